Source: an optimization exercise on an open RTL-to-GDS flow (aim: small area, a short achievable clock period and few clock cycles). Production flows keep margins and buffers that such runs may drop.
The RTL was checked by simulation tests, not by an equivalence proof against the original design.
Runs are listed by start time; runs that overlapped did not see each other's results, and the first one shown may already differ from the original design.
The series may have gaps, and a smaller design here may also do less where the tests do not look.
No activity file was given, so power comes from the tool's default toggle rates.

==> design/flow/design.v <==
`timescale 1ns / 1ps
module pawd_crack(
    input clk,
    input reset_n,
    input [0:127]password_hash,
    input [4:0]blocknum,
    input btn_pressed,
    output reg find,
    output reg [7:0] out0,
    output reg [7:0] out1,
    output reg [7:0] out2,
    output reg [7:0] out3,
    output reg [7:0] out4,
    output reg [7:0] out5,
    output reg [7:0] out6,
    output reg [7:0] out7
    );
    localparam [3:0] INIT = 0,Pre = 1, For1 = 2, For2part1 = 3, Store = 4, Cmp = 5, Show = 6,Wait = 7,Sprintf = 8,For2part2 = 9, For2part3 = 10,For2part4 = 11,Sprintf2 = 12,Initialidx = 13;
    reg [3:0] P,P_next;
    reg pre_done,for1_done,store_done;
    wire for2_done;
    reg [6:0] for2_counter;
    reg sprintf_done;
    reg [7:0] msg[0:119];
    reg [7:0] hash[0:15];
    reg [3:0] idx[0:8];
    reg [3:0] idx2[0:8];
    reg [3:0] idx3[0:8];
    reg [3:0] idx4[0:8];
    reg [31:0] h0,h1,h2,h3;
    reg [31:0] w[0:15];
    reg [31:0] a,b,c,d,f,g,rotatepart1,rotatepart2,temp;
    function [31:0] r;
        input [6:0] i;
        begin
            case (i[5:0])
                6'd0: r = 32'd7;
                6'd1: r = 32'd12;
                6'd2: r = 32'd17;
                6'd3: r = 32'd22;
                6'd4: r = 32'd7;
                6'd5: r = 32'd12;
                6'd6: r = 32'd17;
                6'd7: r = 32'd22;
                6'd8: r = 32'd7;
                6'd9: r = 32'd12;
                6'd10: r = 32'd17;
                6'd11: r = 32'd22;
                6'd12: r = 32'd7;
                6'd13: r = 32'd12;
                6'd14: r = 32'd17;
                6'd15: r = 32'd22;
                6'd16: r = 32'd5;
                6'd17: r = 32'd9;
                6'd18: r = 32'd14;
                6'd19: r = 32'd20;
                6'd20: r = 32'd5;
                6'd21: r = 32'd9;
                6'd22: r = 32'd14;
                6'd23: r = 32'd20;
                6'd24: r = 32'd5;
                6'd25: r = 32'd9;
                6'd26: r = 32'd14;
                6'd27: r = 32'd20;
                6'd28: r = 32'd5;
                6'd29: r = 32'd9;
                6'd30: r = 32'd14;
                6'd31: r = 32'd20;
                6'd32: r = 32'd4;
                6'd33: r = 32'd11;
                6'd34: r = 32'd16;
                6'd35: r = 32'd23;
                6'd36: r = 32'd4;
                6'd37: r = 32'd11;
                6'd38: r = 32'd16;
                6'd39: r = 32'd23;
                6'd40: r = 32'd4;
                6'd41: r = 32'd11;
                6'd42: r = 32'd16;
                6'd43: r = 32'd23;
                6'd44: r = 32'd4;
                6'd45: r = 32'd11;
                6'd46: r = 32'd16;
                6'd47: r = 32'd23;
                6'd48: r = 32'd6;
                6'd49: r = 32'd10;
                6'd50: r = 32'd15;
                6'd51: r = 32'd21;
                6'd52: r = 32'd6;
                6'd53: r = 32'd10;
                6'd54: r = 32'd15;
                6'd55: r = 32'd21;
                6'd56: r = 32'd6;
                6'd57: r = 32'd10;
                6'd58: r = 32'd15;
                6'd59: r = 32'd21;
                6'd60: r = 32'd6;
                6'd61: r = 32'd10;
                6'd62: r = 32'd15;
                6'd63: r = 32'd21;
                default: r = 32'd0;
            endcase
        end
    endfunction
    function [31:0] k;
        input [6:0] i;
        begin
            case (i[5:0])
                6'd0: k = 32'hd76aa478;
                6'd1: k = 32'he8c7b756;
                6'd2: k = 32'h242070db;
                6'd3: k = 32'hc1bdceee;
                6'd4: k = 32'hf57c0faf;
                6'd5: k = 32'h4787c62a;
                6'd6: k = 32'ha8304613;
                6'd7: k = 32'hfd469501;
                6'd8: k = 32'h698098d8;
                6'd9: k = 32'h8b44f7af;
                6'd10: k = 32'hffff5bb1;
                6'd11: k = 32'h895cd7be;
                6'd12: k = 32'h6b901122;
                6'd13: k = 32'hfd987193;
                6'd14: k = 32'ha679438e;
                6'd15: k = 32'h49b40821;
                6'd16: k = 32'hf61e2562;
                6'd17: k = 32'hc040b340;
                6'd18: k = 32'h265e5a51;
                6'd19: k = 32'he9b6c7aa;
                6'd20: k = 32'hd62f105d;
                6'd21: k = 32'h02441453;
                6'd22: k = 32'hd8a1e681;
                6'd23: k = 32'he7d3fbc8;
                6'd24: k = 32'h21e1cde6;
                6'd25: k = 32'hc33707d6;
                6'd26: k = 32'hf4d50d87;
                6'd27: k = 32'h455a14ed;
                6'd28: k = 32'ha9e3e905;
                6'd29: k = 32'hfcefa3f8;
                6'd30: k = 32'h676f02d9;
                6'd31: k = 32'h8d2a4c8a;
                6'd32: k = 32'hfffa3942;
                6'd33: k = 32'h8771f681;
                6'd34: k = 32'h6d9d6122;
                6'd35: k = 32'hfde5380c;
                6'd36: k = 32'ha4beea44;
                6'd37: k = 32'h4bdecfa9;
                6'd38: k = 32'hf6bb4b60;
                6'd39: k = 32'hbebfbc70;
                6'd40: k = 32'h289b7ec6;
                6'd41: k = 32'heaa127fa;
                6'd42: k = 32'hd4ef3085;
                6'd43: k = 32'h04881d05;
                6'd44: k = 32'hd9d4d039;
                6'd45: k = 32'he6db99e5;
                6'd46: k = 32'h1fa27cf8;
                6'd47: k = 32'hc4ac5665;
                6'd48: k = 32'hf4292244;
                6'd49: k = 32'h432aff97;
                6'd50: k = 32'hab9423a7;
                6'd51: k = 32'hfc93a039;
                6'd52: k = 32'h655b59c3;
                6'd53: k = 32'h8f0ccc92;
                6'd54: k = 32'hffeff47d;
                6'd55: k = 32'h85845dd1;
                6'd56: k = 32'h6fa87e4f;
                6'd57: k = 32'hfe2ce6e0;
                6'd58: k = 32'ha3014314;
                6'd59: k = 32'h4e0811a1;
                6'd60: k = 32'hf7537e82;
                6'd61: k = 32'hbd3af235;
                6'd62: k = 32'h2ad7d2bb;
                6'd63: k = 32'heb86d391;
                default: k = 32'h0;
            endcase
        end
    endfunction
    always @(posedge clk) begin
      if (~reset_n) P <= Wait;
      else P <= P_next;
    end
    always @(*) begin
        case(P)
            INIT:
                P_next = Wait;
            Wait:
                if(btn_pressed)  P_next = Initialidx;
                else P_next = Wait;
            Initialidx:
                P_next = Sprintf;
            Sprintf:
                if(sprintf_done) P_next = Sprintf2;
                else P_next = Sprintf;
            Sprintf2:
                P_next = Pre;
            Pre:
                if(pre_done) P_next = For1;
                else P_next = Pre;
            For1:
                if(for1_done) P_next = For2part1;
                else P_next = For1;
            For2part1:
                P_next = For2part2;
            For2part2:
                P_next = For2part3;
            For2part3:
                P_next = For2part4;
            For2part4:
                if (for2_done) P_next = Store;
                else P_next = For2part1;
            Store:
                if(store_done) P_next = Cmp;
                else P_next = Store;
            Cmp:
                if(find) P_next = Show;
                else P_next = Sprintf;
            Show:
                P_next = Show;
            default:
                P_next = Wait;
        endcase
    end
    always @(posedge clk)begin
        if(P == Initialidx) begin
            if(blocknum == 0) begin
                {idx[0],idx[1],idx[2],idx[3],idx[4],idx[5],idx[6],idx[7],idx[8]} <=
                {4'd0,4'd0,4'd0,4'd0,4'd0,4'd0,4'd0,4'd0,4'd0};
            end
            else if(blocknum == 1) begin
                {idx[0],idx[1],idx[2],idx[3],idx[4],idx[5],idx[6],idx[7],idx[8]} <=
                {4'd0,4'd0,4'd5,4'd0,4'd0,4'd0,4'd0,4'd0,4'd0};
            end
            else if(blocknum == 2) begin
                {idx[0],idx[1],idx[2],idx[3],idx[4],idx[5],idx[6],idx[7],idx[8]} <=
                {4'd0,4'd1,4'd0,4'd0,4'd0,4'd0,4'd0,4'd0,4'd0};
            end
            else if(blocknum == 3) begin
                {idx[0],idx[1],idx[2],idx[3],idx[4],idx[5],idx[6],idx[7],idx[8]} <=
                {4'd0,4'd1,4'd5,4'd0,4'd0,4'd0,4'd0,4'd0,4'd0};
            end
            else if(blocknum == 4) begin
                {idx[0],idx[1],idx[2],idx[3],idx[4],idx[5],idx[6],idx[7],idx[8]} <=
                 {4'd0,4'd2,4'd0,4'd0,4'd0,4'd0,4'd0,4'd0,4'd0};
            end
            else if(blocknum == 5) begin
                {idx[0],idx[1],idx[2],idx[3],idx[4],idx[5],idx[6],idx[7],idx[8]} <=
                {4'd0,4'd2,4'd5,4'd0,4'd0,4'd0,4'd0,4'd0,4'd0};
            end
            else if(blocknum == 6) begin
                {idx[0],idx[1],idx[2],idx[3],idx[4],idx[5],idx[6],idx[7],idx[8]} <=
                {4'd0,4'd3,4'd0,4'd0,4'd0,4'd0,4'd0,4'd0,4'd0};
            end
            else if(blocknum == 7) begin
                {idx[0],idx[1],idx[2],idx[3],idx[4],idx[5],idx[6],idx[7],idx[8]} <=
                {4'd0,4'd3,4'd5,4'd0,4'd0,4'd0,4'd0,4'd0,4'd0};
            end
            else if(blocknum == 8) begin
                {idx[0],idx[1],idx[2],idx[3],idx[4],idx[5],idx[6],idx[7],idx[8]} <=
                {4'd0,4'd4,4'd0,4'd0,4'd0,4'd0,4'd0,4'd0,4'd0};
            end
            else if(blocknum == 9) begin
                {idx[0],idx[1],idx[2],idx[3],idx[4],idx[5],idx[6],idx[7],idx[8]} <=
                {4'd0,4'd4,4'd5,4'd0,4'd0,4'd0,4'd0,4'd0,4'd0};
            end
            else if(blocknum == 10) begin
                {idx[0],idx[1],idx[2],idx[3],idx[4],idx[5],idx[6],idx[7],idx[8]} <=
                {4'd0,4'd5,4'd0,4'd0,4'd0,4'd0,4'd0,4'd0,4'd0};
            end
            else if(blocknum == 11) begin
                {idx[0],idx[1],idx[2],idx[3],idx[4],idx[5],idx[6],idx[7],idx[8]} <=
                {4'd0,4'd5,4'd5,4'd0,4'd0,4'd0,4'd0,4'd0,4'd0};
            end
            else if(blocknum == 12) begin
                {idx[0],idx[1],idx[2],idx[3],idx[4],idx[5],idx[6],idx[7],idx[8]} <=
                {4'd0,4'd6,4'd0,4'd0,4'd0,4'd0,4'd0,4'd0,4'd0};
            end
            else if(blocknum == 13) begin
                {idx[0],idx[1],idx[2],idx[3],idx[4],idx[5],idx[6],idx[7],idx[8]} <=
                {4'd0,4'd6,4'd5,4'd0,4'd0,4'd0,4'd0,4'd0,4'd0};
            end
            else if(blocknum == 14) begin
                {idx[0],idx[1],idx[2],idx[3],idx[4],idx[5],idx[6],idx[7],idx[8]} <=
                {4'd0,4'd7,4'd0,4'd0,4'd0,4'd0,4'd0,4'd0,4'd0};
            end
            else if(blocknum == 15) begin
                {idx[0],idx[1],idx[2],idx[3],idx[4],idx[5],idx[6],idx[7],idx[8]} <=
                 {4'd0,4'd7,4'd5,4'd0,4'd0,4'd0,4'd0,4'd0,4'd0};
            end
            else if(blocknum == 16) begin
                {idx[0],idx[1],idx[2],idx[3],idx[4],idx[5],idx[6],idx[7],idx[8]} <=
                {4'd0,4'd8,4'd0,4'd0,4'd0,4'd0,4'd0,4'd0,4'd0};
            end
            else if(blocknum == 17) begin
                {idx[0],idx[1],idx[2],idx[3],idx[4],idx[5],idx[6],idx[7],idx[8]} <=
                {4'd0,4'd8,4'd5,4'd0,4'd0,4'd0,4'd0,4'd0,4'd0};
            end
            else if(blocknum == 18) begin
                {idx[0],idx[1],idx[2],idx[3],idx[4],idx[5],idx[6],idx[7],idx[8]} <=
                {4'd0,4'd9,4'd0,4'd0,4'd0,4'd0,4'd0,4'd0,4'd0};
            end
            else if(blocknum == 19) begin
                {idx[0],idx[1],idx[2],idx[3],idx[4],idx[5],idx[6],idx[7],idx[8]} <=
                {4'd0,4'd9,4'd5,4'd0,4'd0,4'd0,4'd0,4'd0,4'd0};
            end
            else  begin
                {idx[0],idx[1],idx[2],idx[3],idx[4],idx[5],idx[6],idx[7],idx[8]} <=
                {4'd0,4'd0,4'd0,4'd0,4'd0,4'd0,4'd0,4'd0,4'd0};
            end
        end
        else if(P == Sprintf2 && idx[8] < 9) 
        begin
            idx[8] <= idx[8] + 1;
        end
        else if(P == Sprintf2 && idx[8] == 9 && idx[7] < 9) begin
            idx[7] <= idx[7] + 1;
            idx[8] <= 0;
        end
        else if(P == Sprintf2 && idx[8] == 9 && idx[7] == 9 && idx[6] < 9)begin
            idx[6] <= idx[6] + 1;
            idx[7] <= 0;
            idx[8] <= 0;
        end
        else if(P == Sprintf2 && idx[8] == 9 && idx[7] == 9 && idx[6] == 9 && idx[5] < 9)begin
            idx[5] <= idx[5] + 1;
            idx[6] <= 0;
            idx[7] <= 0;
            idx[8] <= 0;
        end
        else if(P == Sprintf2 && idx[8] == 9 && idx[7] == 9 && idx[6] == 9 && idx[5] == 9 && idx[4] < 9)begin
            idx[4] <= idx[4] + 1;
            idx[5] <= 0;
            idx[6] <= 0;
            idx[7] <= 0;
            idx[8] <= 0;
        end
        else if(P == Sprintf2 && idx[8] == 9 && idx[7] == 9 && idx[6] == 9 && idx[5] == 9 && idx[4] == 9 && idx[3] < 9)begin
           idx[3] <= idx[3] + 1;
           idx[4] <= 0;
           idx[5] <= 0;
           idx[6] <= 0;
           idx[7] <= 0;
           idx[8] <= 0;
        end
        else if(P == Sprintf2 && idx[8] == 9 && idx[7] == 9 && idx[6] == 9 && idx[5] == 9 && idx[4] == 9 && idx[3] == 9 && idx[2] < 9)begin
          idx[2] <= idx[2] + 1;
          idx[3] <= 0;
          idx[4] <= 0;
          idx[5] <= 0;
          idx[6] <= 0;
          idx[7] <= 0;
          idx[8] <= 0;
        end
        else if(P == Sprintf2 && idx[8] == 9 && idx[7] == 9 && idx[6] == 9 && idx[5] == 9 && idx[4] == 9 && idx[3] == 9 && idx[2] == 9 && idx[1] < 9)begin
            idx[1] <= idx[1] + 1;
            idx[2] <= 0;
            idx[3] <= 0;
            idx[4] <= 0;
            idx[5] <= 0;
            idx[6] <= 0;
            idx[7] <= 0;
            idx[8] <= 0;
        end
        else if(P == Sprintf2 && idx[8] == 9 && idx[7] == 9 && idx[6] == 9 && idx[5] == 9 && idx[4] == 9 && idx[3] == 9 && idx[2] == 9 && idx[1] == 9)begin
            idx[0] <= 0;
            idx[1] <= 0;
            idx[2] <= 0;
            idx[3] <= 0;
            idx[4] <= 0;
            idx[5] <= 0;
            idx[6] <= 0;
            idx[7] <= 0;
            idx[8] <= 0;
        end
        else idx[0] <= idx[0];
    end
    always @(posedge clk)begin
        if(~reset_n) sprintf_done <= 0;
        else if(P == Store) sprintf_done <= 0;
        else if(P == Sprintf) begin
            out0 <= "0" +idx[1];
            out1 <= "0" +idx[2];
            out2 <= "0" +idx[3];
            out3 <= "0" +idx[4];
            out4 <= "0" +idx[5];
            out5 <= "0" +idx[6];
            out6 <= "0" +idx[7];
            out7 <= "0" +idx[8];
            sprintf_done <= 1;
        end
        else out0 <= out0;
    end
    always @(posedge clk)begin
        if(P == Pre)begin
            h0 <= 32'h67452301;
            h1 <= 32'hefcdab89;
            h2 <= 32'h98badcfe;
            h3 <= 32'h10325476;
        end
        else if(P == For2part4 && for2_counter > 63)begin
            h0 <= h0 + a;
            h1 <= h1 + b;
            h2 <= h2 + c;
            h3 <= h3 + d;
        end
        else begin
            h0 <= h0;
            h1 <= h1;
            h2 <= h2;
            h3 <= h3;
        end
    end
    always @(posedge clk)begin
        if(~reset_n) pre_done <= 0;
        else if(P == Sprintf) pre_done <= 0;
        else if(P == Pre) begin
            { msg[9  ],
            msg[10 ],msg[11 ],msg[12 ],msg[13 ],msg[14 ],msg[15 ],msg[16 ],msg[17 ],msg[18 ],msg[19 ],
            msg[20 ],msg[21 ],msg[22 ],msg[23 ],msg[24 ],msg[25 ],msg[26 ],msg[27 ],msg[28 ],msg[29 ],
            msg[30 ],msg[31 ],msg[32 ],msg[33 ],msg[34 ],msg[35 ],msg[36 ],msg[37 ],msg[38 ],msg[39 ],
            msg[40 ],msg[41 ],msg[42 ],msg[43 ],msg[44 ],msg[45 ],msg[46 ],msg[47 ],msg[48 ],msg[49 ],
            msg[50 ],msg[51 ],msg[52 ],msg[53 ],msg[54 ],msg[55 ] ,msg[57 ],msg[58 ],msg[59 ],
            msg[60 ],msg[61 ],msg[62 ],msg[63 ],msg[64 ],msg[65 ],msg[66 ],msg[67 ],msg[68 ],msg[69 ],
            msg[70 ],msg[71 ],msg[72 ],msg[73 ],msg[74 ],msg[75 ],msg[76 ],msg[77 ],msg[78 ],msg[79 ],
            msg[80 ],msg[81 ],msg[82 ],msg[83 ],msg[84 ],msg[85 ],msg[86 ],msg[87 ],msg[88 ],msg[89 ],
            msg[90 ],msg[91 ],msg[92 ],msg[93 ],msg[94 ],msg[95 ],msg[96 ],msg[97 ],msg[98 ],msg[99 ],
            msg[100],msg[101],msg[102],msg[103],msg[104],msg[105],msg[106],msg[107],msg[108],msg[109],
            msg[110],msg[111],msg[112],msg[113],msg[114],msg[115],msg[116],msg[117],msg[118],msg[119]} <=
            { 8'd0,
            8'd0,8'd0,8'd0,8'd0,8'd0,8'd0,8'd0,8'd0,8'd0,8'd0,
            8'd0,8'd0,8'd0,8'd0,8'd0,8'd0,8'd0,8'd0,8'd0,8'd0,
            8'd0,8'd0,8'd0,8'd0,8'd0,8'd0,8'd0,8'd0,8'd0,8'd0,
            8'd0,8'd0,8'd0,8'd0,8'd0,8'd0,8'd0,8'd0,8'd0,8'd0,
            8'd0,8'd0,8'd0,8'd0,8'd0,8'd0,8'd0,8'd0,8'd0,8'd0,
            8'd0,8'd0,8'd0,8'd0,8'd0,8'd0,8'd0,8'd0,8'd0,8'd0,
            8'd0,8'd0,8'd0,8'd0,8'd0,8'd0,8'd0,8'd0,8'd0,8'd0,
            8'd0,8'd0,8'd0,8'd0,8'd0,8'd0,8'd0,8'd0,8'd0,8'd0,
            8'd0,8'd0,8'd0,8'd0,8'd0,8'd0,8'd0,8'd0,8'd0,8'd0,
            8'd0,8'd0,8'd0,8'd0,8'd0,8'd0,8'd0,8'd0,8'd0,8'd0,
            8'd0,8'd0,8'd0,8'd0,8'd0,8'd0,8'd0,8'd0,8'd0 };
            msg[0] <= out0;
            msg[1] <= out1;
            msg[2] <= out2;
            msg[3] <= out3;
            msg[4] <= out4;
            msg[5] <= out5;
            msg[6] <= out6;
            msg[7] <= out7; 
            msg[8] <= 8'd128;
            msg[56] <= 8'd64;
            pre_done <= 1;
        end
        else msg[0] <= msg[0];
    end
    always @(posedge clk) begin
        if(~reset_n) for1_done <= 0;
        else if(P == Cmp) for1_done <= 0;
        else if(P == For1) begin
            w[0 ] <= {msg[3 ],msg[2 ],msg[1 ],msg[0 ]};
            w[1 ] <= {msg[7 ],msg[6 ],msg[5 ],msg[4 ]};
            w[2 ] <= {msg[11],msg[10],msg[9 ],msg[8 ]};
            w[3 ] <= {msg[15],msg[14],msg[13],msg[12]};
            w[4 ] <= {msg[19],msg[18],msg[17],msg[16]};
            w[5 ] <= {msg[23],msg[22],msg[21],msg[20]};
            w[6 ] <= {msg[27],msg[26],msg[25],msg[24]};
            w[7 ] <= {msg[31],msg[30],msg[29],msg[28]};
            w[8 ] <= {msg[35],msg[34],msg[33],msg[32]};
            w[9 ] <= {msg[39],msg[38],msg[37],msg[36]};
            w[10] <= {msg[43],msg[42],msg[41],msg[40]};
            w[11] <= {msg[47],msg[46],msg[45],msg[44]};
            w[12] <= {msg[51],msg[50],msg[49],msg[48]};
            w[13] <= {msg[55],msg[54],msg[53],msg[52]};
            w[14] <= {msg[59],msg[58],msg[57],msg[56]};
            w[15] <= {msg[63],msg[62],msg[61],msg[60]};
            for1_done <= 1;
        end
    end
    always @(posedge clk)begin
        if(~reset_n) for2_counter <= 0;
        else if(P == For2part4 && for2_counter < 127 && P_next == For2part1) for2_counter <= for2_counter + 1;
        else if(P == Cmp) for2_counter <= 0;
        else for2_counter <= for2_counter; 
    end
    always @(posedge clk)begin
        if(P == For2part1 && for2_counter < 16) begin
            f <= (b & c) | ( (~b) & d);
            g <= for2_counter;
        end
        else if(P == For2part1 && for2_counter < 32) begin
            f <= (d & b) | ((~d) & c);
            g <= (5*for2_counter+1)%16;
        end
        else if(P == For2part1 && for2_counter < 48) begin
            f <= b ^ c ^ d;
            g <= (3*for2_counter+5)%16;
        end
        else if(P == For2part1 && for2_counter < 64) begin
            f <= c ^ (b | (~d));
            g <= (7*for2_counter)%16;
        end
        else if(P == Store)begin
            f <= 0;g <= 0;
        end
        else begin
            f <= f;
        end
    end
    always @(posedge clk)begin
        if(P == For1) begin
            c <= h2;
            d <= h3;
        end
        else if(P == For2part2 && for2_counter < 16) begin
            d <= c;
            c <= b;
            rotatepart1 <= a + f + k(for2_counter) + w[g];
            temp <= d;
        end
        else if(P == For2part2 && for2_counter < 32) begin
            d <= c;
            c <= b;
            rotatepart1 <= a + f + k(for2_counter) + w[g];
            temp <= d;
        end
        else if(P == For2part2 && for2_counter < 48) begin
            d <= c;
            c <= b;
            rotatepart1 <= a + f + k(for2_counter) + w[g];
            temp <= d;
        end
        else if(P == For2part2 && for2_counter < 64) begin
            d <= c;
            c <= b;
            rotatepart1 <= a + f + k(for2_counter) + w[g];
            temp <= d;
        end
        else if(P == Store)begin
           rotatepart1 <= 0;
        end
        else rotatepart1 <= rotatepart1;
    end
    always @ (posedge clk) begin
        if(P == For2part3 && for2_counter < 16) begin
            rotatepart2 <= (((rotatepart1) << (r(for2_counter))) | ((rotatepart1) >> (32 - (r(for2_counter)))));
        end
        else if(P == For2part3 && for2_counter < 32) begin  
            rotatepart2 <= (((rotatepart1) << (r(for2_counter))) | ((rotatepart1) >> (32 - (r(for2_counter)))));
        end
        else if(P == For2part3 && for2_counter < 48) begin
            rotatepart2 <= (((rotatepart1) << (r(for2_counter))) | ((rotatepart1) >> (32 - (r(for2_counter)))));
        end
        else if(P == For2part3 && for2_counter < 64) begin
            rotatepart2 <= (((rotatepart1) << (r(for2_counter))) | ((rotatepart1) >> (32 - (r(for2_counter)))));
        end
        else if(P == Store)begin
           rotatepart2 <= 0;
        end
        else rotatepart2 <= rotatepart2;
    end
    always @(posedge clk) begin
        if(P == For1) begin
            a <= h0;
            b <= h1;
        end
        else if(P == For2part4 && for2_counter < 16) begin
            b <= b + rotatepart2;
            a <= temp;
        end
        else if(P == For2part4 && for2_counter < 32) begin
            b <= b + rotatepart2;
            a <= temp;
        end
        else if(P == For2part4 && for2_counter < 48) begin
            b <= b + rotatepart2;
            a <= temp;
        end
        else if(P == For2part4 && for2_counter < 65) begin
            b <= b + rotatepart2;
            a <= temp;
        end
        else a <= a;
    end
    assign for2_done = (for2_counter > 63);
    always @(posedge clk) begin
        if(~reset_n) store_done <= 0;
        else if(P == Sprintf) store_done <= 0;
        else if(P == Store) begin
            hash[0 ] <= h0[7:0];
            hash[1 ] <= h0[15:8];
            hash[2 ] <= h0[23:16];
            hash[3 ] <= h0[31:24];
            hash[4 ] <= h1[7:0];
            hash[5 ] <= h1[15:8];
            hash[6 ] <= h1[23:16];
            hash[7 ] <= h1[31:24];
            hash[8 ] <= h2[7:0];
            hash[9 ] <= h2[15:8];
            hash[10] <= h2[23:16];
            hash[11] <= h2[31:24];
            hash[12] <= h3[7:0];
            hash[13] <= h3[15:8];
            hash[14] <= h3[23:16];
            hash[15] <= h3[31:24];
            store_done <= 1;
        end
        else hash[0 ] <= hash[0 ];
    end
    always @(posedge clk)begin
        if(~reset_n) find <= 0;
        else if(P == Store && store_done &&
        hash[0 ] == password_hash[0:7] && hash[1] == password_hash[8:15] && hash[2] == password_hash[16:23] && hash[3] == password_hash[24:31]&& 
        hash[4 ] == password_hash[32:39] && hash[5] == password_hash[40:47] && hash[6] == password_hash[48:55] && hash[7] == password_hash[56:63]&&
        hash[8 ] == password_hash[64:71] && hash[9] == password_hash[72:79] && hash[10] == password_hash[80:87] && hash[11] == password_hash[88:95]&&
        hash[12] == password_hash[96:103] && hash[13] == password_hash[104:111] && hash[14] == password_hash[112:119] && hash[15] == password_hash[120:127])
        find <= 1;
        else find <= find;
    end
endmodule               
==> design/flow/run.sh <==
#!/bin/bash
# synth_recipe.tcl (not shown) runs the flow's synth.tcl, then flattens the netlist and writes it again
# the make line also repeats each setting of config.mk as NAME=value (left out here)
make -C /OpenROAD-flow-scripts/flow DESIGN_CONFIG=/design/flow/config.mk WORK_HOME=/design/flow/orfs CLKGATE_MAP_FILE= SYNTH_SCRIPT=/design/flow/synth_recipe.tcl finish
==> design/flow/config.mk <==
export PLATFORM = sky130hd
export DESIGN_NAME = pawd_crack
export DESIGN_NICKNAME = pawd_crack
export VERILOG_FILES = /design/flow/design.v
export SDC_FILE = /design/flow/constraint.sdc
export NUM_CORES = 4
export LEC_CHECK = 0
export CAP_MARGIN = 20
export CORE_MARGIN = 2
export CORE_UTILIZATION = 40
export PLACE_DENSITY = 0.6
export SLEW_MARGIN = 20
==> design/flow/constraint.sdc <==
create_clock -name core_clock -period 10.0 [get_ports {clk}]
set_input_delay 2.0000 -clock core_clock [delete_from_list [all_inputs] [get_ports {clk}]]
set_output_delay 2.0000 -clock core_clock [all_outputs]
set_load 0.01 [all_outputs]
==> results of run 1 <==
==> kinds of logic after synthesis <==
group,share of synthesized area
xor+xnor,0.0682
simple gates,0.156
buf+inv,0.0407
flops,0.413
fa+ha+maj,0.0896
other cells,0.000164
mux,0.0298
compound gates,0.202
==> state kept, by name (all words and copies together), names as in the netlist, 7 cells and up, named ones only <==
name and cells:
a 32, b 32, c 32, d 32, f 32, for2_counter 7
h0 32, h1 32, h2 32, h3 32, hash 128, idx 32
msg 32, rotatepart1 32, rotatepart2 32, temp 32, w 32
==> per-layer routing <==
layer	share of wire	global-route usage
met1	0.44	0.368
met2	0.44	0.408
met3	0.076	0.0408
met4	0.039	0.0979
met5	0.000083	0
==> path summary, 6_finish.rpt <==
check	cells past startpoint	to	slack [ps]
max	16	rotatepart1[31]	3880
max reg2reg	16	rotatepart1[31]	3880
min reg2reg	0	w[1][26]	420
min	0	w[1][26]	420
==> stage by stage <==
stage | hold slack [ps] | cell area (µm²) | instances
floorplan | 400 | 45800 | 5027
global placement | 400 | 48800 | 6494
detailed placement | 405 | 48800 | 6494
CTS | 417 | 51500 | 6645
global route | 422 | 51500 | 6645
finish | 418 | 51500 | 6646
==> power by group through the flow <==
stage	clock [mW]	sequential [mW]	combinational (mW)
after global placement	0	4.06	4.29
after global routing	3.23	4.04	4.88
after detailed placement	0	4.06	4.32
final	3.09	4.01	4.41
after CTS	3.13	4.00	4.35
after floorplan	0	3.79	3.31
==> cells in the final DEF, fill, tap and decap left out, types with 35 or more instances in the layout <==
| cell type | count |
|---|---|
| edfxtp_1 | 492 |
| nand2b_1 | 57 |
| inv_1 | 167 |
| nand2_1 | 719 |
| o211ai_1 | 78 |
| o21a_1 | 42 |
| buf_4 | 64 |
| a311oi_1 | 38 |
| a21oi_1 | 435 |
| o21ai_0 | 393 |
| nand3_1 | 84 |
| nor3_1 | 82 |
| fa_1 | 35 |
| ha_1 | 271 |
| xor2_1 | 144 |
| a21o_1 | 104 |
| xnor2_1 | 208 |
| dfxtp_1 | 201 |
| or2_2 | 38 |
| a211oi_1 | 81 |
| a31oi_1 | 46 |
| clkbuf_16 | 86 |
| o21bai_1 | 37 |
| mux2i_1 | 92 |
| nand4_1 | 41 |
| nor2_1 | 391 |
| clkdlybuf4s50_1 | 168 |
==> area by class of cell <==
class | instances | area [µm²] | area share
clock buffers | 102 | 2240 | 0.0436
diodes | 1 | 2.50 | 0.0000486
inverters | 175 | 657 | 0.0128
flip-flops and latches | 697 | 18900 | 0.367
clock inverters | 49 | 482 | 0.00936
repair buffers | 233 | 2180 | 0.0424
well taps | 1500 | 1880 | 0.0365
multi-input cells | 3889 | 25200 | 0.489
==> worst register-to-register path, stage by stage, from the launching register on <==
cell       delay, ps
edfxtp_1         400
nor3_1           830
clkinv_1         880
nor2_1           320
fa_1             440
ha_1             220
fa_1             480
a211oi_1         230
nor2_1           110
o41a_1           380
a211oi_2         300
a2111oi_0        210
or3_1            440
a31o_1           230
a21oi_1          170
xnor3_1          230
nor2_1            90
==> summary.txt, run 1 <==
Synthesis
  • Post-synth top area cell: edfxtp_1
  • Primary FF master, synth: edfxtp_1
  • Yosys warning count: 5
  • Syn Std Cell Area: approximately 0.046 mm²
  • Unique masters post-synth: 110
  • Post-synth EDFFs: 492
  • Mapped Cells: 4997
  • Sequential element share of the synthesized area: 0.413
  • Yosys top cell area share: 0.323
  • Top-count cell post-synth: nand2_1
  • Top cells by area, synth: edfxtp_1 (32%), dfxtp_1 (9.0%), ha_1 (7.4%)
  • Post-synth top cells: nand2_1 (721), edfxtp_1 (492), a21oi_1 (435)
  • FF+latch count, synth: 697
  • Synth async-reset ratio: 0
  • Syn_area_per_cell: 9.14 µm²

Die
  • Die extent in x: 342 µm
  • Row cnt: 123
  • Initial core utilization: 0.405
  • Die Area: 0.117 mm²
  • I/O Pins: 201
  • Die Y: 342 µm
  • Total core area: around 0.11 mm²

Timing
  • Final setup margin: 3880 ps
  • Unrepaired setup endpoints after global routing: no
  • Final Hold Vio Count: 0
  • Tmin final: 6120 ps
  • Final Max Tran Viols: 0
  • Fmax: between 150 and 200 MHz
  • Tcrit/Tclk final: 0.612
  • Worst rel slew slack: 0.234
  • Final setup vio count: 0
  • Clock skew: about 30 ps
  • Slew at the pin closest to its max-slew limit: around 1100 ps
  • Total negative slack: 0 ps

CTS
  • Clock slew seen by the registers of the worst setup and hold paths: ~70 ps
  • Worst-Skew Late Latency: 660 ps
  • TritonCTS clock tree: built
  • CTS Buf Count: 82
  • Number of setup buffers added after CTS: 0
  • Root Buffer: clkbuf_16
  • H-tree levels: 3
  • Sink Count: 697
  • Resize count post-CTS: 0
  • CTS max path bufs: 3
  • Hold-fix buffers, CTS: 0

Worst setup path
  • Worst-path cell chain: nor3_1, clkinv_1, nor2_1, fa_1, ha_1, fa_1, a211oi_1, nor2_1, o41a_1, a211oi_2, a2111oi_0, or3_1, a31o_1, a21oi_1, xnor3_1, nor2_1
  • CP max stage delay: about 880 ps
  • Worst setup startpoint: g[3]
  • Worst-path maximum fanout: 15
  • Critical Path Source Type: register
  • Crit-path leading delay family: simple AND/OR/NAND/NOR gates
  • Crit-path slowest cell: clkinv_1
  • Crit path arrival time: 6620 ps
  • Most common cell on crit path: nor2_1
  • WP buf/inv: 1
  • CP Data Required Time: 10500 ps
  • Crit path kind: reg -> reg
  • RR Startpoint: g[3]
  • Critical path capture point type: register

Drt
  • Drt via density: 5.85
  • Total Wirelength: 158000 µm
  • Routed via count: 38900
  • DR iter-0 viols: 4255
  • Antenna Violating Nets Remaining: 0
  • Drt first pass iters: 6
  • Avg WL per Cell: 23.7 µm
  • # DRC: 0

Min path
  • Worst Hold Launch: msg[7][2]
  • Hold Crit Class: reg -> reg

Global routing
  • Vias in the first global route: 36200
  • Largest net degree at the start of global routing: 129
  • Antenna violations before repair: 1
  • Global-route wire length before repair: around 230000 µm
  • Total Routing Usage GR: 0.262
  • Total gr overflow: 0

Pwr
  • VDD IR max: about 0.13 mV
  • Leak: 20.1 nW
  • Int Power: roughly 7.1 mW
  • Clock power frac: 0.268
  • Sw power: around 4.4 mW
  • PwrDens: 223 mW/mm²
  • Combinational share of power: 0.383
  • Sequential power share: 0.348
  • Net Sw Frac: 0.383
  • Final Power: 11.5 mW

Layout
  • Synth-to-Final Area Change: 12.7%
  • Final Net Count: 5520
  • FILL cells: 10800
  • Fraction of layout cells with a size suffix above 1: 0.0634
  • Util after Layout: 0.456

Place
  • Setup WS pre-CTS: 3920 ps
  • Port Buffer Count: 168
  • HPWL Detailed: about 120000 µm
  • GP Congestion: approximately 0.96

Job
  • Max-cap violations: 0

Status
  • Status: finished clean
Testbench counts, summed over its fixed seeds: cycles 900,848.
==> run 2, diff against run 1 <==
==> design/flow/design.v (replaced) <==
`timescale 1ns / 1ps
module pawd_crack(
    input clk,
    input reset_n,
    input [0:127] password_hash,
    input [4:0] blocknum,
    input btn_pressed,
    output reg find,
    output [7:0] out0,
    output [7:0] out1,
    output [7:0] out2,
    output [7:0] out3,
    output [7:0] out4,
    output [7:0] out5,
    output [7:0] out6,
    output [7:0] out7
    );
    localparam [31:0] IVA = 32'h67452301, IVB = 32'hefcdab89,
                      IVC = 32'h98badcfe, IVD = 32'h10325476;
    localparam [31:0] S0C = 32'h6edff7a9;  
    localparam [1:0] IDLE = 2'd0, LOAD = 2'd1, RUN = 2'd2, DONE = 2'd3;
    function [31:0] kpn; input [5:0] r; begin
        kpn =
            ({32{r == 6'd0}} & 32'h18f7e786) |
            ({32{r == 6'd1}} & 32'h2420715b) |
            ({32{r == 6'd2}} & 32'hc1bdceee) |
            ({32{r == 6'd3}} & 32'hf57c0faf) |
            ({32{r == 6'd4}} & 32'h4787c62a) |
            ({32{r == 6'd5}} & 32'ha8304613) |
            ({32{r == 6'd6}} & 32'hfd469501) |
            ({32{r == 6'd7}} & 32'h698098d8) |
            ({32{r == 6'd8}} & 32'h8b44f7af) |
            ({32{r == 6'd9}} & 32'hffff5bb1) |
            ({32{r == 6'd10}} & 32'h895cd7be) |
            ({32{r == 6'd11}} & 32'h6b901122) |
            ({32{r == 6'd12}} & 32'hfd987193) |
            ({32{r == 6'd13}} & 32'ha67943ce) |
            ({32{r == 6'd14}} & 32'h49b40821) |
            ({32{r == 6'd15}} & 32'h264e5592) |
            ({32{r == 6'd16}} & 32'hc040b340) |
            ({32{r == 6'd17}} & 32'h265e5a51) |
            ({32{r == 6'd18}} & 32'h19e6f7da) |
            ({32{r == 6'd19}} & 32'hd62f105d) |
            ({32{r == 6'd20}} & 32'h02441453) |
            ({32{r == 6'd21}} & 32'hd8a1e681) |
            ({32{r == 6'd22}} & 32'he7d3fbc8) |
            ({32{r == 6'd23}} & 32'h21e1cde6) |
            ({32{r == 6'd24}} & 32'hc3370816) |
            ({32{r == 6'd25}} & 32'hf4d50d87) |
            ({32{r == 6'd26}} & 32'h455a14ed) |
            ({32{r == 6'd27}} & 32'ha9e3e905) |
            ({32{r == 6'd28}} & 32'hfcefa478) |
            ({32{r == 6'd29}} & 32'h676f02d9) |
            ({32{r == 6'd30}} & 32'h8d2a4c8a) |
            ({32{r == 6'd31}} & 32'hfffa3942) |
            ({32{r == 6'd32}} & 32'h8771f681) |
            ({32{r == 6'd33}} & 32'h6d9d6122) |
            ({32{r == 6'd34}} & 32'hfde5384c) |
            ({32{r == 6'd35}} & 32'hd4ef1a74) |
            ({32{r == 6'd36}} & 32'h4bdecfa9) |
            ({32{r == 6'd37}} & 32'hf6bb4b60) |
            ({32{r == 6'd38}} & 32'hbebfbc70) |
            ({32{r == 6'd39}} & 32'h289b7ec6) |
            ({32{r == 6'd40}} & 32'h1ad1582a) |
            ({32{r == 6'd41}} & 32'hd4ef3085) |
            ({32{r == 6'd42}} & 32'h04881d05) |
            ({32{r == 6'd43}} & 32'hd9d4d039) |
            ({32{r == 6'd44}} & 32'he6db99e5) |
            ({32{r == 6'd45}} & 32'h1fa27cf8) |
            ({32{r == 6'd46}} & 32'hc4ac56e5) |
            ({32{r == 6'd47}} & 32'h24595274) |
            ({32{r == 6'd48}} & 32'h432aff97) |
            ({32{r == 6'd49}} & 32'hab9423e7) |
            ({32{r == 6'd50}} & 32'hfc93a039) |
            ({32{r == 6'd51}} & 32'h655b59c3) |
            ({32{r == 6'd52}} & 32'h8f0ccc92) |
            ({32{r == 6'd53}} & 32'hffeff47d) |
            ({32{r == 6'd54}} & 32'hb5b48e01) |
            ({32{r == 6'd55}} & 32'h6fa87e4f) |
            ({32{r == 6'd56}} & 32'hfe2ce6e0) |
            ({32{r == 6'd57}} & 32'ha3014314) |
            ({32{r == 6'd58}} & 32'h4e0811a1) |
            ({32{r == 6'd59}} & 32'hf7537e82) |
            ({32{r == 6'd60}} & 32'hbd3af235) |
            ({32{r == 6'd61}} & 32'h2ad7d33b) |
            ({32{r == 6'd62}} & 32'heb86d391) |
            ({32{r == 6'd63}} & 32'h079ad4a8);
    end endfunction
    function [1:0] xseln; input [5:0] r; begin case (r)
        6'd0: xseln = 2'd2;
        6'd15: xseln = 2'd2;
        6'd18: xseln = 2'd1;
        6'd35: xseln = 2'd2;
        6'd40: xseln = 2'd1;
        6'd47: xseln = 2'd1;
        6'd54: xseln = 2'd2;
        6'd63: xseln = 2'd1;
        default: xseln = 2'd0;
    endcase end endfunction
    function [4:0] rotamt; input [5:0] r; begin
        case ({r[5:4], r[1:0]})
            4'd0: rotamt = 5'd7;   4'd1: rotamt = 5'd12; 4'd2: rotamt = 5'd17; 4'd3: rotamt = 5'd22;
            4'd4: rotamt = 5'd5;   4'd5: rotamt = 5'd9;  4'd6: rotamt = 5'd14; 4'd7: rotamt = 5'd20;
            4'd8: rotamt = 5'd4;   4'd9: rotamt = 5'd11; 4'd10: rotamt = 5'd16; 4'd11: rotamt = 5'd23;
            4'd12: rotamt = 5'd6;  4'd13: rotamt = 5'd10; 4'd14: rotamt = 5'd15; default: rotamt = 5'd21;
        endcase
    end endfunction
    function [31:0] xw0; input [31:0] d; begin
        xw0 = {4'h0, d[19:16], 4'h0, d[23:20], 4'h0, d[27:24], 4'h0, d[31:28]};
    end endfunction
    function [31:0] xw1; input [31:0] d; begin
        xw1 = {4'h0, d[3:0], 4'h0, d[7:4], 4'h0, d[11:8], 4'h0, d[15:12]};
    end endfunction
    reg [1:0] st;
    reg ph;               
    reg [6:0] rnd;        
    reg [31:0] G;         
    reg a0, a1, h0;       
    reg ld1;              
    reg [31:0] S, B, C, D;         
    reg [31:0] T1, Sn, B1, C1;     
    reg [4:0] sh1;
    reg [31:0] Hc;        
    assign out0 = {4'h3, G[31:28]};
    assign out1 = {4'h3, G[27:24]};
    assign out2 = {4'h3, G[23:20]};
    assign out3 = {4'h3, G[19:16]};
    assign out4 = {4'h3, G[15:12]};
    assign out5 = {4'h3, G[11:8]};
    assign out6 = {4'h3, G[7:4]};
    assign out7 = {4'h3, G[3:0]};
    reg [31:0] G2;
    reg cy;
    integer j;
    always @(*) begin
        if (G[3:0] == 4'd8) begin G2[3:0] = 4'd0; cy = 1'b1; end
        else begin G2[3:0] = G[3:0] + 4'd2; cy = 1'b0; end
        for (j = 1; j < 8; j = j + 1) begin
            if (cy) begin
                if (G[4*j +: 4] == 4'd9) G2[4*j +: 4] = 4'd0;
                else begin G2[4*j +: 4] = G[4*j +: 4] + 4'd1; cy = 1'b0; end
            end else G2[4*j +: 4] = G[4*j +: 4];
        end
    end
    reg [31:0] F;
    always @(*) begin
        case (rnd[5:4])
            2'd0: F = (B & C) | (~B & D);
            2'd1: F = (D & B) | (~D & C);
            2'd2: F = B ^ C ^ D;
            default: F = C ^ (B | ~D);
        endcase
    end
    wire [1:0] xs = xseln(rnd[5:0]);
    wire [31:0] Gt = {G[31:1], ph};    
    wire [31:0] Xn = (xs == 2'd1) ? xw0(Gt) : (xs == 2'd2) ? xw1(Gt) : 32'd0;
    always @(posedge clk) begin
        T1 <= S + F;
        Sn <= D + kpn(rnd[5:0]) + Xn;
        B1 <= B;
        C1 <= C;
        sh1 <= rotamt(rnd[5:0]);
    end
    wire [63:0] T1d = {T1, T1} << sh1;
    wire [31:0] Bn = B1 + T1d[63:32];
    reg [31:0] Kc;
    always @(*) begin
        case (rnd[1:0])
            2'd1: Kc = IVA;      
            2'd2: Kc = IVD;      
            2'd3: Kc = IVC;      
            default: Kc = IVB;   
        endcase
    end
    wire [31:0] cin = B ^ Kc ^ Hc;
    wire [31:0] cout = (B & Kc) | (B & cin) | (Kc & cin);
    wire hit = ~cin[0] & (cin[31:1] == cout[30:0]);
    always @(posedge clk) begin
        if (ph) case (rnd[1:0])
            2'd0: Hc <= {password_hash[24:31], password_hash[16:23], password_hash[8:15], password_hash[0:7]};
            2'd1: Hc <= {password_hash[120:127], password_hash[112:119], password_hash[104:111], password_hash[96:103]};
            2'd2: Hc <= {password_hash[88:95], password_hash[80:87], password_hash[72:79], password_hash[64:71]};
            default: Hc <= {password_hash[56:63], password_hash[48:55], password_hash[40:47], password_hash[32:39]};
        endcase
    end
    wire chk = (st == RUN) && (rnd >= 7'd61);
    wire n0 = a0 & h0;
    wire n1 = a1 & hit;
    wire endpair = chk && ph;                        
    wire found = endpair && rnd[6] && (n0 | n1);
    wire drop = endpair && !(n0 | n1);
    wire load0 = (st == LOAD) || drop;               
    wire [31:0] S0 = S0C + xw0(drop ? G2 : G);
    always @(posedge clk) begin
        if (!reset_n) begin
            st <= IDLE;
            find <= 1'b0;
        end else begin
            case (st)
                IDLE: if (btn_pressed) st <= LOAD;
                LOAD: st <= RUN;
                RUN: if (found) begin st <= DONE; find <= 1'b1; end
                default: ;
            endcase
        end
    end
    always @(posedge clk) begin
        if (st == IDLE)
            G <= (blocknum < 5'd20) ? {blocknum[4:1], blocknum[0] ? 4'd5 : 4'd0, 24'd0} : 32'd0;
        else if (drop)
            G <= G2;
        else if (found && !n0)
            G <= {G[31:1], 1'b1};
    end
    always @(posedge clk) begin
        if (load0 || ld1) begin
            S <= S0;
            B <= IVB;
            C <= IVC;
            D <= IVD;
        end else begin
            S <= Sn;
            B <= Bn;
            C <= B1;
            D <= C1;
        end
    end
    always @(posedge clk) begin
        ld1 <= load0;
        if (load0) begin
            ph <= 1'b0;
            rnd <= 7'd0;
            a0 <= 1'b1;
            a1 <= 1'b1;
        end else begin
            ph <= ~ph;
            if (ph) rnd <= rnd + 7'd1;
            if (chk && !ph) h0 <= hit;
            if (endpair) begin a0 <= n0; a1 <= n1; end
        end
    end
endmodule
--- a/design/flow/config.mk
+++ b/design/flow/config.mk
@@ -7,2 +7,3 @@
 export LEC_CHECK = 0
+export ABC_AREA = 1
 export CAP_MARGIN = 20
==> summary.txt, run 2 <==
Status
  • Status: finished clean

Drt
  • Uppermost layer routed: met5
  • DR iter-0 viols: 2627
  • # DRC: 0
  • Metal3 WL: 7670 µm
  • Drt via density: 5.47
  • Avg WL per Cell: 22.6 µm
  • Drt first pass iters: 6
  • Total Wirelength: approximately 100000 µm
  • Routed via count: 24700
  • WL met1: about 44000 µm
  • Antenna Violating Nets Remaining: 0
  • Met2 Wirelength: approximately 46000 µm

Job
  • Max-cap violations: 0

Layout
  • Finished Layout Cells: about 4500
  • Synth-to-Final Area Change: 15.0%
  • Commonest cells after routing, fill and taps aside: nand2_1 (670), nor2_1 (477), inv_1 (435)
  • FILL cells: 6323
  • Register area: between 0.007 and 0.008 mm²
  • Final Net Count: ~4000
  • Multi-input logic area: 0.0150 mm²
  • Commonest non-fill, non-tap cell in the layout: nand2_1
  • Fraction of layout cells with a size suffix above 1: 0.0624

CTS
  • TritonCTS clock tree: built
  • CTS max path bufs: 3
  • H-tree levels: 2
  • Sink Count: 340
  • Resize count post-CTS: 0
  • Number of setup buffers added after CTS: 0
  • Clock slew seen by the registers of the worst setup and hold paths: 60 ps
  • Hold-fix buffers, CTS: 0
  • CTS Buf Count: 40
  • Worst-Skew Late Latency: 590 ps
  • Root Buffer: clkbuf_16

Synthesis
  • Yosys warning count: 1
  • Top-count cell post-synth: nand2_1
  • Post-synth top area cell: dfxtp_1
  • Mapped Cells: 3546
  • Yosys top cell area share: 0.223
  • Synth async-reset ratio: 0
  • Post-synthesis compound-gate area fraction: 0.152
  • Post-synth top cells: nand2_1 (670), nor2_1 (477), inv_1 (435)
  • Top cells by area, synth: dfxtp_1 (22%), nand2_1 (10%), edfxtp_1 (7.9%)
  • FF+latch count, synth: 340
  • Primary FF master, synth: dfxtp_1
  • Sequential element share of the synthesized area: 0.302
  • Unique masters post-synth: 71
  • Mux cell area share after synthesis: 0.0113
  • Adder-Cell Fraction of Synth Area: 0.108
  • Main combinational cell family by area after synthesis: simple AND/OR/NAND/NOR gates
  • Syn Std Cell Area: 0.0247 mm²
  • Simple logic cell fraction of the synthesized area: 0.296
  • Synth Area in XOR/XNOR: 0.0340
  • Syn_area_per_cell: about 7 µm²
  • Post-synth EDFFs: 65

Die
  • Row cnt: about 90
  • Total core area: 0.0614 mm²
  • Die Y: 253 µm
  • Die extent in x: 253 µm
  • I/O Pins: 201
  • Die Area: about 0.064 mm²
  • Initial core utilization: 0.403

Place
  • Port Buffer Count: 168
  • GP Congestion: between 1 and 1.5
  • HPWL Detailed: 82400 µm
  • Inst Count DP: 4432

Timing
  • Hold WS: between 300 and 400 ps
  • Unrepaired setup endpoints after global routing: no
  • Final Hold Vio Count: 0
  • Slew at the pin closest to its max-slew limit: between 1000 and 1500 ps
  • Final setup vio count: 0
  • Final Max Tran Viols: 0
  • Tcrit/Tclk final: 0.639
  • Fmax: ~160 MHz
  • Total negative slack: 0 ps
  • Worst rel slew slack: 0.244
  • Clock skew: approximately 36 ps
  • Tmin final: 6390 ps

Worst setup path
  • CP endpoint: Sn[25]
  • Worst setup startpoint: rnd[4]
  • Crit path arrival time: 6920 ps
  • CP max stage delay: between 700 and 800 ps
  • Worst-path maximum fanout: 21
  • Crit-path slowest cell: nor3_1
  • RR Startpoint: rnd[4]
  • Crit path kind: reg -> reg
  • Flop2flop setup slack: 3610 ps
  • Critical path capture point type: register
  • Critical Path Source Type: register
  • Reg2Reg Depth: 26
  • Critical R2R Capture: Sn[25]
  • CP Data Required Time: about 11000 ps

Global routing
  • Largest net degree at the start of global routing: 94
  • Total gr overflow: 0
  • Vias in the first global route: 22500
  • Antenna violations before repair: 3
  • Global-route wire length before repair: 146000 µm
  • Total Routing Usage GR: 0.310

Min path
  • Hold Crit Class: reg -> reg
-- run 2: changes by cell type after synthesis, sizes merged, moves of 75 or more --
cell,previous run,this run
clkbuf,173,52
xnor2,208,29
a21oi,437,291
edfxtp,492,65
a211oi,82,2
ha,271,133
nor2,397,487
inv,171,448
o211ai,79,4
o21ai,403,232
xor2,145,66
a21o,104,7
nand3,85,169
-- run 2: layout make-up --
class                      count  share of cell area
multi-input combinational   2657               0.527
antenna                        1           0.0000880
clock buffer                  57              0.0422
timing repair buffer         197              0.0668
clock inverter                17             0.00709
inverter                     448              0.0593
tap                          790              0.0348
sequential                   340               0.262
-- run 2: worst min-delay path by stage --
stage | from | to | slack, ps | cells past startpoint
final | C[26] | C1[26] | 380 | 0
after global routing | C[14] | C1[14] | 380 | 0
after CTS | C[14] | C1[14] | 370 | 0
after detailed placement | C[25] | C1[25] | 370 | 0
after global placement | C[25] | C1[25] | 370 | 0
after floorplan | C[0] | C1[0] | 360 | 0
-- run 2: layer usage --
metal	track usage	vias to the layer above
met5	0	-
met4	0.108	2
met3	0.0527	229
met2	0.503	1010
met1	0.415	11500
li1	-	12000
-- run 2: cells by family after synthesis --
| group | count (synthesis) |
|---|---|
| other | 2 |
| adders and majority gates | 183 |
| DFF | 340 |
| AOI/OAI and AO/OA | 662 |
| muxes | 28 |
| xor gates and xnor gates | 95 |
| and+or+nand+nor | 1657 |
| buffers and inverters | 579 |
-- run 2: stage by stage --
stage / setup slack [ps] / utilization / instance area [µm²]
after CTS: 3730 / 0.463 / 28400
after global placement: 3750 / 0.440 / 27000
after global routing: 3320 / 0.463 / 28400
after detailed placement: 3710 / 0.440 / 27000
after floorplan: 5370 / - / 24800
final: 3610 / 0.463 / 28400
-- run 2: critical path, delay by kind of cell (launching register included) --
family	cells	cell delay, ps
buf+inv	7	1730
simple gates	9	1490
compound gates	7	1490
fa+ha+maj	3	1040
flops	1	570
Testbench counts for the RTL of run 2, summed over its fixed seeds: cycles 212,072.
Power of run 2 is left out: the tool's default activity adds up to more than one toggle a clock period on the data nets, which glitch-free logic cannot reach.
==> run 3, diff against run 2 <==
--- a/design/flow/config.mk
+++ b/design/flow/config.mk
@@ -12,2 +12,3 @@
 export PLACE_DENSITY = 0.6
+export SETUP_SLACK_MARGIN = 4.5
 export SLEW_MARGIN = 20
==> summary.txt, run 3 <==
Status
  • Status: finished clean

Job
  • Max-cap violations: 0

Drt
  • Avg WL per Cell: about 23 µm
  • DR iter-0 viols: 2617
  • Drt via density: 5.49
  • Total Wirelength: 102000 µm
  • # DRC: 0
  • Routed via count: 24800
  • Drt first pass iters: 9
  • Antenna Violating Nets Remaining: 0

CTS
  • Sink Count: 340
  • TritonCTS clock tree: built
  • Root Buffer: clkbuf_16
  • CTS max path bufs: 3
  • Clock slew seen by the registers of the worst setup and hold paths: about 60 ps
  • H-tree levels: 2
  • Worst-Skew Late Latency: 590 ps
  • CTS Buf Count: 40

Die
  • I/O Pins: about 200
  • Row cnt: 91
  • Die Y: 253 µm
  • Die extent in x: 253 µm
  • Total core area: a little over 0.06 mm²
  • Die Area: 0.0638 mm²
  • Initial core utilization: 0.403

Timing
  • Slew at the pin closest to its max-slew limit: 1000 ps
  • Final Hold Vio Count: 0
  • Fmax: 185 MHz
  • Tmin final: 5390 ps
  • Unrepaired setup endpoints after global routing: no
  • Final setup vio count: 0
  • Total negative slack: 0 ps
  • Final Max Tran Viols: 0
  • Final setup margin: 4610 ps
  • Worst rel slew slack: 0.333
  • Tcrit/Tclk final: 0.539
  • Clock skew: 33.1 ps

Worst setup path
  • Crit-path slowest cell: nor4_1
  • Crit path kind: reg -> reg
  • Worst-path cell chain: nor2_1, inv_2, nor2_1, inv_1, nand2_1, nor4_1, or3b_1, nor3_2, fa_1, inv_1, ha_1, a21oi_1, o21ai_0, a221oi_1, o21ai_0, a21oi_1, xnor2_1
  • CP Data Required Time: 10460 ps
  • Worst-path maximum fanout: 20
  • Crit path arrival time: 5850 ps
  • CP max stage delay: 680 ps
  • Critical path capture point type: register
  • Crit-path leading delay family: simple AND/OR/NAND/NOR gates
  • WP buf/inv: 3
  • Critical Path Source Type: register

Layout
  • Synth-to-Final Area Change: 16.1%
  • Util after Layout: 0.468
  • Final Net Count: 4013
  • Fraction of layout cells with a size suffix above 1: 0.0749
  • Finished Layout Cells: around 4500
  • Commonest non-fill, non-tap cell in the layout: nand2_1
  • Commonest cells after routing, fill and taps aside: nand2_1 (666), nor2_1 (462), inv_1 (432)

Synthesis
  • Top-count cell post-synth: nand2_1
  • Syn Std Cell Area: about 0.025 mm²
  • Top cells by area, synth: dfxtp_1 (22%), nand2_1 (10%), edfxtp_1 (7.9%)
  • Yosys warning count: 1
  • Primary FF master, synth: dfxtp_1
  • Post-synth top area cell: dfxtp_1
  • Syn_area_per_cell: 6.97 µm²
  • Synth async-reset ratio: 0
  • Unique masters post-synth: 71
  • Post-synth EDFFs: 65
  • Mapped Cells: 3546
  • Yosys top cell area share: 0.223
  • Post-synth top cells: nand2_1 (670), nor2_1 (477), inv_1 (435)
  • Sequential element share of the synthesized area: 0.302
  • FF+latch count, synth: 340

Place
  • Setup WS pre-CTS: roughly 3700 ps
  • Port Buffer Count: 168
  • GP Congestion: 1.08
  • Inst Count DP: 4432
  • HPWL Detailed: just over 80000 µm

Global routing
  • Vias in the first global route: approximately 23000
  • Total Routing Usage GR: 0.311
  • Largest net degree at the start of global routing: 94
  • Total gr overflow: 0
  • Global-route wire length before repair: 147000 µm
  • Antenna violations before repair: 3

Min path
  • Hold Crit Class: reg -> reg
[run 3: cell type report]
type / instances / area [µm²]
Fill cell: 6308 / 32700
Sequential cell: 340 / 7460
Antenna cell: 2 / 5.00
Tap cell: 790 / 988
Clock inverter: 17 / 201
Timing Repair Buffer: 206 / 1980
Clock buffer: 57 / 1200
Multi-Input combinational cell: 2658 / 15200
Inverter: 448 / 1700
[run 3: worst register-to-register path: stages, from the launching register on]
cell	delay (ps)
dfxtp_1	570
nor2_1	180
inv_2	370
nor2_1	280
inv_1	300
nand2_1	140
nor4_1	680
or3b_1	450
nor3_2	390
fa_1	490
inv_1	60
ha_1	280
a21oi_1	210
o21ai_0	140
a221oi_1	340
o21ai_0	150
a21oi_1	170
xnor2_1	100
[run 3: kinds of logic after synthesis]
group | Yosys count | synth area share
mux | 28 | 0.0113
fa+ha+maj | 183 | 0.108
flops | 340 | 0.302
compound gates | 662 | 0.152
buf+inv | 579 | 0.0964
xor+xnor | 95 | 0.0340
simple gates | 1657 | 0.296
other cells | 2 | 0.000304
[run 3: what timing repair did]
item / CTS / global route
buffers inserted: 4 / 5
hold buffers: 0 / 0
cloned: 1 / 0
endpoints found under the setup margin: 112 / 67
pin swaps: 2 / 3
resized for setup: 23 / 30
[run 3: metal layers]
metal,up-vias,GRT usage,share of wire
li1,12000,-,-
met1,11500,0.415,0.43
met2,1045,0.504,0.46
met3,234,0.0542,0.080
met4,2,0.108,0.039
met5,-,0,0.00013
[run 3: worst paths after layout]
path,from,endpoint,slack [ps],cells past startpoint
worst max-delay path,rnd[4],Sn[31],4610,17
worst min-delay path,C[21],C1[21],380,0
worst max register to register,rnd[4],Sn[31],4610,17
worst min register to register,C[21],C1[21],380,0
[run 3: through the flow]
step / cell area [µm²] / hold WS (ps)
floorplan: 24800 / 359
global placement: 27000 / 367
detailed placement: 27000 / 368
CTS: 28500 / 375
global route: 28700 / 381
finish: 28700 / 379
Power of run 3 is left out for the same reason.
==> run 4, diff against run 3 <==
==> design/flow/design.v (replaced) <==
`timescale 1ns / 1ps
module pawd_crack(
    input clk,
    input reset_n,
    input [0:127] password_hash,
    input [4:0] blocknum,
    input btn_pressed,
    output reg find,
    output [7:0] out0,
    output [7:0] out1,
    output [7:0] out2,
    output [7:0] out3,
    output [7:0] out4,
    output [7:0] out5,
    output [7:0] out6,
    output [7:0] out7
    );
    localparam [31:0] IVA = 32'h67452301, IVB = 32'hefcdab89,
                      IVC = 32'h98badcfe, IVD = 32'h10325476;
    localparam [1:0] IDLE = 2'd0, LOAD = 2'd1, RUN = 2'd2, DONE = 2'd3;
    function [31:0] kpn2; input [5:0] r; begin
        kpn2 =
            ({32{r == 6'd0}} & 32'h2420715b) |
            ({32{r == 6'd1}} & 32'hc1bdceee) |
            ({32{r == 6'd2}} & 32'hf57c0faf) |
            ({32{r == 6'd3}} & 32'h4787c62a) |
            ({32{r == 6'd4}} & 32'ha8304613) |
            ({32{r == 6'd5}} & 32'hfd469501) |
            ({32{r == 6'd6}} & 32'h698098d8) |
            ({32{r == 6'd7}} & 32'h8b44f7af) |
            ({32{r == 6'd8}} & 32'hffff5bb1) |
            ({32{r == 6'd9}} & 32'h895cd7be) |
            ({32{r == 6'd10}} & 32'h6b901122) |
            ({32{r == 6'd11}} & 32'hfd987193) |
            ({32{r == 6'd12}} & 32'ha67943ce) |
            ({32{r == 6'd13}} & 32'h49b40821) |
            ({32{r == 6'd14}} & 32'h264e5592) |
            ({32{r == 6'd15}} & 32'hc040b340) |
            ({32{r == 6'd16}} & 32'h265e5a51) |
            ({32{r == 6'd17}} & 32'h19e6f7da) |
            ({32{r == 6'd18}} & 32'hd62f105d) |
            ({32{r == 6'd19}} & 32'h02441453) |
            ({32{r == 6'd20}} & 32'hd8a1e681) |
            ({32{r == 6'd21}} & 32'he7d3fbc8) |
            ({32{r == 6'd22}} & 32'h21e1cde6) |
            ({32{r == 6'd23}} & 32'hc3370816) |
            ({32{r == 6'd24}} & 32'hf4d50d87) |
            ({32{r == 6'd25}} & 32'h455a14ed) |
            ({32{r == 6'd26}} & 32'ha9e3e905) |
            ({32{r == 6'd27}} & 32'hfcefa478) |
            ({32{r == 6'd28}} & 32'h676f02d9) |
            ({32{r == 6'd29}} & 32'h8d2a4c8a) |
            ({32{r == 6'd30}} & 32'hfffa3942) |
            ({32{r == 6'd31}} & 32'h8771f681) |
            ({32{r == 6'd32}} & 32'h6d9d6122) |
            ({32{r == 6'd33}} & 32'hfde5384c) |
            ({32{r == 6'd34}} & 32'hd4ef1a74) |
            ({32{r == 6'd35}} & 32'h4bdecfa9) |
            ({32{r == 6'd36}} & 32'hf6bb4b60) |
            ({32{r == 6'd37}} & 32'hbebfbc70) |
            ({32{r == 6'd38}} & 32'h289b7ec6) |
            ({32{r == 6'd39}} & 32'h1ad1582a) |
            ({32{r == 6'd40}} & 32'hd4ef3085) |
            ({32{r == 6'd41}} & 32'h04881d05) |
            ({32{r == 6'd42}} & 32'hd9d4d039) |
            ({32{r == 6'd43}} & 32'he6db99e5) |
            ({32{r == 6'd44}} & 32'h1fa27cf8) |
            ({32{r == 6'd45}} & 32'hc4ac56e5) |
            ({32{r == 6'd46}} & 32'h24595274) |
            ({32{r == 6'd47}} & 32'h432aff97) |
            ({32{r == 6'd48}} & 32'hab9423e7) |
            ({32{r == 6'd49}} & 32'hfc93a039) |
            ({32{r == 6'd50}} & 32'h655b59c3) |
            ({32{r == 6'd51}} & 32'h8f0ccc92) |
            ({32{r == 6'd52}} & 32'hffeff47d) |
            ({32{r == 6'd53}} & 32'hb5b48e01) |
            ({32{r == 6'd54}} & 32'h6fa87e4f) |
            ({32{r == 6'd55}} & 32'hfe2ce6e0) |
            ({32{r == 6'd56}} & 32'ha3014314) |
            ({32{r == 6'd57}} & 32'h4e0811a1) |
            ({32{r == 6'd58}} & 32'hf7537e82) |
            ({32{r == 6'd59}} & 32'hbd3af235) |
            ({32{r == 6'd60}} & 32'h2ad7d33b) |
            ({32{r == 6'd61}} & 32'heb86d391) |
            ({32{r == 6'd62}} & 32'h079ad4a8) |
            ({32{r == 6'd63}} & 32'h18f7e786);
    end endfunction
    function [1:0] xseln2; input [5:0] r; begin
        xseln2 = {r == 6'd14 | r == 6'd34 | r == 6'd53 | r == 6'd63,
                  r == 6'd17 | r == 6'd39 | r == 6'd46 | r == 6'd62};
    end endfunction
    localparam [31:0] KP1 = 32'h18f7e786;  
    localparam [1:0] XS1 = 2'd2;       
    function [4:0] rotamt; input [5:0] r; begin
        case ({r[5:4], r[1:0]})
            4'd0: rotamt = 5'd7;   4'd1: rotamt = 5'd12; 4'd2: rotamt = 5'd17; 4'd3: rotamt = 5'd22;
            4'd4: rotamt = 5'd5;   4'd5: rotamt = 5'd9;  4'd6: rotamt = 5'd14; 4'd7: rotamt = 5'd20;
            4'd8: rotamt = 5'd4;   4'd9: rotamt = 5'd11; 4'd10: rotamt = 5'd16; 4'd11: rotamt = 5'd23;
            4'd12: rotamt = 5'd6;  4'd13: rotamt = 5'd10; 4'd14: rotamt = 5'd15; default: rotamt = 5'd21;
        endcase
    end endfunction
    function [31:0] xw0; input [31:0] d; begin
        xw0 = {4'h0, d[19:16], 4'h0, d[23:20], 4'h0, d[27:24], 4'h0, d[31:28]};
    end endfunction
    function [31:0] xw1; input [31:0] d; begin
        xw1 = {4'h0, d[3:0], 4'h0, d[7:4], 4'h0, d[11:8], 4'h0, d[15:12]};
    end endfunction
    reg [1:0] st;
    reg ph;               
    reg [6:0] rnd;        
    reg [31:0] G;         
    reg a0, a1;           
    reg hl, hf;           
    reg dk;               
    reg ld1;              
    reg [31:0] S, B, C, D;         
    reg [31:0] T1, Sn, B1, C1;     
    reg [4:0] sh1;
    reg [31:0] Kr;        
    reg [1:0] xs;         
    reg [3:0] fg;         
    reg ck;               
    reg [3:0] kc;         
    reg [31:0] Hc;        
    assign out0 = {4'h3, G[31:28]};
    assign out1 = {4'h3, G[27:24]};
    assign out2 = {4'h3, G[23:20]};
    assign out3 = {4'h3, G[19:16]};
    assign out4 = {4'h3, G[15:12]};
    assign out5 = {4'h3, G[11:8]};
    assign out6 = {4'h3, G[7:4]};
    assign out7 = {4'h3, G[3:0]};
    reg [31:0] G2;
    reg cy;
    integer j;
    always @(*) begin
        if (G[3:0] == 4'd8) begin G2[3:0] = 4'd0; cy = 1'b1; end
        else begin G2[3:0] = G[3:0] + 4'd2; cy = 1'b0; end
        for (j = 1; j < 8; j = j + 1) begin
            if (cy) begin
                if (G[4*j +: 4] == 4'd9) G2[4*j +: 4] = 4'd0;
                else begin G2[4*j +: 4] = G[4*j +: 4] + 4'd1; cy = 1'b0; end
            end else G2[4*j +: 4] = G[4*j +: 4];
        end
    end
    wire [31:0] F = ({32{fg[0]}} & ((B & C) | (~B & D)))
                  | ({32{fg[1]}} & ((D & B) | (~D & C)))
                  | ({32{fg[2]}} & (B ^ C ^ D))
                  | ({32{fg[3]}} & (C ^ (B | ~D)));
    wire [31:0] Gt = {G[31:1], ph};    
    wire [31:0] Xn = ({32{xs[0]}} & xw0(Gt)) | ({32{xs[1]}} & xw1(Gt));
    always @(posedge clk) begin
        T1 <= S + F;
        Sn <= D + Kr + Xn;
        B1 <= B;
        C1 <= C;
        sh1 <= rotamt(rnd[5:0]);
    end
    wire [63:0] T1d = {T1, T1} << sh1;
    wire [31:0] Bn = B1 + T1d[63:32];
    wire [31:0] Kc = ({32{kc[0]}} & IVA) | ({32{kc[1]}} & IVD)
                   | ({32{kc[2]}} & IVC) | ({32{kc[3]}} & IVB);
    wire [31:0] cin = B ^ Kc ^ Hc;
    wire [31:0] cout = (B & Kc) | (B & cin) | (Kc & cin);
    wire hit = ~cin[0] & (cin[31:1] == cout[30:0]);
    wire run = (st == RUN);
    wire n0 = a0 & hl;
    wire n1 = a1 & hf;
    wire last = rnd[6] & rnd[0];                     
    wire found = run && dk && last && (n0 | n1);
    wire drop = run && dk && !(n0 | n1);
    wire load0 = (st == LOAD) || drop;               
    wire [31:0] S0 = 32'h6edff7a9 + xw0(drop ? G2 : G);    
    always @(posedge clk) begin
        if (!reset_n) begin
            st <= IDLE;
            find <= 1'b0;
        end else begin
            case (st)
                IDLE: if (btn_pressed) st <= LOAD;
                LOAD: st <= RUN;
                RUN: if (found) begin st <= DONE; find <= 1'b1; end
                default: ;
            endcase
        end
    end
    always @(posedge clk) begin
        if (st == IDLE)
            G <= (blocknum < 5'd20) ? {blocknum[4:1], blocknum[0] ? 4'd5 : 4'd0, 24'd0} : 32'd0;
        else if (drop)
            G <= G2;
        else if (found && !n0)
            G <= {G[31:1], 1'b1};
    end
    always @(posedge clk) begin
        if (load0 || ld1) begin
            S <= S0;
            B <= IVB;
            C <= IVC;
            D <= IVD;
        end else begin
            S <= Sn;
            B <= Bn;
            C <= B1;
            D <= C1;
        end
    end
    wire [6:0] rn = rnd + 7'd1;
    always @(posedge clk) begin
        ld1 <= load0;
        if (ck) begin
            if (ph) hf <= hit;
            else hl <= hit;
        end
        if (load0) begin
            ph <= 1'b0;
            rnd <= 7'd0;
            a0 <= 1'b1;
            a1 <= 1'b1;
            dk <= 1'b0;
            Kr <= KP1;
            xs <= XS1;
            fg <= 4'b0001;
            ck <= 1'b0;
        end else begin
            ph <= ~ph;
            dk <= ph & ck;
            if (dk) begin a0 <= n0; a1 <= n1; end
            if (ph) begin
                rnd <= rn;
                Kr <= kpn2(rnd[5:0]);
                xs <= xseln2(rnd[5:0]);
                fg <= 4'b0001 << rn[5:4];
                ck <= (rn >= 7'd61) && (rn <= 7'd64);
                kc <= 4'b0001 << (rn[1:0] - 2'd1);
                case (rn[1:0])
                    2'd1: Hc <= {password_hash[24:31], password_hash[16:23], password_hash[8:15], password_hash[0:7]};
                    2'd2: Hc <= {password_hash[120:127], password_hash[112:119], password_hash[104:111], password_hash[96:103]};
                    2'd3: Hc <= {password_hash[88:95], password_hash[80:87], password_hash[72:79], password_hash[64:71]};
                    default: Hc <= {password_hash[56:63], password_hash[48:55], password_hash[40:47], password_hash[32:39]};
                endcase
            end
        end
    end
endmodule
--- a/design/flow/config.mk
+++ b/design/flow/config.mk
@@ -12,3 +12,3 @@
 export PLACE_DENSITY = 0.6
-export SETUP_SLACK_MARGIN = 4.5
+export SETUP_SLACK_MARGIN = 5
 export SLEW_MARGIN = 20
==> summary.txt, run 4 <==
Global routing
  • Largest net degree at the start of global routing: 63
  • Total gr overflow: 0
  • Vias in the first global route: 24400
  • Antenna violations before repair: 6
  • Global-route wire length before repair: 153000 µm
  • Total Routing Usage GR: 0.300

Layout
  • Fraction of layout cells with a size suffix above 1: 0.0651
  • FILL cells: roughly 6700
  • Commonest non-fill, non-tap cell in the layout: nand2_1
  • Commonest cells after routing, fill and taps aside: nand2_1 (675), inv_1 (479), nor2_1 (449)
  • Final Net Count: 4147
  • Synth-to-Final Area Change: 15.3%

Worst setup path
  • Crit path arrival time: 4990 ps
  • Crit path kind: reg -> reg
  • Critical Path Source Type: register
  • CP Data Required Time: 10520 ps
  • Worst-path maximum fanout: 38
  • Critical path capture point type: register

Synthesis
  • Top-count cell post-synth: nand2_1
  • Post-synth top cells: nand2_1 (675), inv_1 (480), nor2_1 (449)
  • Post-synth EDFFs: 70
  • Unique masters post-synth: 66
  • Sequential element share of the synthesized area: 0.322
  • Top cells by area, synth: dfxtp_1 (24%), nand2_1 (9.7%), edfxtp_1 (8.1%)
  • Syn Std Cell Area: between 0.02 and 0.03 mm²
  • FF+latch count, synth: 385
  • Syn_area_per_cell: ~7 µm²
  • Yosys top cell area share: 0.242
  • Primary FF master, synth: dfxtp_1
  • Mapped Cells: between 3000 and 4000
  • Yosys warning count: 1
  • Synth async-reset ratio: 0
  • Post-synth top area cell: dfxtp_1

Job
  • Max-cap violations: 0

Die
  • Die Area: 0.0673 mm²
  • Die extent in x: 259 µm
  • Die Y: 259 µm
  • Row cnt: between 90 and 100
  • Initial core utilization: 0.405
  • Total core area: 0.0645 mm²
  • I/O Pins: ~200

Drt
  • # DRC: 0
  • Drt first pass iters: 6
  • Total Wirelength: 103000 µm
  • Avg WL per Cell: 21.8 µm
  • DR iter-0 viols: 2671
  • Antenna Violating Nets Remaining: 0
  • Routed via count: 25900
  • Drt via density: ~5.5

Timing
  • Worst rel slew slack: 0.317
  • Fmax: 223 MHz
  • Unrepaired setup endpoints after global routing: no
  • Slew at the pin closest to its max-slew limit: 1020 ps
  • Final setup vio count: 0
  • Total negative slack: 0 ps
  • Tmin final: approximately 4500 ps
  • Clock skew: just under 20 ps
  • Final Hold Vio Count: 0
  • Final Max Tran Viols: 0
  • Tcrit/Tclk final: 0.448

CTS
  • CTS Buf Count: 47
  • TritonCTS clock tree: built
  • CTS max path bufs: 3
  • Number of setup buffers added after CTS: 0
  • Resize count post-CTS: 0
  • Hold-fix buffers, CTS: 0
  • H-tree levels: 2
  • Sink Count: between 300 and 400
  • Root Buffer: clkbuf_16
  • Worst-Skew Late Latency: roughly 590 ps
  • Clock slew seen by the registers of the worst setup and hold paths: roughly 60 ps

Place
  • Port Buffer Count: roughly 170
  • GP Congestion: around 1.1
  • HPWL Detailed: 82900 µm

Min path
  • Hold Crit Class: reg -> reg

Status
  • Status: finished clean
==> run 4: cell types whose count changed in the layout (fill, tap and decap cells not counted), moves of 14 or more <==
cell	before	now
o21ai_0	199	287
a21oi_1	288	210
inv_1	432	479
dfxtp_1	271	314
a21o_1	7	49
nand3_1	165	124
inv_2	11	51
o211ai_1	4	43
o2111ai_1	1	36
or2_2	73	43
a22o_1	32	3
a31oi_1	20	42
a2111oi_0	17	2
nor3_1	104	90
==> run 4: layout make-up <==
type	instances	area, µm²	share of cell area
flip-flops and latches	385	8410	0.279
inverters	534	2000	0.0666
well taps	855	1070	0.0355
repair buffers	194	1880	0.0624
diodes	1	2.50	0.0000831
multi-input cells	2672	15100	0.503
clock inverters	20	208	0.00690
clock buffers	66	1390	0.0462
==> run 4: through the flow <==
stage | cell area (µm²) | cells | setup slack [ps] | hold slack (ps) | util
final | 30100 | 4727 | 5520 | 395 | 0.467
after global routing | 30100 | 4727 | 5110 | 410 | 0.467
after CTS | 30100 | 4726 | 5620 | 394 | 0.467
after detailed placement | 28500 | 4640 | 5660 | 397 | 0.442
after global placement | 28500 | 4640 | 5690 | 393 | 0.442
after floorplan | 26200 | 3722 | 6590 | 376 | -
==> run 4: critical path, stage by stage, from the launching register on <==
cell	delay, ps
dfxtp_1	380
inv_1	430
buf_4	410
o21ai_0	140
inv_1	80
nor2_1	40
a21oi_1	230
mux2i_1	110
inv_1	90
nand2_1	50
o21ai_0	80
ha_1	190
inv_1	60
fa_1	420
o21ai_0	270
a31oi_1	210
o21ai_0	500
a21oi_1	190
o21ai_0	230
o21ai_0	110
a21oi_1	160
==> run 4: cell families (layout without fill, tap and decap cells) <==
logic type               count (synthesis)  after routing  share of synthesized area
AND/OR/NAND/NOR                       1564           1564                      0.262
AO/OA/AOI/OAI                          792            792                      0.177
buffers and inverters                  665            814                      0.102
flip-flops                             385            385                      0.322
adder cells (fa/ha/maj)                177            177                     0.0992
XOR/XNOR                                81             81                     0.0272
multiplexers                            26             26                     0.0100
other                                    2             33                   0.000288
==> run 4: final timing paths <==
kind / startpoint / to / slack (ps) / cells after the start
setup / recovery: sh1[1] / B[20] / 5520 / 20
hold / removal: C1[15] / D[15] / 390 / 2
setup reg to reg: sh1[1] / B[20] / 5520 / 20
hold reg to reg: C1[15] / D[15] / 390 / 2
==> run 4: metal layers <==
layer | global-route usage | wire (µm)
met1 | 0.397 | 44600
met2 | 0.476 | 45900
met3 | 0.0447 | 6660
met4 | 0.154 | 6000
met5 | 0 | 0
Testbench counts for the RTL of run 4, summed over its fixed seeds: cycles 213,774.
Power of run 4 is not shown: the default activity estimate is doubtful for this run.
==> run 5, diff against run 4 <==
--- a/design/flow/config.mk
+++ b/design/flow/config.mk
@@ -7,3 +7,3 @@
 export LEC_CHECK = 0
-export ABC_AREA = 1
+export ABC_CLOCK_PERIOD_IN_PS = 3500
 export CAP_MARGIN = 20
==> summary.txt, run 5 <==
Drt
  • # DRC: 0
  • Drt first pass iters: 9
  • Drt via density: a little under 6
  • Routed via count: about 25000
  • Total Wirelength: 98700 µm
  • Antenna Violating Nets Remaining: 0
  • DR iter-0 viols: ~3100
  • Avg WL per Cell: 23.5 µm

Synthesis
  • Mapped Cells: roughly 3200
  • Synth async-reset ratio: 0
  • Post-synth EDFFs: 70
  • Primary FF master, synth: dfxtp_1
  • Yosys warning count: 1
  • Syn Std Cell Area: 0.0268 mm²
  • Unique masters post-synth: 93
  • Top cells by area, synth: dfxtp_1 (24%), edfxtp_1 (7.8%), ha_1 (5.9%)
  • Sequential element share of the synthesized area: 0.314
  • Top-count cell post-synth: nand2_1
  • Post-synth top area cell: dfxtp_1
  • Post-synth top cells: nand2_1 (368), dfxtp_1 (315), nor2_1 (263)
  • FF+latch count, synth: 385
  • Syn_area_per_cell: a little over 8 µm²
  • Yosys top cell area share: 0.235

Die
  • Die Y: 263 µm
  • Die Area: slightly below 0.07 mm²
  • Row cnt: 94
  • I/O Pins: about 200
  • Total core area: about 0.066 mm²
  • Initial core utilization: 0.406
  • Die extent in x: around 260 µm

Layout
  • Fraction of layout cells with a size suffix above 1: 0.0721
  • Final Net Count: approximately 3600
  • Commonest non-fill, non-tap cell in the layout: nand2_1
  • FILL cells: 6420
  • Final instance area: 0.0305 mm²
  • Register area: 0.00842 mm²
  • Commonest cells after routing, fill and taps aside: nand2_1 (368), dfxtp_1 (309), nor2_1 (262)
  • Util after Layout: 0.463
  • Synth-to-Final Area Change: 14.0%
  • Multi-input logic area: 0.0169 mm²

Place
  • Port Buffer Count: 168
  • DP Area: 0.0290 mm²
  • HPWL Detailed: 73600 µm
  • Setup WS pre-CTS: 4920 ps
  • GP Congestion: 1.05

Timing
  • Slew at the pin closest to its max-slew limit: between 1000 and 1500 ps
  • Worst rel slew slack: 0.186
  • Final Hold Vio Count: 0
  • Clock skew: between 20 and 25 ps
  • Final setup margin: 5320 ps
  • Total negative slack: 0 ps
  • Final Max Tran Viols: 0
  • Final setup vio count: 0
  • Tmin final: 4680 ps
  • Fmax: 214 MHz
  • Unrepaired setup endpoints after global routing: no
  • Tcrit/Tclk final: 0.468

CTS
  • Clock slew seen by the registers of the worst setup and hold paths: approximately 60 ps
  • CTS max path bufs: 3
  • TritonCTS clock tree: built
  • Root Buffer: clkbuf_16
  • Worst-Skew Late Latency: 590 ps
  • Hold-fix buffers, CTS: 0
  • H-tree levels: 2
  • Sink Count: 385
  • CTS Buf Count: 45

Worst setup path
  • Worst-path maximum fanout: 32
  • CP Data Required Time: 10450 ps
  • Crit path arrival time: 5130 ps
  • Critical path capture point type: register
  • Crit path kind: reg -> reg
  • Reg2Reg Depth: 16
  • Critical Path Source Type: register

Global routing
  • Antenna violations before repair: 0
  • Total Routing Usage GR: 0.277
  • Vias in the first global route: 23400
  • Total gr overflow: 0
  • Largest net degree at the start of global routing: between 80 and 90
  • Global-route wire length before repair: 148000 µm

Job
  • Max-cap violations: 0

Status
  • Status: finished clean

Min path
  • Hold Crit Class: reg -> reg
  • Hold path depth: 0
## run 5: changes by cell type after synthesis, sizes merged, moves of 38 or more
cell    delta
a31oi     +47
and2      +50
clkbuf    +96
inv      -360
mux2i     +70
nand2    -318
nand2b    +38
nand3     -76
nand4     -49
nor2     -216
o21ai     -65
xnor2    +130
## run 5: worst max-delay path, stage by stage, from the launching register on
cell and delay (ps):
dfxtp_1 300, buf_4 230, inv_1 660, o21ai_0 270, mux2i_1 330, ha_1 270
inv_1 80, fa_1 440, nand2b_1 180, a21oi_1 270, o2111ai_1 200, nand2_1 170
o211ai_1 200, o2bb2ai_1 260, o221ai_1 240, nor4b_1 360, a211oi_1 70
## run 5: metrics by stage
stage,instances,hold WS [ps]
finish,4207,394
detailed placement,4123,394
global placement,4123,387
CTS,4205,395
floorplan,3272,329
global route,4206,409
## run 5: kinds of logic (layout without fill, tap and decap cells)
family	count (synthesis)	after routing	share of synthesized area
and+or+nand+nor	1069	1069	0.190
AOI/OAI and AO/OA	870	870	0.202
muxes	147	147	0.0713
other	2	33	0.000280
adders and majority gates	177	177	0.0967
buffers and inverters	390	460	0.0594
DFF	385	385	0.314
xor gates and xnor gates	202	202	0.0661
## run 5: per-layer routing
metal | routed length (µm) | vias to the layer above | global-route usage
li1 | - | 11600 | -
met1 | 42400 | 11700 | 0.379
met4 | 4490 | 0 | 0.113
met3 | 7120 | 241 | 0.0348
met5 | 0 | - | 0
met2 | 44700 | 1144 | 0.442
## run 5: final cells by class
cell class / count / area share
Multi-Input combinational cell: 2497 / 0.554
Sequential cell: 385 / 0.276
Timing Repair Buffer: 207 / 0.0652
Clock buffer: 62 / 0.0423
Tap cell: 864 / 0.0354
Inverter: 171 / 0.0210
Clock inverter: 20 / 0.00582
Antenna cell: 1 / 0.0000820
## run 5: timing repair
action	4_1_cts	5_1_grt
endpoints found under the hold margin	0	0
resized for setup	1	2
setup buffers	0	1
setup endpoints to repair	2	4
pin swaps	0	0
## run 5: path summary, 6_finish.rpt
path                             start    end  slack, ps
worst min register to register    B[3]  B1[3]        390
worst max register to register  sh1[3]  B[30]       5320
worst min-delay path              B[3]  B1[3]        390
worst max-delay path            sh1[3]  B[30]       5320
Power of run 5 is not shown: the default activity estimate is doubtful for this run.
==> run 6, diff against run 5 <==
--- a/design/flow/design.v
+++ b/design/flow/design.v
@@ -20,75 +20,74 @@
     localparam [1:0] IDLE = 2'd0, LOAD = 2'd1, RUN = 2'd2, DONE = 2'd3;
-    function [31:0] kpn2; input [5:0] r; begin
-        kpn2 =
-            ({32{r == 6'd0}} & 32'h2420715b) |
-            ({32{r == 6'd1}} & 32'hc1bdceee) |
-            ({32{r == 6'd2}} & 32'hf57c0faf) |
-            ({32{r == 6'd3}} & 32'h4787c62a) |
-            ({32{r == 6'd4}} & 32'ha8304613) |
-            ({32{r == 6'd5}} & 32'hfd469501) |
-            ({32{r == 6'd6}} & 32'h698098d8) |
-            ({32{r == 6'd7}} & 32'h8b44f7af) |
-            ({32{r == 6'd8}} & 32'hffff5bb1) |
-            ({32{r == 6'd9}} & 32'h895cd7be) |
-            ({32{r == 6'd10}} & 32'h6b901122) |
-            ({32{r == 6'd11}} & 32'hfd987193) |
-            ({32{r == 6'd12}} & 32'ha67943ce) |
-            ({32{r == 6'd13}} & 32'h49b40821) |
-            ({32{r == 6'd14}} & 32'h264e5592) |
-            ({32{r == 6'd15}} & 32'hc040b340) |
-            ({32{r == 6'd16}} & 32'h265e5a51) |
-            ({32{r == 6'd17}} & 32'h19e6f7da) |
-            ({32{r == 6'd18}} & 32'hd62f105d) |
-            ({32{r == 6'd19}} & 32'h02441453) |
-            ({32{r == 6'd20}} & 32'hd8a1e681) |
-            ({32{r == 6'd21}} & 32'he7d3fbc8) |
-            ({32{r == 6'd22}} & 32'h21e1cde6) |
-            ({32{r == 6'd23}} & 32'hc3370816) |
-            ({32{r == 6'd24}} & 32'hf4d50d87) |
-            ({32{r == 6'd25}} & 32'h455a14ed) |
-            ({32{r == 6'd26}} & 32'ha9e3e905) |
-            ({32{r == 6'd27}} & 32'hfcefa478) |
-            ({32{r == 6'd28}} & 32'h676f02d9) |
-            ({32{r == 6'd29}} & 32'h8d2a4c8a) |
-            ({32{r == 6'd30}} & 32'hfffa3942) |
-            ({32{r == 6'd31}} & 32'h8771f681) |
-            ({32{r == 6'd32}} & 32'h6d9d6122) |
-            ({32{r == 6'd33}} & 32'hfde5384c) |
-            ({32{r == 6'd34}} & 32'hd4ef1a74) |
-            ({32{r == 6'd35}} & 32'h4bdecfa9) |
-            ({32{r == 6'd36}} & 32'hf6bb4b60) |
-            ({32{r == 6'd37}} & 32'hbebfbc70) |
-            ({32{r == 6'd38}} & 32'h289b7ec6) |
-            ({32{r == 6'd39}} & 32'h1ad1582a) |
-            ({32{r == 6'd40}} & 32'hd4ef3085) |
-            ({32{r == 6'd41}} & 32'h04881d05) |
-            ({32{r == 6'd42}} & 32'hd9d4d039) |
-            ({32{r == 6'd43}} & 32'he6db99e5) |
-            ({32{r == 6'd44}} & 32'h1fa27cf8) |
-            ({32{r == 6'd45}} & 32'hc4ac56e5) |
-            ({32{r == 6'd46}} & 32'h24595274) |
-            ({32{r == 6'd47}} & 32'h432aff97) |
-            ({32{r == 6'd48}} & 32'hab9423e7) |
-            ({32{r == 6'd49}} & 32'hfc93a039) |
-            ({32{r == 6'd50}} & 32'h655b59c3) |
-            ({32{r == 6'd51}} & 32'h8f0ccc92) |
-            ({32{r == 6'd52}} & 32'hffeff47d) |
-            ({32{r == 6'd53}} & 32'hb5b48e01) |
-            ({32{r == 6'd54}} & 32'h6fa87e4f) |
-            ({32{r == 6'd55}} & 32'hfe2ce6e0) |
-            ({32{r == 6'd56}} & 32'ha3014314) |
-            ({32{r == 6'd57}} & 32'h4e0811a1) |
-            ({32{r == 6'd58}} & 32'hf7537e82) |
-            ({32{r == 6'd59}} & 32'hbd3af235) |
-            ({32{r == 6'd60}} & 32'h2ad7d33b) |
-            ({32{r == 6'd61}} & 32'heb86d391) |
-            ({32{r == 6'd62}} & 32'h079ad4a8) |
-            ({32{r == 6'd63}} & 32'h18f7e786);
-    end endfunction
-    function [1:0] xseln2; input [5:0] r; begin
-        xseln2 = {r == 6'd14 | r == 6'd34 | r == 6'd53 | r == 6'd63,
-                  r == 6'd17 | r == 6'd39 | r == 6'd46 | r == 6'd62};
-    end endfunction
-    localparam [31:0] KP1 = 32'h18f7e786;  
-    localparam [1:0] XS1 = 2'd2;       
+    function [31:0] kpn; input [5:0] r; begin
+        kpn =
+            ({32{r == 6'd0}} & 32'h18f7e786) |
+            ({32{r == 6'd1}} & 32'h2420715b) |
+            ({32{r == 6'd2}} & 32'hc1bdceee) |
+            ({32{r == 6'd3}} & 32'hf57c0faf) |
+            ({32{r == 6'd4}} & 32'h4787c62a) |
+            ({32{r == 6'd5}} & 32'ha8304613) |
+            ({32{r == 6'd6}} & 32'hfd469501) |
+            ({32{r == 6'd7}} & 32'h698098d8) |
+            ({32{r == 6'd8}} & 32'h8b44f7af) |
+            ({32{r == 6'd9}} & 32'hffff5bb1) |
+            ({32{r == 6'd10}} & 32'h895cd7be) |
+            ({32{r == 6'd11}} & 32'h6b901122) |
+            ({32{r == 6'd12}} & 32'hfd987193) |
+            ({32{r == 6'd13}} & 32'ha67943ce) |
+            ({32{r == 6'd14}} & 32'h49b40821) |
+            ({32{r == 6'd15}} & 32'h264e5592) |
+            ({32{r == 6'd16}} & 32'hc040b340) |
+            ({32{r == 6'd17}} & 32'h265e5a51) |
+            ({32{r == 6'd18}} & 32'h19e6f7da) |
+            ({32{r == 6'd19}} & 32'hd62f105d) |
+            ({32{r == 6'd20}} & 32'h02441453) |
+            ({32{r == 6'd21}} & 32'hd8a1e681) |
+            ({32{r == 6'd22}} & 32'he7d3fbc8) |
+            ({32{r == 6'd23}} & 32'h21e1cde6) |
+            ({32{r == 6'd24}} & 32'hc3370816) |
+            ({32{r == 6'd25}} & 32'hf4d50d87) |
+            ({32{r == 6'd26}} & 32'h455a14ed) |
+            ({32{r == 6'd27}} & 32'ha9e3e905) |
+            ({32{r == 6'd28}} & 32'hfcefa478) |
+            ({32{r == 6'd29}} & 32'h676f02d9) |
+            ({32{r == 6'd30}} & 32'h8d2a4c8a) |
+            ({32{r == 6'd31}} & 32'hfffa3942) |
+            ({32{r == 6'd32}} & 32'h8771f681) |
+            ({32{r == 6'd33}} & 32'h6d9d6122) |
+            ({32{r == 6'd34}} & 32'hfde5384c) |
+            ({32{r == 6'd35}} & 32'hd4ef1a74) |
+            ({32{r == 6'd36}} & 32'h4bdecfa9) |
+            ({32{r == 6'd37}} & 32'hf6bb4b60) |
+            ({32{r == 6'd38}} & 32'hbebfbc70) |
+            ({32{r == 6'd39}} & 32'h289b7ec6) |
+            ({32{r == 6'd40}} & 32'h1ad1582a) |
+            ({32{r == 6'd41}} & 32'hd4ef3085) |
+            ({32{r == 6'd42}} & 32'h04881d05) |
+            ({32{r == 6'd43}} & 32'hd9d4d039) |
+            ({32{r == 6'd44}} & 32'he6db99e5) |
+            ({32{r == 6'd45}} & 32'h1fa27cf8) |
+            ({32{r == 6'd46}} & 32'hc4ac56e5) |
+            ({32{r == 6'd47}} & 32'h24595274) |
+            ({32{r == 6'd48}} & 32'h432aff97) |
+            ({32{r == 6'd49}} & 32'hab9423e7) |
+            ({32{r == 6'd50}} & 32'hfc93a039) |
+            ({32{r == 6'd51}} & 32'h655b59c3) |
+            ({32{r == 6'd52}} & 32'h8f0ccc92) |
+            ({32{r == 6'd53}} & 32'hffeff47d) |
+            ({32{r == 6'd54}} & 32'hb5b48e01) |
+            ({32{r == 6'd55}} & 32'h6fa87e4f) |
+            ({32{r == 6'd56}} & 32'hfe2ce6e0) |
+            ({32{r == 6'd57}} & 32'ha3014314) |
+            ({32{r == 6'd58}} & 32'h4e0811a1) |
+            ({32{r == 6'd59}} & 32'hf7537e82) |
+            ({32{r == 6'd60}} & 32'hbd3af235) |
+            ({32{r == 6'd61}} & 32'h2ad7d33b) |
+            ({32{r == 6'd62}} & 32'heb86d391) |
+            ({32{r == 6'd63}} & 32'h079ad4a8);
+    end endfunction
+    function [1:0] xseln; input [5:0] r; begin
+        xseln = {r == 6'd0 | r == 6'd15 | r == 6'd35 | r == 6'd54,
+                 r == 6'd18 | r == 6'd40 | r == 6'd47 | r == 6'd63};
+    end endfunction
+    localparam [31:0] S0C = 32'h6edff7a9;  
     function [4:0] rotamt; input [5:0] r; begin
@@ -116,5 +115,5 @@
     reg [31:0] S, B, C, D;         
-    reg [31:0] T1, Sn, B1, C1;     
+    reg [31:0] T1, D1, B1, C1;     
     reg [4:0] sh1;
-    reg [31:0] Kr;        
+    reg [5:0] rb;         
     reg [1:0] xs;         
@@ -152,4 +151,4 @@
     always @(posedge clk) begin
-        T1 <= S + F;
-        Sn <= D + Kr + Xn;
+        T1 <= S + F + Xn;
+        D1 <= D;
         B1 <= B;
@@ -157,2 +156,3 @@
         sh1 <= rotamt(rnd[5:0]);
+        rb <= rnd[5:0];
     end
@@ -160,2 +160,3 @@
     wire [31:0] Bn = B1 + T1d[63:32];
+    wire [31:0] Sn = D1 + kpn(rb);       
     wire [31:0] Kc = ({32{kc[0]}} & IVA) | ({32{kc[1]}} & IVD)
@@ -172,3 +173,2 @@
     wire load0 = (st == LOAD) || drop;               
-    wire [31:0] S0 = 32'h6edff7a9 + xw0(drop ? G2 : G);    
     always @(posedge clk) begin
@@ -196,3 +196,3 @@
         if (load0 || ld1) begin
-            S <= S0;
+            S <= S0C;
             B <= IVB;
@@ -220,4 +220,3 @@
             dk <= 1'b0;
-            Kr <= KP1;
-            xs <= XS1;
+            xs <= 2'b01;
             fg <= 4'b0001;
@@ -230,4 +229,3 @@
                 rnd <= rn;
-                Kr <= kpn2(rnd[5:0]);
-                xs <= xseln2(rnd[5:0]);
+                xs <= xseln(rnd[5:0]);
                 fg <= 4'b0001 << rn[5:4];
--- a/design/flow/config.mk
+++ b/design/flow/config.mk
@@ -7,3 +7,3 @@
 export LEC_CHECK = 0
-export ABC_CLOCK_PERIOD_IN_PS = 3500
+export ABC_AREA = 1
 export CAP_MARGIN = 20
==> summary.txt, run 6 <==
Status
  • Status: finished clean

Timing
  • Clock skew: roughly 63 ps
  • Tmin final: 4510 ps
  • Slew at the pin closest to its max-slew limit: around 1200 ps
  • Fmax: between 200 and 250 MHz
  • Final Max Tran Viols: 0
  • Unrepaired setup endpoints after global routing: no
  • Total negative slack: 0 ps
  • Hold WS: between 300 and 400 ps
  • Worst rel slew slack: 0.189
  • Final Hold Vio Count: 0
  • Final setup vio count: 0
  • Tcrit/Tclk final: 0.451

Worst setup path
  • Reg2Reg Depth: 18
  • RR Startpoint: rb[2]
  • CP Data Required Time: approximately 11000 ps
  • Worst-path maximum fanout: 6
  • Crit path kind: reg -> reg
  • Critical R2R Capture: S[30]
  • Crit path arrival time: 5060 ps
  • Critical path capture point type: register
  • Flop2flop setup slack: between 5000 and 6000 ps
  • Critical Path Source Type: register

Global routing
  • Largest net degree at the start of global routing: 67
  • Antenna violations before repair: 7
  • Vias in the first global route: 24100
  • Total Routing Usage GR: 0.334
  • Global-route wire length before repair: 158000 µm
  • Total gr overflow: 0

Synthesis
  • Top cells by area, synth: dfxtp_1 (23%), nand2_1 (11%), edfxtp_1 (8.4%)
  • Unique masters post-synth: 54
  • Post-synth top cells: nand2_1 (746), inv_1 (416), nor2_1 (375)
  • Top-count cell post-synth: nand2_1
  • Synth async-reset ratio: 0
  • FF+latch count, synth: 359
  • Post-synth EDFFs: 70
  • Syn Std Cell Area: 0.0249 mm²
  • Post-synth top area cell: dfxtp_1
  • Sequential element share of the synthesized area: 0.316
  • Yosys top cell area share: 0.232
  • Mapped Cells: 3539
  • Primary FF master, synth: dfxtp_1
  • Syn_area_per_cell: 7.05 µm²
  • Yosys warning count: 1

Drt
  • Drt via density: roughly 5.6
  • Routed via count: roughly 26000
  • # DRC: 0
  • Avg WL per Cell: between 20 and 25 µm
  • DR iter-0 viols: 2501
  • Total Wirelength: approximately 110000 µm
  • Antenna Violating Nets Remaining: 0
  • Drt first pass iters: 6

Layout
  • Synth-to-Final Area Change: 16.1%
  • Final Net Count: 4004
  • Commonest cells after routing, fill and taps aside: nand2_1 (746), inv_1 (414), nor2_1 (374)
  • Final instance area: 0.0290 mm²
  • Finished Layout Cells: 4562
  • Commonest non-fill, non-tap cell in the layout: nand2_1
  • Fraction of layout cells with a size suffix above 1: 0.0492

Place
  • HPWL Detailed: 86800 µm
  • Port Buffer Count: 168
  • DP Area: 0.0273 mm²
  • Inst Count DP: approximately 4500
  • GP Congestion: 1.05

CTS
  • CTS Buf Count: 44
  • CTS max path bufs: 3
  • TritonCTS clock tree: built
  • Worst-Skew Late Latency: 620 ps
  • Root Buffer: clkbuf_16
  • Sink Count: around 360
  • Clock slew seen by the registers of the worst setup and hold paths: 70 ps
  • H-tree levels: 2

Min path
  • Worst Hold Launch: D[2]
  • Hold Crit Class: reg -> reg
  • Hold path depth: 0
  • Hold Path Sink: D1[2]

Die
  • Row cnt: 91
  • Die Y: around 250 µm
  • Initial core utilization: 0.404
  • Die extent in x: 254 µm
  • Total core area: 0.0617 mm²
  • I/O Pins: 201
  • Die Area: 0.0644 mm²

Job
  • Max-cap violations: 0
-- run 6: cell count changes after synthesis, moves of 66 or more --
cell,change
nand2_1,+378
inv_1,+248
nand3_1,+168
xnor2_1,-136
nor2_1,+112
clkbuf_1,-100
mux2i_1,-66
-- run 6: cell type report --
type	count	area, µm²
well taps	837	1050
clock inverters	21	310
multi-input cells	2662	15000
clock buffers	61	1300
repair buffers	185	1820
fillers	6436	32700
inverters	432	1630
diodes	5	12.5
flip-flops and latches	359	7890
-- run 6: per-layer routing --
metal	track usage	wire length [µm]
met1	0.445	46000
met2	0.520	47300
met3	0.0617	9010
met4	0.164	6150
met5	0	13
-- run 6: metrics by stage --
stage          worst slack, ps  utilization
3_5_place_dp              4970        0.443
4_1_cts                   5210        0.469
2_1_floorplan             6660            -
3_3_place_gp              4990        0.443
6_report                  5490        0.469
5_1_grt                   5180        0.469
-- run 6: worst max-delay path: stages (launching register included) --
cell and delay [ps]:
dfxtp_1 450, inv_2 80, nand2_1 130, nor2_1 100, nand2_1 390, nand2_1 400
nor2_1 250, nand3_1 90, nor3_1 440, nand4_1 430, ha_1 570, nand2_1 130
nor2_1 130, inv_1 90, nor4_1 350, nand3_1 160, nand2_1 130, a21oi_1 70
o21ai_0 90
-- run 6: logic make-up (layout without fill, tap and decap cells) --
group / Yosys count / count (layout) / share of synthesized area
AOI/OAI and AO/OA: 722 / 722 / 0.170
xor gates and xnor gates: 66 / 66 / 0.0232
adders and majority gates: 184 / 184 / 0.107
buffers and inverters: 548 / 699 / 0.0889
DFF: 359 / 359 / 0.316
muxes: 29 / 29 / 0.0116
other: 2 / 37 / 0.000301
and+or+nand+nor: 1629 / 1629 / 0.283
-- run 6: worst max-delay path by stage --
stage	start	to	slack [ps]	depth (start not counted)
finish	rb[2]	S[30]	5490	18
global route	sh1[1]	B[30]	5180	17
floorplan	st[0]	rnd[0]	6660	9
CTS	sh1[1]	B[30]	5210	17
global placement	sh1[2]	B[30]	4990	15
detailed placement	sh1[2]	B[30]	4970	15
-- run 6: repair_timing --
action                     CTS  global route
setup buffers                0             0
resized for setup            1             3
setup endpoints to repair    3             7
pin swaps                    0             0
hold buffers                 0             0
Testbench counts for the RTL of run 6, summed over its fixed seeds: cycles 213,774.
Power of run 6 is left out: the tool's default activity adds up to more than one toggle a clock period on the data nets, which glitch-free logic cannot reach.
==> run 7, diff against run 6 <==
==> design/flow/flow/run.sh (new file) <==
#!/bin/bash
set -o pipefail
export BUFFER_PORTS_ARGS="-buffer_cell sky130_fd_sc_hd__buf_1"
bash standard.sh > standard.log 2>&1
==> design/flow/standard.sh (new file) <==
#!/bin/bash
# synth_recipe.tcl (not shown) runs the flow's synth.tcl, then flattens the netlist and writes it again
# the make line also repeats each setting of config.mk as NAME=value (left out here)
make -C /OpenROAD-flow-scripts/flow DESIGN_CONFIG=/design/flow/config.mk WORK_HOME=/design/flow/orfs CLKGATE_MAP_FILE= SYNTH_SCRIPT=/design/flow/synth_recipe.tcl "${@:-finish}"
removed: design/flow/run.sh
==> summary.txt, run 7 <==
Global routing
  • Total Routing Usage GR: 0.313
  • Vias in the first global route: 23300
  • Antenna violations before repair: 4
  • Global-route wire length before repair: between 100000 and 150000 µm
  • Largest net degree at the start of global routing: 69
  • Total gr overflow: 0

CTS
  • CTS Buf Count: 42
  • Sink Count: 359
  • Root Buffer: clkbuf_16
  • CTS max path bufs: 3
  • Number of setup buffers added after CTS: 0
  • TritonCTS clock tree: built
  • Worst-Skew Late Latency: 590 ps
  • H-tree levels: 2
  • Clock slew seen by the registers of the worst setup and hold paths: 80 ps

Worst setup path
  • CP Data Required Time: between 10000 and 15000 ps
  • Crit path arrival time: ~5000 ps
  • Worst-path cell chain: nor2_2, nand3_1, nand2_1, nor4_1, nand4_1, ha_1, nand2_1, nor2_1, inv_1, nor3_1, nand2_1, nand3_1, nand3_1, a21oi_1, nor2_1
  • Critical path capture point type: register
  • CP max stage delay: 1020 ps
  • Crit-path slowest cell: nor4_1
  • Crit path kind: reg -> reg
  • Critical Path Source Type: register
  • Worst-path maximum fanout: 17

Layout
  • Fraction of layout cells with a size suffix above 1: 0.0477
  • Final Net Count: 4000
  • Synth-to-Final Area Change: 10.9%
  • Register area: between 0.007 and 0.008 mm²
  • FILL cells: 6530
  • Multi-input logic area: 0.0150 mm²
  • Commonest cells after routing, fill and taps aside: nand2_1 (746), inv_1 (414), nor2_1 (374)
  • Util after Layout: 0.449
  • Commonest non-fill, non-tap cell in the layout: nand2_1

Drt
  • # DRC: 0
  • Drt first pass iters: 6
  • Avg WL per Cell: approximately 22 µm
  • Routed via count: 25500
  • Drt via density: 5.61
  • Total Wirelength: a little over 100000 µm
  • DR iter-0 viols: 2329
  • Antenna Violating Nets Remaining: 0

Min path
  • Hold Crit Class: reg -> reg

Synthesis
  • Top cells by area, synth: dfxtp_1 (23%), nand2_1 (11%), edfxtp_1 (8.4%)
  • Yosys warning count: 1
  • Post-synth top area cell: dfxtp_1
  • Sequential element share of the synthesized area: 0.316
  • Yosys top cell area share: 0.232
  • Post-synth top cells: nand2_1 (746), inv_1 (416), nor2_1 (375)
  • Synth async-reset ratio: 0
  • Syn Std Cell Area: 0.0249 mm²
  • Primary FF master, synth: dfxtp_1
  • Syn_area_per_cell: approximately 7.0 µm²
  • Mapped Cells: about 3500
  • Post-synth EDFFs: 70
  • Top-count cell post-synth: nand2_1
  • FF+latch count, synth: 359
  • Unique masters post-synth: 54

Timing
  • Clock skew: 22.3 ps
  • Total negative slack: 0 ps
  • Final Hold Vio Count: 0
  • Tcrit/Tclk final: 0.452
  • Unrepaired setup endpoints after global routing: no
  • Fmax: 221 MHz
  • Tmin final: about 4500 ps
  • Slew at the pin closest to its max-slew limit: 1150 ps
  • Final setup vio count: 0
  • Final Max Tran Viols: 0
  • Worst rel slew slack: 0.229

Die
  • Initial core utilization: 0.404
  • I/O Pins: 201
  • Row cnt: 91
  • Total core area: 0.0617 mm²
  • Die extent in x: around 250 µm
  • Die Y: ~250 µm
  • Die Area: 0.0644 mm²

Status
  • Status: finished clean

Place
  • HPWL Detailed: 81400 µm
  • Port Buffer Count: 168
  • GP Congestion: about 1.1

Job
  • Max-cap violations: 0
==> run 7: through the flow <==
stage	instance area, µm²	cells	worst slack, ps	hold WS (ps)
floorplan	25100	3569	6660	329
global placement	26300	4472	5020	361
detailed placement	26300	4472	4980	359
CTS	27600	4547	5280	367
global route	27700	4548	5140	366
finish	27700	4551	5480	363
==> run 7: cell families after synthesis <==
logic type / Yosys count / share of synthesized area
flops: 359 / 0.316
other cells: 2 / 0.000301
simple gates: 1629 / 0.283
buf+inv: 548 / 0.0889
fa+ha+maj: 184 / 0.107
compound gates: 722 / 0.170
mux: 29 / 0.0116
xor+xnor: 66 / 0.0232
==> run 7: routing by layer <==
metal | vias to the layer above | GRT usage | wire length [µm]
met5 | - | 0 | 13
li1 | 12200 | - | -
met4 | 2 | 0.128 | 4960
met3 | 241 | 0.0508 | 8320
met1 | 11900 | 0.426 | 43800
met2 | 1224 | 0.493 | 44500
==> run 7: worst max-delay path: cells and delay by family, from the launching register on <==
| family | cells | cell delay [ps] |
|---|---|---|
| fa+ha+maj | 1 | 520 |
| buf+inv | 1 | 80 |
| compound gates | 1 | 160 |
| flops | 1 | 470 |
| simple gates | 12 | 3160 |
==> run 7: final timing paths <==
| kind | startpoint | end | slack [ps] | cells past startpoint |
|---|---|---|---|---|
| max | rb[4] | S[28] | 5480 | 15 |
| min reg2reg | D[11] | D1[11] | 360 | 0 |
| max reg2reg | rb[4] | S[28] | 5480 | 15 |
| min | D[11] | D1[11] | 360 | 0 |
==> run 7: final cells by class <==
class	instances	share of cell area
Tap cell	837	0.0378
Multi-Input combinational cell	2662	0.541
Timing Repair Buffer	183	0.0273
Clock inverter	12	0.00312
Inverter	432	0.0588
Clock buffer	63	0.0467
Antenna cell	3	0.000271
Sequential cell	359	0.285
==> run 7: what timing repair did <==
item,CTS,global route
endpoints found under the setup margin,2,9
hold buffers,0,0
resized for setup,1,4
Power of run 7 is left out for the same reason.
==> run 8, diff against run 7 <==
==> design/flow/run.sh (new file) <==
#!/bin/bash
# synth_recipe.tcl (not shown) runs the flow's synth.tcl, then flattens the netlist and writes it again
# the make line also repeats each setting of config.mk as NAME=value (left out here)
make -C /OpenROAD-flow-scripts/flow DESIGN_CONFIG=/design/flow/config.mk WORK_HOME=/design/flow/orfs CLKGATE_MAP_FILE= SYNTH_SCRIPT=/design/flow/synth_recipe.tcl finish
--- a/design/flow/config.mk
+++ b/design/flow/config.mk
@@ -11,2 +11,3 @@
 export CORE_UTILIZATION = 40
+export CTS_BUF_LIST = sky130_fd_sc_hd__clkbuf_4
 export PLACE_DENSITY = 0.6
removed: design/flow/flow/run.sh
removed: design/flow/standard.sh
==> summary.txt, run 8 <==
CTS
  • Clock slew seen by the registers of the worst setup and hold paths: 70 ps
  • Worst-Skew Late Latency: between 900 and 1000 ps
  • Hold-fix buffers, CTS: 0
  • H-tree levels: 3
  • CTS max path bufs: 3
  • Sink Count: between 300 and 400
  • CTS Buf Count: 101
  • Root Buffer: clkbuf_4
  • TritonCTS clock tree: built

Synthesis
  • Mapped Cells: 3539
  • Synth async-reset ratio: 0
  • FF+latch count, synth: 359
  • Sequential element share of the synthesized area: 0.316
  • Syn Std Cell Area: 0.0249 mm²
  • Post-synth top area cell: dfxtp_1
  • Yosys top cell area share: 0.232
  • Yosys warning count: 1
  • Post-synth top cells: nand2_1 (746), inv_1 (416), nor2_1 (375)
  • Unique masters post-synth: 54
  • Top-count cell post-synth: nand2_1
  • Primary FF master, synth: dfxtp_1
  • Post-synth EDFFs: 70
  • Syn_area_per_cell: 7.05 µm²
  • Top cells by area, synth: dfxtp_1 (23%), nand2_1 (11%), edfxtp_1 (8.4%)

Worst setup path
  • Crit path arrival time: roughly 5300 ps
  • Crit-path slowest cell: clkinvlp_4
  • RR Startpoint: sh1[0]
  • CP Data Required Time: 10740 ps
  • Worst-path maximum fanout: 51
  • CP max stage delay: 480 ps
  • Critical Path Source Type: register
  • Worst setup startpoint: sh1[0]
  • Critical path capture point type: register
  • Worst-path cell chain: buf_4, clkinvlp_4, nand2_1, nand2_1, o21ai_0, mux2i_1, o21ai_0, mux2i_1, ha_1, nand2_1, a21oi_1, a21oi_1, o21ai_0, nand3b_1, a21oi_1, nor2_1
  • Crit path kind: reg -> reg

Timing
  • Unrepaired setup endpoints after global routing: no
  • Tcrit/Tclk final: 0.460
  • Tmin final: 4600 ps
  • Final setup vio count: 0
  • Slew at the pin closest to its max-slew limit: 1110 ps
  • Final Hold Vio Count: 0
  • Total negative slack: 0 ps
  • Final Max Tran Viols: 0
  • Fmax: 217 MHz
  • Worst rel slew slack: 0.254
  • Clock skew: 127 ps

Die
  • Total core area: just over 0.06 mm²
  • Row cnt: 91
  • Initial core utilization: 0.404
  • Die Area: approximately 0.064 mm²
  • I/O Pins: 201
  • Die Y: 254 µm
  • Die extent in x: 254 µm

Layout
  • Final Net Count: roughly 4100
  • FILL cells: 6511
  • Commonest non-fill, non-tap cell in the layout: nand2_1
  • Finished Layout Cells: approximately 4700
  • Synth-to-Final Area Change: 14.9%
  • Multi-input logic area: 0.0150 mm²
  • Register area: 0.00789 mm²
  • Fraction of layout cells with a size suffix above 1: 0.0705
  • Commonest cells after routing, fill and taps aside: nand2_1 (746), inv_1 (414), nor2_1 (374)

Global routing
  • Total gr overflow: 0
  • Antenna violations before repair: 9
  • Global-route wire length before repair: 159000 µm
  • Total Routing Usage GR: 0.336
  • Largest net degree at the start of global routing: 67
  • Vias in the first global route: 24600

Drt
  • # DRC: 0
  • Routed via count: 26100
  • DR iter-0 viols: 2512
  • Total Wirelength: 109000 µm
  • Drt first pass iters: 6
  • Avg WL per Cell: 23.4 µm
  • Metal3 WL: 9020 µm
  • Uppermost layer routed: met4
  • Antenna Violating Nets Remaining: 0
  • WL met1: 46700 µm
  • Met2 Wirelength: 47600 µm
  • Drt via density: between 5 and 6

Min path
  • Hold Crit Class: reg -> reg
  • Worst Hold Launch: C1[8]

Job
  • Max-cap violations: 0

Place
  • Inst Count DP: 4474
  • HPWL Detailed: 86800 µm
  • GP Congestion: 1.05
  • Port Buffer Count: approximately 170

Status
  • Status: finished clean
==> run 8: layer usage <==
| metal | track usage | vias to the layer above |
|---|---|---|
| met5 | 0 | - |
| met4 | 0.170 | 0 |
| met3 | 0.0707 | 273 |
| met2 | 0.521 | 1312 |
| met1 | 0.442 | 12100 |
| li1 | - | 12400 |
==> run 8: logic make-up (layout without fill, tap and decap cells) <==
family                   count (synthesis)  after routing  synth area share
adder cells (fa/ha/maj)                184            184             0.107
multiplexers                            29             29            0.0116
AND/OR/NAND/NOR                       1629           1629             0.283
buffers and inverters                  548            797            0.0889
flip-flops                             359            359             0.316
AO/OA/AOI/OAI                          722            722             0.170
XOR/XNOR                                66             66            0.0232
other                                    2             40          0.000301
==> run 8: path summary, 6_finish.rpt <==
kind / slack, ps / to / cells after the start
worst max-delay path: 5400 / B[28] / 16
worst min-delay path: 320 / D[8] / 2
worst max register to register: 5400 / B[28] / 16
worst min register to register: 320 / D[8] / 2
==> run 8: area by class of cell <==
type	instances	share of cell area
Antenna cell	8	0.000698
Clock buffer	151	0.0395
Clock inverter	29	0.00580
Inverter	432	0.0568
Multi-Input combinational cell	2662	0.522
Sequential cell	359	0.275
Tap cell	837	0.0365
Timing Repair Buffer	185	0.0635
==> run 8: timing repair <==
action,4_1_cts,5_1_grt
resized for setup,1,3
endpoints found under the setup margin,4,8
setup buffers,0,0
==> run 8: critical path, delay by kind of cell, from the launching register on <==
family | cells | cell delay (ps)
compound gates | 6 | 2020
buf+inv | 2 | 880
simple gates | 5 | 520
fa+ha+maj | 1 | 340
flops | 1 | 320
mux | 2 | 310
==> run 8: per-stage QoR <==
| step | area [µm²] | setup slack [ps] | hold slack [ps] | util |
|---|---|---|---|---|
| 2_1_floorplan | 25100 | 6660 | 329 | - |
| 3_3_place_gp | 27300 | 4990 | 363 | 0.443 |
| 3_5_place_dp | 27300 | 4970 | 363 | 0.443 |
| 4_1_cts | 28600 | 5150 | 302 | 0.464 |
| 5_1_grt | 28700 | 5130 | 354 | 0.464 |
| 6_report | 28700 | 5400 | 321 | 0.465 |
Power of run 8 is left out for the same reason.
==> run 9, diff against run 8 <==
==> design/flow/flow/run.sh (new file) <==
#!/bin/bash
set -o pipefail
export BUFFER_PORTS_ARGS="-buffer_cell sky130_fd_sc_hd__buf_1"
export SETUP_SLACK_MARGIN=6.2
bash standard.sh > standard.log 2>&1
==> design/flow/standard.sh (new file) <==
#!/bin/bash
# synth_recipe.tcl (not shown) runs the flow's synth.tcl, then flattens the netlist and writes it again
# the make line also repeats each setting of config.mk as NAME=value (left out here)
make -C /OpenROAD-flow-scripts/flow DESIGN_CONFIG=/design/flow/config.mk WORK_HOME=/design/flow/orfs CLKGATE_MAP_FILE= SYNTH_SCRIPT=/design/flow/synth_recipe.tcl "${@:-finish}"
--- a/design/flow/config.mk
+++ b/design/flow/config.mk
@@ -11,5 +11,3 @@
 export CORE_UTILIZATION = 40
-export CTS_BUF_LIST = sky130_fd_sc_hd__clkbuf_4
 export PLACE_DENSITY = 0.6
-export SETUP_SLACK_MARGIN = 5
 export SLEW_MARGIN = 20
removed: design/flow/run.sh
==> summary.txt, run 9 <==
Synthesis
  • Post-synth top cells: nand2_1 (746), inv_1 (416), nor2_1 (375)
  • Synth async-reset ratio: 0
  • Top-count cell post-synth: nand2_1
  • Primary FF master, synth: dfxtp_1
  • Top cells by area, synth: dfxtp_1 (23%), nand2_1 (11%), edfxtp_1 (8.4%)
  • Post-synth EDFFs: 70
  • Post-synth top area cell: dfxtp_1
  • Sequential element share of the synthesized area: 0.316
  • Syn Std Cell Area: around 0.025 mm²
  • Mapped Cells: 3539
  • Unique masters post-synth: 54
  • Yosys top cell area share: 0.232
  • Syn_area_per_cell: 7.05 µm²
  • Yosys warning count: 1
  • FF+latch count, synth: approximately 360

Worst setup path
  • Critical path capture point type: register
  • WP buf/inv: 1
  • Crit-path leading delay family: simple AND/OR/NAND/NOR gates
  • Most common cell on crit path: nand2_1
  • Critical Path Source Type: register
  • Crit path kind: reg -> reg
  • Worst-path maximum fanout: 6
  • Worst-path cell chain: inv_2, nand2_2, nor2_1, nand2_2, nand2_1, nor2_2, nand3_1, nor3_2, nand4_1, ha_2, nand2_1, o21ai_0, nand2_1, nand3_1, a21oi_1, nand2_1, a21oi_1, o21ai_0
  • Crit-path slowest cell: ha_2
  • Crit path arrival time: 4290 ps
  • CP Data Required Time: between 10000 and 15000 ps
  • CP max stage delay: roughly 500 ps

Timing
  • Final Max Tran Viols: 0
  • Total negative slack: 0 ps
  • Unrepaired setup endpoints after global routing: yes
  • Final setup vio count: 0
  • Worst rel slew slack: 0.288
  • Clock skew: 18.8 ps
  • Final setup margin: 6210 ps
  • Final Hold Vio Count: 0
  • Slew at the pin closest to its max-slew limit: 1060 ps
  • Tcrit/Tclk final: 0.379
  • Fmax: ~260 MHz
  • Tmin final: 3790 ps

Global routing
  • Largest net degree at the start of global routing: 69
  • Vias in the first global route: 23500
  • Global-route wire length before repair: ~150000 µm
  • Total gr overflow: 0
  • Total Routing Usage GR: 0.315
  • Antenna violations before repair: 2

Die
  • Die Area: 0.0644 mm²
  • Initial core utilization: 0.404
  • Total core area: around 0.06 mm²
  • I/O Pins: 201
  • Row cnt: between 90 and 100
  • Die Y: 254 µm
  • Die extent in x: about 250 µm

Layout
  • Fraction of layout cells with a size suffix above 1: 0.101
  • Final instance area: 0.0288 mm²
  • Commonest non-fill, non-tap cell in the layout: nand2_1
  • Final Net Count: 4038
  • Finished Layout Cells: between 4000 and 5000
  • Synth-to-Final Area Change: 15.6%
  • Commonest cells after routing, fill and taps aside: nand2_1 (703), inv_1 (410), nor2_1 (360)

Place
  • Port Buffer Count: around 170
  • Setup WS pre-CTS: 4980 ps
  • DP Area: 0.0263 mm²
  • Inst Count DP: 4472
  • GP Congestion: around 1.1
  • HPWL Detailed: 81400 µm

CTS
  • CTS max path bufs: 3
  • CTS Buf Count: 42
  • TritonCTS clock tree: built
  • Root Buffer: clkbuf_16
  • Clock slew seen by the registers of the worst setup and hold paths: ~80 ps
  • H-tree levels: 2
  • Worst-Skew Late Latency: 580 ps
  • Sink Count: 359
  • Hold-fix buffers, CTS: 0

Drt
  • Met2 Wirelength: 45400 µm
  • DR iter-0 viols: roughly 2400
  • Drt via density: about 5.6
  • # DRC: 0
  • WL met1: 44300 µm
  • Drt first pass iters: 6
  • Total Wirelength: between 100000 and 150000 µm
  • Routed via count: approximately 26000
  • Metal3 WL: a little over 8000 µm
  • Avg WL per Cell: between 20 and 25 µm
  • Uppermost layer routed: met4
  • Antenna Violating Nets Remaining: 0

Min path
  • Hold Crit Class: reg -> reg

Job
  • Max-cap violations: 0

Status
  • Status: finished clean
run 9: cell counts after synthesis:
Identical to the previous run, type by type.
run 9: cells by family (layout without fill, tap and decap cells):
family          after synthesis  after routing  share of synthesized area
simple gates               1629           1630                      0.283
buf+inv                     548            727                     0.0889
mux                          29             29                     0.0116
compound gates              722            722                      0.170
flops                       359            359                      0.316
fa+ha+maj                   184            184                      0.107
xor+xnor                     66             66                     0.0232
other cells                   2             33                   0.000301
run 9: metal layers:
metal	up-vias	global-route usage
met5	-	0
li1	12300	-
met1	12000	0.431
met4	0	0.128
met2	1197	0.496
met3	238	0.0469
run 9: final cells by class:
class	instances	area [µm²]
fillers	6436	32900
flip-flops and latches	359	7920
repair inverters	4	30.0
well taps	837	1050
diodes	1	2.50
multi-input cells	2663	15800
clock inverters	12	86.3
inverters	432	1650
repair buffers	216	1050
clock buffers	63	1290
run 9: what timing repair did:
action	4_1_cts	5_1_grt
cloned	3	3
buffers inserted	12	20
pin swaps	4	22
endpoints found under the setup margin	62	64
hold endpoints to repair	0	0
gates resized for setup	81	158
run 9: through the flow:
step,util,hold slack (ps)
6_report,0.467,368
5_1_grt,0.467,366
4_1_cts,0.454,367
3_5_place_dp,0.426,359
3_3_place_gp,0.425,361
2_1_floorplan,-,329
run 9: final timing paths:
check	from	to	slack [ps]	cells after the start
hold / removal	D[11]	D1[11]	370	0
setup reg to reg	rb[0]	S[30]	6210	18
setup / recovery	rb[0]	S[30]	6210	18
hold reg to reg	D[11]	D1[11]	370	0
Power of run 9 is left out for the same reason.
==> run 10, diff against run 9 <==
==> design/flow/flow/run.sh (replaced) <==
#!/bin/bash
set -o pipefail
export BUFFER_PORTS_ARGS="-buffer_cell sky130_fd_sc_hd__buf_1"
export SETUP_SLACK_MARGIN=6.7
bash standard.sh > standard.log 2>&1
==> summary.txt, run 10 <==
Status
  • Status: finished clean

Min path
  • Hold Path Sink: D1[10]
  • Worst Hold Launch: D[10]
  • Hold Crit Class: reg -> reg
  • Hold path depth: 0

Global routing
  • Total Routing Usage GR: 0.337
  • Largest net degree at the start of global routing: 46
  • Global-route wire length before repair: 160000 µm
  • Total gr overflow: 0
  • Antenna violations before repair: 4
  • Vias in the first global route: 24700

Synthesis
  • Primary FF master, synth: dfxtp_1
  • Post-synth EDFFs: 70
  • Top cells by area, synth: dfxtp_1 (23%), nand2_1 (11%), edfxtp_1 (8.4%)
  • Syn Std Cell Area: 0.0249 mm²
  • Post-synth top area cell: dfxtp_1
  • Yosys warning count: 1
  • Post-synth top cells: nand2_1 (746), inv_1 (416), nor2_1 (375)
  • Synth async-reset ratio: 0
  • Mapped Cells: 3539
  • Syn_area_per_cell: between 7 and 8 µm²
  • FF+latch count, synth: 359
  • Unique masters post-synth: 54
  • Top-count cell post-synth: nand2_1
  • Yosys top cell area share: 0.232
  • Sequential element share of the synthesized area: 0.316

Worst setup path
  • Critical Path Source Type: register
  • Critical R2R Capture: S[31]
  • Crit path arrival time: 3930 ps
  • Flop2flop setup slack: 6560 ps
  • CP Data Required Time: 10490 ps
  • Critical path capture point type: register
  • Crit path kind: reg -> reg
  • Reg2Reg Depth: 18
  • Worst-path maximum fanout: 5
  • RR Startpoint: rb[3]

CTS
  • H-tree levels: 2
  • Root Buffer: clkbuf_16
  • CTS Buf Count: 42
  • Clock slew seen by the registers of the worst setup and hold paths: 60 ps
  • TritonCTS clock tree: built
  • CTS max path bufs: 3
  • Sink Count: 359
  • Worst-Skew Late Latency: 610 ps

Layout
  • Final Net Count: around 4200
  • Register area: approximately 0.008 mm²
  • Finished Layout Cells: around 4800
  • Multi-input logic area: 0.0188 mm²
  • Commonest cells after routing, fill and taps aside: nand2_1 (604), inv_1 (381), nor2_1 (292)
  • Commonest non-fill, non-tap cell in the layout: nand2_1
  • Fraction of layout cells with a size suffix above 1: 0.265
  • FILL cells: a little under 6000
  • Synth-to-Final Area Change: 34.5%

Drt
  • Antenna Violating Nets Remaining: 0
  • Routed via count: 27200
  • Total Wirelength: 113000 µm
  • DR iter-0 viols: 2672
  • Avg WL per Cell: about 24 µm
  • # DRC: 0
  • Drt via density: 5.71
  • Drt first pass iters: 6

Die
  • I/O Pins: 201
  • Die Y: approximately 250 µm
  • Row cnt: 91
  • Die Area: approximately 0.064 mm²
  • Initial core utilization: 0.404
  • Total core area: 0.0617 mm²
  • Die extent in x: approximately 250 µm

Timing
  • Final setup margin: 6560 ps
  • Clock skew: 44.2 ps
  • Final Max Tran Viols: 0
  • Worst rel slew slack: 0.356
  • Unrepaired setup endpoints after global routing: yes
  • Tmin final: 3440 ps
  • Final Hold Vio Count: 0
  • Total negative slack: 0 ps
  • Slew at the pin closest to its max-slew limit: 959 ps
  • Fmax: between 200 and 300 MHz
  • Tcrit/Tclk final: 0.344
  • Final setup vio count: 0

Job
  • Max-cap violations: 0

Place
  • HPWL Detailed: 84800 µm
  • Setup WS pre-CTS: 4950 ps
  • GP Congestion: between 1 and 1.5
  • Inst Count DP: between 4000 and 5000
  • Port Buffer Count: 168
run 10: final cells by class:
| cell class | instances | area share |
|---|---|---|
| timing repair inverter | 4 | 0.000895 |
| timing repair buffer | 393 | 0.0792 |
| clock inverter | 14 | 0.00485 |
| tap | 837 | 0.0312 |
| inverter | 432 | 0.0502 |
| antenna | 2 | 0.000149 |
| sequential | 359 | 0.238 |
| multi-input combinational | 2664 | 0.559 |
| clock buffer | 62 | 0.0366 |
run 10: critical path: stages (launching register included):
cell and delay [ps]:
dfxtp_4 420, inv_2 90, nand2_4 120, nor2_2 100
nand2_4 140, buf_12 130, nand2_1 70, nor2_4 270
nand4_1 220, nor2_2 220, nand4_1 310, ha_4 400
inv_1 90, nor4_2 330, nand3_1 130, nand2_2 120
nand3_1 90, nand2_1 60, nor2_1 50
run 10: metal layers:
layer	global-route usage	vias to the layer above	share of wire
met5	0	-	0.00012
met4	0.159	2	0.060
met3	0.0518	322	0.086
met2	0.547	1426	0.45
met1	0.441	12800	0.40
li1	-	12600	-
run 10: how the worst max path moves through the flow:
stage / from / endpoint / cells after the start
after CTS: sh1[0] / B[26] / 19
after floorplan: sh1[0] / B[28] / 22
final: rb[3] / S[31] / 18
after global routing: rb[0] / S[31] / 18
after global placement: sh1[2] / B[26] / 15
after detailed placement: sh1[2] / B[26] / 15
run 10: through the flow:
| stage | hold WS (ps) | area, µm² | utilization |
|---|---|---|---|
| after floorplan | 329 | 25100 | - |
| final | 357 | 33600 | 0.544 |
| after detailed placement | 370 | 26300 | 0.426 |
| after CTS | 369 | 30600 | 0.496 |
| after global routing | 377 | 33600 | 0.544 |
| after global placement | 362 | 26300 | 0.426 |
run 10: cells by family after synthesis:
kind of cell	synth area share
buffers and inverters	0.0889
muxes	0.0116
other	0.000301
DFF	0.316
xor gates and xnor gates	0.0232
and+or+nand+nor	0.283
AOI/OAI and AO/OA	0.170
adders and majority gates	0.107
run 10: what timing repair did:
item | CTS | global route
hold buffers | 0 | 0
setup buffers | 89 | 116
cloned | 7 | 3
resized for setup | 546 | 486
endpoints found under the setup margin | 118 | 105
pin swaps | 85 | 175
Power of run 10 is left out for the same reason.
==> run 11, diff against run 10 <==
==> design/flow/flow/run.sh (replaced) <==
#!/bin/bash
set -o pipefail
export BUFFER_PORTS_ARGS="-buffer_cell sky130_fd_sc_hd__buf_1"
export SETUP_SLACK_MARGIN=6.45
bash standard.sh > standard.log 2>&1
==> summary.txt, run 11 <==
Worst setup path
  • Critical Path Source Type: register
  • Worst-path maximum fanout: 10
  • Critical path capture point type: register
  • Most common cell on crit path: a21oi_1
  • CP max stage delay: 430 ps
  • Crit path kind: reg -> reg
  • Crit path arrival time: 3990 ps
  • Worst-path cell chain: nor2_4, buf_4, nand2_2, nand2_1, inv_1, nand3_1, nor4_4, nand4_1, ha_4, a21oi_1, o21ai_1, a21oi_1, nand2_2, a21oi_1, or2_2, nand3_1
  • CP Data Required Time: 10440 ps
  • Crit-path slowest cell: dfxtp_2

Die
  • Row cnt: 91
  • Initial core utilization: 0.404
  • Die Y: about 250 µm
  • Total core area: around 0.062 mm²
  • Die extent in x: 254 µm
  • Die Area: roughly 0.064 mm²
  • I/O Pins: 201

Synthesis
  • FF+latch count, synth: 359
  • Syn_area_per_cell: around 7 µm²
  • Syn Std Cell Area: 0.0249 mm²
  • Post-synth top area cell: dfxtp_1
  • Unique masters post-synth: 54
  • Yosys warning count: 1
  • Sequential element share of the synthesized area: 0.316
  • Post-synth EDFFs: 70
  • Top-count cell post-synth: nand2_1
  • Mapped Cells: 3539
  • Top cells by area, synth: dfxtp_1 (23%), nand2_1 (11%), edfxtp_1 (8.4%)
  • Post-synth top cells: nand2_1 (746), inv_1 (416), nor2_1 (375)
  • Yosys top cell area share: 0.232
  • Synth async-reset ratio: 0
  • Primary FF master, synth: dfxtp_1

Layout
  • Commonest cells after routing, fill and taps aside: nand2_1 (663), inv_1 (404), nor2_1 (335)
  • Final Net Count: 4074
  • Commonest non-fill, non-tap cell in the layout: nand2_1
  • Util after Layout: 0.493
  • Synth-to-Final Area Change: 21.9%
  • Fraction of layout cells with a size suffix above 1: 0.157
  • Finished Layout Cells: 4624

Drt
  • Drt first pass iters: 6
  • Routed via count: 26000
  • Antenna Violating Nets Remaining: 0
  • # DRC: 0
  • Drt via density: 5.63
  • Total Wirelength: 105000 µm
  • DR iter-0 viols: 2340
  • Avg WL per Cell: 22.8 µm

CTS
  • H-tree levels: 2
  • Clock slew seen by the registers of the worst setup and hold paths: 80 ps
  • TritonCTS clock tree: built
  • Sink Count: 359
  • Worst-Skew Late Latency: between 500 and 600 ps
  • CTS Buf Count: 42
  • CTS max path bufs: 3
  • Root Buffer: clkbuf_16
  • Hold-fix buffers, CTS: 0

Place
  • HPWL Detailed: 81400 µm
  • GP Congestion: 1.09
  • Inst Count DP: 4472
  • Port Buffer Count: 168

Timing
  • Tcrit/Tclk final: 0.355
  • Hold WS: 364 ps
  • Fmax: 282 MHz
  • Unrepaired setup endpoints after global routing: yes
  • Clock skew: between 20 and 25 ps
  • Final Hold Vio Count: 0
  • Final Max Tran Viols: 0
  • Tmin final: around 3600 ps
  • Slew at the pin closest to its max-slew limit: 1020 ps
  • Final setup vio count: 0
  • Worst rel slew slack: 0.315
  • Total negative slack: 0 ps

Min path
  • Hold Crit Class: reg -> reg

Global routing
  • Largest net degree at the start of global routing: 69
  • Vias in the first global route: between 20000 and 25000
  • Total gr overflow: 0
  • Antenna violations before repair: 7
  • Global-route wire length before repair: between 150000 and 200000 µm
  • Total Routing Usage GR: 0.318

Status
  • Status: finished clean

Job
  • Max-cap violations: 0
[run 11: cell counts after synthesis]
No cell type changed its count.
[run 11: final cells by class]
cell class	count	area, µm²
clock inverters	12	86.3
multi-input cells	2663	16900
clock buffers	63	1290
flip-flops and latches	359	7940
repair buffers	252	1410
well taps	837	1050
diodes	2	5.00
inverters	432	1650
repair inverters	4	30.0
fillers	6248	31300
[run 11: critical path, delay by kind of cell (launching register included)]
kind / cells / cell delay (ps)
flip-flops: 1 / 430
adder cells (fa/ha/maj): 1 / 320
AO/OA/AOI/OAI: 4 / 780
AND/OR/NAND/NOR: 9 / 1550
buffers and inverters: 2 / 300
[run 11: logic make-up (layout without fill, tap and decap cells)]
group,after synthesis,count (layout),share of synthesized area
and+or+nand+nor,1629,1630,0.283
AOI/OAI and AO/OA,722,722,0.170
buffers and inverters,548,763,0.0889
DFF,359,359,0.316
adders and majority gates,184,184,0.107
xor gates and xnor gates,66,66,0.0232
muxes,29,29,0.0116
other,2,34,0.000301
[run 11: what timing repair did]
item | 4_1_cts | 5_1_grt
setup endpoints to repair | 78 | 92
endpoints found under the hold margin | 0 | 0
cloned | 6 | 2
buffers inserted | 28 | 38
resized for setup | 211 | 339
pin swaps | 21 | 72
[run 11: final timing paths]
| kind | end | depth (start not counted) | slack (ps) | start |
|---|---|---|---|---|
| setup reg to reg | S[19] | 16 | 6450 | rb[4] |
| hold / removal | D1[10] | 0 | 360 | D[10] |
| hold reg to reg | D1[10] | 0 | 360 | D[10] |
| setup / recovery | S[19] | 16 | 6450 | rb[4] |
[run 11: routing by layer]
layer,global-route usage,share of wire,vias to the layer above
met3,0.0536,0.084,261
met2,0.496,0.44,1237
met1,0.431,0.43,12200
met5,0,0.00026,-
li1,-,-,12300
met4,0.137,0.050,4
[run 11: through the flow]
| step | setup WS, ps | cell area [µm²] |
|---|---|---|
| global placement | 5020 | 26300 |
| finish | 6450 | 30400 |
| CTS | 6420 | 28700 |
| global route | 6350 | 30400 |
| detailed placement | 4980 | 26300 |
| floorplan | 6660 | 25100 |
Power of run 11 is left out for the same reason.
==> run 12, diff against run 11 <==
--- a/design/flow/design.v
+++ b/design/flow/design.v
@@ -144,2 +144,17 @@
     end
+    function [31:0] padd; input [31:0] x, y;
+        reg [31:0] g, p, gn, pn;
+        integer l, i, jj;
+        begin
+            g = x & y; p = x ^ y;
+            for (l = 0; l < 5; l = l + 1) begin
+                gn = g; pn = p;
+                for (i = 0; i < 32; i = i + 1) begin
+                    if ((i >> l) & 1) begin jj = ((i >> l) << l) - 1; gn[i] = g[i] | (p[i] & g[jj]); pn[i] = p[i] & p[jj]; end
+                end
+                g = gn; p = pn;
+            end
+            padd = (x ^ y) ^ {g[30:0], 1'b0};
+        end
+    endfunction
     wire [31:0] F = ({32{fg[0]}} & ((B & C) | (~B & D)))
@@ -159,4 +174,4 @@
     wire [63:0] T1d = {T1, T1} << sh1;
-    wire [31:0] Bn = B1 + T1d[63:32];
-    wire [31:0] Sn = D1 + kpn(rb);       
+    wire [31:0] Bn = padd(B1, T1d[63:32]);
+    wire [31:0] Sn = padd(D1, kpn(rb));       
     wire [31:0] Kc = ({32{kc[0]}} & IVA) | ({32{kc[1]}} & IVD)
==> design/flow/flow/run.sh (replaced) <==
#!/bin/bash
set -o pipefail
export BUFFER_PORTS_ARGS="-buffer_cell sky130_fd_sc_hd__buf_1"
export SETUP_SLACK_MARGIN=6.2
bash standard.sh > standard.log 2>&1
==> summary.txt, run 12 <==
Status
  • Status: finished clean

Layout
  • Commonest non-fill, non-tap cell in the layout: nand2_1
  • Multi-input logic area: 0.0151 mm²
  • Register area: 0.00792 mm²
  • Synth-to-Final Area Change: 18.3%
  • Fraction of layout cells with a size suffix above 1: 0.119
  • FILL cells: 5963
  • Final Net Count: 3876
  • Commonest cells after routing, fill and taps aside: nand2_1 (659), inv_1 (402), nor2_1 (339)
  • ANT cells: 0

Synthesis
  • Post-synth top cells: nand2_1 (739), inv_1 (422), nor2_1 (364)
  • Post-synth EDFFs: 70
  • Mapped Cells: 3343
  • Syn Std Cell Area: 0.0240 mm²
  • Post-synth top area cell: dfxtp_1
  • Yosys top cell area share: 0.241
  • Sequential element share of the synthesized area: 0.329
  • Top-count cell post-synth: nand2_1
  • Primary FF master, synth: dfxtp_1
  • Yosys warning count: 1
  • Syn_area_per_cell: 7.18 µm²
  • Synth async-reset ratio: 0
  • Top cells by area, synth: dfxtp_1 (24%), nand2_1 (12%), edfxtp_1 (8.8%)
  • FF+latch count, synth: 359
  • Unique masters post-synth: 55

Timing
  • Worst rel slew slack: 0.300
  • Final Hold Vio Count: 0
  • Tcrit/Tclk final: 0.379
  • Final Max Tran Viols: 0
  • Fmax: approximately 260 MHz
  • Unrepaired setup endpoints after global routing: yes
  • Hold WS: 373 ps
  • Final setup vio count: 0
  • Clock skew: 32.8 ps
  • Tmin final: 3790 ps
  • Slew at the pin closest to its max-slew limit: 1050 ps
  • Total negative slack: 0 ps

CTS
  • H-tree levels: 2
  • CTS Buf Count: 41
  • TritonCTS clock tree: built
  • Clock slew seen by the registers of the worst setup and hold paths: roughly 60 ps
  • Worst-Skew Late Latency: 590 ps
  • CTS max path bufs: 3
  • Root Buffer: clkbuf_16
  • Sink Count: roughly 360
  • Hold-fix buffers, CTS: 0

Die
  • Die Area: 0.0620 mm²
  • Row cnt: 89
  • Die extent in x: 249 µm
  • Total core area: 0.0591 mm²
  • Initial core utilization: 0.406
  • I/O Pins: 201
  • Die Y: 249 µm

Global routing
  • Largest net degree at the start of global routing: 66
  • Vias in the first global route: 22000
  • Total Routing Usage GR: 0.285
  • Total gr overflow: 0
  • Antenna violations before repair: 7
  • Global-route wire length before repair: about 140000 µm

Place
  • Port Buffer Count: 168
  • GP Congestion: around 1.1
  • HPWL Detailed: 72200 µm

Drt
  • DR iter-0 viols: 2164
  • # DRC: 0
  • Total Wirelength: ~93000 µm
  • Drt via density: 5.52
  • Routed via count: about 24000
  • Drt first pass iters: 7
  • Antenna Violating Nets Remaining: 0
  • Avg WL per Cell: 21.3 µm

Worst setup path
  • Crit path kind: reg -> reg
  • Critical path capture point type: register
  • Crit path arrival time: 4210 ps
  • Critical Path Source Type: register
  • CP Data Required Time: approximately 10000 ps
  • Worst-path maximum fanout: 8

Min path
  • Hold Crit Class: reg -> reg

Job
  • Max-cap violations: 0
==> run 12: cell count changes after synthesis, moves of 7 or more <==
cell      change
o21ai_0      -62
a21oi_1      -56
nand4_1      -22
mux2i_1      +19
nand2_2      -18
a21o_1       -11
nor2_1       -11
o21a_1       -10
o21bai_1      -9
fa_1          +8
o211ai_1      -8
clkbuf_1      +7
nand2_1       -7
==> run 12: kinds of logic (layout without fill, tap and decap cells) <==
| family | Yosys count | in the layout | synth area share |
|---|---|---|---|
| AO/OA/AOI/OAI | 562 | 562 | 0.139 |
| XOR/XNOR | 70 | 70 | 0.0256 |
| AND/OR/NAND/NOR | 1565 | 1569 | 0.279 |
| multiplexers | 48 | 48 | 0.0200 |
| other | 2 | 32 | 0.000313 |
| buffers and inverters | 549 | 755 | 0.0921 |
| adder cells (fa/ha/maj) | 188 | 188 | 0.116 |
| flip-flops | 359 | 359 | 0.329 |
==> run 12: stage by stage <==
step                cell area [µm²]  worst slack [ps]  std cells  utilization
floorplan                     24100              6510       3373            -
global placement              25300              5120       4217        0.428
detailed placement            25300              5090       4217        0.428
CTS                           27300              6200       4309        0.462
global route                  28400              6110       4356        0.480
finish                        28400              6210       4356        0.480
==> run 12: worst paths after layout <==
kind         depth (start not counted)      to  start  slack, ps
max                                 18   S[27]  rb[4]       6210
min                                  0  D1[28]  D[28]        370
max reg2reg                         18   S[27]  rb[4]       6210
min reg2reg                          0  D1[28]  D[28]        370
==> run 12: layer usage <==
layer / vias to the layer above / track usage / part of all wire
met5: - / 0 / 0.00025
met4: 4 / 0.108 / 0.046
met3: 258 / 0.0501 / 0.077
met2: 1097 / 0.470 / 0.46
met1: 11200 / 0.373 / 0.42
li1: 11500 / - / -
==> run 12: repair_timing <==
item                                    CTS  global route
endpoints found under the setup margin   69            54
resized for setup                       141           182
gates cloned                              4             3
pin swaps                                13            44
setup buffers                            14            44
==> run 12: area by class of cell <==
type / instances / share of cell area
timing repair inverter: 2 / 0.000441
timing repair buffer: 249 / 0.0475
sequential: 359 / 0.279
clock inverter: 13 / 0.00507
multi-input combinational: 2469 / 0.531
tap: 773 / 0.0341
clock buffer: 61 / 0.0431
inverter: 430 / 0.0592
==> run 12: worst max-delay path, cell delays in order, from the launching register on <==
cell and delay [ps]:
dfxtp_4 380, buf_4 150, nor2_4 70, buf_6 130, buf_4 130, nand2_2 140
nand2_1 140, nor2_1 330, and3_1 290, nand4_1 290, ha_1 440, a21oi_1 280
o21ai_2 130, nand2_1 90, nand2_2 130, a211oi_1 300, nand2_1 90, nand2_1 70
nand3_1 50
Testbench counts for the RTL of run 12, summed over its fixed seeds: cycles 213,774.
Power of run 12 is not shown: the default activity estimate is doubtful for this run.
==> run 13, diff against run 12 <==
--- a/design/flow/design.v
+++ b/design/flow/design.v
@@ -165,4 +165,6 @@
     wire [31:0] Xn = ({32{xs[0]}} & xw0(Gt)) | ({32{xs[1]}} & xw1(Gt));
-    always @(posedge clk) begin
-        T1 <= S + F + Xn;
+    wire [31:0] cs = S ^ F ^ Xn;
+    wire [31:0] cc = (S & F) | (S & Xn) | (F & Xn);
+    always @(posedge clk) begin
+        T1 <= padd(cs, {cc[30:0], 1'b0});
         D1 <= D;
==> summary.txt, run 13 <==
Synthesis
  • Top cells by area, synth: dfxtp_1 (25%), nand2_1 (12%), edfxtp_1 (9.0%)
  • Yosys top cell area share: 0.246
  • Mapped Cells: 3229
  • Mux cell area share after synthesis: 0.0119
  • Primary FF master, synth: dfxtp_1
  • Simple logic cell fraction of the synthesized area: 0.273
  • Post-synth top cells: nand2_1 (730), inv_1 (393), nor2_1 (326)
  • Syn_area_per_cell: 7.27 µm²
  • Sequential element share of the synthesized area: 0.336
  • Post-synthesis compound-gate area fraction: 0.144
  • Main combinational cell family by area after synthesis: simple AND/OR/NAND/NOR gates
  • Unique masters post-synth: 52
  • Yosys warning count: 1
  • FF+latch count, synth: between 300 and 400
  • Synth Area in XOR/XNOR: 0.0224
  • Post-synth top area cell: dfxtp_1
  • Top-count cell post-synth: nand2_1
  • Syn Std Cell Area: 0.0235 mm²
  • Adder-Cell Fraction of Synth Area: 0.122
  • Synth async-reset ratio: 0
  • Post-synth EDFFs: 70

Timing
  • Final Hold Vio Count: 0
  • Final Max Tran Viols: 0
  • Tmin final: 3730 ps
  • Total negative slack: 0 ps
  • Fmax: roughly 270 MHz
  • Unrepaired setup endpoints after global routing: yes
  • Final setup vio count: 0
  • Slew at the pin closest to its max-slew limit: 1010 ps
  • Worst rel slew slack: 0.326
  • Clock skew: 24.1 ps
  • Tcrit/Tclk final: 0.373

Global routing
  • Total Routing Usage GR: 0.299
  • Global-route wire length before repair: around 140000 µm
  • Antenna violations before repair: 4
  • Vias in the first global route: 21700
  • Total gr overflow: 0
  • Largest net degree at the start of global routing: 81

Layout
  • Commonest cells after routing, fill and taps aside: nand2_1 (640), inv_1 (381), nor2_1 (300)
  • Fraction of layout cells with a size suffix above 1: 0.125
  • Finished Layout Cells: 4234
  • Commonest non-fill, non-tap cell in the layout: nand2_1
  • Final instance area: 0.0283 mm²
  • Final Net Count: 3766
  • FILL cells: 5740
  • Synth-to-Final Area Change: 20.4%

Drt
  • Drt via density: roughly 5.5
  • DR iter-0 viols: 2066
  • # DRC: 0
  • Total Wirelength: 93100 µm
  • Routed via count: between 20000 and 25000
  • Drt first pass iters: 6
  • Avg WL per Cell: 22.0 µm
  • Antenna Violating Nets Remaining: 0

Place
  • GP Congestion: 1.10
  • HPWL Detailed: just over 70000 µm
  • Port Buffer Count: 168
  • Inst Count DP: 4095
  • DP Area: 0.0247 mm²

Worst setup path
  • CP max stage delay: ~480 ps
  • Crit path kind: reg -> reg
  • Worst-path maximum fanout: 16
  • CP Data Required Time: 10460 ps
  • Critical path capture point type: register
  • Most common cell on crit path: a21oi_2
  • Crit-path slowest cell: fa_1
  • Reg2Reg Depth: 14
  • Crit path arrival time: 4190 ps
  • Critical Path Source Type: register
  • Worst-path cell chain: nand2_1, clkinvlp_4, buf_12, nand3_2, nand4_1, nor3_2, nand3_1, ha_4, a21oi_2, o21ai_0, a21oi_2, nand2_4, fa_1, or2_2

CTS
  • Root Buffer: clkbuf_16
  • Sink Count: 359
  • Hold-fix buffers, CTS: 0
  • H-tree levels: 2
  • Worst-Skew Late Latency: 590 ps
  • CTS Buf Count: 44
  • CTS max path bufs: 3
  • TritonCTS clock tree: built
  • Clock slew seen by the registers of the worst setup and hold paths: 60 ps

Job
  • Max-cap violations: 0

Die
  • Initial core utilization: 0.406
  • Die extent in x: 246 µm
  • Die Area: around 0.061 mm²
  • Row cnt: 88
  • I/O Pins: 201
  • Die Y: 246 µm
  • Total core area: 0.0578 mm²

Min path
  • Hold Crit Class: reg -> reg
  • Hold path depth: 0

Status
  • Status: finished clean
==> run 13: final timing paths <==
path,endpoint,startpoint,slack [ps]
max reg2reg,S[16],rb[4],6270
max,S[16],rb[4],6270
min,D1[5],D[5],370
min reg2reg,D1[5],D[5],370
==> run 13: through the flow <==
step / hold WS, ps / setup slack (ps) / utilization
after global placement: 359 / 5050 / 0.428
after detailed placement: 361 / 5100 / 0.428
after global routing: 380 / 6120 / 0.489
final: 367 / 6270 / 0.489
after floorplan: 351 / 6430 / -
after CTS: 370 / 6150 / 0.469
==> run 13: area by class of cell <==
| class | count | area, µm² | area share |
|---|---|---|---|
| multi-input combinational | 2383 | 14900 | 0.529 |
| sequential | 359 | 7920 | 0.280 |
| inverter | 400 | 1530 | 0.0541 |
| tap | 765 | 957 | 0.0339 |
| timing repair inverter | 5 | 37.5 | 0.00133 |
| clock inverter | 17 | 287 | 0.0101 |
| timing repair buffer | 244 | 1350 | 0.0478 |
| clock buffer | 60 | 1220 | 0.0434 |
| antenna | 1 | 2.50 | 0.0000886 |
==> run 13: logic make-up after synthesis <==
family          after synthesis
compound gates              569
xor+xnor                     60
fa+ha+maj                   193
buf+inv                     518
flops                       359
mux                          28
other cells                   2
simple gates               1500
==> run 13: what timing repair did <==
action	4_1_cts	5_1_grt
setup endpoints to repair	72	51
setup buffers	22	29
cloned	7	3
resized for setup	157	219
pin swaps	9	50
==> run 13: layer usage <==
| metal | GRT usage | vias up | part of all wire |
|---|---|---|---|
| met2 | 0.491 | 971 | 0.46 |
| met4 | 0.124 | 0 | 0.044 |
| met5 | 0 | - | 0 |
| met3 | 0.0437 | 209 | 0.070 |
| met1 | 0.393 | 11000 | 0.42 |
| li1 | - | 11200 | - |
==> run 13: critical path, delay by kind of cell (launching register included) <==
family,cells,cell delay [ps]
AND/OR/NAND/NOR,7,1700
adder cells (fa/ha/maj),2,760
AO/OA/AOI/OAI,3,480
flip-flops,1,390
buffers and inverters,2,270
Testbench counts for the RTL of run 13, summed over its fixed seeds: cycles 213,774.
Power of run 13 is not shown: the default activity estimate is doubtful for this run.
==> run 14, diff against run 13 <==
--- a/design/flow/config.mk
+++ b/design/flow/config.mk
@@ -11,2 +11,3 @@
 export CORE_UTILIZATION = 40
+export CTS_BUF_LIST = sky130_fd_sc_hd__clkbuf_8
 export PLACE_DENSITY = 0.6
==> summary.txt, run 14 <==
Synthesis
  • Yosys top cell area share: 0.246
  • Post-synth EDFFs: 70
  • FF+latch count, synth: 359
  • Syn_area_per_cell: 7.27 µm²
  • Syn Std Cell Area: about 0.023 mm²
  • Primary FF master, synth: dfxtp_1
  • Top cells by area, synth: dfxtp_1 (25%), nand2_1 (12%), edfxtp_1 (9.0%)
  • Mapped Cells: 3229
  • Top-count cell post-synth: nand2_1
  • Synth async-reset ratio: 0
  • Post-synth top cells: nand2_1 (730), inv_1 (393), nor2_1 (326)
  • Sequential element share of the synthesized area: 0.336
  • Unique masters post-synth: between 50 and 60
  • Yosys warning count: 1
  • Post-synth top area cell: dfxtp_1

Drt
  • Drt via density: roughly 5.5
  • DR iter-0 viols: approximately 1800
  • Total Wirelength: 92900 µm
  • # DRC: 0
  • Avg WL per Cell: 21.7 µm
  • Drt first pass iters: 6
  • Antenna Violating Nets Remaining: 0
  • Routed via count: roughly 23000

Job
  • Max-cap violations: 0

Layout
  • Util after Layout: 0.485
  • Commonest non-fill, non-tap cell in the layout: nand2_1
  • Synth-to-Final Area Change: 19.5%
  • Fraction of layout cells with a size suffix above 1: 0.129
  • Commonest cells after routing, fill and taps aside: nand2_1 (637), inv_1 (408), nor2_1 (298)
  • Final Net Count: 3783

Die
  • Initial core utilization: 0.406
  • Die Y: 246 µm
  • I/O Pins: 201
  • Die Area: 0.0606 mm²
  • Total core area: about 0.058 mm²
  • Row cnt: 88
  • Die extent in x: 246 µm

Global routing
  • Total Routing Usage GR: 0.301
  • Antenna violations before repair: 5
  • Global-route wire length before repair: 136000 µm
  • Largest net degree at the start of global routing: between 80 and 90
  • Vias in the first global route: 21900
  • Total gr overflow: 0

CTS
  • Root Buffer: clkbuf_8
  • Sink Count: 359
  • H-tree levels: 3
  • CTS max path bufs: 3
  • Hold-fix buffers, CTS: 0
  • Clock slew seen by the registers of the worst setup and hold paths: 70 ps
  • CTS Buf Count: 69
  • TritonCTS clock tree: built
  • Worst-Skew Late Latency: approximately 660 ps

Timing
  • Final Max Tran Viols: 0
  • Total negative slack: 0 ps
  • Worst rel slew slack: 0.319
  • Final Hold Vio Count: 0
  • Tcrit/Tclk final: 0.378
  • Tmin final: 3780 ps
  • Clock skew: roughly 42 ps
  • Unrepaired setup endpoints after global routing: yes
  • Slew at the pin closest to its max-slew limit: approximately 1000 ps
  • Final setup vio count: 0
  • Fmax: 265 MHz

Min path
  • Hold Crit Class: reg -> reg

Place
  • GP Congestion: 1.10
  • HPWL Detailed: 72200 µm
  • Port Buffer Count: 168

Worst setup path
  • Worst-path maximum fanout: 28
  • Crit path kind: reg -> reg
  • CP Data Required Time: 10480 ps
  • Critical path capture point type: register
  • Crit-path slowest cell: fa_1
  • Most common cell on crit path: o21ai_0
  • Critical Path Source Type: register
  • Crit path arrival time: around 4300 ps
  • Worst-path cell chain: buf_6, clkinvlp_4, buf_4, o21ai_0, o21ai_0, o21ai_0, mux2i_1, ha_1, nand2_1, nor4_2, nand2_1, nand2_4, inv_1, fa_1, xor2_1, nor2_1
  • CP max stage delay: 400 ps

Status
  • Status: finished clean
run 14: routing by layer:
metal | vias to the layer above | GRT usage | wire, µm
li1 | 11200 | - | -
met1 | 10900 | 0.389 | 39400
met2 | 963 | 0.492 | 43000
met3 | 205 | 0.0517 | 6520
met4 | 2 | 0.131 | 4000
met5 | - | 0 | 12
run 14: per-stage QoR:
stage | hold WS (ps) | instances | worst slack (ps) | instance area, µm²
global placement | 359 | 4095 | 5050 | 24700
CTS | 364 | 4239 | 6040 | 26800
floorplan | 351 | 3259 | 6430 | 23600
finish | 362 | 4273 | 6220 | 28100
global route | 373 | 4270 | 6070 | 28000
detailed placement | 361 | 4095 | 5100 | 24700
run 14: what timing repair did:
action | 4_1_cts | 5_1_grt
gates resized for setup | 115 | 277
endpoints found under the setup margin | 72 | 53
setup buffers | 16 | 28
pin swaps | 6 | 45
cloned | 7 | 2
run 14: layout make-up:
type | instances | area, µm²
Clock buffer | 79 | 1090
Multi-Input combinational cell | 2383 | 15000
Tap cell | 765 | 957
Timing Repair inverter | 5 | 37.5
Sequential cell | 359 | 7920
Antenna cell | 4 | 10.0
Timing Repair Buffer | 236 | 1260
Inverter | 400 | 1530
Fill cell | 5826 | 29800
Clock inverter | 42 | 256
run 14: final timing paths:
kind / startpoint / to / slack (ps) / cells past startpoint
worst max register to register: sh1[1] / B[17] / 6220 / 16
worst max-delay path: sh1[1] / B[17] / 6220 / 16
worst min register to register: D[5] / D1[5] / 360 / 0
worst min-delay path: D[5] / D1[5] / 360 / 0
run 14: worst max-delay path, delay by kind of cell (launching register included):
family | cells | cell delay [ps]
adder cells (fa/ha/maj) | 2 | 770
AND/OR/NAND/NOR | 5 | 670
XOR/XNOR | 1 | 170
multiplexers | 1 | 160
buffers and inverters | 4 | 690
AO/OA/AOI/OAI | 3 | 810
flip-flops | 1 | 330
run 14: cell families after synthesis:
kind of cell | Yosys count | share of synthesized area
AOI/OAI and AO/OA | 569 | 0.144
xor gates and xnor gates | 60 | 0.0224
adders and majority gates | 193 | 0.122
buffers and inverters | 518 | 0.0898
DFF | 359 | 0.336
muxes | 28 | 0.0119
other | 2 | 0.000320
and+or+nand+nor | 1500 | 0.273
Power of run 14 is not shown: the default activity estimate is doubtful for this run.
==> run 15, diff against run 14 <==
--- a/design/flow/design.v
+++ b/design/flow/design.v
@@ -225,4 +225,12 @@
     wire [6:0] rn = rnd + 7'd1;
+    wire [6:0] rs = ph ? rn : rnd;      
     always @(posedge clk) begin
         ld1 <= load0;
+        kc <= 4'b0001 << (rs[1:0] - 2'd1);
+        case (rs[1:0])
+            2'd1: Hc <= {password_hash[24:31], password_hash[16:23], password_hash[8:15], password_hash[0:7]};
+            2'd2: Hc <= {password_hash[120:127], password_hash[112:119], password_hash[104:111], password_hash[96:103]};
+            2'd3: Hc <= {password_hash[88:95], password_hash[80:87], password_hash[72:79], password_hash[64:71]};
+            default: Hc <= {password_hash[56:63], password_hash[48:55], password_hash[40:47], password_hash[32:39]};
+        endcase
         if (ck) begin
@@ -247,12 +255,5 @@
                 xs <= xseln(rnd[5:0]);
-                fg <= 4'b0001 << rn[5:4];
-                ck <= (rn >= 7'd61) && (rn <= 7'd64);
-                kc <= 4'b0001 << (rn[1:0] - 2'd1);
-                case (rn[1:0])
-                    2'd1: Hc <= {password_hash[24:31], password_hash[16:23], password_hash[8:15], password_hash[0:7]};
-                    2'd2: Hc <= {password_hash[120:127], password_hash[112:119], password_hash[104:111], password_hash[96:103]};
-                    2'd3: Hc <= {password_hash[88:95], password_hash[80:87], password_hash[72:79], password_hash[64:71]};
-                    default: Hc <= {password_hash[56:63], password_hash[48:55], password_hash[40:47], password_hash[32:39]};
-                endcase
             end
+            fg <= 4'b0001 << rs[5:4];
+            ck <= (rs >= 7'd61) && (rs <= 7'd64);
         end
--- a/design/flow/config.mk
+++ b/design/flow/config.mk
@@ -11,3 +11,2 @@
 export CORE_UTILIZATION = 40
-export CTS_BUF_LIST = sky130_fd_sc_hd__clkbuf_8
 export PLACE_DENSITY = 0.6
==> summary.txt, run 15 <==
Status
  • Status: finished clean

Synthesis
  • Top-count cell post-synth: nand2_1
  • Top cells by area, synth: dfxtp_1 (28%), nand2_1 (11%), ha_1 (7.3%)
  • Post-synth top area cell: dfxtp_1
  • Post-synthesis compound-gate area fraction: 0.146
  • Yosys warning count: 1
  • Post-synth EDFFs: 34
  • Syn_area_per_cell: between 7 and 8 µm²
  • Adder-Cell Fraction of Synth Area: 0.126
  • Simple logic cell fraction of the synthesized area: 0.268
  • FF+latch count, synth: about 360
  • Syn Std Cell Area: 0.0232 mm²
  • Mapped Cells: 3194
  • Mux cell area share after synthesis: 0.0211
  • Yosys top cell area share: 0.280
  • Synth Area in XOR/XNOR: 0.0249
  • Unique masters post-synth: 54
  • Main combinational cell family by area after synthesis: simple AND/OR/NAND/NOR gates
  • Sequential element share of the synthesized area: 0.324
  • Primary FF master, synth: dfxtp_1
  • Post-synth top cells: nand2_1 (676), inv_1 (395), dfxtp_1 (325)
  • Synth async-reset ratio: 0

Worst setup path
  • WP buf/inv: 2
  • Critical Path Source Type: register
  • Worst-path maximum fanout: 6
  • Critical path capture point type: register
  • CP max stage delay: about 420 ps
  • Flop2flop setup slack: 6160 ps
  • Crit path arrival time: 4290 ps
  • Crit-path leading delay family: simple AND/OR/NAND/NOR gates
  • Crit-path slowest cell: dfxtp_4
  • Worst-path cell chain: clkinvlp_4, nand2_4, nor2_4, nand2_2, nand3_1, nor2_4, nand3_1, nor4_4, nand2_1, nor2_2, inv_1, ha_1, nand2_1, nor4_2, nand2_2, nand2_4, fa_1, or2_2
  • CP Data Required Time: roughly 10000 ps
  • Crit path kind: reg -> reg

Place
  • Inst Count DP: 4056
  • GP Congestion: 1.07
  • DP Area: 0.0244 mm²
  • HPWL Detailed: 66300 µm
  • Port Buffer Count: 168

Global routing
  • Total Routing Usage GR: 0.286
  • Total gr overflow: 0
  • Antenna violations before repair: 4
  • Vias in the first global route: 21000
  • Largest net degree at the start of global routing: 66
  • Global-route wire length before repair: 129000 µm

Drt
  • Antenna Violating Nets Remaining: 0
  • Drt first pass iters: 6
  • DR iter-0 viols: 2341
  • Drt via density: ~5.4
  • Routed via count: 22900
  • Total Wirelength: 87700 µm
  • # DRC: 0
  • Avg WL per Cell: 20.9 µm

Layout
  • Synth-to-Final Area Change: 18.2%
  • Final instance area: 0.0275 mm²
  • Finished Layout Cells: 4200
  • Commonest non-fill, non-tap cell in the layout: nand2_1
  • Commonest cells after routing, fill and taps aside: nand2_1 (605), inv_1 (381), dfxtp_1 (312)
  • Fraction of layout cells with a size suffix above 1: 0.116
  • Final Net Count: ~3700

Timing
  • Final Max Tran Viols: 0
  • Fmax: 260 MHz
  • Total negative slack: 0 ps
  • Hold WS: 376 ps
  • Final setup vio count: 0
  • Tcrit/Tclk final: 0.384
  • Final Hold Vio Count: 0
  • Unrepaired setup endpoints after global routing: yes
  • Tmin final: 3840 ps
  • Slew at the pin closest to its max-slew limit: between 1000 and 1500 ps
  • Worst rel slew slack: 0.309
  • Clock skew: 25.3 ps

CTS
  • H-tree levels: 2
  • Sink Count: roughly 360
  • CTS max path bufs: 3
  • CTS Buf Count: 41
  • Hold-fix buffers, CTS: 0
  • Worst-Skew Late Latency: 570 ps
  • Root Buffer: clkbuf_16
  • TritonCTS clock tree: built
  • Clock slew seen by the registers of the worst setup and hold paths: ~60 ps

Die
  • Row cnt: 88
  • Die Area: between 0.06 and 0.07 mm²
  • Total core area: about 0.058 mm²
  • Die Y: 245 µm
  • I/O Pins: 201
  • Initial core utilization: 0.403
  • Die extent in x: 245 µm

Min path
  • Hold Crit Class: reg -> reg

Job
  • Max-cap violations: 0
-- run 15: cell count changes after synthesis, moves of 9 or more --
cell      previous run  this run
nor4_1              62        41
edfxtp_1            70        34
mux2i_1             28        49
nand2_1            730       676
a22o_1               5        38
a31oi_1             42         8
o21ai_0            214       223
nor2_1             326       306
nand3_1            203       234
dfxtp_1            289       325
-- run 15: cell families (layout without fill, tap and decap cells) --
| logic type | Yosys count | count (layout) |
|---|---|---|
| flip-flops | 359 | 359 |
| multiplexers | 49 | 49 |
| adder cells (fa/ha/maj) | 197 | 197 |
| other | 2 | 33 |
| buffers and inverters | 515 | 723 |
| AND/OR/NAND/NOR | 1445 | 1447 |
| AO/OA/AOI/OAI | 561 | 561 |
| XOR/XNOR | 66 | 66 |
-- run 15: final timing paths --
| check | startpoint | end | cells after the start |
|---|---|---|---|
| setup / recovery | rb[0] | S[16] | 18 |
| hold / removal | D[11] | D1[11] | 0 |
| setup reg to reg | rb[0] | S[16] | 18 |
| hold reg to reg | D[11] | D1[11] | 0 |
-- run 15: worst reg2reg max path, stage by stage (launching register included) --
cell        delay (ps)
dfxtp_4            420
clkinvlp_4         190
nand2_4            150
nor2_4              80
nand2_2            160
nand3_1            140
nor2_4             150
nand3_1            210
nor4_4             240
nand2_1            130
nor2_2             150
inv_1               70
ha_1               270
nand2_1             70
nor4_2             370
nand2_2            120
nand2_4            110
fa_1               420
or2_2              300
-- run 15: cell type report --
type	count	area, µm²
fillers	5695	30100
multi-input cells	2352	14700
flip-flops and latches	359	7570
inverters	401	1550
repair buffers	247	1300
clock buffers	63	1270
well taps	765	957
clock inverters	11	63.8
repair inverters	1	7.51
diodes	1	2.50
-- run 15: metrics by stage --
stage,util,worst slack [ps]
2_1_floorplan,-,6550
3_3_place_gp,0.425,5010
3_5_place_dp,0.425,5030
4_1_cts,0.461,6140
5_1_grt,0.477,6040
6_report,0.477,6160
-- run 15: layer usage --
layer  global-route usage  routed length [µm]  share of wire  vias up
li1                     -                   -              -    11100
met5                    0                  15        0.00017        -
met1                0.369               36100           0.41    10500
met3               0.0435                6650          0.076      251
met2                0.472               40500           0.46     1088
met4                0.130                4420          0.050        2
-- run 15: what timing repair did --
item / 4_1_cts / 5_1_grt
setup endpoints to repair: 69 / 100
pin swaps: 12 / 33
endpoints found under the hold margin: 0 / 0
resized for setup: 159 / 146
cloned: 3 / 0
buffers inserted: 24 / 42
Testbench counts for the RTL of run 15, summed over its fixed seeds: cycles 213,774.
Power of run 15 is not shown: the default activity estimate is doubtful for this run.
==> run 16, diff against run 15 <==
--- a/design/flow/config.mk
+++ b/design/flow/config.mk
@@ -10,4 +10,4 @@
 export CORE_MARGIN = 2
-export CORE_UTILIZATION = 40
-export PLACE_DENSITY = 0.6
+export CORE_UTILIZATION = 55
+export PLACE_DENSITY = 0.7
 export SLEW_MARGIN = 20
==> summary.txt, run 16 <==
Layout
  • Commonest non-fill, non-tap cell in the layout: nand2_1
  • Register area: 0.00757 mm²
  • FILL cells: approximately 3500
  • Util after Layout: 0.647
  • Synth-to-Final Area Change: 16.5%
  • Fraction of layout cells with a size suffix above 1: 0.117
  • Final Net Count: 3732
  • Multi-input logic area: 0.0148 mm²
  • Commonest cells after routing, fill and taps aside: nand2_1 (599), inv_1 (382), dfxtp_1 (311)

Synthesis
  • Unique masters post-synth: 54
  • Top cells by area, synth: dfxtp_1 (28%), nand2_1 (11%), ha_1 (7.3%)
  • Post-synth top cells: nand2_1 (676), inv_1 (395), dfxtp_1 (325)
  • Post-synth top area cell: dfxtp_1
  • Syn_area_per_cell: 7.27 µm²
  • Sequential element share of the synthesized area: 0.324
  • Primary FF master, synth: dfxtp_1
  • Mapped Cells: 3194
  • Yosys warning count: 1
  • Yosys top cell area share: 0.280
  • Synth async-reset ratio: 0
  • Top-count cell post-synth: nand2_1
  • Syn Std Cell Area: around 0.023 mm²
  • FF+latch count, synth: about 360
  • Post-synth EDFFs: 34

CTS
  • Clock slew seen by the registers of the worst setup and hold paths: around 60 ps
  • Sink Count: between 300 and 400
  • TritonCTS clock tree: built
  • H-tree levels: 2
  • Worst-Skew Late Latency: 560 ps
  • CTS Buf Count: 39
  • Root Buffer: clkbuf_16
  • Hold-fix buffers, CTS: 0
  • CTS max path bufs: 3

Timing
  • Slew at the pin closest to its max-slew limit: 1020 ps
  • Tmin final: roughly 3800 ps
  • Fmax: 260 MHz
  • Worst rel slew slack: 0.319
  • Final Max Tran Viols: 0
  • Tcrit/Tclk final: 0.385
  • Clock skew: approximately 16 ps
  • Final setup vio count: 0
  • Final Hold Vio Count: 0
  • Final setup margin: between 6000 and 7000 ps
  • Unrepaired setup endpoints after global routing: yes
  • Total negative slack: 0 ps

Drt
  • Drt via density: 6.20
  • # DRC: 0
  • Avg WL per Cell: about 23 µm
  • Antenna Violating Nets Remaining: 0
  • Total Wirelength: 92000 µm
  • Drt first pass iters: 6
  • Routed via count: 24600
  • DR iter-0 viols: 3413

Die
  • Initial core utilization: 0.555
  • Row cnt: 75
  • Total core area: 0.0419 mm²
  • I/O Pins: 201
  • Die Area: 0.0439 mm²
  • Die Y: 210 µm
  • Die extent in x: 210 µm

Min path
  • Hold Crit Class: reg -> reg

Place
  • Port Buffer Count: 168
  • HPWL Detailed: 70600 µm
  • Setup WS pre-CTS: 5030 ps
  • GP Congestion: approximately 1.2

Global routing
  • Antenna violations before repair: 3
  • Total Routing Usage GR: 0.403
  • Vias in the first global route: 23200
  • Global-route wire length before repair: 134000 µm
  • Largest net degree at the start of global routing: 74
  • Total gr overflow: 0

Worst setup path
  • Critical path capture point type: register
  • Worst-path maximum fanout: 8
  • Crit path arrival time: 4290 ps
  • CP Data Required Time: 10440 ps
  • Crit path kind: reg -> reg
  • Critical Path Source Type: register

Job
  • Max-cap violations: 0

Status
  • Status: finished clean
## run 16: changes by cell type in the layout (fill, tap and decap cells not counted), moves of 4 or more
cell,change
a21oi_1,-5
clkbuf_16,-4
nand2_1,-6
nand2_4,+4
nand3_1,+5
nor2_2,+6
nor2_4,-4
nor3_1,+4
nor3_2,-5
o21ai_0,+8
o21ai_1,-7
## run 16: cells by family (layout without fill, tap and decap cells)
kind of cell,Yosys count,after routing,synth area share
AND/OR/NAND/NOR,1445,1446,0.268
AO/OA/AOI/OAI,561,561,0.146
buffers and inverters,515,710,0.0901
flip-flops,359,359,0.324
adder cells (fa/ha/maj),197,197,0.126
XOR/XNOR,66,66,0.0249
multiplexers,49,49,0.0211
other,2,35,0.000323
## run 16: worst paths after layout
path | start | end | slack [ps] | depth (start not counted)
hold / removal | D[14] | D1[14] | 370 | 0
setup / recovery | rb[4] | S[16] | 6150 | 17
hold reg to reg | D[14] | D1[14] | 370 | 0
setup reg to reg | rb[4] | S[16] | 6150 | 17
## run 16: worst max-delay path, stage by stage (launching register included)
cell and delay [ps]:
dfxtp_4 390, inv_2 140, nor2_4 110, buf_6 150
nand2_2 150, nand2_2 150, nor2_4 170, nand2_1 100
nor4_2 180, nand4_1 330, ha_4 350, buf_4 140
a21oi_1 190, o21ai_2 140, a21oi_2 180, nand2_4 110
fa_1 460, or2_2 300
## run 16: timing repair
action,in CTS,in global routing
pin swaps,22,34
endpoints found under the setup margin,72,48
buffers inserted,33,33
gates resized for setup,164,152
cloned,2,2
## run 16: metal layers
layer / wire, µm / vias up / global-route usage
li1: - / 11000 / -
met1: 36300 / 11700 / 0.528
met2: 39300 / 1510 / 0.610
met3: 11200 / 328 / 0.121
met4: 5210 / 0 / 0.197
met5: 0 / - / 0
## run 16: layout make-up
type                       count  area share
antenna                        3    0.000277
clock buffer                  52      0.0404
clock inverter                10     0.00407
inverter                     401      0.0575
multi-input combinational   2351       0.546
sequential                   359       0.280
tap                          539      0.0249
timing repair buffer         245      0.0467
timing repair inverter         2    0.000508
## run 16: metrics by stage
| step | instances | hold slack [ps] | area (µm²) |
|---|---|---|---|
| after global placement | 3827 | 361 | 24100 |
| final | 3962 | 368 | 27100 |
| after floorplan | 3224 | 329 | 23300 |
| after CTS | 3924 | 368 | 26200 |
| after global routing | 3959 | 376 | 27100 |
| after detailed placement | 3827 | 363 | 24100 |
Power of run 16 is left out: the tool's default activity adds up to more than one toggle a clock period on the data nets, which glitch-free logic cannot reach.
==> run 17, diff against run 16 <==
==> design/flow/flow/run.sh (replaced) <==
#!/bin/bash
set -o pipefail
export BUFFER_PORTS_ARGS="-buffer_cell sky130_fd_sc_hd__buf_1"
export SETUP_SLACK_MARGIN=6.45
bash standard.sh > standard.log 2>&1
--- a/design/flow/config.mk
+++ b/design/flow/config.mk
@@ -10,4 +10,4 @@
 export CORE_MARGIN = 2
-export CORE_UTILIZATION = 55
-export PLACE_DENSITY = 0.7
+export CORE_UTILIZATION = 60
+export PLACE_DENSITY = 0.75
 export SLEW_MARGIN = 20
==> summary.txt, run 17 <==
Synthesis
  • Yosys warning count: 1
  • Post-synth top cells: nand2_1 (676), inv_1 (395), dfxtp_1 (325)
  • Synth async-reset ratio: 0
  • Top-count cell post-synth: nand2_1
  • Syn_area_per_cell: a little over 7 µm²
  • Syn Std Cell Area: 0.0232 mm²
  • Post-synth EDFFs: 34
  • FF+latch count, synth: 359
  • Yosys top cell area share: 0.280
  • Sequential element share of the synthesized area: 0.324
  • Primary FF master, synth: dfxtp_1
  • Top cells by area, synth: dfxtp_1 (28%), nand2_1 (11%), ha_1 (7.3%)
  • Post-synth top area cell: dfxtp_1
  • Unique masters post-synth: 54
  • Mapped Cells: approximately 3200

Drt
  • Total Wirelength: ~100000 µm
  • Drt via density: around 6.6
  • # DRC: 0
  • Routed via count: 26600
  • Antenna Violating Nets Remaining: 0
  • DR iter-0 viols: 3742
  • Drt first pass iters: 9
  • Avg WL per Cell: ~25 µm

Global routing
  • Total Routing Usage GR: 0.468
  • Vias in the first global route: 24800
  • Global-route wire length before repair: 144000 µm
  • Antenna violations before repair: 6
  • Total gr overflow: 0
  • Largest net degree at the start of global routing: 85

Timing
  • Clock skew: 28.6 ps
  • Hold WS: around 370 ps
  • Unrepaired setup endpoints after global routing: yes
  • Slew at the pin closest to its max-slew limit: 1110 ps
  • Fmax: 262 MHz
  • Tcrit/Tclk final: 0.381
  • Final setup margin: 6190 ps
  • Final Max Tran Viols: 0
  • Final setup vio count: 0
  • Final Hold Vio Count: 0
  • Worst rel slew slack: 0.258
  • Tmin final: 3810 ps
  • Total negative slack: 0 ps

Worst setup path
  • Crit path kind: reg -> reg
  • CP max stage delay: 490 ps
  • Worst-path maximum fanout: 6
  • Crit path arrival time: 4310 ps
  • Crit-path slowest cell: ha_4
  • Worst-path cell chain: inv_6, nor2_4, buf_4, nand2_4, nand2_2, nor3_4, nand4_1, nor3_2, nand4_1, ha_4, nand2_4, nor2_4, buf_4, nand2_1, inv_1, a21boi_2, a21o_1, nand3_1
  • Reg2Reg Depth: 18
  • Critical R2R Capture: S[29]
  • CP Data Required Time: 10490 ps
  • RR Startpoint: rb[5]
  • Critical Path Source Type: register
  • Flop2flop setup slack: 6190 ps
  • Critical path capture point type: register

Place
  • Setup WS pre-CTS: 4970 ps
  • HPWL Detailed: 71200 µm
  • GP Congestion: roughly 1.2
  • Port Buffer Count: 168

Layout
  • Final Net Count: 3813
  • Synth-to-Final Area Change: 25.8%
  • Commonest non-fill, non-tap cell in the layout: nand2_1
  • FILL cells: 2624
  • Util after Layout: 0.759
  • Register area: 0.00757 mm²
  • Multi-input logic area: between 0.015 and 0.02 mm²
  • Commonest cells after routing, fill and taps aside: nand2_1 (550), inv_1 (362), dfxtp_1 (309)
  • Fraction of layout cells with a size suffix above 1: 0.197

Die
  • Row cnt: between 70 and 80
  • Die Area: 0.0403 mm²
  • Initial core utilization: 0.604
  • Die Y: 201 µm
  • Die extent in x: about 200 µm
  • I/O Pins: 201
  • Total core area: 0.0385 mm²

Min path
  • Worst Hold Launch: D[10]
  • Hold Path Sink: D1[10]
  • Hold path depth: 0
  • Hold Crit Class: reg -> reg

CTS
  • H-tree levels: 2
  • CTS Buf Count: 39
  • TritonCTS clock tree: built
  • Worst-Skew Late Latency: approximately 570 ps
  • Hold-fix buffers, CTS: 0
  • Sink Count: between 300 and 400
  • CTS max path bufs: 3
  • Clock slew seen by the registers of the worst setup and hold paths: 60 ps
  • Root Buffer: clkbuf_16

Status
  • Status: finished clean

Job
  • Max-cap violations: 0
run 17: cell types whose count changed in the layout (fill, tap and decap cells not counted), sizes merged:
cell / change
buf: +78
bufinv: +1
clkbuf: +9
clkinv: -3
clkinvlp: +2
diode: +7
inv: -1
nor2: +1
run 17: kinds of logic (layout without fill, tap and decap cells):
family / after synthesis / count (layout) / synth area share
AND/OR/NAND/NOR: 1445 / 1447 / 0.268
AO/OA/AOI/OAI: 561 / 561 / 0.146
buffers and inverters: 515 / 796 / 0.0901
flip-flops: 359 / 359 / 0.324
adder cells (fa/ha/maj): 197 / 197 / 0.126
XOR/XNOR: 66 / 66 / 0.0249
multiplexers: 49 / 49 / 0.0211
other: 2 / 42 / 0.000323
run 17: final cells by class:
| class | count | area share |
|---|---|---|
| Multi-Input combinational cell | 2352 | 0.548 |
| Clock inverter | 8 | 0.00428 |
| Timing Repair Buffer | 324 | 0.0708 |
| Inverter | 401 | 0.0542 |
| Timing Repair inverter | 3 | 0.00103 |
| Antenna cell | 10 | 0.000857 |
| Sequential cell | 359 | 0.259 |
| Clock buffer | 60 | 0.0392 |
| Tap cell | 518 | 0.0222 |
run 17: layer usage:
metal / track usage / up-vias / wire, µm
met2: 0.706 / 2316 / 43100
met1: 0.587 / 12400 / 35900
met3: 0.164 / 689 / 15300
met4: 0.253 / 6 / 7950
li1: - / 11200 / -
met5: 0 / - / 69
run 17: timing repair:
item / 4_1_cts / 5_1_grt
pin swaps: 45 / 111
buffers inserted: 69 / 72
cloned: 4 / 3
endpoints found under the setup margin: 86 / 67
resized for setup: 323 / 341
run 17: metrics by stage:
stage               instances  area, µm²
floorplan                3224      23300
global placement         3809      24100
detailed placement       3809      24100
CTS                      3950      27200
global route             4025      29200
finish                   4035      29200
run 17: worst max-delay path: cells and delay by family, from the launching register on:
kind                     cells  cell delay (ps)
buffers and inverters        4              560
AO/OA/AOI/OAI                2              280
AND/OR/NAND/NOR             11             2020
adder cells (fa/ha/maj)      1              490
flip-flops                   1              380
run 17: worst max-delay path by stage:
stage	start	end	slack (ps)
2_1_floorplan	rb[1]	S[16]	6550
3_3_place_gp	sh1[0]	B[17]	5140
3_5_place_dp	sh1[0]	B[17]	4970
4_1_cts	rb[0]	S[16]	6360
5_1_grt	rb[0]	S[29]	6170
6_report	rb[5]	S[29]	6190
Power of run 17 is left out for the same reason.
==> run 18, diff against run 17 <==
==> design/flow/flow/run.sh (replaced) <==
#!/bin/bash
set -o pipefail
export BUFFER_PORTS_ARGS="-buffer_cell sky130_fd_sc_hd__buf_1"
export SETUP_SLACK_MARGIN=6.0
bash standard.sh > standard.log 2>&1
--- a/design/flow/config.mk
+++ b/design/flow/config.mk
@@ -10,4 +10,4 @@
 export CORE_MARGIN = 2
-export CORE_UTILIZATION = 60
-export PLACE_DENSITY = 0.75
+export CORE_UTILIZATION = 55
+export PLACE_DENSITY = 0.7
 export SLEW_MARGIN = 20
==> summary.txt, run 18 <==
Status
  • Status: finished clean

CTS
  • Clock slew seen by the registers of the worst setup and hold paths: ~60 ps
  • Sink Count: 359
  • H-tree levels: 2
  • CTS max path bufs: 3
  • Root Buffer: clkbuf_16
  • Worst-Skew Late Latency: about 560 ps
  • CTS Buf Count: 39
  • Hold-fix buffers, CTS: 0
  • TritonCTS clock tree: built

Die
  • Initial core utilization: 0.555
  • Die Area: 0.0439 mm²
  • Die Y: approximately 210 µm
  • I/O Pins: 201
  • Row cnt: 75
  • Die extent in x: approximately 210 µm
  • Total core area: about 0.042 mm²

Place
  • GP Congestion: 1.17
  • Port Buffer Count: 168
  • HPWL Detailed: 70600 µm

Layout
  • Synth-to-Final Area Change: 13.7%
  • Commonest cells after routing, fill and taps aside: nand2_1 (616), inv_1 (389), dfxtp_1 (313)
  • Final Net Count: around 3700
  • Fraction of layout cells with a size suffix above 1: 0.0927
  • Commonest non-fill, non-tap cell in the layout: nand2_1
  • FILL cells: 3617

Synthesis
  • Post-synth EDFFs: 34
  • Sequential element share of the synthesized area: 0.324
  • Simple logic cell fraction of the synthesized area: 0.268
  • Synth Area in XOR/XNOR: 0.0249
  • Mux cell area share after synthesis: 0.0211
  • Main combinational cell family by area after synthesis: simple AND/OR/NAND/NOR gates
  • Yosys top cell area share: 0.280
  • Unique masters post-synth: 54
  • Yosys warning count: 1
  • Adder-Cell Fraction of Synth Area: 0.126
  • Syn_area_per_cell: 7.27 µm²
  • Mapped Cells: roughly 3200
  • Post-synth top area cell: dfxtp_1
  • Post-synth top cells: nand2_1 (676), inv_1 (395), dfxtp_1 (325)
  • Top cells by area, synth: dfxtp_1 (28%), nand2_1 (11%), ha_1 (7.3%)
  • Top-count cell post-synth: nand2_1
  • FF+latch count, synth: 359
  • Synth async-reset ratio: 0
  • Syn Std Cell Area: 0.0232 mm²
  • Post-synthesis compound-gate area fraction: 0.146
  • Primary FF master, synth: dfxtp_1

Timing
  • Clock skew: between 10 and 15 ps
  • Final Hold Vio Count: 0
  • Worst rel slew slack: 0.315
  • Fmax: 251 MHz
  • Tmin final: 3990 ps
  • Total negative slack: 0 ps
  • Hold WS: 368 ps
  • Tcrit/Tclk final: 0.399
  • Slew at the pin closest to its max-slew limit: between 1000 and 1500 ps
  • Final Max Tran Viols: 0
  • Unrepaired setup endpoints after global routing: no
  • Final setup vio count: 0

Global routing
  • Total Routing Usage GR: 0.401
  • Global-route wire length before repair: between 100000 and 150000 µm
  • Antenna violations before repair: 2
  • Vias in the first global route: 23000
  • Largest net degree at the start of global routing: 74
  • Total gr overflow: 0

Worst setup path
  • WP buf/inv: 2
  • CP max stage delay: 420 ps
  • CP Data Required Time: about 10000 ps
  • Worst-path cell chain: inv_2, nor2_2, buf_4, nand2_2, nand2_2, nor2_1, nand3_1, nor4_1, nand4_1, ha_1, nand2_1, nor4_2, nand2_1, nand2_4, fa_1, or2_2
  • Crit path arrival time: 4430 ps
  • Worst-path maximum fanout: 6
  • Crit-path leading delay family: simple AND/OR/NAND/NOR gates
  • Critical Path Source Type: register
  • Crit path kind: reg -> reg
  • Crit-path slowest cell: fa_1
  • Critical path capture point type: register

Drt
  • # DRC: 0
  • Routed via count: ~24000
  • DR iter-0 viols: 3081
  • Avg WL per Cell: 23.0 µm
  • Drt first pass iters: 6
  • Total Wirelength: between 90000 and 100000 µm
  • Drt via density: 6.16
  • Antenna Violating Nets Remaining: 0

Min path
  • Hold Crit Class: reg -> reg

Job
  • Max-cap violations: 0
[run 18: cell counts after synthesis]
Identical to the previous run, type by type.
[run 18: cell type report]
class,instances,area (µm²),area share
antenna,2,5.00,0.000189
clock buffer,52,1090,0.0414
clock inverter,10,110,0.00417
inverter,401,1540,0.0581
multi-input combinational,2352,14500,0.547
sequential,359,7560,0.286
tap,539,674,0.0255
timing repair buffer,211,973,0.0368
timing repair inverter,1,7.51,0.000284
[run 18: path summary, 6_finish.rpt]
path | start | to | slack, ps | cells past startpoint
max | rb[4] | S[16] | 6010 | 16
max reg2reg | rb[4] | S[16] | 6010 | 16
min reg2reg | D[14] | D1[14] | 370 | 0
min | D[14] | D1[14] | 370 | 0
[run 18: logic make-up (layout without fill, tap and decap cells)]
kind of cell	after synthesis	after routing
XOR/XNOR	66	66
other	2	34
AND/OR/NAND/NOR	1445	1447
buffers and inverters	515	675
AO/OA/AOI/OAI	561	561
multiplexers	49	49
adder cells (fa/ha/maj)	197	197
flip-flops	359	359
[run 18: through the flow]
stage,area (µm²),setup slack (ps),utilization,cells
floorplan,23300,6550,-,3224
global placement,24100,5160,0.577,3827
detailed placement,24100,5030,0.577,3827
CTS,25800,5970,0.615,3902
global route,26400,5980,0.631,3925
finish,26400,6010,0.631,3927
[run 18: repair_timing]
item                                   in CTS  in global routing
endpoints found under the hold margin       0                  0
resized for setup                          91                119
gates cloned                                2                  1
pin swaps                                  11                 16
setup buffers                              11                 22
setup endpoints to repair                  60                 41
[run 18: per-layer routing]
layer,wire (µm),GRT usage
met5,11,0
met3,11000,0.115
met1,36000,0.528
met4,4840,0.192
met2,38600,0.607
Power of run 18 is left out for the same reason.

-- separate check: timing with driven ports --
In the flow no input, the clock included, has a driving cell. The finished layouts below were timed again as built, in two steps. Step 1: set_driving_cell puts a clkbuf_16 on clk and a buf_2 on each other input, an assumption about the parent block. Step 2 times the ports against the registers' clock, not the clock port: input delays grow and output delays shrink by t, the midpoint of the rising clock arrivals with the driver on. Three values: ideal, step 1, step 2; two values: the first two.
run | t (ns) | slack for setup (ns) | clock arrival spread, ns
run 1 | 0.723 | 3.879 / 3.879 / 3.879 | 0.031 / 0.032
run 2 | 0.633 | 3.606 / 3.606 / 3.606 | 0.036 / 0.036
run 3 | 0.631 | 4.605 / 4.605 / 4.605 | 0.033 / 0.033
run 4 | 0.640 | 5.522 / 5.522 / 5.522 | 0.020 / 0.020
run 5 | 0.642 | 5.322 / 5.322 / 5.322 | 0.022 / 0.022
run 6 | 0.656 | 5.494 / 5.494 / 5.494 | 0.063 / 0.063
run 7 | 0.639 | 5.475 / 5.475 / 5.475 | 0.022 / 0.022
run 8 | 0.930 | 5.401 / 5.401 / 5.401 | 0.127 / 0.128
run 9 | 0.637 | 6.211 / 6.211 / 6.211 | 0.022 / 0.021
run 10 | 0.646 | 6.559 / 6.559 / 6.559 | 0.046 / 0.046
run 11 | 0.643 | 6.449 / 6.449 / 6.449 | 0.023 / 0.023
run 12 | 0.635 | 6.209 / 6.209 / 6.209 | 0.033 / 0.032
run 13 | 0.641 | 6.265 / 6.265 / 6.265 | 0.026 / 0.025
run 14 | 0.701 | 6.225 / 6.225 / 6.225 | 0.043 / 0.043
run 15 | 0.617 | 6.161 / 6.161 / 6.161 | 0.026 / 0.026
run 16 | 0.610 | 6.152 / 6.152 / 6.152 | 0.016 / 0.016
run 17 | 0.611 | 6.186 / 6.186 / 6.186 | 0.029 / 0.028
run 18 | 0.611 | 6.009 / 6.009 / 6.009 | 0.015 / 0.015
After both steps every run listed still meets setup and hold.
